This design comes from an exercise in tuning for small area on the open sky130 flow, not from production work.
The RTL was checked by simulation tests, not by an equivalence proof against the original design.
The runs stand in the order in which they began. Some may have run side by side, so a run need not build on the results above it, and the first need not be the original design.
Not every run is shown, and edits may drop behaviour that the tests do not exercise.
No activity file was given, so power comes from the tool's default toggle rates.

### flow/run.sh
#!/bin/bash
# synth_recipe.tcl (not shown) runs the flow's synth.tcl, then flattens the netlist and writes it again
# the make line also repeats each setting of config.mk as NAME=value (left out here)
make -C /OpenROAD-flow-scripts/flow DESIGN_CONFIG=/design/flow/config.mk WORK_HOME=/design/flow/orfs CLKGATE_MAP_FILE= SYNTH_SCRIPT=/design/flow/synth_recipe.tcl finish
### flow/config.mk
export PLATFORM = sky130hd
export DESIGN_NAME = router
export DESIGN_NICKNAME = router
export VERILOG_FILES = /design/flow/design.v
export SDC_FILE = /design/flow/constraint.sdc
export NUM_CORES = 4
export LEC_CHECK = 0
export CAP_MARGIN = 20
export CORE_MARGIN = 2
export CORE_UTILIZATION = 40
export SLEW_MARGIN = 20
### flow/constraint.sdc
create_clock -name core_clock -period 5.0 [get_ports {clk}]
set_input_delay 1.0000 -clock core_clock [delete_from_list [all_inputs] [get_ports {clk}]]
set_output_delay 1.0000 -clock core_clock [all_outputs]
set_load 0.01 [all_outputs]
### flow/design.v
 module fifo1(input clk,rst,sft_rst,read_enb,write_enb,lfd_state,input [7:0] data_in,output reg[7:0] data_out,output empty,full);
reg [8:0]mem[0:15];
reg [4:0] w_ptr,r_ptr;
reg lfd_t;
integer i;
reg [5:0]temp;
always@(posedge clk)
begin
        if(rst==1'b0)
        begin
                w_ptr<=5'b0;
                for(i=0;i<16;i=i+1)
                begin
                        mem[i]<=9'b0;
                end
        end
        else if(sft_rst)
        begin
                w_ptr<=5'b0;
                for(i=0;i<16;i=i+1)
                begin
                        mem[i]<=9'b0;
                end
        end
        else if(write_enb && !full)
        begin
                mem[w_ptr[3:0]]<={lfd_t,data_in};
                w_ptr<=w_ptr+1'b1;
        end
        else
                        w_ptr<=w_ptr;
end
always@(posedge clk)
begin
        if(rst==1'b0)
        begin
                r_ptr<=5'b0;
                data_out<=8'b0;
        end
        else if(empty==0 && read_enb==1'b1)
        begin
                data_out<=mem[r_ptr[3:0]];
                r_ptr<=r_ptr+1'b1;
        end
        else if(sft_rst==1'b1)
        begin
                data_out<=8'b0;
        end
        else if(temp==0)
                        data_out<=8'b0;
end
always@(posedge clk)
begin
        if(rst==1'b0)
        begin
                lfd_t<=0;
        end
        else if(sft_rst==1'b1)
                lfd_t<=0;
        else
                lfd_t<=lfd_state;
end
always@(posedge clk)
begin
        if(rst==0)
                temp<=0;
        else if(sft_rst)
                temp<=0;
        else if(empty==0 && read_enb)
        begin
                if(mem[r_ptr[3:0]][8]==1)
                temp<=mem[r_ptr[3:0]][7:2]+1'b1;
                else if(temp!=0)
           temp<=temp-1'b1;
                end
end
assign full=(w_ptr==5'd16 && r_ptr==5'd0)?1'b1:1'b0;
assign empty=(r_ptr==w_ptr)?1'b1:1'b0;
endmodule
module Synchronizer(input rst,clk,detect_add,
                          read_enb_0,read_enb_1,read_enb_2,
                          full_0,full_1,full_2,
                          empty_0,empty_1,empty_2,
                          write_enb_reg,
                          input [1:0] data_in,
                    output vld_out_0,vld_out_1,vld_out_2,
                         output reg sft_rst_0,sft_rst_1,sft_rst_2,
                            fifo_full,
                    output reg [2:0] write_enb);
            reg [1:0] address;
            reg [7:0] count_0,count_1,count_2;
                 wire flag_0,flag_1,flag_2;
            always@(posedge clk)
            begin
                    if(rst==1'b0)
                            address<=2'b00;
                    else if(detect_add==1'b1)
                            address<=data_in;
            end
            always@(*)
            begin
                    if(write_enb_reg==1'b1)
                         begin
                            case(address)
                                    2'b00:write_enb=3'b001;
                                    2'b01:write_enb=3'b010;
                                    2'b10:write_enb=3'b100;
                                    default : write_enb=3'b000;
                    endcase
                         end
                    else
                            write_enb=3'b000;
            end
            always@(*)
            begin
                    case(address)
                            2'b00:fifo_full=full_0;
                            2'b01:fifo_full=full_1;
                            2'b10:fifo_full=full_2;
                            default:fifo_full=1'b0;
            endcase
    end
    assign vld_out_0= ~empty_0;
    assign vld_out_1= ~empty_1;
    assign vld_out_2= ~empty_2;
    assign flag_0=(count_0==8'd29);
    assign flag_1=(count_1==8'd29);
    assign flag_2=(count_2==8'd29);
    always@(posedge clk)
    begin
            if(rst==1'b0)
            begin
                    count_0<=0;
                    sft_rst_0<=1'b0;
            end
            else if(vld_out_0==1'b0)
            begin
                    count_0<=0;
                    sft_rst_0<=1'b0;
            end
            else if(read_enb_0==1'b1)
            begin
                    count_0<=8'b0;
                    sft_rst_0<=1'b0;
            end
            else
            begin
                    if(flag_0)
                            begin
                                    count_0<=0;
                                    sft_rst_0<=1'b1;
                            end
                    else
                            count_0<=count_0+1;
            end
    end
         always@(posedge clk)
    begin
            if(rst==1'b0)
            begin
                    count_1<=0;
                    sft_rst_1<=1'b0;
            end
            else if(vld_out_1==1'b0)
            begin
                    count_1<=0;
                    sft_rst_1<=1'b0;
            end
            else if(read_enb_1==1'b1)
            begin
                    count_1<=8'b0;
                    sft_rst_1<=1'b0;
            end
            else
            begin
                    if(flag_1)
                            begin
                                    count_1<=0;
                                    sft_rst_1<=1'b1;
                            end
                    else
                            count_1<=count_1+1;
            end
    end
         always@(posedge clk)
    begin
            if(rst==1'b0)
            begin
                    count_2<=0;
                    sft_rst_2<=1'b0;
            end
            else if(vld_out_2==1'b0)
            begin
                    count_2<=0;
                    sft_rst_2<=1'b0;
            end
            else if(vld_out_2==1'b0)
            begin
                    count_2<=0;
                    sft_rst_2<=1'b0;
            end
            else if(read_enb_2==1'b1)
            begin
                    count_2<=1'b0;
                    sft_rst_2<=1'b0;
            end
            else
            begin
                    if(flag_2)
                            begin
                                    count_2<=0;
                                    sft_rst_2<=1'b1;
                            end
                    else
                            count_2<=count_2+1;
            end
    end
    endmodule
module fsm(input clk,rst,pkt_valid,parity_done,
                 sft_rst_0,sft_rst_1,sft_rst_2,
                 fifo_full,low_pkt_valid,
                 fifo_empty_0,fifo_empty_1,fifo_empty_2,
           input [1:0] data_in,
           output busy,detect_add,ld_state,laf_state,full_state,write_enb_reg,rst_int_reg,lfd_state);
parameter decoder_address=3'b000,
               load_first_data=3'b001,
               wait_till_empty=3'b010,
                         load_data=3'b011,
                    load_parity=3'b100,
               check_parity_error=3'b101,
               fifo_full_state=3'b110,
               load_after_full=3'b111;
  reg [2:0] state,next_state;
  always@(posedge clk)begin
          if(rst==1'b0)
                  state<= decoder_address;
                else if(sft_rst_0 ||sft_rst_1 || sft_rst_2)
                        state<= decoder_address;
          else
                  state<=next_state;
  end
  always@(*)
       begin
               next_state=decoder_address;
               case(state)
                                decoder_address:if((pkt_valid &&(data_in[1:0]==0)&& fifo_empty_0)||
                                               (pkt_valid &&(data_in[1:0]==1)&& fifo_empty_1)||
                                                         (pkt_valid &&(data_in[1:0]==2)&& fifo_empty_2))
                                                                                  begin
                                                                                                next_state=load_first_data;
                                                                                  end
                                        else if((pkt_valid &&(data_in[1:0]==0)&& !fifo_empty_0)||
                                                            (pkt_valid &&(data_in[1:0]==1)&& !fifo_empty_1)||
                                                            (pkt_valid &&(data_in[1:0]==2)&& !fifo_empty_2))
                                                                                  begin
                                                                                                next_state=wait_till_empty;
                                end
                                                                         else
                                                                                                next_state=decoder_address;
                       load_first_data:next_state=load_data;
                                 wait_till_empty:if((fifo_empty_0  && (data_in[1:0]==0)) ||
                                                                                   (fifo_empty_1 && (data_in[1:0]==1)) ||
                                                          (fifo_empty_2 && (data_in[1:0]==2)) )
                                                                                        next_state= load_first_data;
                                                                         else
                                                                                        next_state=wait_till_empty;
                       load_data:if((!fifo_full) && (!pkt_valid))
                                                                        next_state=load_parity;
                                                          else if(fifo_full)
                                                                        next_state=fifo_full_state;
                                                          else
                                                                        next_state=load_data;
                                load_parity:next_state=check_parity_error;
                                check_parity_error:if(!fifo_full)
                                                                                                next_state=decoder_address;
                                                                                 else if(fifo_full)
                                                                                                next_state=fifo_full_state;
                                fifo_full_state:if(!fifo_full)
                                                next_state=load_after_full;
                                        else
                                                next_state=fifo_full_state;
                                load_after_full:if(!parity_done && !low_pkt_valid)
                                           next_state=load_data;
                                        else if(!parity_done && low_pkt_valid)
                                                                        next_state=load_parity;
                                                  else if(parity_done)
                                                                        next_state=decoder_address;
                                                  else
                                                                        next_state=load_after_full;
                endcase
        end
assign busy=((state==load_first_data) ||(state==load_parity)||(state==fifo_full_state) ||(state==load_after_full) ||(state== wait_till_empty) || (state==check_parity_error));
assign detect_add= (state==decoder_address);
assign ld_state= (state==load_data);
assign laf_state= (state==load_after_full);
assign full_state= (state==fifo_full_state);
assign write_enb_reg=(state==load_parity) ||(state==load_data) ||(state==load_after_full) ;
assign rst_int_reg=(state==check_parity_error);
assign lfd_state=(state==load_first_data);
endmodule
module register(input clk,rst,pkt_valid,fifo_full,rst_int_reg,detect_add,ld_state,laf_state,full_state,lfd_state,input [7:0] data_in,output reg parity_done,low_pkt_valid,err,output reg [7:0] dout);
reg [7:0] header;
reg [7:0] full_state_byte;
reg [7:0] internal_parity;
reg [7:0] packet_parity;
always@(posedge clk)
begin
        if(rst==1'b0)
        begin
                dout<=8'b0;
                full_state_byte<=0;
                end
        else if(detect_add && pkt_valid && data_in[1:0]!=2'd3)
                dout<=dout;
        else if(lfd_state)
                dout<=header;
        else if(ld_state && !fifo_full)
                dout<=data_in;
        else if(ld_state && fifo_full)
                full_state_byte<=data_in;
        else if(laf_state)
                dout<=full_state_byte;
        else
                dout<=dout;
end
always@(posedge clk)
begin
        if(rst==1'b0)
                header<=0;
        else if(detect_add && pkt_valid && data_in[1:0]!=3)
                header<=data_in;
        else
                header<=header;
end
always@(posedge clk)
begin
        if(rst==1'b0)
                internal_parity<=8'b0;
        else if(detect_add)
                internal_parity<=8'b0;
        else if(lfd_state)
                internal_parity<=internal_parity^header;
        else if(pkt_valid && ld_state && !full_state)
                internal_parity<=internal_parity^data_in;
        else
                internal_parity<=internal_parity;
end
always@(posedge clk)
begin
        if(rst==1'b0)
                 packet_parity<=8'b0;
        else if(detect_add)
                 packet_parity<=8'b0;
        else if(ld_state && !pkt_valid)
                 packet_parity<=data_in;
        else
                 packet_parity<= packet_parity;
 end
always@(posedge clk)
begin
        if(rst==1'b0)
                parity_done<=1'b0;
        else if((ld_state==1'b1 && (!fifo_full && !pkt_valid)) || (laf_state && low_pkt_valid && (!parity_done)))
                parity_done<=1'b1;
        else if(detect_add)
                parity_done<=1'b0;
end
always@(posedge clk)
begin
        if(!rst)
                low_pkt_valid<=1'b0;
        else if(rst_int_reg==1'b1)
                low_pkt_valid<=1'b0;
        else if(ld_state && (!pkt_valid))
                low_pkt_valid<=1'b1;
        else
        low_pkt_valid<=1'b0;
end
always@(posedge clk)
begin
        if(!rst)
                err<=1'b0;
        else if((packet_parity!=internal_parity) && (parity_done))
                err<=1'b1;
        else if((packet_parity ==internal_parity) && parity_done)
                err<=1'b0;
end
endmodule
module router(input clk,rst,
                                                read_enb_0,read_enb_1,read_enb_2,pkt_valid,
                                                input [7:0] data_in,
                                                output vld_out_0,vld_out_1,vld_out_2,err,busy,
                                                output [7:0] data_out_0,data_out_1,data_out_2);
wire [2:0] write_enb;
wire [7:0] dout;
fifo1 F0(.clk(clk),.rst(rst),.write_enb(write_enb[0]),.sft_rst(sft_rst_0),.read_enb(read_enb_0),.data_in(dout),.lfd_state(lfd_state),.empty(fifo_empty_0),.data_out(data_out_0),.full(full_0));
fifo1 F1(.clk(clk),.rst(rst),.write_enb(write_enb[1]),.sft_rst(sft_rst_1),.read_enb(read_enb_1),.data_in(dout),.lfd_state(lfd_state),.empty(fifo_empty_1),.data_out(data_out_1),.full(full_1));
fifo1 F2(.clk(clk),.rst(rst),.write_enb(write_enb[2]),.sft_rst(sft_rst_2),.read_enb(read_enb_2),.data_in(dout),.lfd_state(lfd_state),.empty(fifo_empty_2),.data_out(data_out_2),.full(full_2));
Synchronizer synch1(.detect_add(detect_add),.data_in(data_in[1:0]),.clk(clk),.rst(rst),.write_enb_reg(write_enb_reg),
                                         .read_enb_0(read_enb_0),.read_enb_1(read_enb_1),.read_enb_2(read_enb_2),
                                         .empty_0(fifo_empty_0),.empty_1(fifo_empty_1),.empty_2(fifo_empty_2),
                                         .full_0(full_0),.full_1(full_1),.full_2(full_2),
                                         .vld_out_0(vld_out_0),.vld_out_1(vld_out_1),.vld_out_2(vld_out_2),
                                         .sft_rst_0(sft_rst_0),.sft_rst_1(sft_rst_1),.sft_rst_2(sft_rst_2),
                                         .fifo_full(fifo_full),.write_enb(write_enb));
fsm fsm1(.clk(clk),.rst(rst),.pkt_valid(pkt_valid),
       .parity_done(parity_done),
            .sft_rst_0(sft_rst_0),.sft_rst_1(sft_rst_1),.sft_rst_2(sft_rst_2),
            .fifo_full(fifo_full),.low_pkt_valid(low_pkt_valid),
                 .fifo_empty_0(fifo_empty_0),.fifo_empty_1(fifo_empty_1),.fifo_empty_2(fifo_empty_2),
            .data_in(data_in[1:0]),
            .busy(busy),.detect_add(detect_add),.ld_state(ld_state),.laf_state(laf_state),.full_state(full_state),
                 .write_enb_reg(write_enb_reg),.rst_int_reg(rst_int_reg),.lfd_state(lfd_state));
register r1(.clk(clk),.rst(rst),.pkt_valid(pkt_valid),.fifo_full(fifo_full),
                                .rst_int_reg(rst_int_reg),.detect_add(detect_add),.ld_state(ld_state),.laf_state(laf_state),
                                .full_state(full_state),.lfd_state(lfd_state),.data_in(data_in),
                                .parity_done(parity_done),.low_pkt_valid(low_pkt_valid),.err(err),.dout(dout));
endmodule
==> results of run 1 <==
## logic make-up after synthesis
kind of cell | Yosys count | share of synthesized area [%]
AO/OA/AOI/OAI | 255 | 5.95
buffers and inverters | 159 | 2.51
multiplexers | 148 | 10.7
adder cells (fa/ha/maj) | 33 | 1.49
AND/OR/NAND/NOR | 874 | 18.4
flip-flops | 594 | 58.4
XOR/XNOR | 80 | 2.52
## layout make-up
class	instances	area, um2
Fill cell	6140	37300
Sequential cell	594	16200
Clock inverter	32	338
Timing Repair Buffer	89	773
Inverter	36	135
Antenna cell	1	2.50
Tap cell	931	1160
Multi-Input combinational cell	1390	10900
Clock buffer	89	1840
## power by group
group          internal, uW  switching (uW)
Sequential             5420             113
Clock                  2910            1980
Combinational           230             431
Total                  8560            2520
## cells in the final DEF (no fill, tap or decap), types with 11 or more instances in the layout
cell type | Yosys | routed
dfxtp_2 | 0 | 11
xor2_1 | 51 | 51
nand2b_1 | 26 | 26
mux4_2 | 120 | 120
nand2_1 | 78 | 78
a21oi_1 | 54 | 54
a31oi_1 | 26 | 26
a211oi_1 | 17 | 17
a22o_1 | 12 | 12
ha_1 | 33 | 33
clkdlybuf4s50_1 | 0 | 42
o21ai_1 | 24 | 22
nand4_1 | 19 | 19
clkbuf_1 | 94 | 15
xnor2_1 | 29 | 29
nor2_1 | 145 | 143
and2_1 | 441 | 441
a22oi_1 | 22 | 22
mux2i_1 | 26 | 26
nand3_1 | 48 | 48
o21ai_0 | 43 | 43
clkbuf_16 | 0 | 68
nor2_2 | 24 | 26
inv_1 | 34 | 34
nor2b_1 | 13 | 13
edfxtp_1 | 432 | 432
o31ai_1 | 15 | 15
buf_4 | 5 | 47
dfxtp_1 | 162 | 150
## path summary, 6_finish.rpt
check / cells past startpoint / from / to
worst max-delay path: 4 / F2.w_ptr[2]$_SDFFE_PP0N_ / vld_out_2
worst min-delay path: 2 / r1.packet_parity[3]$_SDFFE_PP0P_ / r1.packet_parity[3]$_SDFFE_PP0P_
worst max register to register: 6 / fsm1.state[1]$_SDFF_PP0_ / F0.mem[1][4]$_SDFFCE_PN0P_
worst min register to register: 2 / r1.packet_parity[3]$_SDFFE_PP0P_ / r1.packet_parity[3]$_SDFFE_PP0P_
## through the flow
step,hold slack (ns),instance area [um2]
floorplan,0.433,27800
global placement,0.449,29200
detailed placement,0.458,29200
CTS,0.466,31300
global route,0.486,31400
finish,0.464,31400
## routing by layer
layer	share of wire (%)	GRT usage [%]	up-vias
li1	-	-	7906
met1	46	27.5	8686
met2	46	30.1	495
met3	5.0	3.14	111
met4	2.8	5.98	0
met5	0	0	-
## worst reg2reg max path: stages, from the launching register on
cell	delay, ns
dfxtp_1	0.66
inv_2	0.15
mux2_2	0.37
nor4_4	0.85
nand3_4	0.26
nor3_4	0.41
nand2b_1	0.51
==> flow_summary.rst, run 1 <==
.. list-table::
   :header-rows: 1

   * - Metric
     - Value
   * - Sum of negative setup slack
     - 0 ns
   * - Clock Sink Count
     - 594
   * - Total number of nets in the final design
     - 2224
   * - Count of buffer and inverter cells on the critical path
     - 1
   * - Overall power
     - 11100 uW
   * - Classification of the worst-slack hold path
     - flop to flop
   * - Post-synthesis sequential element count
     - 594
   * - Clock period minus final worst setup slack
     - 3.70 ns
   * - PnR worst setup slack
     - 1.30 ns
   * - Setup repair after global routing missed its margin
     - false
   * - Final weighted congestion of routability-driven global placement
     - 0.838
   * - Number of hold-repair buffers added at the cts stage
     - 0
   * - Effective utilization at floorplan
     - 40.4%
   * - Net count of the mapped netlist
     - 2190
   * - Initial DRC Count
     - 1467
   * - Largest net degree at the start of global routing
     - 50
   * - # setup viols final
     - 0
   * - Global routing usage summed across all routing layers
     - 19.3%
   * - Number of buffers inserted by post-CTS setup repair
     - 0
   * - Wire length of the first global-routing pass
     - 105000 um
   * - Core box area
     - 0.0687 mm2
   * - Share of Yosys cell area claimed by the top area cell type
     - 46.7%
   * - Slowest cell on the critical path
     - dfxtp_1
   * - Maximum cell stage delay along the critical path
     - 0.71 ns
   * - Share of synthesized area occupied by flip-flops and latches
     - 58.4%
   * - Detailed placer's ending HPWL
     - 44600 um
   * - Mapped Cells
     - 2143
   * - Endpoint class of the critical path
     - output port
   * - Clk Latency, worst-skew pair
     - 0.61 ns
   * - Maximum achievable frequency
     - 0.270 GHz
   * - Crit Path Max Fanout
     - 11
   * - Routed len/inst
     - 21.5 um
   * - Vias
     - 17200
   * - P per Cell Area
     - 353 mW/mm2
   * - Ys Warns
     - 23
   * - Final Hold Fails
     - 0
   * - Non-filler instance count after layout
     - 3162
   * - Layout cells sized above 1
     - 15.2%
   * - Die Outline Area
     - 0.0716 mm2
   * - Final setup skew
     - 0.0379 ns
   * - Most numerous cell in the Yosys netlist
     - and2_1
   * - Number of antenna violations at the first check in global routing
     - 1
   * - Top cells by area, synth
     - edfxtp_1 47%, dfxtp_1 12%, and2_1 9.9%
   * - Number of global-route vias before repair
     - 17000
   * - Total CTS buffers
     - 66
   * - Count of flip-flops with a built-in enable after synthesis
     - 432
   * - Most common flop cell mapped by yosys
     - edfxtp_1
   * - Setup slack of the worst register-to-register path
     - 1.43 ns
   * - Required time worst endpoint
     - 4.00 ns
   * - Data arrival time of the worst path
     - 2.70 ns
   * - Fraction of synthesis flops using an asynchronous set or reset pin
     - 0%
   * - Cell family with most CP delay
     - flip-flops
   * - Place WS
     - 1.05 ns
   * - Std-Cell Rows
     - 96
   * - Cells along the critical path
     - xor2_1, nor2_1, nand2_1, clkdlybuf4s50_1
   * - Die Height
     - 268 um
   * - CTS HTree Levels
     - 3
   * - Post-synth cell types
     - 74
   * - Clock slew at reported path FFs
     - 0.06 ns
   * - Number of instances in the placed design
     - 3040
   * - Mean post-synth cell area
     - 13.0 um2
   * - First-pass detailed-route iteration total
     - 5
   * - Area grow syn2layout
     - 12.9%
   * - Number of top-level pins
     - 43
   * - Slew at the pin closest to its max-slew limit
     - 1.07 ns
   * - Period Utilization, post-route
     - 74.0%
   * - Routed wire length
     - 68100 um
   * - Static Leakage
     - 0.0109 uW
   * - Clock tree root driver cell
     - clkbuf_16
   * - Clk buf depth
     - 3
   * - Tightest slew margin relative to the limit
     - 28.8%
   * - Number of nets still failing antenna checks after routing
     - 0
   * - Die span in x
     - 268 um
   * - Resized Gates After CTS
     - 0
   * - Max capacitance violation total
     - 0
   * - Result of the run
     - no timing/DRC/antenna violations
   * - CTS tree
     - built
   * - Quantity of I/O buffers inserted on ports
     - 42
   * - Largest voltage drop on the vdd net
     - 0.000212 V
   * - Crit Path Class
     - flop to output port
   * - Remaining DRCs
     - 0
   * - Final max-slew violation count
     - 0
   * - Worst setup SP type
     - flop
   * - Final design utilization
     - 45.6%
   * - Via density per instance
     - 5.44
   * - Overall overflow remaining after global route
     - 0
   * - Combined area of all synthesized cells
     - 0.0278 mm2
   * - Commonest cells in the netlist
     - 441 x and2_1, 432 x edfxtp_1, 162 x dfxtp_1, 145 x nor2_1, 120 x mux4_2
   * - Largest area contributor in the netlist
     - edfxtp_1
==> inputs of run 2 (changes only) <==
==> flow/design.v (replaced) <==
module fifo1(input clk, rst, sft_rst, read_enb, write_enb, lfd_state,
             input [7:0] data_in,
             output reg [7:0] data_out,
             output empty, full);
reg [8:0] mem [0:15];
reg [4:0] w_ptr, r_ptr;
reg wrapped;
reg [5:0] temp;
wire rd = !empty && read_enb;
wire we = write_enb && !full;
wire valid = wrapped || (r_ptr[3:0] < w_ptr[3:0]);
wire [8:0] rdata = valid ? mem[r_ptr[3:0]] : 9'b0;
always @(posedge clk)
        if (we)
                mem[w_ptr[3:0]] <= {lfd_state, data_in};
always @(posedge clk)
        if (!rst || sft_rst) begin
                w_ptr <= 5'b0;
                wrapped <= 1'b0;
        end else if (we) begin
                w_ptr <= w_ptr + 1'b1;
                if (w_ptr[3:0] == 4'hf)
                        wrapped <= 1'b1;
        end
always @(posedge clk)
        if (!rst)
                r_ptr <= 5'b0;
        else if (rd)
                r_ptr <= r_ptr + 1'b1;
always @(posedge clk)
        if (!rst)
                data_out <= 8'b0;
        else if (rd)
                data_out <= rdata[7:0];
        else if (sft_rst || temp == 6'd0)
                data_out <= 8'b0;
always @(posedge clk)
        if (!rst || sft_rst)
                temp <= 6'b0;
        else if (rd) begin
                if (rdata[8])
                        temp <= rdata[7:2] + 1'b1;
                else if (temp != 6'd0)
                        temp <= temp - 1'b1;
        end
assign full = (w_ptr == 5'd16) && (r_ptr == 5'd0);
assign empty = (r_ptr == w_ptr);
endmodule
module Synchronizer(input rst, clk, detect_add,
                    read_enb_0, read_enb_1, read_enb_2,
                    full_0, full_1, full_2,
                    empty_0, empty_1, empty_2,
                    write_enb_reg,
                    input [1:0] data_in,
                    output vld_out_0, vld_out_1, vld_out_2,
                    output sft_rst_0, sft_rst_1, sft_rst_2,
                    output fifo_full,
                    output [2:0] write_enb);
reg [1:0] address;
always @(posedge clk)
        if (!rst)
                address <= 2'b00;
        else if (detect_add)
                address <= data_in;
assign write_enb = write_enb_reg ? {address == 2'd2, address == 2'd1, address == 2'd0} : 3'b000;
assign fifo_full = (address == 2'd0 && full_0) || (address == 2'd1 && full_1) || (address == 2'd2 && full_2);
assign vld_out_0 = ~empty_0;
assign vld_out_1 = ~empty_1;
assign vld_out_2 = ~empty_2;
timeout t0(.clk(clk), .rst(rst), .vld(vld_out_0), .read_enb(read_enb_0), .sft_rst(sft_rst_0));
timeout t1(.clk(clk), .rst(rst), .vld(vld_out_1), .read_enb(read_enb_1), .sft_rst(sft_rst_1));
timeout t2(.clk(clk), .rst(rst), .vld(vld_out_2), .read_enb(read_enb_2), .sft_rst(sft_rst_2));
endmodule
module timeout(input clk, rst, vld, read_enb, output reg sft_rst);
reg [4:0] count;
always @(posedge clk)
        if (!rst || !vld || read_enb) begin
                count <= 5'd0;
                sft_rst <= 1'b0;
        end else if (count == 5'd29) begin
                count <= 5'd0;
                sft_rst <= 1'b1;
        end else
                count <= count + 1'b1;
endmodule
module fsm(input clk, rst, pkt_valid, parity_done,
           sft_rst_0, sft_rst_1, sft_rst_2,
           fifo_full,
           fifo_empty_0, fifo_empty_1, fifo_empty_2,
           input [1:0] data_in,
           output busy, detect_add, ld_state, laf_state, write_enb_reg, lfd_state);
localparam decoder_address    = 3'b000,
           load_data          = 3'b001,
           load_first_data    = 3'b010,
           load_parity        = 3'b011,
           wait_till_empty    = 3'b100,
           load_after_full    = 3'b101,
           check_parity_error = 3'b110,
           fifo_full_state    = 3'b111;
reg [2:0] state, next_state;
wire addr_ok = (data_in != 2'd3);
wire dest_empty = (data_in == 2'd0 && fifo_empty_0) ||
                  (data_in == 2'd1 && fifo_empty_1) ||
                  (data_in == 2'd2 && fifo_empty_2);
always @(posedge clk)
        if (!rst || sft_rst_0 || sft_rst_1 || sft_rst_2)
                state <= decoder_address;
        else
                state <= next_state;
always @(*) begin
        case (state)
        decoder_address:    next_state = (pkt_valid && addr_ok) ? (dest_empty ? load_first_data : wait_till_empty) : decoder_address;
        load_first_data:    next_state = load_data;
        wait_till_empty:    next_state = dest_empty ? load_first_data : wait_till_empty;
        load_data:          next_state = fifo_full ? fifo_full_state : (pkt_valid ? load_data : load_parity);
        load_parity:        next_state = check_parity_error;
        check_parity_error: next_state = fifo_full ? fifo_full_state : decoder_address;
        fifo_full_state:    next_state = fifo_full ? fifo_full_state : load_after_full;
        default:            next_state = parity_done ? decoder_address : load_data;  
        endcase
end
assign busy = state[2] | state[1];
assign detect_add = (state == decoder_address);
assign ld_state = (state == load_data);
assign laf_state = (state == load_after_full);
assign lfd_state = (state == load_first_data);
assign write_enb_reg = (state == load_data) || (state == load_parity) || (state == load_after_full);
endmodule
module register(input clk, rst, pkt_valid, fifo_full, detect_add, ld_state, laf_state,
                input [7:0] data_in,
                output reg parity_done, err,
                output reg [7:0] dout);
reg [7:0] full_state_byte;
reg [7:0] parity;
always @(posedge clk)
        if (!rst)
                dout <= 8'b0;
        else if ((detect_add && pkt_valid && data_in[1:0] != 2'd3) || (ld_state && !fifo_full))
                dout <= data_in;
        else if (laf_state)
                dout <= full_state_byte;
always @(posedge clk)
        if (!rst)
                full_state_byte <= 8'b0;
        else if (ld_state && fifo_full)
                full_state_byte <= data_in;
always @(posedge clk)
        if (detect_add)
                parity <= data_in;
        else if (ld_state && (pkt_valid || !fifo_full))
                parity <= parity ^ data_in;
always @(posedge clk)
        if (!rst)
                parity_done <= 1'b0;
        else if (ld_state && !fifo_full && !pkt_valid)
                parity_done <= 1'b1;
        else if (detect_add)
                parity_done <= 1'b0;
always @(posedge clk)
        if (!rst)
                err <= 1'b0;
        else if (parity_done)
                err <= (parity != 8'b0);
endmodule
module router(input clk, rst,
              read_enb_0, read_enb_1, read_enb_2, pkt_valid,
              input [7:0] data_in,
              output vld_out_0, vld_out_1, vld_out_2, err, busy,
              output [7:0] data_out_0, data_out_1, data_out_2);
wire [2:0] write_enb;
wire [7:0] dout;
wire sft_rst_0, sft_rst_1, sft_rst_2;
wire fifo_empty_0, fifo_empty_1, fifo_empty_2;
wire full_0, full_1, full_2, fifo_full;
wire detect_add, ld_state, laf_state, write_enb_reg, lfd_state, parity_done;
reg lfd_t;
always @(posedge clk)
        lfd_t <= lfd_state;
fifo1 F0(.clk(clk), .rst(rst), .write_enb(write_enb[0]), .sft_rst(sft_rst_0), .read_enb(read_enb_0),
         .data_in(dout), .lfd_state(lfd_t), .empty(fifo_empty_0), .data_out(data_out_0), .full(full_0));
fifo1 F1(.clk(clk), .rst(rst), .write_enb(write_enb[1]), .sft_rst(sft_rst_1), .read_enb(read_enb_1),
         .data_in(dout), .lfd_state(lfd_t), .empty(fifo_empty_1), .data_out(data_out_1), .full(full_1));
fifo1 F2(.clk(clk), .rst(rst), .write_enb(write_enb[2]), .sft_rst(sft_rst_2), .read_enb(read_enb_2),
         .data_in(dout), .lfd_state(lfd_t), .empty(fifo_empty_2), .data_out(data_out_2), .full(full_2));
Synchronizer synch1(.detect_add(detect_add), .data_in(data_in[1:0]), .clk(clk), .rst(rst),
                    .write_enb_reg(write_enb_reg),
                    .read_enb_0(read_enb_0), .read_enb_1(read_enb_1), .read_enb_2(read_enb_2),
                    .empty_0(fifo_empty_0), .empty_1(fifo_empty_1), .empty_2(fifo_empty_2),
                    .full_0(full_0), .full_1(full_1), .full_2(full_2),
                    .vld_out_0(vld_out_0), .vld_out_1(vld_out_1), .vld_out_2(vld_out_2),
                    .sft_rst_0(sft_rst_0), .sft_rst_1(sft_rst_1), .sft_rst_2(sft_rst_2),
                    .fifo_full(fifo_full), .write_enb(write_enb));
fsm fsm1(.clk(clk), .rst(rst), .pkt_valid(pkt_valid), .parity_done(parity_done),
         .sft_rst_0(sft_rst_0), .sft_rst_1(sft_rst_1), .sft_rst_2(sft_rst_2),
         .fifo_full(fifo_full),
         .fifo_empty_0(fifo_empty_0), .fifo_empty_1(fifo_empty_1), .fifo_empty_2(fifo_empty_2),
         .data_in(data_in[1:0]),
         .busy(busy), .detect_add(detect_add), .ld_state(ld_state), .laf_state(laf_state),
         .write_enb_reg(write_enb_reg), .lfd_state(lfd_state));
register r1(.clk(clk), .rst(rst), .pkt_valid(pkt_valid), .fifo_full(fifo_full),
            .detect_add(detect_add), .ld_state(ld_state), .laf_state(laf_state),
            .data_in(data_in), .parity_done(parity_done), .err(err), .dout(dout));
endmodule
==> run 2 against run 1 <==
  * Utilization grew 0.27 points
  * Setup slack gained 0.095 ns
  * Sequential power increased by 2%
  * Cell count down 25%
  * Combinational power decreased by 16%
  * Die area down 16%
  * Fmax up 2.6%
  * Critical endpoint is now vld_out_1
==> flow_summary.rst, run 2 <==
.. list-table::
   :header-rows: 1

   * - Metric
     - Value
   * - Endpoint class of the critical path
     - output port
   * - Total CTS buffers
     - 56
   * - Final setup skew
     - 0.0170 ns
   * - Quantity of I/O buffers inserted on ports
     - 42
   * - Non-filler instance count after layout
     - 2372
   * - Largest voltage drop on the vdd net
     - 0.000269 V
   * - CTS HTree Levels
     - 2
   * - # setup viols final
     - 0
   * - Area share of xor/xnor cells in the synthesized design
     - 1.95%
   * - Result of the run
     - no timing/DRC/antenna violations
   * - Total number of nets in the final design
     - 1617
   * - Std-Cell Rows
     - 88
   * - Most frequent standard cell in the layout excluding fill and tap cells
     - edfxtp_1
   * - Clock Sink Count
     - 569
   * - Net count of the mapped netlist
     - 1556
   * - Tightest slew margin relative to the limit
     - 22.3%
   * - Number of hold-repair buffers added at the cts stage
     - 0
   * - Slowest cell on the critical path
     - clkdlybuf4s50_1
   * - Data arrival time of the worst path
     - 2.61 ns
   * - Most numerous cell in the Yosys netlist
     - edfxtp_1
   * - Share of synthesized area occupied by flip-flops and latches
     - 67.6%
   * - Largest net degree at the start of global routing
     - 50
   * - Post-synthesis sequential element count
     - 569
   * - Final weighted congestion of routability-driven global placement
     - 0.821
   * - Number of buffers inserted by post-CTS setup repair
     - 0
   * - Setup repair after global routing missed its margin
     - false
   * - Multi-input combinational cell area
     - 0.00708 mm2
   * - Detailed placer's ending HPWL
     - 32500 um
   * - Synth Area in Adders
     - 2.41%
   * - Number of nets still failing antenna checks after routing
     - 0
   * - Final design utilization
     - 45.9%
   * - Routed len/inst
     - 21.7 um
   * - Count of flip-flops with a built-in enable after synthesis
     - 440
   * - First-pass detailed-route iteration total
     - 5
   * - Compound-gate portion of the synthesized area
     - 4.75%
   * - Largest family of logic cells by synthesized area
     - multiplexers
   * - Commonest cells in the netlist
     - 440 x edfxtp_1, 149 x nor2_1, 129 x dfxtp_1, 90 x mux4_2, 81 x nand2_1
   * - Number of instances in the placed design
     - 2262
   * - CTS tree
     - built
   * - Final Hold Fails
     - 0
   * - Fraction of synthesis flops using an asynchronous set or reset pin
     - 0%
   * - Die span in x
     - 246 um
   * - Top cells by area, synth
     - edfxtp_1 57%, dfxtp_1 11%, mux4_2 8.7%
   * - Maximum achievable frequency
     - 0.277 GHz
   * - Share of Yosys cell area claimed by the top area cell type
     - 56.5%
   * - Remaining DRCs
     - 0
   * - Maximum cell stage delay along the critical path
     - 0.57 ns
   * - Initial DRC Count
     - 1020
   * - Storage cell area
     - 0.0158 mm2
   * - Clock slew at reported path FFs
     - 0.06 ns
   * - Combined area of all synthesized cells
     - 0.0234 mm2
   * - Resized Gates After CTS
     - 0
   * - Via density per instance
     - 5.45
   * - Fill cell total of the finished layout
     - 5006
   * - Multiplexer share of the synthesized area
     - 12.9%
   * - Routed wire length
     - 51500 um
   * - Static Leakage
     - 0.00844 uW
   * - Die Outline Area
     - 0.0604 mm2
   * - Largest area contributor in the netlist
     - edfxtp_1
   * - Global routing usage summed across all routing layers
     - 17.3%
   * - Clk buf depth
     - 3
   * - Number of antenna violations at the first check in global routing
     - 0
   * - Crit Path Class
     - flop to output port
   * - Max capacitance violation total
     - 0
   * - Number of top-level pins
     - 43
   * - P per Cell Area
     - 390 mW/mm2
   * - Vias
     - 12900
   * - Classification of the worst-slack hold path
     - flop to flop
   * - Crit Path Max Fanout
     - 8
   * - Die Height
     - 246 um
   * - Slew at the pin closest to its max-slew limit
     - 1.16 ns
   * - Wire length of the first global-routing pass
     - 79100 um
   * - Cells along the critical path
     - inv_1, ha_1, and4_1, nand2_1, clkdlybuf4s50_1
   * - Period Utilization, post-route
     - 72.1%
   * - Mean post-synth cell area
     - 15.6 um2
   * - Area grow syn2layout
     - 13.4%
   * - Top library cells by usage in the layout, fill and taps aside
     - 440 x edfxtp_1, 142 x nor2_1, 117 x dfxtp_1
   * - Layout cells sized above 1
     - 15.3%
   * - Effective utilization at floorplan
     - 40.5%
   * - Clock period minus final worst setup slack
     - 3.61 ns
   * - Clock tree root driver cell
     - clkbuf_16
   * - Clk Latency, worst-skew pair
     - 0.62 ns
   * - Overall overflow remaining after global route
     - 0
   * - Worst setup SP type
     - flop
   * - Required time worst endpoint
     - 4.00 ns
   * - Mapped Cells
     - 1497
   * - Core box area
     - 0.0577 mm2
   * - Basic-gate share of the synthesized area counting and, or, nand and nor cells
     - 8.10%
   * - Post-synth cell types
     - 70
   * - Ys Warns
     - 6
   * - Final max-slew violation count
     - 0
   * - Sum of negative setup slack
     - 0 ns
   * - Number of global-route vias before repair
     - 13000
   * - Most common flop cell mapped by yosys
     - edfxtp_1
[run 2: changes by cell type in the layout (fill, tap and decap cells not counted), moves of 22 or more]
cell     previous run  this run
mux4_2            120        90
dfxtp_1           150       117
xor2_1             51        18
o21ai_1            22         0
mux2i_1            26        53
and2_1            441        15
a21oi_1            54        21
[run 2: final timing paths]
kind | endpoint | from | slack, ns | cells after the start
max reg2reg | r1.dout[5]$_SDFFE_PN0P_ | F2.w_ptr[1]$_SDFFE_PP0P_ | 1.67 | 9
min | F1.data_out[6]$_SDFFE_PN0P_ | F1.data_out[6]$_SDFFE_PN0P_ | 0.47 | 2
max | vld_out_1 | F1.w_ptr[3]$_SDFFE_PP0P_ | 1.39 | 5
min reg2reg | F1.data_out[6]$_SDFFE_PN0P_ | F1.data_out[6]$_SDFFE_PN0P_ | 0.47 | 2
[run 2: logic make-up after synthesis]
family,after synthesis
XOR/XNOR,52
AND/OR/NAND/NOR,399
flip-flops,569
buffers and inverters,111
adder cells (fa/ha/maj),45
multiplexers,163
AO/OA/AOI/OAI,158
[run 2: routing by layer]
layer	GRT usage, %	vias to the layer above	wire [um]
li1	-	5914	-
met1	23.5	6607	22500
met2	29.0	313	25400
met3	2.46	89	2370
met4	5.15	0	1210
met5	0	-	0
[run 2: layout make-up]
class                   instances  area share (%)
diodes                          2          0.0189
multi-input cells             817            26.7
clock buffers                  70            5.71
clock inverters                35            1.16
repair buffers                 74            2.49
well taps                     765            3.61
flip-flops and latches        569            59.7
inverters                      40           0.567
[run 2: report_power, final]
part	switching, uW	total, uW	leakage, uW	internal (uW)
Clock	1800	4160	0.000896	2360
Combinational	309	554	0.00246	245
Sequential	280	5630	0.00509	5350
[run 2: critical path: cells and delay by family, from the launching register on]
family | cells | cell delay [ns]
buffers and inverters | 2 | 0.72
flip-flops | 1 | 0.49
adder cells (fa/ha/maj) | 1 | 0.35
AND/OR/NAND/NOR | 2 | 0.43
[run 2: stage by stage]
stage                     total power [uW]  worst slack [ns]  instance area [um2]  hold slack, ns
after global placement                6280              1.57                24600           0.445
after CTS                            10500              1.37                26400           0.470
after detailed placement              6310              1.68                24600           0.461
final                                10300              1.39                26500           0.465
after floorplan                       6000              2.32                23400           0.433
after global routing                 10700              1.24                26500           0.491
==> inputs of run 3 (changes only) <==
--- a/flow/config.mk
+++ b/flow/config.mk
@@ -7,5 +7,7 @@
 export LEC_CHECK = 0
 export CAP_MARGIN = 20
 export CORE_MARGIN = 2
-export CORE_UTILIZATION = 40
+export CORE_UTILIZATION = 70
+export CTS_CLUSTER_DIAMETER = 100
+export CTS_CLUSTER_SIZE = 20
 export SLEW_MARGIN = 20
==> run 3 against run 2 <==
  * Utilization rose by 31 points
  * Count of clock-buffer cells in the layout decreased by 12
  * Design area decreased by 4.8%
  * Sequential share of layout area increased by 3.0 points
  * Setup slack gained 0.10 ns
  * Die area is 42% lower
  * Critical path type is now flop to flop
  * Still clean
  * Synthesized cell count unchanged
  * Largest power group unchanged
  * Critical path depth rose by 4
==> flow_summary.rst, run 3 <==
.. list-table::
   :header-rows: 1

   * - Metric
     - Value
   * - Period Utilization, post-route
     - 70.1%
   * - Maximum cell stage delay along the critical path
     - 0.83 ns
   * - Final weighted congestion of routability-driven global placement
     - 0.834
   * - Count of buffer and inverter cells on the critical path
     - 1
   * - Overall power
     - 8990 uW
   * - Vias
     - 13200
   * - Share of Yosys cell area claimed by the top area cell type
     - 56.5%
   * - Routed len/inst
     - 25.0 um
   * - Most frequent standard cell in the layout excluding fill and tap cells
     - edfxtp_1
   * - Placement Cell Area
     - 0.0242 mm2
   * - Cell family with most CP delay
     - compound AO/OA/AOI/OAI gates
   * - Initial DRC Count
     - 1332
   * - Layout cells sized above 1
     - 11.9%
   * - Number of buffers inserted by post-CTS setup repair
     - 0
   * - Combined area of all synthesized cells
     - 0.0234 mm2
   * - Clock tree root driver cell
     - clkbuf_16
   * - P per Cell Area
     - 356 mW/mm2
   * - Slew at the pin closest to its max-slew limit
     - 1.19 ns
   * - Number of global-route vias before repair
     - 13100
   * - Area grow syn2layout
     - 7.90%
   * - Final setup skew
     - 0.0208 ns
   * - Die Outline Area
     - 0.0349 mm2
   * - Post-synth cell types
     - 70
   * - Crit Path Max Fanout
     - 16
   * - Slowest cell on the critical path
     - a21oi_1
   * - Core box area
     - 0.0327 mm2
   * - Sum of negative setup slack
     - 0 ns
   * - Resized Gates After CTS
     - 0
   * - CTS tree
     - built
   * - Die Height
     - 187 um
   * - Overall overflow remaining after global route
     - 0
   * - Cells along the critical path
     - inv_1, ha_1, nor4bb_1, nand4_1, a31oi_1, nor2_1, a21oi_1, o21ai_0, o311a_1
   * - Die span in x
     - 187 um
   * - Quantity of I/O buffers inserted on ports
     - 42
   * - Via density per instance
     - 6.59
   * - Mapped Cells
     - 1497
   * - Global routing usage summed across all routing layers
     - 29.2%
   * - CTS HTree Levels
     - 2
   * - Clk buf depth
     - 3
   * - Top cells by area, synth
     - edfxtp_1 57%, dfxtp_1 11%, mux4_2 8.7%
   * - Mean post-synth cell area
     - 15.6 um2
   * - Clock Sink Count
     - 569
   * - Most numerous cell in the Yosys netlist
     - edfxtp_1
   * - Wire length of the first global-routing pass
     - 77000 um
   * - Most common flop cell mapped by yosys
     - edfxtp_1
   * - # setup viols final
     - 0
   * - Number of antenna violations at the first check in global routing
     - 0
   * - Routed wire length
     - 50100 um
   * - Total number of nets in the final design
     - 1596
   * - Final Hold Fails
     - 0
   * - Final max-slew violation count
     - 0
   * - Fill cell total of the finished layout
     - 1881
   * - Clock period minus final worst setup slack
     - 3.51 ns
   * - Ys Warns
     - 6
   * - Tightest slew margin relative to the limit
     - 20.1%
   * - Largest net degree at the start of global routing
     - 50
   * - Number of nets still failing antenna checks after routing
     - 0
   * - Static Leakage
     - 0.00800 uW
   * - Design Area, Final
     - 0.0252 mm2
   * - Detailed placer's ending HPWL
     - 31000 um
   * - Worst setup SP type
     - flop
   * - Inserted Diodes
     - 0
   * - Fraction of synthesis flops using an asynchronous set or reset pin
     - 0%
   * - Effective utilization at floorplan
     - 71.5%
   * - Data arrival time of the worst path
     - 3.93 ns
   * - Net count of the mapped netlist
     - 1556
   * - Required time worst endpoint
     - 5.42 ns
   * - Top library cells by usage in the layout, fill and taps aside
     - 440 x edfxtp_1, 147 x nor2_1, 118 x dfxtp_1
   * - Endpoint class of the critical path
     - flop
   * - Number of top-level pins
     - 43
   * - Clock slew at reported path FFs
     - 0.08 ns
   * - Setup repair after global routing missed its margin
     - false
   * - Remaining DRCs
     - 0
   * - Total CTS buffers
     - 34
   * - Largest area contributor in the netlist
     - edfxtp_1
   * - Largest voltage drop on the vdd net
     - 0.000346 V
   * - First-pass detailed-route iteration total
     - 5
   * - Std-Cell Rows
     - 66
   * - Result of the run
     - no timing/DRC/antenna violations
   * - Clk Latency, worst-skew pair
     - 0.54 ns
   * - Maximum achievable frequency
     - 0.285 GHz
   * - Share of synthesized area occupied by flip-flops and latches
     - 67.6%
   * - Max capacitance violation total
     - 0
   * - Classification of the worst-slack hold path
     - flop to flop
   * - Number of hold-repair buffers added at the cts stage
     - 0
   * - Count of flip-flops with a built-in enable after synthesis
     - 440
   * - Post-synthesis sequential element count
     - 569
   * - Commonest cells in the netlist
     - 440 x edfxtp_1, 149 x nor2_1, 129 x dfxtp_1, 90 x mux4_2, 81 x nand2_1
   * - Crit Path Class
     - flop to flop
run 3: cell count changes in the layout (fill, tap and decap cells not counted), moves of 5 or more:
| cell | previous run | this run |
|---|---|---|
| clkbuf_8 | 6 | 0 |
| clkinv_1 | 10 | 0 |
| clkinv_2 | 13 | 0 |
| clkbuf_16 | 56 | 34 |
| clkbuf_1 | 8 | 24 |
| nor2_2 | 8 | 3 |
| nor2_1 | 142 | 147 |
run 3: cells by family (layout without fill, tap and decap cells):
kind of cell / count (synthesis) / count (layout) / synth area share (%)
fa+ha+maj: 45 / 45 / 2.41
compound gates: 158 / 158 / 4.75
flops: 569 / 569 / 67.6
xor+xnor: 52 / 52 / 1.95
mux: 163 / 163 / 12.9
buf+inv: 111 / 175 / 2.27
simple gates: 399 / 399 / 8.10
run 3: final cells by class:
cell class / instances / area [um2] / area share, %
inverter: 40 / 150 / 0.595
tap: 442 / 553 / 2.19
sequential: 569 / 15800 / 62.7
timing repair buffer: 75 / 666 / 2.64
clock buffer: 58 / 941 / 3.73
clock inverter: 2 / 32.5 / 0.129
multi-input combinational: 817 / 7050 / 28.0
run 3: stage by stage:
step	hold slack, ns	setup WS, ns	cells	utilization (%)
after floorplan	0.433	2.32	1497	-
after CTS	0.476	1.52	2003	77.0
after global routing	0.511	1.30	2003	77.1
after global placement	0.444	1.71	1942	74.1
final	0.473	1.49	2003	77.1
after detailed placement	0.458	1.57	1943	74.1
run 3: path summary, 6_finish.rpt:
path	startpoint	to	slack, ns	depth (start not counted)
hold reg to reg	synch1.t0.count[0]$_SDFF_PP0_	synch1.t0.count[0]$_SDFF_PP0_	0.47	1
setup reg to reg	F2.w_ptr[0]$_SDFFE_PP0P_	r1.dout[0]$_SDFFE_PN0P_	1.49	9
setup / recovery	F2.w_ptr[0]$_SDFFE_PP0P_	r1.dout[0]$_SDFFE_PN0P_	1.49	9
hold / removal	synch1.t0.count[0]$_SDFF_PP0_	synch1.t0.count[0]$_SDFF_PP0_	0.47	1
run 3: power by group:
| part | internal [uW] | total [uW] | switching, uW |
|---|---|---|---|
| clock network | 1300 | 2810 | 1500 |
| logic | 245 | 536 | 291 |
| registers | 5340 | 5650 | 304 |
| total | 6890 | 8990 | 2100 |
run 3: per-layer routing:
metal | up-vias | share of wire [%] | GRT usage (%)
li1 | 5834 | - | -
met5 | - | 0 | 0
met1 | 6618 | 41 | 41.6
met2 | 642 | 49 | 47.3
met4 | 0 | 3.1 | 9.31
met3 | 111 | 7.7 | 4.40
==> inputs of run 4 (changes only) <==
--- a/flow/config.mk
+++ b/flow/config.mk
@@ -8,6 +8,6 @@
 export CAP_MARGIN = 20
 export CORE_MARGIN = 2
 export CORE_UTILIZATION = 70
-export CTS_CLUSTER_DIAMETER = 100
-export CTS_CLUSTER_SIZE = 20
+export CTS_BUF_LIST = sky130_fd_sc_hd__clkbuf_8
+export CTS_CLUSTER_SIZE = 30
 export SLEW_MARGIN = 20
==> run 4 against run 3 <==
  * Register-to-register slack improved by 0.03 ns
  * Setup slack got worse by 0.053 ns
  * Clock power rose by 25%
  * Highest routed layer unchanged
  * Combinational power barely moved
  * Sequential cell count did not move
  * Global-route usage barely moved
==> flow_summary.rst, run 4 <==
.. list-table::
   :header-rows: 1

   * - Metric
     - Value
   * - Std-Cell Rows
     - 66
   * - Combined area of all synthesized cells
     - 0.0234 mm2
   * - Post-synth cell types
     - 70
   * - Endpoint class of the critical path
     - output port
   * - Place WS
     - 1.57 ns
   * - P per Cell Area
     - 375 mW/mm2
   * - Number of nets still failing antenna checks after routing
     - 0
   * - Overall power
     - 9690 uW
   * - Wire length of the first global-routing pass
     - 77000 um
   * - Setup slack of the worst register-to-register path
     - 1.52 ns
   * - Initial DRC Count
     - 1328
   * - Worst setup SP type
     - flop
   * - Largest voltage drop on the vdd net
     - 0.000298 V
   * - Sum of negative setup slack
     - 0 ns
   * - Die Height
     - 187 um
   * - Design Area, Final
     - 0.0258 mm2
   * - Multi-input combinational cell area
     - 0.00705 mm2
   * - PnR worst setup slack
     - 1.44 ns
   * - Static Leakage
     - 0.00848 uW
   * - Die Outline Area
     - 0.0349 mm2
   * - Most numerous cell in the Yosys netlist
     - edfxtp_1
   * - Die span in x
     - 187 um
   * - Tightest slew margin relative to the limit
     - 24.9%
   * - Core box area
     - 0.0327 mm2
   * - Remaining DRCs
     - 0
   * - # setup viols final
     - 0
   * - Final Hold Fails
     - 0
   * - Fraction of synthesis flops using an asynchronous set or reset pin
     - 0%
   * - Detailed placer's ending HPWL
     - 31000 um
   * - Required time worst endpoint
     - 4.00 ns
   * - Final weighted congestion of routability-driven global placement
     - 0.834
   * - Net count of the mapped netlist
     - 1556
   * - Number of top-level pins
     - 43
   * - Clk Latency, worst-skew pair
     - 0.65 ns
   * - Mean post-synth cell area
     - 15.6 um2
   * - Number of antenna violations at the first check in global routing
     - 1
   * - Area grow syn2layout
     - 10.5%
   * - Top cells by area, synth
     - edfxtp_1 57%, dfxtp_1 11%, mux4_2 8.7%
   * - Overall overflow remaining after global route
     - 0
   * - Period Utilization, post-route
     - 71.2%
   * - Cell family with most CP delay
     - buffers and inverters
   * - Slowest cell on the critical path
     - clkdlybuf4s50_1
   * - Count of flip-flops with a built-in enable after synthesis
     - 440
   * - Layout cells sized above 1
     - 15.4%
   * - Most common flop cell mapped by yosys
     - edfxtp_1
   * - Total number of nets in the final design
     - 1649
   * - Quantity of I/O buffers inserted on ports
     - 42
   * - Cells along the critical path
     - inv_1, ha_1, and4_1, nand2_1, clkdlybuf4s50_1
   * - Final setup skew
     - 0.0270 ns
   * - Share of synthesized area occupied by flip-flops and latches
     - 67.6%
   * - Number of buffers inserted by post-CTS setup repair
     - 0
   * - Total CTS buffers
     - 87
   * - Max capacitance violation total
     - 0
   * - Largest net degree at the start of global routing
     - 50
   * - Count of buffer and inverter cells on the critical path
     - 2
   * - Top library cells by usage in the layout, fill and taps aside
     - 440 x edfxtp_1, 147 x nor2_1, 118 x dfxtp_1
   * - Largest area contributor in the netlist
     - edfxtp_1
   * - Vias
     - 13500
   * - CTS HTree Levels
     - 3
   * - Maximum cell stage delay along the critical path
     - 0.56 ns
   * - Fill cell total of the finished layout
     - 1815
   * - Hold_ws
     - 0.465 ns
   * - Slew at the pin closest to its max-slew limit
     - 1.13 ns
   * - Ys Warns
     - 6
   * - Global routing usage summed across all routing layers
     - 29.2%
   * - Crit Path Max Fanout
     - 8
   * - Data arrival time of the worst path
     - 2.56 ns
   * - Number of hold-repair buffers added at the cts stage
     - 0
   * - First-pass detailed-route iteration total
     - 5
   * - Commonest cells in the netlist
     - 440 x edfxtp_1, 149 x nor2_1, 129 x dfxtp_1, 90 x mux4_2, 81 x nand2_1
   * - Clock period minus final worst setup slack
     - 3.56 ns
   * - Resized Gates After CTS
     - 0
   * - Mapped Cells
     - 1497
   * - Clk buf depth
     - 3
   * - Routed wire length
     - 49700 um
   * - Number of global-route vias before repair
     - 13500
   * - Final max-slew violation count
     - 0
   * - Share of Yosys cell area claimed by the top area cell type
     - 56.5%
   * - Clock slew at reported path FFs
     - 0.06 ns
   * - Post-synthesis sequential element count
     - 569
   * - Routed len/inst
     - 23.6 um
   * - Setup repair after global routing missed its margin
     - false
   * - Via density per instance
     - 6.41
   * - Most frequent standard cell in the layout excluding fill and tap cells
     - edfxtp_1
   * - Inserted Diodes
     - 0
   * - Placement Cell Area
     - 0.0242 mm2
   * - CTS tree
     - built
   * - Crit Path Class
     - flop to output port
   * - Clock Sink Count
     - 569
   * - Maximum achievable frequency
     - 0.281 GHz
   * - Effective utilization at floorplan
     - 71.5%
   * - Clock tree root driver cell
     - clkbuf_8
   * - Result of the run
     - no timing/DRC/antenna violations
   * - Storage cell area
     - 0.0158 mm2
   * - Classification of the worst-slack hold path
     - flop to flop
==> run 4: layout make-up <==
class	instances	share of cell area, %
clock buffers	94	5.01
clock inverters	67	1.13
inverters	40	0.581
multi-input cells	817	27.3
flip-flops and latches	569	61.2
well taps	442	2.14
repair buffers	75	2.58
==> run 4: worst reg2reg max path: cells and delay by family (launching register included) <==
| family | cells | cell delay (ns) |
|---|---|---|
| adder cells (fa/ha/maj) | 1 | 0.20 |
| AND/OR/NAND/NOR | 3 | 0.82 |
| AO/OA/AOI/OAI | 4 | 1.86 |
| buffers and inverters | 1 | 0.12 |
| flip-flops | 1 | 0.38 |
==> run 4: logic make-up (layout without fill, tap and decap cells) <==
logic type,after synthesis,after routing,synth area share (%)
DFF,569,569,67.6
and+or+nand+nor,399,399,8.10
muxes,163,163,12.9
AOI/OAI and AO/OA,158,158,4.75
buffers and inverters,111,276,2.27
xor gates and xnor gates,52,52,1.95
adders and majority gates,45,45,2.41
==> run 4: worst paths after layout <==
path	from	endpoint	cells past startpoint
hold / removal	synch1.t0.count[0]$_SDFF_PP0_	synch1.t0.count[0]$_SDFF_PP0_	1
setup reg to reg	F2.w_ptr[0]$_SDFFE_PP0P_	r1.dout[7]$_SDFFE_PN0P_	9
setup / recovery	F1.w_ptr[3]$_SDFFE_PP0P_	vld_out_1	5
hold reg to reg	synch1.t0.count[0]$_SDFF_PP0_	synch1.t0.count[0]$_SDFF_PP0_	1
==> run 4: metrics by stage <==
stage          utilization, %  std cells
2_1_floorplan               -       1497
3_3_place_gp             74.1       1942
3_5_place_dp             74.1       1943
4_1_cts                  78.9       2104
5_1_grt                  79.0       2104
6_report                 79.0       2104
==> run 4: power by group <==
part           internal (uW)  switching [uW]
Combinational            245             290
Clock                   1740            1760
Sequential              5350             301
==> run 4: routing by layer <==
layer  global-route usage [%]  vias up  wire [um]
met3                     5.44      134       3720
met1                     41.1     6782      20300
met2                     46.3      590      24000
met4                     10.9        0       1640
li1                         -     5990          -
met5                        0        -          0
==> inputs of run 5 (changes only) <==
--- a/flow/design.v
+++ b/flow/design.v
@@ -5,11 +5,20 @@
 reg [8:0] mem [0:15];
 reg [4:0] w_ptr, r_ptr;
 reg wrapped;
-reg [5:0] temp;
+reg [5:0] temp;   
+wire temp_zero = &temp;
 wire rd = !empty && read_enb;
 wire we = write_enb && !full;
-wire valid = wrapped || (r_ptr[3:0] < w_ptr[3:0]);
-wire [8:0] rdata = valid ? mem[r_ptr[3:0]] : 9'b0;
+reg [15:0] sel;
+reg [8:0] rdata;
+integer i;
+always @(*) begin
+        rdata = 9'b0;
+        for (i = 0; i < 16; i = i + 1) begin
+                sel[i] = (r_ptr[3:0] == i) && (wrapped || w_ptr[3:0] > i);
+                rdata = rdata | ({9{sel[i]}} & mem[i]);
+        end
+end
 always @(posedge clk)
         if (we)
                 mem[w_ptr[3:0]] <= {lfd_state, data_in};
@@ -32,15 +41,15 @@
                 data_out <= 8'b0;
         else if (rd)
                 data_out <= rdata[7:0];
-        else if (sft_rst || temp == 6'd0)
+        else if (sft_rst || temp_zero)
                 data_out <= 8'b0;
 always @(posedge clk)
         if (!rst || sft_rst)
-                temp <= 6'b0;
+                temp <= 6'h3f;
         else if (rd) begin
                 if (rdata[8])
-                        temp <= rdata[7:2] + 1'b1;
-                else if (temp != 6'd0)
+                        temp <= rdata[7:2];
+                else if (!temp_zero)
                         temp <= temp - 1'b1;
         end
 assign full = (w_ptr == 5'd16) && (r_ptr == 5'd0);
@@ -77,11 +86,11 @@
         if (!rst || !vld || read_enb) begin
                 count <= 5'd0;
                 sft_rst <= 1'b0;
-        end else if (count == 5'd29) begin
+        end else if (count == 5'b11000) begin
                 count <= 5'd0;
                 sft_rst <= 1'b1;
         end else
-                count <= count + 1'b1;
+                count <= {count[3:0], ~(count[4] ^ count[2])};
 endmodule
 module fsm(input clk, rst, pkt_valid, parity_done,
            sft_rst_0, sft_rst_1, sft_rst_2,
--- a/flow/config.mk
+++ b/flow/config.mk
@@ -8,6 +8,6 @@
 export CAP_MARGIN = 20
 export CORE_MARGIN = 2
 export CORE_UTILIZATION = 70
-export CTS_BUF_LIST = sky130_fd_sc_hd__clkbuf_8
-export CTS_CLUSTER_SIZE = 30
+export CTS_CLUSTER_DIAMETER = 100
+export CTS_CLUSTER_SIZE = 20
 export SLEW_MARGIN = 20
==> run 5 against run 4 <==
  * Combinational power shrank 38%
  * Synthesized cell count increased by 6.6%
  * Design area down 6.5%
  * Largest cell class unchanged
  * Largest power group unchanged
  * Highest routed layer unchanged
==> flow_summary.rst, run 5 <==
.. list-table::
   :header-rows: 1

   * - Metric
     - Value
   * - Result of the run
     - no timing/DRC/antenna violations
   * - Fill cell total of the finished layout
     - 1961
   * - Mapped Cells
     - 1596
   * - Endpoint of the worst hold-timing path
     - F1.data_out[0]$_SDFFE_PN0P_
   * - Slew at the pin closest to its max-slew limit
     - 1.14 ns
   * - CTS tree
     - built
   * - Commonest cells in the netlist
     - 440 x edfxtp_1, 117 x dfxtp_1, 106 x a22oi_1, 104 x nor2_1, 102 x nand2_1
   * - Crit Path Class
     - flop to flop
   * - Worst setup SP type
     - flop
   * - Total CTS buffers
     - 31
   * - Number of antenna violations at the first check in global routing
     - 0
   * - Wire length of the first global-routing pass
     - 81300 um
   * - Clock period minus final worst setup slack
     - 3.61 ns
   * - Final setup skew
     - 0.0308 ns
   * - Tightest slew margin relative to the limit
     - 23.4%
   * - Quantity of I/O buffers inserted on ports
     - 42
   * - Maximum achievable frequency
     - 0.277 GHz
   * - Share of synthesized area occupied by flip-flops and latches
     - 69.2%
   * - Period Utilization, post-route
     - 72.1%
   * - Layout cells sized above 1
     - 6.05%
   * - Net count of the mapped netlist
     - 1643
   * - Clk Latency, worst-skew pair
     - 0.62 ns
   * - Die Height
     - 183 um
   * - Required time worst endpoint
     - 5.48 ns
   * - Combined area of all synthesized cells
     - 0.0225 mm2
   * - Area grow syn2layout
     - 7.40%
   * - Detailed placer's ending HPWL
     - 34100 um
   * - Number of hold-repair buffers added at the cts stage
     - 0
   * - Post-synthesis sequential element count
     - 557
   * - Most common flop cell mapped by yosys
     - edfxtp_1
   * - Source of the worst hold timing path
     - F1.data_out[0]$_SDFFE_PN0P_
   * - # setup viols final
     - 0
   * - Hold path depth
     - 2
   * - Effective utilization at floorplan
     - 71.2%
   * - Length in cells of the worst reg-to-reg path
     - 9
   * - Crit Path Max Fanout
     - 11
   * - Total number of nets in the final design
     - 1658
   * - Mean post-synth cell area
     - 14.1 um2
   * - Number of top-level pins
     - 43
   * - Number of instances in the placed design
     - 1978
   * - Most frequent standard cell in the layout excluding fill and tap cells
     - edfxtp_1
   * - Origin of the worst setup path
     - F0.w_ptr[1]$_SDFFE_PP0P_
   * - Endpoint class of the critical path
     - flop
   * - Final weighted congestion of routability-driven global placement
     - 0.922
   * - Vias
     - 14200
   * - Number of global-route vias before repair
     - 13600
   * - Startpoint of the most critical register-to-register path
     - F0.w_ptr[1]$_SDFFE_PP0P_
   * - Post-synth cell types
     - 80
   * - Endpoint of the worst-slack reg-to-reg timing path
     - F0.w_ptr[4]$_SDFFE_PP0P_
   * - Die span in x
     - 183 um
   * - Die Outline Area
     - 0.0336 mm2
   * - Top library cells by usage in the layout, fill and taps aside
     - 440 x edfxtp_1, 108 x dfxtp_1, 106 x a22oi_1
   * - Overall overflow remaining after global route
     - 0
   * - Global routing usage summed across all routing layers
     - 32.2%
   * - Clk buf depth
     - 3
   * - Ys Warns
     - 6
   * - Share of Yosys cell area claimed by the top area cell type
     - 58.8%
   * - Routed len/inst
     - 26.3 um
   * - First-pass detailed-route iteration total
     - 7
   * - Initial DRC Count
     - 1651
   * - Routed wire length
     - 53600 um
   * - CTS HTree Levels
     - 1
   * - Data arrival time of the worst path
     - 4.08 ns
   * - Number of nets still failing antenna checks after routing
     - 0
   * - Top cells by area, synth
     - edfxtp_1 59%, dfxtp_1 10%, a22oi_1 3.5%
   * - Clock tree root driver cell
     - clkbuf_16
   * - Std-Cell Rows
     - 65
   * - Hold_ws
     - 0.465 ns
   * - Largest voltage drop on the vdd net
     - 0.000341 V
   * - Most numerous cell in the Yosys netlist
     - edfxtp_1
   * - Clock Sink Count
     - 557
   * - Max capacitance violation total
     - 0
   * - Setup slack of the worst register-to-register path
     - 1.39 ns
   * - Final Hold Fails
     - 0
   * - Core box area
     - 0.0316 mm2
   * - Static Leakage
     - 0.00799 uW
   * - P per Cell Area
     - 347 mW/mm2
   * - Largest net degree at the start of global routing
     - 54
   * - Largest area contributor in the netlist
     - edfxtp_1
   * - Clock slew at reported path FFs
     - 0.09 ns
   * - Via density per instance
     - 6.95
   * - Fraction of synthesis flops using an asynchronous set or reset pin
     - 0%
   * - Non-filler instance count after layout
     - 2039
   * - Resized Gates After CTS
     - 0
   * - Remaining DRCs
     - 0
   * - Setup repair after global routing missed its margin
     - false
   * - Number of buffers inserted by post-CTS setup repair
     - 0
   * - Sum of negative setup slack
     - 0 ns
   * - Final max-slew violation count
     - 0
   * - Classification of the worst-slack hold path
     - flop to flop
   * - Count of flip-flops with a built-in enable after synthesis
     - 440
## run 5: cell count changes after synthesis, sizes merged, moves of 16 or more
cell    change
a22o       +29
nor2       -46
and3       +21
a222oi     +44
clkbuf     +18
mux2i      -33
mux4      -106
a221oi     +18
a22oi      +65
and2       +16
nand2      +21
## run 5: per-stage QoR
| stage | total power [uW] | instance area [um2] | worst slack (ns) | util (%) |
|---|---|---|---|---|
| CTS | 8390 | 24100 | 1.36 | 76.4 |
| floorplan | 5650 | 22500 | 1.91 | - |
| global route | 8610 | 24100 | 1.10 | 76.5 |
| detailed placement | 5880 | 23200 | 1.47 | 73.5 |
| global placement | 5870 | 23200 | 1.50 | 73.5 |
| finish | 8380 | 24100 | 1.39 | 76.5 |
## run 5: cell type report
type | instances | area (um2) | share of cell area (%)
clock buffer | 56 | 870 | 3.60
tap | 402 | 503 | 2.08
timing repair buffer | 61 | 568 | 2.35
sequential | 557 | 15600 | 64.5
inverter | 35 | 131 | 0.544
antenna | 1 | 2.50 | 0.0104
clock inverter | 2 | 25.0 | 0.104
multi-input combinational | 925 | 6470 | 26.8
## run 5: how the worst max path moves through the flow
stage	cells past startpoint	slack [ns]	end
2_1_floorplan	12	1.91	F1.temp[1]$_SDFFE_PP1P_
3_3_place_gp	7	1.50	F0.mem[15][5]$_DFFE_PP_
3_5_place_dp	9	1.47	F0.w_ptr[4]$_SDFFE_PP0P_
4_1_cts	4	1.36	vld_out_0
5_1_grt	9	1.10	F0.w_ptr[4]$_SDFFE_PP0P_
6_report	9	1.39	F0.w_ptr[4]$_SDFFE_PP0P_
## run 5: worst max-delay path: stages, from the launching register on
cell       delay, ns
dfxtp_1         0.60
inv_1           0.17
ha_1            0.31
nand4bb_1       0.16
nor3_1          0.07
nor4_2          0.69
nand2_1         0.36
nor2_1          0.87
xnor2_1         0.20
nor2_1          0.05
## run 5: layer usage
metal | GRT usage (%) | share of wire [%] | vias to the layer above
met5 | 0 | 0 | -
met4 | 12.0 | 3.8 | 0
met3 | 5.68 | 9.8 | 125
met2 | 50.0 | 46 | 757
met1 | 46.6 | 40 | 7030
li1 | - | - | 6263
## run 5: cells by family (layout without fill, tap and decap cells)
group | after synthesis | count (layout) | share of synthesized area, %
adders and majority gates | 33 | 33 | 1.84
DFF | 557 | 557 | 69.2
AOI/OAI and AO/OA | 349 | 349 | 12.6
xor gates and xnor gates | 49 | 49 | 1.91
buffers and inverters | 114 | 154 | 2.13
muxes | 25 | 25 | 1.16
and+or+nand+nor | 469 | 469 | 11.2
other | 0 | 1 | 0
## run 5: power breakdown
part	switching [uW]	internal [uW]	total, uW	leakage (uW)
clock	1420	1180	2600	0.000425
sequential	244	5210	5450	0.00499
combinational	208	123	331	0.00257
==> inputs of run 6 (changes only) <==
==> flow/flow/run.sh (new file) <==
#!/bin/bash
# Standard layout, with a leaner clock tree (small buffers, no dummy loads)
# and the smallest buffer on the ports.
export CTS_ARGS="-sink_clustering_enable -repair_clock_nets -dont_use_dummy_load -buf_list sky130_fd_sc_hd__clkbuf_8 -sink_clustering_size 20 -sink_clustering_max_diameter 50"
export BUFFER_PORTS_ARGS="-buffer_cell sky130_fd_sc_hd__buf_1"
bash standard.sh > standard_run.log 2>&1
==> flow/standard.sh (new file) <==
#!/bin/bash
# synth_recipe.tcl (not shown) runs the flow's synth.tcl, then flattens the netlist and writes it again
# the make line also repeats each setting of config.mk as NAME=value (left out here)
make -C /OpenROAD-flow-scripts/flow DESIGN_CONFIG=/design/flow/config.mk WORK_HOME=/design/flow/orfs CLKGATE_MAP_FILE= SYNTH_SCRIPT=/design/flow/synth_recipe.tcl "${@:-finish}"
--- a/flow/config.mk
+++ b/flow/config.mk
@@ -8,6 +8,4 @@
 export CAP_MARGIN = 20
 export CORE_MARGIN = 2
 export CORE_UTILIZATION = 70
-export CTS_CLUSTER_DIAMETER = 100
-export CTS_CLUSTER_SIZE = 20
 export SLEW_MARGIN = 20
removed: flow/run.sh
==> run 6 against run 5 <==
  * Still clean on timing, DRC and antenna
  * Sequential cell count unchanged
  * Total power down 6.6%
  * Combinational power fell by 5%
  * Clock skew grew 0.042 ns
  * Die area is the same
  * Highest routed layer is now met5
  * Fmax up 4.6%
  * Critical path type unchanged
  * Clock power is 21% lower
==> flow_summary.rst, run 6 <==
.. list-table::
   :header-rows: 1

   * - Metric
     - Value
   * - Die Height
     - 183 um
   * - Most frequent standard cell in the layout excluding fill and tap cells
     - edfxtp_1
   * - Data arrival time of the worst path
     - 3.86 ns
   * - Crit Path Max Fanout
     - 11
   * - Slew at the pin closest to its max-slew limit
     - 1.19 ns
   * - Clock period minus final worst setup slack
     - 3.45 ns
   * - First-pass detailed-route iteration total
     - 7
   * - Std-Cell Rows
     - 65
   * - Worst setup SP type
     - flop
   * - Max capacitance violation total
     - 0
   * - Fraction of synthesis flops using an asynchronous set or reset pin
     - 0%
   * - Total number of nets in the final design
     - 1670
   * - Sum of negative setup slack
     - 0 ns
   * - Final max-slew violation count
     - 0
   * - Endpoint class of the critical path
     - flop
   * - Number of nets still failing antenna checks after routing
     - 0
   * - Mapped Cells
     - 1596
   * - Via density per instance
     - 6.90
   * - Post-synthesis sequential element count
     - 557
   * - Net count of the mapped netlist
     - 1643
   * - Global routing usage summed across all routing layers
     - 32.2%
   * - Mean post-synth cell area
     - 14.1 um2
   * - Remaining DRCs
     - 0
   * - Routed wire length
     - 53000 um
   * - Layout cells sized above 1
     - 6.66%
   * - Top routing layer in use
     - met5
   * - Classification of the worst-slack hold path
     - flop to flop
   * - Static Leakage
     - 0.00778 uW
   * - Combined area of all synthesized cells
     - 0.0225 mm2
   * - Top cells by area, synth
     - edfxtp_1 59%, dfxtp_1 10%, a22oi_1 3.5%
   * - Number of top-level pins
     - 43
   * - CTS HTree Levels
     - 2
   * - Inserted Diodes
     - 0
   * - Clock tree root driver cell
     - clkbuf_8
   * - Final Hold Fails
     - 0
   * - Number of hold-repair buffers added at the cts stage
     - 0
   * - Routed len/inst
     - 26.2 um
   * - Clock Sink Count
     - 557
   * - Area grow syn2layout
     - 4.90%
   * - Required time worst endpoint
     - 5.41 ns
   * - Overall overflow remaining after global route
     - 0
   * - Clk buf depth
     - 3
   * - Effective utilization at floorplan
     - 71.2%
   * - Final setup skew
     - 0.0732 ns
   * - Vias
     - 14000
   * - Crit Path Class
     - flop to flop
   * - Clock slew at reported path FFs
     - 0.10 ns
   * - Number of antenna violations at the first check in global routing
     - 1
   * - Most common flop cell mapped by yosys
     - edfxtp_1
   * - Detailed placer's ending HPWL
     - 33800 um
   * - Share of synthesized area occupied by flip-flops and latches
     - 69.2%
   * - Number of instances in the placed design
     - 1980
   * - Maximum achievable frequency
     - 0.290 GHz
   * - P per Cell Area
     - 332 mW/mm2
   * - Top library cells by usage in the layout, fill and taps aside
     - 440 x edfxtp_1, 108 x dfxtp_1, 106 x a22oi_1
   * - Setup repair after global routing missed its margin
     - false
   * - Share of Yosys cell area claimed by the top area cell type
     - 58.8%
   * - Post-synth cell types
     - 80
   * - Number of buffers inserted by post-CTS setup repair
     - 0
   * - Result of the run
     - no timing/DRC/antenna violations
   * - CTS tree
     - built
   * - Largest net degree at the start of global routing
     - 50
   * - Wire length of the first global-routing pass
     - 80500 um
   * - Die span in x
     - 183 um
   * - Commonest cells in the netlist
     - 440 x edfxtp_1, 117 x dfxtp_1, 106 x a22oi_1, 104 x nor2_1, 102 x nand2_1
   * - Non-filler instance count after layout
     - 2023
   * - Clk Latency, worst-skew pair
     - 0.60 ns
   * - Most numerous cell in the Yosys netlist
     - edfxtp_1
   * - Largest area contributor in the netlist
     - edfxtp_1
   * - Count of flip-flops with a built-in enable after synthesis
     - 440
   * - # setup viols final
     - 0
   * - Initial DRC Count
     - 1850
   * - Design Area, Final
     - 0.0236 mm2
   * - Final design utilization
     - 74.7%
   * - Largest voltage drop on the vdd net
     - 0.000323 V
   * - Period Utilization, post-route
     - 69.0%
   * - Quantity of I/O buffers inserted on ports
     - 42
   * - Core box area
     - 0.0316 mm2
   * - Die Outline Area
     - 0.0336 mm2
   * - Ys Warns
     - 6
   * - Resized Gates After CTS
     - 0
   * - Met2 Wirelength
     - 24700 um
   * - Total CTS buffers
     - 42
   * - Final weighted congestion of routability-driven global placement
     - 0.879
   * - Length of routed wiring on met1
     - 21400 um
   * - Hold_ws
     - 0.461 ns
   * - Placement Cell Area
     - 0.0230 mm2
   * - Met3 wire length
     - 5170 um
   * - Number of global-route vias before repair
     - 13600
   * - Tightest slew margin relative to the limit
     - 20.6%
[run 6: routing by layer]
layer / global-route usage, % / vias to the layer above
met5: 0 / -
met4: 10.7 / 2
met3: 7.68 / 111
met2: 50.4 / 658
met1: 45.1 / 6952
li1: - / 6238
[run 6: path summary, 6_finish.rpt]
path                                                    start                             to  slack, ns  depth (start not counted)
worst max-delay path                 F0.w_ptr[0]$_SDFFE_PP0P_       F0.w_ptr[4]$_SDFFE_PP0P_       1.55                          9
worst min-delay path            synch1.t0.count[1]$_SDFF_PP0_  synch1.t0.count[2]$_SDFF_PP0_       0.46                          1
worst max register to register       F0.w_ptr[0]$_SDFFE_PP0P_       F0.w_ptr[4]$_SDFFE_PP0P_       1.55                          9
worst min register to register  synch1.t0.count[1]$_SDFF_PP0_  synch1.t0.count[2]$_SDFF_PP0_       0.46                          1
[run 6: layout make-up]
type / count / area, um2
Sequential cell: 557 / 15600
Fill cell: 1991 / 7970
Multi-Input combinational cell: 925 / 6470
Clock buffer: 42 / 578
Tap cell: 402 / 503
Timing Repair Buffer: 62 / 322
Inverter: 35 / 131
[run 6: critical path, cell delays in order (launching register included)]
cell and delay [ns]:
dfxtp_1 0.57, inv_1 0.15, ha_1 0.31, nand4bb_1 0.18, nor3_1 0.07, nor4_2 0.60, nand2_1 0.30, nor2_1 0.84
xnor2_1 0.20, nor2_1 0.05
[run 6: metrics by stage]
| stage | worst slack [ns] | total power, uW |
|---|---|---|
| floorplan | 1.91 | 5650 |
| global placement | 1.59 | 5860 |
| detailed placement | 1.63 | 5870 |
| CTS | 1.56 | 7840 |
| global route | 1.27 | 8040 |
| finish | 1.55 | 7830 |
[run 6: where the power goes]
group / total, uW / switching, uW / internal, uW
combinational: 316 / 208 / 107
clock: 2060 / 1300 / 755
sequential: 5460 / 248 / 5210
total: 7830 / 1760 / 6070
[run 6: cell families after synthesis]
group / synth area share, %
and+or+nand+nor: 11.2
DFF: 69.2
buffers and inverters: 2.13
muxes: 1.16
AOI/OAI and AO/OA: 12.6
adders and majority gates: 1.84
xor gates and xnor gates: 1.91
==> inputs of run 7 (changes only) <==
==> flow/flow/run.sh (replaced) <==
#!/bin/bash
# Standard layout, with a leaner clock tree (small buffers, no dummy loads)
# and the smallest buffer on the ports.
export CTS_ARGS="-sink_clustering_enable -repair_clock_nets -dont_use_dummy_load -buf_list sky130_fd_sc_hd__clkbuf_16 -sink_clustering_size 35 -sink_clustering_max_diameter 60"
export BUFFER_PORTS_ARGS="-buffer_cell sky130_fd_sc_hd__buf_1"
bash standard.sh > standard_run.log 2>&1
==> run 7 against run 6 <==
  * Largest cell class unchanged
  * Critical endpoint is now F0.mem[2][2]$_DFFE_PP_
  * Highest routed layer unchanged
  * Sequential power hardly changed
  * Fmax is 0.26% lower
  * Critical path depth shrank 2
  * Clock skew fell by 0.011 ns
==> flow_summary.rst, run 7 <==
.. list-table::
   :header-rows: 1

   * - Metric
     - Value
   * - Largest net degree at the start of global routing
     - 50
   * - Result of the run
     - no timing/DRC/antenna violations
   * - Number of hold-repair buffers added at the cts stage
     - 0
   * - Clock slew at reported path FFs
     - 0.08 ns
   * - P per Cell Area
     - 354 mW/mm2
   * - Die span in x
     - 183 um
   * - Mapped Cells
     - 1596
   * - Static Leakage
     - 0.00794 uW
   * - Endpoint of the worst-slack reg-to-reg timing path
     - F0.mem[2][2]$_DFFE_PP_
   * - Routed len/inst
     - 26.6 um
   * - Total number of nets in the final design
     - 1667
   * - Final setup skew
     - 0.0627 ns
   * - Most numerous cell in the Yosys netlist
     - edfxtp_1
   * - Final max-slew violation count
     - 0
   * - Layout cells sized above 1
     - 6.49%
   * - CTS tree
     - built
   * - Clock power share
     - 31.9%
   * - Slew at the pin closest to its max-slew limit
     - 1.16 ns
   * - Power share of the combinational group
     - 3.7%
   * - Setup repair after global routing missed its margin
     - false
   * - # setup viols final
     - 0
   * - Top library cells by usage in the layout, fill and taps aside
     - 440 x edfxtp_1, 108 x dfxtp_1, 106 x a22oi_1
   * - Storage cell area
     - 0.0156 mm2
   * - Fraction of synthesis flops using an asynchronous set or reset pin
     - 0%
   * - Max capacitance violation total
     - 0
   * - Clk Latency, worst-skew pair
     - 0.56 ns
   * - Commonest cells in the netlist
     - 440 x edfxtp_1, 117 x dfxtp_1, 106 x a22oi_1, 104 x nor2_1, 102 x nand2_1
   * - Die Height
     - 183 um
   * - Number of nets still failing antenna checks after routing
     - 0
   * - Worst setup SP type
     - flop
   * - Number of global-route vias before repair
     - 13700
   * - Combined area of all synthesized cells
     - 0.0225 mm2
   * - Crit Path Class
     - flop to flop
   * - CTS HTree Levels
     - 2
   * - Most common flop cell mapped by yosys
     - edfxtp_1
   * - Maximum achievable frequency
     - 0.289 GHz
   * - Top cells by area, synth
     - edfxtp_1 59%, dfxtp_1 10%, a22oi_1 3.5%
   * - Data arrival time of the worst path
     - 3.61 ns
   * - Startpoint of the most critical register-to-register path
     - F0.w_ptr[1]$_SDFFE_PP0P_
   * - Required time worst endpoint
     - 5.15 ns
   * - Count of flip-flops with a built-in enable after synthesis
     - 440
   * - Classification of the worst-slack hold path
     - flop to flop
   * - Number of antenna violations at the first check in global routing
     - 1
   * - Total internal power
     - 6630 uW
   * - Share of Yosys cell area claimed by the top area cell type
     - 58.8%
   * - Length in cells of the worst reg-to-reg path
     - 7
   * - Clock tree root driver cell
     - clkbuf_16
   * - Initial DRC Count
     - 1976
   * - Resized Gates After CTS
     - 0
   * - First-pass detailed-route iteration total
     - 8
   * - Crit Path Max Fanout
     - 11
   * - Largest voltage drop on the vdd net
     - 0.000459 V
   * - Final weighted congestion of routability-driven global placement
     - 0.879
   * - Ys Warns
     - 6
   * - Total CTS buffers
     - 37
   * - Net count of the mapped netlist
     - 1643
   * - Net switching power figure
     - 1850 uW
   * - Remaining DRCs
     - 0
   * - Overall overflow remaining after global route
     - 0
   * - Non-filler instance count after layout
     - 2020
   * - Origin of the worst setup path
     - F0.w_ptr[1]$_SDFFE_PP0P_
   * - Detailed placer's ending HPWL
     - 33800 um
   * - Sequential group share of total power
     - 64.4%
   * - Area grow syn2layout
     - 6.51%
   * - Inserted Diodes
     - 0
   * - Endpoint class of the critical path
     - flop
   * - Global routing usage summed across all routing layers
     - 32.7%
   * - Most frequent standard cell in the layout excluding fill and tap cells
     - edfxtp_1
   * - Die Outline Area
     - 0.0336 mm2
   * - Wire length of the first global-routing pass
     - 81800 um
   * - Clock period minus final worst setup slack
     - 3.46 ns
   * - Number of buffers inserted by post-CTS setup repair
     - 0
   * - Largest area contributor in the netlist
     - edfxtp_1
   * - Multi-input combinational cell area
     - 0.00647 mm2
   * - Routed wire length
     - 53800 um
   * - Quantity of I/O buffers inserted on ports
     - 42
   * - Core box area
     - 0.0316 mm2
   * - Setup slack of the worst register-to-register path
     - 1.54 ns
   * - Final Hold Fails
     - 0
   * - Share of synthesized area occupied by flip-flops and latches
     - 69.2%
   * - Post-synthesis sequential element count
     - 557
   * - Mean post-synth cell area
     - 14.1 um2
   * - Net Sw Frac
     - 21.8%
   * - Post-synth cell types
     - 80
   * - Tightest slew margin relative to the limit
     - 22.3%
   * - Std-Cell Rows
     - 65
   * - End of the critical path
     - F0.mem[2][2]$_DFFE_PP_
   * - Hold path depth
     - 2
   * - Period Utilization, post-route
     - 69.2%
   * - Effective utilization at floorplan
     - 71.2%
   * - Clock Sink Count
     - 557
   * - Vias
     - 14200
   * - Fill cell total of the finished layout
     - 1942
   * - Sum of negative setup slack
     - 0 ns
   * - Via density per instance
     - 7.04
   * - Number of top-level pins
     - 43
   * - Number of instances in the placed design
     - 1980
   * - Clk buf depth
     - 3
-- run 7: how the worst min path moves through the flow --
stage,slack (ns),from,endpoint
detailed placement,0.44,synch1.t1.count[1]$_SDFF_PP0_,synch1.t1.count[2]$_SDFF_PP0_
global placement,0.44,synch1.t1.count[0]$_SDFF_PP0_,synch1.t1.count[1]$_SDFF_PP0_
finish,0.46,r1.full_state_byte[2]$_SDFFE_PN0P_,r1.full_state_byte[2]$_SDFFE_PN0P_
floorplan,0.43,synch1.t0.count[1]$_SDFF_PP0_,synch1.t0.count[2]$_SDFF_PP0_
global route,0.48,synch1.t1.count[1]$_SDFF_PP0_,synch1.t1.count[2]$_SDFF_PP0_
CTS,0.46,r1.full_state_byte[2]$_SDFFE_PN0P_,r1.full_state_byte[2]$_SDFFE_PN0P_
-- run 7: final cells by class --
type	instances	area share, %
timing repair buffer	64	1.40
multi-input combinational	925	27.0
clock buffer	37	3.87
tap	402	2.10
inverter	35	0.549
sequential	557	65.1
-- run 7: worst max-delay path: stages, from the launching register on --
cell       delay [ns]
dfxtp_1          0.59
inv_1            0.15
ha_1             0.29
nand4bb_1        0.17
nor3_1           0.07
nor4_2           0.65
nand2_1          0.26
nor2_1           0.88
-- run 7: kinds of logic (layout without fill, tap and decap cells) --
kind of cell | count (synthesis) | in the layout | share of synthesized area, %
xor+xnor | 49 | 49 | 1.91
fa+ha+maj | 33 | 33 | 1.84
flops | 557 | 557 | 69.2
mux | 25 | 25 | 1.16
compound gates | 349 | 349 | 12.6
simple gates | 469 | 469 | 11.2
buf+inv | 114 | 136 | 2.13
-- run 7: routing by layer --
metal | global-route usage [%] | routed length (um) | up-vias
met2 | 51.9 | 25100 | 810
met3 | 6.16 | 5510 | 136
met5 | 0 | 13 | -
met1 | 46.5 | 21300 | 7014
li1 | - | - | 6254
met4 | 10.7 | 1910 | 2
-- run 7: stage by stage --
step	power (uW)	util, %	worst slack (ns)	hold WS [ns]	area (um2)
final	8480	75.9	1.54	0.460	23900
after CTS	8480	75.7	1.61	0.458	23900
after global placement	5860	72.7	1.59	0.437	22900
after global routing	8690	75.9	1.34	0.479	23900
after detailed placement	5870	72.8	1.63	0.442	23000
after floorplan	5650	-	1.91	0.430	22500
-- run 7: power by group through the flow --
stage	clock (uW)	combinational, uW	sequential (uW)
3_5_place_dp	0	288	5580
6_report	2700	317	5460
3_3_place_gp	0	283	5580
5_1_grt	2860	348	5480
4_1_cts	2710	291	5480
2_1_floorplan	0	224	5420
==> inputs of run 8 (changes only) <==
==> flow/flow/run.sh (replaced) <==
#!/bin/bash
# Layout flow: the standard synthesis, its combinational logic re-mapped for
# area, then the standard layout steps with a leaner clock tree (clkbuf_8
# only, no dummy loads) and buf_1 cells as the port buffers.
set -euo pipefail
here=$(pwd)
flowdir=$here/flow
res=$here/orfs/results/$FLOW_PLATFORM/router/base
lib=$FLOW_HOME/platforms/$FLOW_PLATFORM/lib/sky130_fd_sc_hd__tt_025C_1v80.lib
YOSYS=$(command -v yosys || echo /OpenROAD-flow-scripts/tools/install/yosys/bin/yosys)

export CTS_ARGS="-sink_clustering_enable -repair_clock_nets -dont_use_dummy_load -buf_list sky130_fd_sc_hd__clkbuf_8 -sink_clustering_size 20 -sink_clustering_max_diameter 50"
export BUFFER_PORTS_ARGS="-buffer_cell sky130_fd_sc_hd__buf_1"

# 1. standard synthesis
bash standard.sh synth > synth_standard.log 2>&1

# 2. re-map the combinational logic
dont_use=""
for c in $(cat "$flowdir/dont_use.txt"); do dont_use="$dont_use -dont_use $c"; done
python3 "$flowdir/genmodels.py" "$lib" "$here/comb_models.v" > genmodels.log 2>&1
cp "$res/1_2_yosys.v" "$here/1_2_yosys.standard.v"
sed -e "s#@LIB@#$lib#g" -e "s#@MODELS@#$here/comb_models.v#" \
    -e "s#@NETLIST_IN@#$here/1_2_yosys.standard.v#" -e "s#@NETLIST_OUT@#$here/1_2_yosys.resynth.v#" \
    -e "s#@TOP@#$FLOW_TOP#" -e "s#@ABC_SCRIPT@#$flowdir/area.abc#" -e "s#@DONT_USE@#$dont_use#" \
    "$flowdir/resynth.ys.in" > resynth.ys
"$YOSYS" -s resynth.ys > resynth.log 2>&1
cp "$here/1_2_yosys.resynth.v" "$res/1_2_yosys.v"
rm -f "$res/1_synth.odb" "$res/1_synth.sdc"

# 3. the rest of the standard layout
bash standard.sh > layout_standard.log 2>&1
==> flow/flow/area.abc (new file) <==
&get -n
&st
&deepsyn -T 60
&dch -f
&nf -R 1000 -p
&put
==> flow/flow/dont_use.txt (new file) <==
sky130_fd_sc_hd__probe_p_8
sky130_fd_sc_hd__probec_p_8
sky130_fd_sc_hd__lpflow_bleeder_1
sky130_fd_sc_hd__lpflow_clkbufkapwr_1
sky130_fd_sc_hd__lpflow_clkbufkapwr_16
sky130_fd_sc_hd__lpflow_clkbufkapwr_2
sky130_fd_sc_hd__lpflow_clkbufkapwr_4
sky130_fd_sc_hd__lpflow_clkbufkapwr_8
sky130_fd_sc_hd__lpflow_clkinvkapwr_1
sky130_fd_sc_hd__lpflow_clkinvkapwr_16
sky130_fd_sc_hd__lpflow_clkinvkapwr_2
sky130_fd_sc_hd__lpflow_clkinvkapwr_4
sky130_fd_sc_hd__lpflow_clkinvkapwr_8
sky130_fd_sc_hd__lpflow_decapkapwr_12
sky130_fd_sc_hd__lpflow_decapkapwr_3
sky130_fd_sc_hd__lpflow_decapkapwr_4
sky130_fd_sc_hd__lpflow_decapkapwr_6
sky130_fd_sc_hd__lpflow_decapkapwr_8
sky130_fd_sc_hd__lpflow_inputiso0n_1
sky130_fd_sc_hd__lpflow_inputiso0p_1
sky130_fd_sc_hd__lpflow_inputiso1n_1
sky130_fd_sc_hd__lpflow_inputiso1p_1
sky130_fd_sc_hd__lpflow_inputisolatch_1
sky130_fd_sc_hd__lpflow_isobufsrc_1
sky130_fd_sc_hd__lpflow_isobufsrc_16
sky130_fd_sc_hd__lpflow_isobufsrc_2
sky130_fd_sc_hd__lpflow_isobufsrc_4
sky130_fd_sc_hd__lpflow_isobufsrc_8
sky130_fd_sc_hd__lpflow_isobufsrckapwr_16
sky130_fd_sc_hd__lpflow_lsbuf_lh_hl_isowell_tap_1
sky130_fd_sc_hd__lpflow_lsbuf_lh_hl_isowell_tap_2
sky130_fd_sc_hd__lpflow_lsbuf_lh_hl_isowell_tap_4
sky130_fd_sc_hd__lpflow_lsbuf_lh_isowell_4
sky130_fd_sc_hd__lpflow_lsbuf_lh_isowell_tap_1
sky130_fd_sc_hd__lpflow_lsbuf_lh_isowell_tap_2
sky130_fd_sc_hd__lpflow_lsbuf_lh_isowell_tap_4
==> flow/flow/genmodels.py (new file) <==
# Write Verilog models of the liberty's combinational cells (from their
# function attributes) so Yosys can re-optimise an already mapped netlist.
import re, sys
lib = open(sys.argv[1]).read()
out = []
cells = re.split(r'\n\s*cell\s*\(', lib)[1:]
for c in cells:
    name = re.match(r'\s*"?(\w+)"?', c).group(1)
    if re.search(r'\b(ff|latch|statetable)\s*\(', c):
        continue
    pins = []
    for m in re.finditer(r'\n\s*pin\s*\(\s*"?(\w+)"?\s*\)\s*\{(.*?)\n\s*\}', c, re.S):
        pn, body = m.group(1), m.group(2)
        d = re.search(r'direction\s*:\s*"?(\w+)"?', body)
        f = re.search(r'function\s*:\s*"([^"]*)"', body)
        pins.append((pn, d.group(1) if d else None, f.group(1) if f else None))
    outs = [p for p in pins if p[1] == 'output']
    ins = [p for p in pins if p[1] == 'input']
    if not outs or any(p[2] is None for p in outs) or not ins:
        continue
    if any(p[1] not in ('input', 'output') for p in pins):
        continue
    def conv(f):
        f = f.replace("'", "")  # not used in sky130
        f = re.sub(r'\s*\+\s*', ' | ', f)
        f = re.sub(r'\s*\*\s*', ' & ', f)
        f = f.replace('!', '~')
        return f
    ports = ', '.join([p[0] for p in ins] + [p[0] for p in outs])
    s = 'module %s(%s);\n' % (name, ports)
    for p in ins: s += '  input %s;\n' % p[0]
    for p in outs: s += '  output %s;\n  assign %s = %s;\n' % (p[0], p[0], conv(p[2]))
    s += 'endmodule\n'
    out.append(s)
open(sys.argv[2], 'w').write('\n'.join(out))
print(len(out), 'cells')
==> flow/flow/resynth.ys.in (new file) <==
# Re-map the combinational logic of the standard synthesis's netlist.
# The flip-flops stay as they are (same instances, names and cell types);
# every combinational cell is read as its liberty function, flattened and
# mapped again by ABC with an area-oriented script.
read_liberty -lib @LIB@
read_verilog -overwrite @MODELS@
read_verilog @NETLIST_IN@
hierarchy -top @TOP@
flatten
opt -purge
techmap
opt -fast
abc -script @ABC_SCRIPT@ -liberty @LIB@ @DONT_USE@
setundef -zero
splitnets
opt_clean -purge
hilomap -singleton -hicell sky130_fd_sc_hd__conb_1 HI -locell sky130_fd_sc_hd__conb_1 LO
insbuf -buf sky130_fd_sc_hd__buf_4 A X
opt_clean -purge
rename -enumerate -pattern rs_%_ w:$* c:$*
stat -liberty @LIB@
write_verilog -noattr -nohex -nodec @NETLIST_OUT@
==> run 8 against run 7 <==
  * Total power fell by 7.5%
  * Non-clock buffer count increased by 19
  * Clock skew increased by 0.012 ns
  * Setup slack lost 0.24 ns
  * Hold slack got worse by 0.022 ns
  * Utilization shrank 0.41 points
  * Combinational power is 4% higher
  * Sequential share of layout area increased by 4.9 points
  * Sequential power grew 0.7%
  * Design area decreased by 7.1%
  * Critical endpoint is now F2.mem[14][0]$_DFFE_PP_
  * Largest power group unchanged
==> flow_summary.rst, run 8 <==
.. list-table::
   :header-rows: 1

   * - Metric
     - Value
   * - Result of the run
     - no timing/DRC/antenna violations
   * - First-pass detailed-route iteration total
     - 6
   * - Largest net degree at the start of global routing
     - 50
   * - Non-filler instance count after layout
     - 1937
   * - Static Leakage
     - 0.00706 uW
   * - Slowest cell on the critical path
     - nor4b_1
   * - Number of top-level pins
     - 43
   * - Hold path depth
     - 2
   * - Worst setup SP type
     - flop
   * - Number of buffers inserted by post-CTS setup repair
     - 0
   * - Clk Latency, worst-skew pair
     - 0.59 ns
   * - Mean post-synth cell area
     - 14.4 um2
   * - Multi-input combinational cell area
     - 0.00510 mm2
   * - Net count of the mapped netlist
     - 1461
   * - Hold_ws
     - 0.438 ns
   * - Mapped Cells
     - 1447
   * - Clock tree root driver cell
     - clkbuf_8
   * - Period Utilization, post-route
     - 74.0%
   * - Number of nets still failing antenna checks after routing
     - 0
   * - Number of hold-repair buffers added at the cts stage
     - 0
   * - Std-Cell Rows
     - 63
   * - Top library cells by usage in the layout, fill and taps aside
     - 440 x edfxtp_1, 143 x nor2_1, 136 x nand2_1
   * - Classification of the worst-slack hold path
     - flop to flop
   * - Resized Gates After CTS
     - 0
   * - Global routing usage summed across all routing layers
     - 32.0%
   * - Cells along the critical path
     - xnor2_1, nand4_1, nor4b_1, nor2b_1, nand2_1, nand3_1, nor2_1
   * - Maximum achievable frequency
     - 0.270 GHz
   * - Slew at the pin closest to its max-slew limit
     - 1.17 ns
   * - Via density per instance
     - 6.95
   * - Crit path depth
     - 7
   * - Vias
     - 13500
   * - Total number of nets in the final design
     - 1562
   * - Final Hold Fails
     - 0
   * - Die Height
     - 177 um
   * - Crit Path Max Fanout
     - 16
   * - Met3 wire length
     - 4950 um
   * - Crit Path Class
     - flop to flop
   * - Effective utilization at floorplan
     - 70.8%
   * - Storage cell area
     - 0.0156 mm2
   * - Clock slew at reported path FFs
     - 0.11 ns
   * - Number of global-route vias before repair
     - 12800
   * - Setup slack of the worst register-to-register path
     - 1.30 ns
   * - Place WS
     - 1.40 ns
   * - P per Cell Area
     - 352 mW/mm2
   * - Setup repair after global routing missed its margin
     - false
   * - Clock period minus final worst setup slack
     - 3.70 ns
   * - Die span in x
     - 177 um
   * - Most frequent standard cell in the layout excluding fill and tap cells
     - edfxtp_1
   * - Top routing layer in use
     - met4
   * - Largest voltage drop on the vdd net
     - 0.000288 V
   * - # setup viols final
     - 0
   * - Final max-slew violation count
     - 0
   * - Number of instances in the placed design
     - 1896
   * - Ys Warns
     - 6
   * - Tightest slew margin relative to the limit
     - 21.6%
   * - Combined area of all synthesized cells
     - 0.0209 mm2
   * - Clock Sink Count
     - 557
   * - CTS tree
     - built
   * - Routed len/inst
     - 25.4 um
   * - Maximum cell stage delay along the critical path
     - 0.88 ns
   * - Area grow syn2layout
     - 6.56%
   * - Initial DRC Count
     - 1891
   * - Length in cells of the worst reg-to-reg path
     - 7
   * - Data arrival time of the worst path
     - 3.86 ns
   * - Total CTS buffers
     - 40
   * - Met2 Wirelength
     - 23200 um
   * - Detailed placer's ending HPWL
     - 31500 um
   * - Endpoint class of the critical path
     - flop
   * - Required time worst endpoint
     - 5.16 ns
   * - Max capacitance violation total
     - 0
   * - Quantity of I/O buffers inserted on ports
     - 42
   * - Length of routed wiring on met1
     - 19600 um
   * - Sum of negative setup slack
     - 0 ns
   * - Core box area
     - 0.0295 mm2
   * - Clk buf depth
     - 3
   * - CTS HTree Levels
     - 2
   * - Overall power
     - 7840 uW
   * - Die Outline Area
     - 0.0312 mm2
   * - PnR worst setup slack
     - 1.30 ns
   * - Fill cell total of the finished layout
     - 1840
   * - Routed wire length
     - 49200 um
   * - Cell family with most CP delay
     - simple AND/OR/NAND/NOR gates
   * - Overall overflow remaining after global route
     - 0
   * - Layout cells sized above 1
     - 6.21%
   * - Remaining DRCs
     - 0
   * - Count of buffer and inverter cells on the critical path
     - 0
   * - Number of antenna violations at the first check in global routing
     - 0
   * - Final weighted congestion of routability-driven global placement
     - 0.895
   * - Wire length of the first global-routing pass
     - 74900 um
   * - Final setup skew
     - 0.0750 ns
run 8: cell types whose count changed in the layout (fill, tap and decap cells not counted), moves of 21 or more:
cell	previous run	this run
nor2_1	103	143
clkbuf_16	37	0
a21oi_1	13	51
buf_4	20	41
nand2_1	102	136
clkbuf_8	0	40
a22oi_1	106	48
a222oi_1	45	85
ha_1	33	0
and2_1	30	0
inv_1	35	0
run 8: routing by layer:
layer  GRT usage (%)  vias to the layer above
met1            46.8                     6656
met4            10.6                        0
met3            4.57                      100
met5               0                        -
met2            50.5                      776
li1                -                     5931
run 8: final cells by class:
class / count / area share, %
Tap cell: 390 / 2.19
Timing Repair Buffer: 83 / 2.09
Inverter: 19 / 0.321
Clock buffer: 40 / 2.47
Antenna cell: 1 / 0.0112
Sequential cell: 557 / 70.0
Multi-Input combinational cell: 847 / 22.9
run 8: power by group:
part	leakage [uW]	internal (uW)	switching [uW]
clock	0.000288	722	1290
sequential	0.00499	5240	266
combinational	0.00178	116	215
total	0.00706	6070	1770
run 8: stage by stage:
step,instance area (um2),utilization [%]
after global placement,21700,73.5
final,22200,75.5
after CTS,22200,75.4
after detailed placement,21700,73.6
after floorplan,20900,-
after global routing,22200,75.5
run 8: worst paths after layout:
check                                      from                             to
setup / recovery       F2.w_ptr[3]$_SDFFE_PP0P_        F2.mem[14][0]$_DFFE_PP_
hold / removal    synch1.t2.count[3]$_SDFF_PP0_  synch1.t2.count[4]$_SDFF_PP0_
setup reg to reg       F2.w_ptr[3]$_SDFFE_PP0P_        F2.mem[14][0]$_DFFE_PP_
hold reg to reg   synch1.t2.count[3]$_SDFF_PP0_  synch1.t2.count[4]$_SDFF_PP0_
run 8: tightest hold or removal path, stage by stage (launching register included):
cell     delay, ns
dfxtp_1       0.33
nand2_1       0.05
nor2_1        0.03
==> inputs of run 9 (changes only) <==
--- a/flow/config.mk
+++ b/flow/config.mk
@@ -5,7 +5,7 @@
 export SDC_FILE = /design/flow/constraint.sdc
 export NUM_CORES = 4
 export LEC_CHECK = 0
-export CAP_MARGIN = 20
+export CAP_MARGIN = 0
 export CORE_MARGIN = 2
 export CORE_UTILIZATION = 70
-export SLEW_MARGIN = 20
+export SLEW_MARGIN = 0
==> run 9 against run 8 <==
  * Synthesized cell count is the same
  * Still clean
  * Highest routed layer is now met5
  * Critical path type unchanged
  * Sequential power is essentially flat
  * Synthesized area is the same
  * Clock power is essentially flat
  * Non-clock buffer count is the same
  * Clock skew shrank 0.026 ns
  * Critical path depth is the same
  * Utilization shrank 0.12 points
  * Cell count is essentially flat
==> flow_summary.rst, run 9 <==
.. list-table::
   :header-rows: 1

   * - Metric
     - Value
   * - Result of the run
     - no timing/DRC/antenna violations
   * - Final setup skew
     - 0.0486 ns
   * - Design Area, Final
     - 0.0222 mm2
   * - Net count of the mapped netlist
     - 1461
   * - Ys Warns
     - 6
   * - Placement Cell Area
     - 0.0217 mm2
   * - Initial DRC Count
     - 1893
   * - Global routing usage summed across all routing layers
     - 32.1%
   * - Endpoint class of the critical path
     - flop
   * - Setup repair after global routing missed its margin
     - false
   * - Fill cell total of the finished layout
     - 1837
   * - Crit Path Max Fanout
     - 16
   * - Total number of nets in the final design
     - 1561
   * - P per Cell Area
     - 352 mW/mm2
   * - Final max-slew violation count
     - 0
   * - Storage cell area
     - 0.0156 mm2
   * - Combined area of all synthesized cells
     - 0.0209 mm2
   * - Tightest slew margin relative to the limit
     - 16.3%
   * - Static Leakage
     - 0.00705 uW
   * - Max capacitance violation total
     - 0
   * - Routed wire length
     - 49200 um
   * - Crit Path Class
     - flop to flop
   * - Total CTS buffers
     - 39
   * - Origin of the worst setup path
     - F2.w_ptr[3]$_SDFFE_PP0P_
   * - Endpoint of the worst hold-timing path
     - synch1.t1.count[0]$_SDFF_PP0_
   * - Number of global-route vias before repair
     - 12800
   * - Maximum achievable frequency
     - 0.262 GHz
   * - Area grow syn2layout
     - 6.38%
   * - Most frequent standard cell in the layout excluding fill and tap cells
     - edfxtp_1
   * - Effective utilization at floorplan
     - 70.8%
   * - Clock tree root driver cell
     - clkbuf_8
   * - CTS HTree Levels
     - 2
   * - Number of top-level pins
     - 43
   * - Required time worst endpoint
     - 5.18 ns
   * - Number of instances in the placed design
     - 1896
   * - Die span in x
     - 177 um
   * - Routed len/inst
     - 25.4 um
   * - Die Height
     - 177 um
   * - Data arrival time of the worst path
     - 4.00 ns
   * - CTS tree
     - built
   * - Top library cells by usage in the layout, fill and taps aside
     - 440 x edfxtp_1, 146 x nor2_1, 136 x nand2_1
   * - Slowest cell on the critical path
     - nor3_1
   * - Std-Cell Rows
     - 63
   * - Slew at the pin closest to its max-slew limit
     - 1.25 ns
   * - # setup viols final
     - 0
   * - Resized Gates After CTS
     - 0
   * - Core box area
     - 0.0295 mm2
   * - Die Outline Area
     - 0.0312 mm2
   * - Multi-input combinational cell area
     - 0.00508 mm2
   * - Startpoint of the most critical register-to-register path
     - F2.w_ptr[3]$_SDFFE_PP0P_
   * - Endpoint of the worst-slack reg-to-reg timing path
     - F2.mem[2][3]$_DFFE_PP_
   * - Classification of the worst-slack hold path
     - flop to flop
   * - Clock slew at reported path FFs
     - 0.11 ns
   * - Clock period minus final worst setup slack
     - 3.82 ns
   * - Mapped Cells
     - 1447
   * - Number of nets still failing antenna checks after routing
     - 0
   * - Length in cells of the worst reg-to-reg path
     - 7
   * - Overall overflow remaining after global route
     - 0
   * - Final weighted congestion of routability-driven global placement
     - 0.895
   * - Number of buffers inserted by post-CTS setup repair
     - 0
   * - Clk Latency, worst-skew pair
     - 0.58 ns
   * - Period Utilization, post-route
     - 76.3%
   * - Cells along the critical path
     - xnor2_1, nand4_1, nor4b_1, nor2b_1, nand2_1, nand3_1, nor3_1
   * - Wire length of the first global-routing pass
     - 75200 um
   * - Vias
     - 13500
   * - Largest voltage drop on the vdd net
     - 0.000279 V
   * - Maximum cell stage delay along the critical path
     - 0.98 ns
   * - Quantity of I/O buffers inserted on ports
     - 42
   * - Number of hold-repair buffers added at the cts stage
     - 0
   * - Largest net degree at the start of global routing
     - 50
   * - Worst setup SP type
     - flop
   * - Overall power
     - 7810 uW
   * - Setup slack of the worst register-to-register path
     - 1.18 ns
   * - Clock Sink Count
     - 557
   * - Number of antenna violations at the first check in global routing
     - 1
   * - Sum of negative setup slack
     - 0 ns
   * - Layout cells sized above 1
     - 5.83%
   * - Non-filler instance count after layout
     - 1936
   * - Source of the worst hold timing path
     - synch1.t1.count[2]$_SDFF_PP0_
   * - Remaining DRCs
     - 0
   * - Clk buf depth
     - 3
   * - Mean post-synth cell area
     - 14.4 um2
   * - Detailed placer's ending HPWL
     - 31500 um
   * - First-pass detailed-route iteration total
     - 9
   * - Hold path depth
     - 2
   * - Final Hold Fails
     - 0
   * - Via density per instance
     - 6.95
run 9: per-stage QoR:
step                      util (%)  hold WS [ns]  worst slack, ns
after global placement        73.5         0.416             1.22
final                         75.3         0.436             1.18
after global routing          75.3         0.458            0.872
after CTS                     75.3         0.437             1.15
after floorplan                  -         0.410             1.56
after detailed placement      73.5         0.424             1.15
run 9: cell type report:
cell class | instances | area share (%)
inverter | 19 | 0.321
sequential | 557 | 70.1
antenna | 1 | 0.0113
timing repair buffer | 83 | 2.10
clock buffer | 39 | 2.42
tap | 390 | 2.20
multi-input combinational | 847 | 22.9
run 9: report_power, final:
group	switching [uW]	leakage [uW]	total [uW]	internal [uW]
Combinational	213	0.00177	330	116
Clock	1280	0.000280	1980	705
Sequential	267	0.00499	5500	5240
run 9: layer usage:
layer / track usage, % / part of all wire [%] / up-vias
li1: - / - / 5939
met3: 4.15 / 10 / 108
met1: 47.6 / 40 / 6585
met4: 10.4 / 3.0 / 2
met5: 0 / 0.037 / -
met2: 50.3 / 47 / 824
run 9: worst max-delay path: cells and delay by family (launching register included):
family           cells  cell delay, ns
AND/OR/NAND/NOR      6            2.56
flip-flops           1            0.69
XOR/XNOR             1            0.18
run 9: how the worst max path moves through the flow:
stage | endpoint | cells past startpoint
6_report | F2.mem[2][3]$_DFFE_PP_ | 7
5_1_grt | F2.mem[2][8]$_DFFE_PP_ | 7
4_1_cts | F2.mem[2][3]$_DFFE_PP_ | 7
3_5_place_dp | F2.mem[2][0]$_DFFE_PP_ | 7
3_3_place_gp | F2.mem[2][0]$_DFFE_PP_ | 7
2_1_floorplan | F0.temp[3]$_SDFFE_PP1P_ | 10
==> inputs of run 10 (changes only) <==
--- a/flow/flow/resynth.ys.in
+++ b/flow/flow/resynth.ys.in
@@ -1,12 +1,11 @@
 # Re-map the combinational logic of the standard synthesis's netlist.
 # The flip-flops stay as they are (same instances, names and cell types);
-# every combinational cell is read as its liberty function, flattened and
-# mapped again by ABC with an area-oriented script.
+# every combinational cell is replaced by its liberty function and the
+# logic mapped again by ABC with an area-oriented script.
 read_liberty -lib @LIB@
-read_verilog -overwrite @MODELS@
 read_verilog @NETLIST_IN@
 hierarchy -top @TOP@
-flatten
+techmap -map @MODELS@
 opt -purge
 techmap
 opt -fast
--- a/flow/config.mk
+++ b/flow/config.mk
@@ -8,4 +8,5 @@
 export CAP_MARGIN = 0
 export CORE_MARGIN = 2
 export CORE_UTILIZATION = 70
+export GPL_TIMING_DRIVEN = 0
 export SLEW_MARGIN = 0
==> run 10 against run 9 <==
  * Now fails the layout checks on capacitance limit, slew limit
  * Register-to-register slack got worse by 0.18 ns
  * Setup slack got worse by 0.18 ns
  * Cell count down 2.2%
  * Via count down 1.8%
  * Routed wire length decreased by 2.0%
  * Largest cell class unchanged
  * Count of clock-buffer cells in the layout grew 1
  * Utilization increased by 1.3 points
  * Largest power group unchanged
  * Synthesized cell count is 2.6% lower
==> flow_summary.rst, run 10 <==
.. list-table::
   :header-rows: 1

   * - Metric
     - Value
   * - Wire length of the first global-routing pass
     - 73700 um
   * - Ys Warns
     - 6
   * - Clock tree root driver cell
     - clkbuf_8
   * - Clock period minus final worst setup slack
     - 3.99 ns
   * - Effective utilization at floorplan
     - 71.4%
   * - Number of top-level pins
     - 43
   * - Clock Sink Count
     - 557
   * - Die Height
     - 176 um
   * - Routed wire length
     - 48300 um
   * - Hold path depth
     - 2
   * - Routed len/inst
     - 25.5 um
   * - Number of hold-repair buffers added at the cts stage
     - 0
   * - # setup viols final
     - 0
   * - Layout checks that failed
     - capacitance limit, slew limit
   * - Mapped Cells
     - 1409
   * - Number of nets still failing antenna checks after routing
     - 0
   * - Result of the run
     - finished with violations
   * - Design Area, Final
     - 0.0221 mm2
   * - Core box area
     - 0.0289 mm2
   * - Worst setup SP type
     - flop
   * - Global routing usage summed across all routing layers
     - 31.9%
   * - Maximum achievable frequency
     - 0.250 GHz
   * - Slew at the pin closest to its max-slew limit
     - 1.51 ns
   * - First-pass detailed-route iteration total
     - 8
   * - Resized Gates After CTS
     - 0
   * - Overall power
     - 8480 uW
   * - Placement Cell Area
     - 0.0215 mm2
   * - Sum of negative setup slack
     - 0 ns
   * - Net count of the mapped netlist
     - 1423
   * - Area grow syn2layout
     - 7.35%
   * - Final Hold Fails
     - 0
   * - P per Cell Area
     - 383 mW/mm2
   * - Clock slew at reported path FFs
     - 0.11 ns
   * - Place WS
     - 1.08 ns
   * - Detailed placer's ending HPWL
     - 31000 um
   * - Total CTS buffers
     - 40
   * - Fill cell total of the finished layout
     - 1736
   * - Die Outline Area
     - 0.0308 mm2
   * - Final weighted congestion of routability-driven global placement
     - 0.898
   * - Largest voltage drop on the vdd net
     - 0.000433 V
   * - Most frequent standard cell in the layout excluding fill and tap cells
     - edfxtp_1
   * - Classification of the worst-slack hold path
     - flop to flop
   * - Top library cells by usage in the layout, fill and taps aside
     - 440 x edfxtp_1, 147 x nand2_1, 124 x nor2_1
   * - Clk buf depth
     - 3
   * - Vias
     - 13200
   * - Overall overflow remaining after global route
     - 0
   * - Max capacitance violation total
     - 1
   * - Via density per instance
     - 6.98
   * - Endpoint class of the critical path
     - flop
   * - Number of antenna violations at the first check in global routing
     - 0
   * - Crit Path Max Fanout
     - 10
   * - Period Utilization, post-route
     - 79.8%
   * - Final max-slew violation count
     - 10
   * - Inserted Diodes
     - 0
   * - Total number of nets in the final design
     - 1526
   * - Die span in x
     - 176 um
   * - Static Leakage
     - 0.00698 uW
   * - Std-Cell Rows
     - 62
   * - Required time worst endpoint
     - 5.42 ns
   * - Number of buffers inserted by post-CTS setup repair
     - 0
   * - Clk Latency, worst-skew pair
     - 0.60 ns
   * - CTS HTree Levels
     - 2
   * - Number of global-route vias before repair
     - 12700
   * - Crit Path Class
     - flop to flop
   * - Largest net degree at the start of global routing
     - 50
   * - PnR worst setup slack
     - 1.01 ns
   * - Final design utilization
     - 76.6%
   * - Data arrival time of the worst path
     - 4.41 ns
   * - Length in cells of the worst reg-to-reg path
     - 10
   * - Combined area of all synthesized cells
     - 0.0206 mm2
   * - Setup repair after global routing missed its margin
     - false
   * - Layout cells sized above 1
     - 5.96%
   * - Quantity of I/O buffers inserted on ports
     - 42
   * - Remaining DRCs
     - 0
   * - Tightest slew margin relative to the limit
     - -1.32%
   * - Initial DRC Count
     - 1990
   * - Mean post-synth cell area
     - 14.6 um2
   * - Final setup skew
     - 0.0814 ns
   * - CTS tree
     - built
run 10: final cells by class:
class / count / area [um2] / area share, %
Clock buffer: 40 / 551 / 2.49
Inverter: 23 / 86.3 / 0.390
Multi-Input combinational cell: 829 / 5080 / 23.0
Sequential cell: 557 / 15600 / 70.4
Tap cell: 384 / 480 / 2.17
Timing Repair Buffer: 61 / 354 / 1.60
run 10: worst paths after layout:
kind	start	end	slack, ns
hold / removal	synch1.t0.count[3]$_SDFF_PP0_	synch1.t0.count[4]$_SDFF_PP0_	0.43
setup / recovery	F2.r_ptr[3]$_SDFFE_PN0P_	r1.dout[7]$_SDFFE_PN0P_	1.01
setup reg to reg	F2.r_ptr[3]$_SDFFE_PN0P_	r1.dout[7]$_SDFFE_PN0P_	1.01
hold reg to reg	synch1.t0.count[3]$_SDFF_PP0_	synch1.t0.count[4]$_SDFF_PP0_	0.43
run 10: metrics by stage:
stage | instances | hold slack [ns]
after floorplan | 1409 | 0.410
after global placement | 1835 | 0.420
after detailed placement | 1852 | 0.424
after CTS | 1892 | 0.433
after global routing | 1894 | 0.457
final | 1894 | 0.432
run 10: routing by layer:
metal / track usage [%] / part of all wire [%]
met1: 45.3 / 38
met2: 52.1 / 48
met3: 4.87 / 10
met4: 10.0 / 3.0
met5: 0 / 0
run 10: worst max-delay path, cell delays in order (launching register included):
cell and delay, ns:
dfxtp_1 0.56, clkinv_1 0.19, a222oi_1 0.34, nand2_1 0.12
o41a_1 0.39, o32ai_1 0.74, nand2_1 0.16, nor2_1 0.59
nor2b_1 0.34, a22oi_1 0.29, a222oi_1 0.10
run 10: power breakdown:
group / internal [uW] / switching, uW
Combinational: 234 / 539
Clock: 722 / 1300
Sequential: 5420 / 267
==> inputs of run 11 (changes only) <==
==> flow/flow/area.abc (replaced) <==
&get -n
&st
&deepsyn -T 60
&dch -f
&nf -R 1000 -p
&put
topo
stime -c
buffer -c
upsize -c
dnsize -c
stime -c
--- a/flow/flow/resynth.ys.in
+++ b/flow/flow/resynth.ys.in
@@ -9,7 +9,7 @@
 opt -purge
 techmap
 opt -fast
-abc -script @ABC_SCRIPT@ -liberty @LIB@ @DONT_USE@
+abc -D 5000 -script @ABC_SCRIPT@ -liberty @LIB@ @DONT_USE@
 setundef -zero
 splitnets
 opt_clean -purge
--- a/flow/config.mk
+++ b/flow/config.mk
@@ -8,5 +8,4 @@
 export CAP_MARGIN = 0
 export CORE_MARGIN = 2
 export CORE_UTILIZATION = 70
-export GPL_TIMING_DRIVEN = 0
 export SLEW_MARGIN = 0
==> run 11 against run 10 <==
  * The run now finishes clean
  * Sequential share of layout area decreased by 0.53 points
  * Clock power hardly changed
  * Routed wire length up 3.5%
  * Count of clock-buffer cells in the layout down 1
  * Sequential power up 3%
  * Sequential cell count is the same
  * Global-route usage grew 0.56 points
  * Utilization decreased by 1.0 points
  * Highest routed layer unchanged
==> flow_summary.rst, run 11 <==
.. list-table::
   :header-rows: 1

   * - Metric
     - Value
   * - Total CTS buffers
     - 39
   * - Max capacitance violation total
     - 0
   * - Final setup skew
     - 0.0713 ns
   * - First-pass detailed-route iteration total
     - 8
   * - Top library cells by usage in the layout, fill and taps aside
     - 440 x edfxtp_1, 143 x nand2_1, 122 x nor2_1
   * - Final weighted congestion of routability-driven global placement
     - 0.870
   * - Number of nets still failing antenna checks after routing
     - 0
   * - Cells along the critical path
     - inv_2, a222oi_1, nand2_1, nor3_1, o221ai_1, buf_1
   * - Crit Path Max Fanout
     - 10
   * - Tightest slew margin relative to the limit
     - 20.9%
   * - Wire length of the first global-routing pass
     - 75400 um
   * - Number of buffers inserted by post-CTS setup repair
     - 0
   * - Resized Gates After CTS
     - 0
   * - P per Cell Area
     - 379 mW/mm2
   * - Overall overflow remaining after global route
     - 0
   * - Setup repair after global routing missed its margin
     - false
   * - Number of top-level pins
     - 43
   * - Quantity of I/O buffers inserted on ports
     - 42
   * - Area grow syn2layout
     - 6.73%
   * - Crit Path Class
     - flop to output port
   * - Combined area of all synthesized cells
     - 0.0209 mm2
   * - Total number of nets in the final design
     - 1539
   * - Slowest cell on the critical path
     - dfxtp_1
   * - Static Leakage
     - 0.00711 uW
   * - Via density per instance
     - 6.99
   * - Number of antenna violations at the first check in global routing
     - 0
   * - Clock tree root driver cell
     - clkbuf_8
   * - Net count of the mapped netlist
     - 1436
   * - Placement Cell Area
     - 0.0217 mm2
   * - Routed len/inst
     - 26.1 um
   * - Number of hold-repair buffers added at the cts stage
     - 0
   * - Clock period minus final worst setup slack
     - 3.71 ns
   * - Clk buf depth
     - 3
   * - Remaining DRCs
     - 0
   * - Design Area, Final
     - 0.0223 mm2
   * - CTS tree
     - built
   * - CTS HTree Levels
     - 2
   * - Period Utilization, post-route
     - 74.2%
   * - Storage cell area
     - 0.0156 mm2
   * - Length in cells of the worst reg-to-reg path
     - 10
   * - Final Hold Fails
     - 0
   * - Die Height
     - 177 um
   * - Die Outline Area
     - 0.0312 mm2
   * - Sum of negative setup slack
     - 0 ns
   * - Multi-input combinational cell area
     - 0.00520 mm2
   * - Data arrival time of the worst path
     - 2.71 ns
   * - Initial DRC Count
     - 2135
   * - Inserted Diodes
     - 0
   * - Hold path depth
     - 2
   * - Slew at the pin closest to its max-slew limit
     - 1.18 ns
   * - Maximum cell stage delay along the critical path
     - 0.59 ns
   * - Required time worst endpoint
     - 4.00 ns
   * - Final max-slew violation count
     - 0
   * - Routed wire length
     - 49900 um
   * - Classification of the worst-slack hold path
     - flop to flop
   * - Number of global-route vias before repair
     - 12500
   * - Core box area
     - 0.0295 mm2
   * - Largest net degree at the start of global routing
     - 50
   * - Clk Latency, worst-skew pair
     - 0.59 ns
   * - Clock slew at reported path FFs
     - 0.11 ns
   * - Effective utilization at floorplan
     - 70.8%
   * - Clock Sink Count
     - 557
   * - Fill cell total of the finished layout
     - 1858
   * - Endpoint class of the critical path
     - output port
   * - Ys Warns
     - 6
   * - Result of the run
     - no timing/DRC/antenna violations
   * - Most frequent standard cell in the layout excluding fill and tap cells
     - edfxtp_1
   * - Std-Cell Rows
     - 63
   * - Detailed placer's ending HPWL
     - 32100 um
   * - Maximum achievable frequency
     - 0.270 GHz
   * - Mean post-synth cell area
     - 14.7 um2
   * - Largest voltage drop on the vdd net
     - 0.000450 V
   * - Vias
     - 13400
   * - Global routing usage summed across all routing layers
     - 32.5%
   * - Die span in x
     - 177 um
   * - Mapped Cells
     - 1422
   * - Worst setup SP type
     - flop
   * - # setup viols final
     - 0
   * - Layout cells sized above 1
     - 8.34%
-- run 11: report_power, final --
group / internal [uW] / switching [uW]
Clock: 705 / 1300
Sequential: 5430 / 425
Combinational: 208 / 391
-- run 11: per-layer routing --
| layer | vias up | wire length, um | GRT usage, % |
|---|---|---|---|
| li1 | 5887 | - | - |
| met1 | 6672 | 19700 | 47.5 |
| met2 | 728 | 24600 | 53.1 |
| met3 | 79 | 4600 | 4.27 |
| met4 | 0 | 1050 | 7.58 |
| met5 | - | 0 | 0 |
-- run 11: critical path: cells and delay by family, from the launching register on --
kind,cells,cell delay [ns]
buffers and inverters,2,0.36
AOI/OAI and AO/OA,2,0.82
DFF,1,0.59
and+or+nand+nor,2,0.33
-- run 11: per-stage QoR --
step	hold WS, ns	setup WS [ns]	utilization [%]	total power [uW]	std cells
after floorplan	0.410	2.43	-	6170	1422
after global placement	0.415	1.62	73.8	6520	1874
after detailed placement	0.427	1.54	73.8	6560	1874
after CTS	0.423	1.30	75.6	8470	1913
after global routing	0.455	1.19	75.6	8720	1913
final	0.431	1.29	75.6	8450	1913
-- run 11: final timing paths --
kind | slack (ns) | startpoint | to
worst max register to register | 1.38 | F2.r_ptr[3]$_SDFFE_PN0P_ | F2.data_out[4]$_SDFFE_PN0P_
worst min register to register | 0.43 | synch1.t1.count[3]$_SDFF_PP0_ | synch1.t1.count[4]$_SDFF_PP0_
worst max-delay path | 1.29 | F2.r_ptr[3]$_SDFFE_PN0P_ | vld_out_2
worst min-delay path | 0.43 | synch1.t1.count[3]$_SDFF_PP0_ | synch1.t1.count[4]$_SDFF_PP0_
-- run 11: layout make-up --
| class | count | share of cell area, % |
|---|---|---|
| clock buffers | 39 | 2.41 |
| flip-flops and latches | 557 | 69.9 |
| multi-input cells | 829 | 23.3 |
| well taps | 390 | 2.19 |
| inverters | 23 | 0.399 |
| repair buffers | 75 | 1.82 |
==> inputs of run 12 (changes only) <==
==> flow/flow/area.abc (replaced) <==
&get -n
&st
&deepsyn -T 60
&dch -f
&nf -R 1000 -p
&put
--- a/flow/flow/resynth.ys.in
+++ b/flow/flow/resynth.ys.in
@@ -9,7 +9,7 @@
 opt -purge
 techmap
 opt -fast
-abc -D 5000 -script @ABC_SCRIPT@ -liberty @LIB@ @DONT_USE@
+abc -script @ABC_SCRIPT@ -liberty @LIB@ @DONT_USE@
 setundef -zero
 splitnets
 opt_clean -purge
--- a/flow/config.mk
+++ b/flow/config.mk
@@ -5,7 +5,8 @@
 export SDC_FILE = /design/flow/constraint.sdc
 export NUM_CORES = 4
 export LEC_CHECK = 0
-export CAP_MARGIN = 0
+export CAP_MARGIN = 10
 export CORE_MARGIN = 2
 export CORE_UTILIZATION = 70
-export SLEW_MARGIN = 0
+export GPL_TIMING_DRIVEN = 0
+export SLEW_MARGIN = 10
==> run 12 against run 11 <==
  * Sequential cell count did not move
  * Sequential share of layout area rose by 0.25 points
  * Utilization rose by 1.4 points
  * Fmax fell by 3.1%
  * Largest cell class unchanged
==> flow_summary.rst, run 12 <==
.. list-table::
   :header-rows: 1

   * - Metric
     - Value
   * - Maximum cell stage delay along the critical path
     - 0.69 ns
   * - CTS HTree Levels
     - 2
   * - Net count of the mapped netlist
     - 1423
   * - Clk buf depth
     - 3
   * - Data arrival time of the worst path
     - 4.22 ns
   * - Mean post-synth cell area
     - 14.6 um2
   * - Largest voltage drop on the vdd net
     - 0.000305 V
   * - Wire length of the first global-routing pass
     - 73500 um
   * - Result of the run
     - no timing/DRC/antenna violations
   * - Std-Cell Rows
     - 62
   * - Inserted Diodes
     - 0
   * - Mapped Cells
     - 1409
   * - Ys Warns
     - 6
   * - First-pass detailed-route iteration total
     - 10
   * - Largest net degree at the start of global routing
     - 50
   * - Crit Path Max Fanout
     - 10
   * - Layout cells sized above 1
     - 6.42%
   * - Clock Sink Count
     - 557
   * - Number of hold-repair buffers added at the cts stage
     - 0
   * - Maximum achievable frequency
     - 0.261 GHz
   * - Cells along the critical path
     - clkinv_1, a222oi_1, nand2_1, o41a_1, o32ai_1, nand2_1, nor2_1, nor2b_1, a22oi_1, a222oi_1
   * - Setup repair after global routing missed its margin
     - false
   * - Final setup skew
     - 0.0590 ns
   * - Count of buffer and inverter cells on the critical path
     - 1
   * - Detailed placer's ending HPWL
     - 31900 um
   * - Setup slack of the worst register-to-register path
     - 1.17 ns
   * - Cell family with most CP delay
     - compound AO/OA/AOI/OAI gates
   * - Resized Gates After CTS
     - 0
   * - Crit Path Class
     - flop to flop
   * - Worst setup SP type
     - flop
   * - Global routing usage summed across all routing layers
     - 31.7%
   * - Area grow syn2layout
     - 7.79%
   * - Die span in x
     - 176 um
   * - Clock period minus final worst setup slack
     - 3.83 ns
   * - Hold_ws
     - 0.434 ns
   * - Routed len/inst
     - 25.3 um
   * - Remaining DRCs
     - 0
   * - Total number of nets in the final design
     - 1528
   * - Clock tree root driver cell
     - clkbuf_8
   * - Number of antenna violations at the first check in global routing
     - 1
   * - CTS tree
     - built
   * - Classification of the worst-slack hold path
     - flop to flop
   * - P per Cell Area
     - 382 mW/mm2
   * - # setup viols final
     - 0
   * - Routed wire length
     - 48000 um
   * - Overall power
     - 8480 uW
   * - Combined area of all synthesized cells
     - 0.0206 mm2
   * - Vias
     - 13200
   * - Top library cells by usage in the layout, fill and taps aside
     - 440 x edfxtp_1, 147 x nand2_1, 123 x nor2_1
   * - Number of nets still failing antenna checks after routing
     - 0
   * - Period Utilization, post-route
     - 76.5%
   * - Number of global-route vias before repair
     - 12500
   * - Number of buffers inserted by post-CTS setup repair
     - 0
   * - Number of top-level pins
     - 43
   * - Required time worst endpoint
     - 5.40 ns
   * - Clock slew at reported path FFs
     - 0.09 ns
   * - Fill cell total of the finished layout
     - 1708
   * - Clk Latency, worst-skew pair
     - 0.58 ns
   * - Total CTS buffers
     - 40
   * - Final weighted congestion of routability-driven global placement
     - 0.898
   * - Max capacitance violation total
     - 0
   * - Effective utilization at floorplan
     - 71.4%
   * - Core box area
     - 0.0289 mm2
   * - Slew at the pin closest to its max-slew limit
     - 1.28 ns
   * - Die Outline Area
     - 0.0308 mm2
   * - Final Hold Fails
     - 0
   * - Die Height
     - 176 um
   * - Via density per instance
     - 6.97
   * - Final max-slew violation count
     - 0
   * - Most frequent standard cell in the layout excluding fill and tap cells
     - edfxtp_1
   * - Static Leakage
     - 0.00702 uW
   * - Overall overflow remaining after global route
     - 0
   * - Endpoint class of the critical path
     - flop
   * - Initial DRC Count
     - 2278
   * - Tightest slew margin relative to the limit
     - 14.2%
   * - Quantity of I/O buffers inserted on ports
     - 42
   * - Slowest cell on the critical path
     - o32ai_1
run 12: where the power goes:
group / switching (uW) / total (uW) / internal, uW
combinational: 527 / 783 / 256
clock: 1280 / 2000 / 722
sequential: 282 / 5700 / 5420
run 12: metal layers:
metal	track usage [%]	share of wire [%]	vias up
met4	8.92	2.9	0
met2	52.7	49	712
li1	-	-	5861
met1	45.5	39	6528
met3	3.61	9.3	107
met5	0	0	-
run 12: worst paths after layout:
check	startpoint	to	cells after the start
max	F2.r_ptr[3]$_SDFFE_PN0P_	r1.dout[7]$_SDFFE_PN0P_	10
min	synch1.t0.count[3]$_SDFF_PP0_	synch1.t0.count[4]$_SDFF_PP0_	2
max reg2reg	F2.r_ptr[3]$_SDFFE_PN0P_	r1.dout[7]$_SDFFE_PN0P_	10
min reg2reg	synch1.t0.count[3]$_SDFF_PP0_	synch1.t0.count[4]$_SDFF_PP0_	2
run 12: tightest hold or removal path, cell delays in order (launching register included):
cell,delay [ns]
dfxtp_1,0.32
nand2_1,0.05
nor2_1,0.03
run 12: final cells by class:
type,count,area (um2),area share [%]
sequential,557,15600,70.1
timing repair buffer,63,419,1.89
inverter,23,86.3,0.389
tap,384,480,2.16
clock buffer,40,551,2.48
multi-input combinational,829,5100,23.0
run 12: per-stage QoR:
step / util [%] / cell area [um2] / setup TNS, ns / setup slack, ns / std cells
2_1_floorplan: - / 20600 / 0 / 1.87 / 1409
3_3_place_gp: 73.6 / 21200 / -0.0401 / -0.0207 / 1835
3_5_place_dp: 75.0 / 21600 / 0 / 1.21 / 1855
4_1_cts: 76.9 / 22200 / 0 / 1.22 / 1895
5_1_grt: 76.9 / 22200 / 0 / 0.832 / 1896
6_report: 76.9 / 22200 / 0 / 1.17 / 1896
==> inputs of run 13 (changes only) <==
==> flow/config.mk (replaced) <==
export PLATFORM = sky130hd
export DESIGN_NAME = router
export DESIGN_NICKNAME = router
export VERILOG_FILES = /design/flow/design.v
export SDC_FILE = /design/flow/constraint.sdc
export NUM_CORES = 4
export LEC_CHECK = 0
export CAP_MARGIN = 0
export CORE_MARGIN = 2
export CORE_UTILIZATION = 70
export SLEW_MARGIN = 0
==> run 13 against run 12 <==
  * Sequential share of layout area is 0.12 points higher
  * Highest routed layer unchanged
  * Routed wire length is 2.5% higher
  * Cell count is 1.1% higher
  * Global-route usage is 0.81 points higher
  * Hold slack better by 0.0018 ns
==> flow_summary.rst, run 13 <==
.. list-table::
   :header-rows: 1

   * - Metric
     - Value
   * - Result of the run
     - no timing/DRC/antenna violations
   * - Largest net degree at the start of global routing
     - 50
   * - Top library cells by usage in the layout, fill and taps aside
     - 440 x edfxtp_1, 147 x nand2_1, 124 x nor2_1
   * - Crit Path Class
     - flop to flop
   * - Clock Sink Count
     - 557
   * - Slew at the pin closest to its max-slew limit
     - 1.35 ns
   * - Cell family with most CP delay
     - simple AND/OR/NAND/NOR gates
   * - Tightest slew margin relative to the limit
     - 9.94%
   * - Global routing usage summed across all routing layers
     - 32.6%
   * - Data arrival time of the worst path
     - 4.26 ns
   * - Endpoint of the worst hold-timing path
     - synch1.t2.count[4]$_SDFF_PP0_
   * - Die Height
     - 176 um
   * - Number of nets still failing antenna checks after routing
     - 0
   * - Total number of nets in the final design
     - 1549
   * - Clk buf depth
     - 3
   * - M2 GR Usage
     - 52.4%
   * - # setup viols final
     - 0
   * - Number of antenna violations at the first check in global routing
     - 0
   * - Vias
     - 13400
   * - Overall overflow remaining after global route
     - 0
   * - Met3 usage in global routing
     - 4.26%
   * - Std-Cell Rows
     - 62
   * - Mapped Cells
     - 1409
   * - Net count of the mapped netlist
     - 1423
   * - Endpoint class of the critical path
     - flop
   * - Required time worst endpoint
     - 5.50 ns
   * - Initial DRC Count
     - 2253
   * - Clock slew at reported path FFs
     - 0.11 ns
   * - Routed len/inst
     - 25.7 um
   * - Clk Latency, worst-skew pair
     - 0.59 ns
   * - Endpoint of the worst-slack reg-to-reg timing path
     - F2.temp[3]$_SDFFE_PP1P_
   * - Place WS
     - 1.30 ns
   * - Length in cells of the worst reg-to-reg path
     - 12
   * - Final setup skew
     - 0.0649 ns
   * - Crit Path Max Fanout
     - 10
   * - Setup repair after global routing missed its margin
     - false
   * - Die Outline Area
     - 0.0308 mm2
   * - Clock period minus final worst setup slack
     - 3.76 ns
   * - Core box area
     - 0.0289 mm2
   * - Final Hold Fails
     - 0
   * - Hold path depth
     - 2
   * - Total CTS buffers
     - 41
   * - Most frequent standard cell in the layout excluding fill and tap cells
     - edfxtp_1
   * - Setup slack of the worst register-to-register path
     - 1.24 ns
   * - Ys Warns
     - 6
   * - Startpoint of the most critical register-to-register path
     - F2.r_ptr[3]$_SDFFE_PN0P_
   * - Resized Gates After CTS
     - 0
   * - Routed wire length
     - 49200 um
   * - Layout cells sized above 1
     - 6.39%
   * - CTS HTree Levels
     - 2
   * - Fill cell total of the finished layout
     - 1741
   * - Clock tree root driver cell
     - clkbuf_8
   * - Detailed placer's ending HPWL
     - 31600 um
   * - First-pass detailed-route iteration total
     - 7
   * - Most used routing layer in global routing
     - met2
   * - Number of buffers inserted by post-CTS setup repair
     - 0
   * - Mean post-synth cell area
     - 14.6 um2
   * - Maximum cell stage delay along the critical path
     - 0.54 ns
   * - Met1 Resource Use GR
     - 47.6%
   * - Classification of the worst-slack hold path
     - flop to flop
   * - Number of top-level pins
     - 43
   * - Max capacitance violation total
     - 0
   * - Remaining DRCs
     - 0
   * - Via density per instance
     - 7.01
   * - Static Leakage
     - 0.00707 uW
   * - Final weighted congestion of routability-driven global placement
     - 0.910
   * - Maximum achievable frequency
     - 0.266 GHz
   * - Largest voltage drop on the vdd net
     - 0.000369 V
   * - Wire length of the first global-routing pass
     - 74800 um
   * - Sum of negative setup slack
     - 0 ns
   * - Final max-slew violation count
     - 0
   * - Count of buffer and inverter cells on the critical path
     - 1
   * - Number of global-route vias before repair
     - 12800
   * - Worst setup SP type
     - flop
   * - CTS tree
     - built
   * - Combined area of all synthesized cells
     - 0.0206 mm2
   * - Inserted Diodes
     - 0
   * - Number of hold-repair buffers added at the cts stage
     - 0
   * - Area grow syn2layout
     - 7.60%
   * - Source of the worst hold timing path
     - synch1.t2.count[3]$_SDFF_PP0_
   * - Period Utilization, post-route
     - 75.3%
   * - Effective utilization at floorplan
     - 71.4%
   * - P per Cell Area
     - 381 mW/mm2
   * - Cells along the critical path
     - clkinv_1, a222oi_1, nand2_1, nor3_1, o221ai_1, and2_0, nand2_1, nor4_1, nor2b_1, nor2_1, nor2_1, a221oi_1
   * - PnR worst setup slack
     - 1.24 ns
   * - Die span in x
     - 176 um
   * - Quantity of I/O buffers inserted on ports
     - 42
   * - Slowest cell on the critical path
     - and2_0
run 13: through the flow:
| step | util, % | instances | power [uW] | instance area [um2] | hold slack, ns |
|---|---|---|---|---|---|
| floorplan | - | 1409 | 6130 | 20600 | 0.410 |
| global placement | 74.9 | 1876 | 6470 | 21600 | 0.413 |
| detailed placement | 74.9 | 1876 | 6510 | 21600 | 0.426 |
| CTS | 76.8 | 1917 | 8440 | 22200 | 0.438 |
| global route | 76.8 | 1917 | 8700 | 22200 | 0.451 |
| finish | 76.8 | 1917 | 8440 | 22200 | 0.436 |
run 13: layer usage:
layer  wire length [um]  vias to the layer above
met5                  0                        -
met4               1370                        0
met3               4960                      107
met2              23600                      794
met1              19300                     6639
li1                   -                     5898
run 13: tightest hold or removal path, stage by stage, from the launching register on:
cell	delay, ns
dfxtp_1	0.32
nand2_1	0.05
nor2_1	0.03
run 13: cell type report:
class | count | area [um2] | share of cell area [%]
flip-flops and latches | 557 | 15600 | 70.2
multi-input cells | 829 | 5000 | 22.6
well taps | 384 | 480 | 2.17
inverters | 23 | 86.3 | 0.389
repair buffers | 83 | 465 | 2.10
clock buffers | 41 | 564 | 2.55
run 13: how the worst max path moves through the flow:
stage | startpoint | to | slack [ns] | depth (start not counted)
after global placement | F2.r_ptr[3]$_SDFFE_PN0P_ | F2.temp[5]$_SDFFE_PP1P_ | 1.43 | 12
after floorplan | F1.r_ptr[3]$_SDFFE_PN0P_ | F1.temp[2]$_SDFFE_PP1P_ | 1.87 | 9
after detailed placement | F2.r_ptr[3]$_SDFFE_PN0P_ | F2.temp[3]$_SDFFE_PP1P_ | 1.30 | 12
after CTS | F2.r_ptr[3]$_SDFFE_PN0P_ | vld_out_2 | 1.32 | 6
after global routing | F2.r_ptr[3]$_SDFFE_PN0P_ | F2.temp[3]$_SDFFE_PP1P_ | 1.05 | 12
final | F2.r_ptr[3]$_SDFFE_PN0P_ | F2.temp[3]$_SDFFE_PP1P_ | 1.24 | 12
run 13: power by group:
part | total, uW | internal, uW | switching, uW
combinational | 575 | 197 | 378
sequential | 5840 | 5430 | 410
clock | 2030 | 738 | 1290
==> inputs of run 14 (changes only) <==
--- a/flow/flow/run.sh
+++ b/flow/flow/run.sh
@@ -28,5 +28,6 @@
 cp "$here/1_2_yosys.resynth.v" "$res/1_2_yosys.v"
 rm -f "$res/1_synth.odb" "$res/1_synth.sdc"
 
-# 3. the rest of the standard layout
+# 3. the rest of the standard layout; repairs use buffers no larger than buf_2
+export DONT_USE_CELLS="sky130_fd_sc_hd__buf_4 sky130_fd_sc_hd__buf_6 sky130_fd_sc_hd__buf_8 sky130_fd_sc_hd__buf_12 sky130_fd_sc_hd__buf_16"
 bash standard.sh > layout_standard.log 2>&1
==> run 14 against run 13 <==
  * Non-clock buffer count is the same
  * Combinational power barely moved
  * Setup slack did not move
  * Sequential power about the same
  * Sequential share of layout area did not move
  * Utilization stayed put
  * Design area unchanged
  * Highest routed layer unchanged
==> flow_summary.rst, run 14 <==
.. list-table::
   :header-rows: 1

   * - Metric
     - Value
   * - Sum of negative setup slack
     - 0 ns
   * - CTS HTree Levels
     - 2
   * - Place WS
     - 1.30 ns
   * - Number of buffers inserted by post-CTS setup repair
     - 0
   * - Number of global-route vias before repair
     - 12800
   * - Length in cells of the worst reg-to-reg path
     - 12
   * - Vias
     - 13400
   * - Period Utilization, post-route
     - 75.3%
   * - Die Outline Area
     - 0.0308 mm2
   * - Source of the worst hold timing path
     - synch1.t2.count[3]$_SDFF_PP0_
   * - Total CTS buffers
     - 41
   * - Slew at the pin closest to its max-slew limit
     - 1.35 ns
   * - Tightest slew margin relative to the limit
     - 9.94%
   * - CTS tree
     - built
   * - Via density per instance
     - 7.01
   * - Detailed placer's ending HPWL
     - 31600 um
   * - Setup repair after global routing missed its margin
     - false
   * - Non-filler instance count after layout
     - 1917
   * - # setup viols final
     - 0
   * - Final setup skew
     - 0.0649 ns
   * - Total number of nets in the final design
     - 1549
   * - Number of hold-repair buffers added at the cts stage
     - 0
   * - Most frequent standard cell in the layout excluding fill and tap cells
     - edfxtp_1
   * - Std-Cell Rows
     - 62
   * - Startpoint of the most critical register-to-register path
     - F2.r_ptr[3]$_SDFFE_PN0P_
   * - First-pass detailed-route iteration total
     - 7
   * - Number of instances in the placed design
     - 1876
   * - Number of antenna violations at the first check in global routing
     - 0
   * - Result of the run
     - no timing/DRC/antenna violations
   * - Crit Path Max Fanout
     - 10
   * - PnR worst setup slack
     - 1.24 ns
   * - Overall power
     - 8440 uW
   * - P per Cell Area
     - 381 mW/mm2
   * - Classification of the worst-slack hold path
     - flop to flop
   * - Core box area
     - 0.0289 mm2
   * - Final Hold Fails
     - 0
   * - Number of nets still failing antenna checks after routing
     - 0
   * - Crit Path Class
     - flop to flop
   * - Net count of the mapped netlist
     - 1423
   * - Hold path depth
     - 2
   * - Ys Warns
     - 6
   * - Wire length of the first global-routing pass
     - 74800 um
   * - Combined area of all synthesized cells
     - 0.0206 mm2
   * - Maximum achievable frequency
     - 0.266 GHz
   * - Resized Gates After CTS
     - 0
   * - Final max-slew violation count
     - 0
   * - Routed len/inst
     - 25.7 um
   * - Endpoint class of the critical path
     - flop
   * - Effective utilization at floorplan
     - 71.4%
   * - Die span in x
     - 176 um
   * - Mapped Cells
     - 1409
   * - Clock period minus final worst setup slack
     - 3.76 ns
   * - Static Leakage
     - 0.00707 uW
   * - Max capacitance violation total
     - 0
   * - Largest net degree at the start of global routing
     - 50
   * - Data arrival time of the worst path
     - 4.26 ns
   * - Clock tree root driver cell
     - clkbuf_8
   * - Die Height
     - 176 um
   * - Inserted Diodes
     - 0
   * - Endpoint of the worst hold-timing path
     - synch1.t2.count[4]$_SDFF_PP0_
   * - Routed wire length
     - 49200 um
   * - Area grow syn2layout
     - 7.60%
   * - Worst setup SP type
     - flop
   * - Endpoint of the worst-slack reg-to-reg timing path
     - F2.temp[3]$_SDFFE_PP1P_
   * - Top library cells by usage in the layout, fill and taps aside
     - 440 x edfxtp_1, 147 x nand2_1, 124 x nor2_1
   * - Clk buf depth
     - 3
   * - Final weighted congestion of routability-driven global placement
     - 0.910
   * - Largest voltage drop on the vdd net
     - 0.000369 V
   * - Required time worst endpoint
     - 5.50 ns
   * - Clock Sink Count
     - 557
   * - Number of top-level pins
     - 43
   * - Layout cells sized above 1
     - 6.39%
   * - Initial DRC Count
     - 2253
   * - Setup slack of the worst register-to-register path
     - 1.24 ns
   * - Global routing usage summed across all routing layers
     - 32.6%
   * - Clk Latency, worst-skew pair
     - 0.59 ns
   * - Clock slew at reported path FFs
     - 0.11 ns
   * - Mean post-synth cell area
     - 14.6 um2
   * - Remaining DRCs
     - 0
   * - Overall overflow remaining after global route
     - 0
   * - Quantity of I/O buffers inserted on ports
     - 42
-- run 14: worst max path at each step --
stage | start | to | slack (ns) | cells past startpoint
after floorplan | F1.r_ptr[3]$_SDFFE_PN0P_ | F1.temp[2]$_SDFFE_PP1P_ | 1.87 | 9
after global placement | F2.r_ptr[3]$_SDFFE_PN0P_ | F2.temp[5]$_SDFFE_PP1P_ | 1.43 | 12
after detailed placement | F2.r_ptr[3]$_SDFFE_PN0P_ | F2.temp[3]$_SDFFE_PP1P_ | 1.30 | 12
after CTS | F2.r_ptr[3]$_SDFFE_PN0P_ | vld_out_2 | 1.32 | 6
after global routing | F2.r_ptr[3]$_SDFFE_PN0P_ | F2.temp[3]$_SDFFE_PP1P_ | 1.05 | 12
final | F2.r_ptr[3]$_SDFFE_PN0P_ | F2.temp[3]$_SDFFE_PP1P_ | 1.24 | 12
-- run 14: worst max-delay path: stages (launching register included) --
cell      delay [ns]
dfxtp_1         0.50
clkinv_1        0.17
a222oi_1        0.38
nand2_1         0.14
nor3_1          0.22
o221ai_1        0.49
and2_0          0.54
nand2_1         0.44
nor4_1          0.21
nor2b_1         0.19
nor2_1          0.16
nor2_1          0.06
a221oi_1        0.22
-- run 14: metrics by stage --
| stage | utilization (%) | hold WS (ns) | cell area, um2 |
|---|---|---|---|
| floorplan | - | 0.410 | 20600 |
| global placement | 74.9 | 0.413 | 21600 |
| detailed placement | 74.9 | 0.426 | 21600 |
| CTS | 76.8 | 0.438 | 22200 |
| global route | 76.8 | 0.451 | 22200 |
| finish | 76.8 | 0.436 | 22200 |
-- run 14: per-layer routing --
| metal | vias to the layer above | GRT usage (%) | part of all wire (%) |
|---|---|---|---|
| li1 | 5898 | - | - |
| met1 | 6639 | 47.6 | 39 |
| met2 | 794 | 52.4 | 48 |
| met3 | 107 | 4.26 | 10 |
| met4 | 0 | 9.95 | 2.8 |
| met5 | - | 0 | 0 |
-- run 14: cell type report --
cell class	instances	area, um2
inverter	23	86.3
tap	384	480
clock buffer	41	564
multi-input combinational	829	5000
timing repair buffer	83	465
sequential	557	15600
fill	1741	6690
-- run 14: power breakdown --
group | switching [uW] | internal, uW | total [uW]
Combinational | 378 | 197 | 575
Sequential | 410 | 5430 | 5840
Clock | 1290 | 738 | 2030
Total | 2080 | 6360 | 8440
==> inputs of run 15 (changes only) <==
--- a/flow/design.v
+++ b/flow/design.v
@@ -144,14 +144,14 @@
 always @(posedge clk)
         if (!rst)
                 dout <= 8'b0;
-        else if ((detect_add && pkt_valid && data_in[1:0] != 2'd3) || (ld_state && !fifo_full))
+        else if (detect_add || (ld_state && !fifo_full))
                 dout <= data_in;
         else if (laf_state)
                 dout <= full_state_byte;
 always @(posedge clk)
         if (!rst)
                 full_state_byte <= 8'b0;
-        else if (ld_state && fifo_full)
+        else if (ld_state)
                 full_state_byte <= data_in;
 always @(posedge clk)
         if (detect_add)
--- a/flow/flow/run.sh
+++ b/flow/flow/run.sh
@@ -28,6 +28,5 @@
 cp "$here/1_2_yosys.resynth.v" "$res/1_2_yosys.v"
 rm -f "$res/1_synth.odb" "$res/1_synth.sdc"
 
-# 3. the rest of the standard layout; repairs use buffers no larger than buf_2
-export DONT_USE_CELLS="sky130_fd_sc_hd__buf_4 sky130_fd_sc_hd__buf_6 sky130_fd_sc_hd__buf_8 sky130_fd_sc_hd__buf_12 sky130_fd_sc_hd__buf_16"
+# 3. the rest of the standard layout
 bash standard.sh > layout_standard.log 2>&1
==> run 15 against run 14 <==
  * Non-clock buffer count shrank 2
  * Total power shrank 4.9%
  * Setup slack lost 0.23 ns
  * Largest cell class unchanged
  * Hold slack lost 0.00069 ns
  * Synthesized area shrank 0.15%
  * Critical path depth shrank 3
  * Clock skew shrank 0.00092 ns
==> flow_summary.rst, run 15 <==
.. list-table::
   :header-rows: 1

   * - Metric
     - Value
   * - Result of the run
     - no timing/DRC/antenna violations
   * - Detailed placer's ending HPWL
     - 31400 um
   * - Final weighted congestion of routability-driven global placement
     - 0.904
   * - Net Sw Frac
     - 23.1%
   * - # setup viols final
     - 0
   * - Max capacitance violation total
     - 0
   * - Endpoint of the worst-slack reg-to-reg timing path
     - F1.mem[10][7]$_DFFE_PP_
   * - End of the critical path
     - F1.mem[10][7]$_DFFE_PP_
   * - Total number of nets in the final design
     - 1526
   * - Number of global-route vias before repair
     - 12500
   * - Crit Path Class
     - flop to flop
   * - Top library cells by usage in the layout, fill and taps aside
     - 440 x edfxtp_1, 141 x nand2_1, 117 x nor2_1
   * - Die Outline Area
     - 0.0308 mm2
   * - Global routing usage summed across all routing layers
     - 32.3%
   * - Sequential group share of total power
     - 70.1%
   * - Fill cell total of the finished layout
     - 1747
   * - Startpoint of the most critical register-to-register path
     - F1.r_ptr[2]$_SDFFE_PN0P_
   * - Die span in x
     - 175 um
   * - Combined area of all synthesized cells
     - 0.0206 mm2
   * - Vias
     - 13200
   * - Period Utilization, post-route
     - 79.8%
   * - Clock slew at reported path FFs
     - 0.11 ns
   * - Total internal power
     - 6170 uW
   * - Slew at the pin closest to its max-slew limit
     - 1.17 ns
   * - Net count of the mapped netlist
     - 1402
   * - Core box area
     - 0.0289 mm2
   * - Quantity of I/O buffers inserted on ports
     - 42
   * - Final max-slew violation count
     - 0
   * - First-pass detailed-route iteration total
     - 6
   * - P per Cell Area
     - 363 mW/mm2
   * - Inserted Diodes
     - 0
   * - Via density per instance
     - 6.96
   * - Clk Latency, worst-skew pair
     - 0.58 ns
   * - Clock Sink Count
     - 557
   * - Length in cells of the worst reg-to-reg path
     - 9
   * - Net switching power figure
     - 1860 uW
   * - Remaining DRCs
     - 0
   * - Largest net degree at the start of global routing
     - 50
   * - CTS HTree Levels
     - 2
   * - Sum of negative setup slack
     - 0 ns
   * - Number of buffers inserted by post-CTS setup repair
     - 0
   * - Final setup skew
     - 0.0639 ns
   * - Std-Cell Rows
     - 62
   * - Final Hold Fails
     - 0
   * - Area grow syn2layout
     - 7.60%
   * - Overall overflow remaining after global route
     - 0
   * - Setup repair after global routing missed its margin
     - false
   * - Worst setup SP type
     - flop
   * - Clock tree root driver cell
     - clkbuf_8
   * - Initial DRC Count
     - 2350
   * - Routed len/inst
     - 26.1 um
   * - Power share of the combinational group
     - 4.3%
   * - Classification of the worst-slack hold path
     - flop to flop
   * - Mean post-synth cell area
     - 14.8 um2
   * - Required time worst endpoint
     - 5.20 ns
   * - Static Leakage
     - 0.00705 uW
   * - Resized Gates After CTS
     - 0
   * - Most frequent standard cell in the layout excluding fill and tap cells
     - edfxtp_1
   * - Setup slack of the worst register-to-register path
     - 1.01 ns
   * - Routed wire length
     - 49400 um
   * - Mapped Cells
     - 1388
   * - Crit Path Max Fanout
     - 15
   * - Die Height
     - 175 um
   * - Endpoint class of the critical path
     - flop
   * - Source of the worst hold timing path
     - synch1.t0.count[3]$_SDFF_PP0_
   * - Wire length of the first global-routing pass
     - 74500 um
   * - Origin of the worst setup path
     - F1.r_ptr[2]$_SDFFE_PN0P_
   * - Number of top-level pins
     - 43
   * - Overall power
     - 8030 uW
   * - Clock period minus final worst setup slack
     - 3.99 ns
   * - Clock power share
     - 25.6%
   * - Ys Warns
     - 6
   * - CTS tree
     - built
   * - Number of nets still failing antenna checks after routing
     - 0
   * - Number of hold-repair buffers added at the cts stage
     - 0
   * - Largest voltage drop on the vdd net
     - 0.000442 V
   * - Data arrival time of the worst path
     - 4.19 ns
   * - Maximum achievable frequency
     - 0.251 GHz
   * - Effective utilization at floorplan
     - 71.3%
   * - Number of antenna violations at the first check in global routing
     - 0
   * - Layout cells sized above 1
     - 6.56%
   * - Tightest slew margin relative to the limit
     - 21.7%
   * - Total CTS buffers
     - 41
   * - Clk buf depth
     - 3
## run 15: cell count changes in the layout (fill, tap and decap cells not counted), sizes merged, moves of 7 or more
cell / change
a21oi: -20
clkinv: -9
a222oi: -15
nor2: -7
a32oi: +7
o21ai: +9
xnor2: +7
## run 15: how the worst min path moves through the flow
stage | slack [ns] | endpoint | depth (start not counted)
floorplan | 0.41 | synch1.t0.count[4]$_SDFF_PP0_ | 2
global placement | 0.42 | synch1.t0.count[4]$_SDFF_PP0_ | 2
detailed placement | 0.42 | synch1.t2.count[4]$_SDFF_PP0_ | 2
CTS | 0.44 | synch1.t0.count[4]$_SDFF_PP0_ | 2
global route | 0.46 | synch1.t2.count[4]$_SDFF_PP0_ | 2
finish | 0.44 | synch1.t0.count[4]$_SDFF_PP0_ | 2
## run 15: through the flow
step,instance area [um2],instances,hold slack (ns),utilization [%],worst slack (ns)
3_3_place_gp,21600,1853,0.415,74.7,1.12
6_report,22100,1894,0.436,76.7,1.01
5_1_grt,22100,1894,0.461,76.7,0.746
3_5_place_dp,21600,1853,0.419,74.7,1.02
2_1_floorplan,20600,1388,0.410,-,1.49
4_1_cts,22100,1894,0.435,76.7,0.962
## run 15: final cells by class
type / instances / area [um2] / share of cell area [%]
Inverter: 14 / 52.6 / 0.237
Multi-Input combinational cell: 817 / 5020 / 22.7
Sequential cell: 557 / 15600 / 70.3
Clock buffer: 41 / 564 / 2.55
Tap cell: 384 / 480 / 2.17
Timing Repair Buffer: 81 / 450 / 2.03
## run 15: power groups by stage
stage,registers [uW],clock network [uW],logic (uW)
2_1_floorplan,5560,0,234
3_3_place_gp,5720,0,329
3_5_place_dp,5740,0,339
4_1_cts,5630,2060,341
5_1_grt,5670,2220,379
6_report,5630,2050,346
## run 15: per-layer routing
| layer | wire, um | global-route usage (%) | vias to the layer above |
|---|---|---|---|
| met3 | 5020 | 5.50 | 77 |
| met1 | 19700 | 47.0 | 6490 |
| met5 | 0 | 0 | - |
| met4 | 1030 | 8.23 | 0 |
| li1 | - | - | 5817 |
| met2 | 23600 | 51.9 | 806 |
## run 15: critical path, stage by stage (launching register included)
cell and delay [ns]:
dfxtp_1 0.63, xnor2_1 0.17, o21ai_0 0.10, or3_1 0.41
nor4b_1 0.80, nor2_1 0.25, nand2_1 0.16, nand2_1 0.07
or2_0 0.29, nor2_1 0.73
==> inputs of run 16 (changes only) <==
--- a/flow/flow/dont_use.txt
+++ b/flow/flow/dont_use.txt
@@ -34,3 +34,11 @@
 sky130_fd_sc_hd__lpflow_lsbuf_lh_isowell_tap_1
 sky130_fd_sc_hd__lpflow_lsbuf_lh_isowell_tap_2
 sky130_fd_sc_hd__lpflow_lsbuf_lh_isowell_tap_4
+sky130_fd_sc_hd__nor3_1
+sky130_fd_sc_hd__nor4_1
+sky130_fd_sc_hd__nor3b_1
+sky130_fd_sc_hd__nor4b_1
+sky130_fd_sc_hd__nor4bb_1
+sky130_fd_sc_hd__a2111oi_0
+sky130_fd_sc_hd__nor3_2
+sky130_fd_sc_hd__nor4_2
==> run 16 against run 15 <==
  * Clock skew is 0.0074 ns higher
  * Non-clock buffer count down 27
  * Combinational power grew 87%
  * Still clean on timing, DRC and antenna
  * Highest routed layer unchanged
  * Die area increased by 0.40%
==> flow_summary.rst, run 16 <==
.. list-table::
   :header-rows: 1

   * - Metric
     - Value
   * - Result of the run
     - no timing/DRC/antenna violations
   * - Global routing usage summed across all routing layers
     - 31.7%
   * - Final setup skew
     - 0.0713 ns
   * - Via density per instance
     - 7.05
   * - Final max-slew violation count
     - 0
   * - Clock power share
     - 23.4%
   * - Final weighted congestion of routability-driven global placement
     - 0.934
   * - Net switching power figure
     - 2200 uW
   * - Largest voltage drop on the vdd net
     - 0.000640 V
   * - PnR worst setup slack
     - 1.60 ns
   * - Crit Path Max Fanout
     - 10
   * - Max capacitance violation total
     - 0
   * - Total CTS buffers
     - 41
   * - Clock tree root driver cell
     - clkbuf_8
   * - Net count of the mapped netlist
     - 1416
   * - Quantity of I/O buffers inserted on ports
     - 42
   * - CTS HTree Levels
     - 2
   * - Period Utilization, post-route
     - 68.0%
   * - Most frequent standard cell in the layout excluding fill and tap cells
     - edfxtp_1
   * - Maximum achievable frequency
     - 0.294 GHz
   * - Place WS
     - 1.63 ns
   * - Slew at the pin closest to its max-slew limit
     - 1.13 ns
   * - Number of instances in the placed design
     - 1840
   * - Top library cells by usage in the layout, fill and taps aside
     - 440 x edfxtp_1, 146 x nor2_1, 138 x nand2_1
   * - Final Hold Fails
     - 0
   * - Mean post-synth cell area
     - 14.7 um2
   * - Clk buf depth
     - 3
   * - Overall overflow remaining after global route
     - 0
   * - Detailed placer's ending HPWL
     - 31500 um
   * - Setup repair after global routing missed its margin
     - false
   * - Sum of negative setup slack
     - 0 ns
   * - Setup slack of the worst register-to-register path
     - 1.60 ns
   * - Classification of the worst-slack hold path
     - flop to flop
   * - Remaining DRCs
     - 0
   * - Clock slew at reported path FFs
     - 0.11 ns
   * - Inserted Diodes
     - 0
   * - Number of antenna violations at the first check in global routing
     - 0
   * - Routed wire length
     - 48700 um
   * - Non-filler instance count after layout
     - 1881
   * - Sequential group share of total power
     - 69.2%
   * - Std-Cell Rows
     - 62
   * - Resized Gates After CTS
     - 0
   * - Area grow syn2layout
     - 6.32%
   * - Die span in x
     - 176 um
   * - Combined area of all synthesized cells
     - 0.0207 mm2
   * - Crit Path Class
     - flop to flop
   * - Number of global-route vias before repair
     - 12500
   * - Total internal power
     - 6470 uW
   * - P per Cell Area
     - 395 mW/mm2
   * - Number of nets still failing antenna checks after routing
     - 0
   * - Number of buffers inserted by post-CTS setup repair
     - 0
   * - Clock Sink Count
     - 557
   * - Clk Latency, worst-skew pair
     - 0.60 ns
   * - Vias
     - 13300
   * - Ys Warns
     - 6
   * - Net Sw Frac
     - 25.4%
   * - Power share of the combinational group
     - 7.5%
   * - Clock period minus final worst setup slack
     - 3.40 ns
   * - Endpoint class of the critical path
     - flop
   * - Total number of nets in the final design
     - 1513
   * - Static Leakage
     - 0.00725 uW
   * - Worst setup SP type
     - flop
   * - CTS tree
     - built
   * - Data arrival time of the worst path
     - 3.83 ns
   * - First-pass detailed-route iteration total
     - 7
   * - Wire length of the first global-routing pass
     - 73400 um
   * - Die Outline Area
     - 0.0309 mm2
   * - Required time worst endpoint
     - 5.43 ns
   * - # setup viols final
     - 0
   * - Number of top-level pins
     - 43
   * - Mapped Cells
     - 1402
   * - Routed len/inst
     - 25.9 um
   * - Largest net degree at the start of global routing
     - 50
   * - Layout cells sized above 1
     - 4.21%
   * - Tightest slew margin relative to the limit
     - 24.2%
   * - Number of hold-repair buffers added at the cts stage
     - 0
   * - Core box area
     - 0.0289 mm2
   * - Effective utilization at floorplan
     - 71.6%
   * - Initial DRC Count
     - 2362
   * - Die Height
     - 176 um
[run 16: routing by layer]
layer / vias to the layer above / track usage [%] / wire [um]
li1: 5792 / - / -
met1: 6553 / 46.2 / 19100
met2: 816 / 50.8 / 23200
met3: 94 / 4.72 / 5170
met4: 0 / 9.30 / 1300
met5: - / 0 / 0
[run 16: layout make-up]
type | instances | area [um2]
sequential | 557 | 15600
fill | 1770 | 6900
multi-input combinational | 834 | 5060
clock buffer | 41 | 564
tap | 384 | 480
timing repair buffer | 54 | 249
inverter | 11 | 41.3
[run 16: power groups by stage]
| stage | registers, uW | clock network, uW | logic [uW] |
|---|---|---|---|
| floorplan | 5840 | 0 | 432 |
| global placement | 6070 | 0 | 620 |
| detailed placement | 6110 | 0 | 633 |
| CTS | 6000 | 2040 | 637 |
| global route | 6050 | 2190 | 700 |
| finish | 6000 | 2020 | 648 |
[run 16: critical path, stage by stage (launching register included)]
cell and delay [ns]:
dfxtp_1 0.42, or3_1 0.47, o211a_1 0.41, a222oi_1 0.56, nand4_1 0.17, nor2_1 0.12
nand2_1 0.08, a21boi_0 0.63, o21ai_0 0.18, a21oi_1 0.16, a21oi_1 0.05
[run 16: final timing paths]
path,startpoint,to,depth (start not counted)
hold reg to reg,F0.data_out[2]$_SDFFE_PN0P_,F0.data_out[2]$_SDFFE_PN0P_,2
setup / recovery,F2.w_ptr[1]$_SDFFE_PP0P_,F2.temp[5]$_SDFFE_PP1P_,10
setup reg to reg,F2.w_ptr[1]$_SDFFE_PP0P_,F2.temp[5]$_SDFFE_PP1P_,10
hold / removal,F0.data_out[2]$_SDFFE_PN0P_,F0.data_out[2]$_SDFFE_PN0P_,2
[run 16: per-stage QoR]
stage / area, um2 / total power [uW] / hold WS (ns) / utilization (%)
after floorplan: 20700 / 6270 / 0.426 / -
after global placement: 21400 / 6690 / 0.429 / 74.1
after global routing: 22000 / 8940 / 0.466 / 76.1
after CTS: 22000 / 8670 / 0.453 / 76.1
after detailed placement: 21400 / 6740 / 0.441 / 74.1
final: 22000 / 8670 / 0.451 / 76.1
==> inputs of run 17 (changes only) <==
--- a/flow/flow/dont_use.txt
+++ b/flow/flow/dont_use.txt
@@ -42,3 +42,12 @@
 sky130_fd_sc_hd__a2111oi_0
 sky130_fd_sc_hd__nor3_2
 sky130_fd_sc_hd__nor4_2
+sky130_fd_sc_hd__a21boi_0
+sky130_fd_sc_hd__o21ai_0
+sky130_fd_sc_hd__o311ai_0
+sky130_fd_sc_hd__and2_0
+sky130_fd_sc_hd__or2_0
+sky130_fd_sc_hd__a21oi_1
+sky130_fd_sc_hd__nor2_1
+sky130_fd_sc_hd__nor2b_1
+sky130_fd_sc_hd__o21ai_1
==> run 17 against run 16 <==
  * Sequential share of layout area fell by 1.3 points
  * Clock power is essentially flat
  * First-iteration DRC count decreased by 19%
  * Fmax fell by 0.21%
  * Global-route usage fell by 0.89 points
  * Sequential power is 7.3% lower
  * Via count shrank 3.6%
  * Cell count is 3.5% lower
  * Die area up 2.2%
  * Non-clock buffer count shrank 8
  * Hold slack worse by 0.044 ns
  * Routed wire length shrank 2.4%
  * Critical endpoint is now r1.parity[5]$_DFFE_PP_
  * Largest power group unchanged
  * Highest routed layer is now met5
==> flow_summary.rst, run 17 <==
.. list-table::
   :header-rows: 1

   * - Metric
     - Value
   * - Final max-slew violation count
     - 0
   * - Total CTS buffers
     - 41
   * - Vias
     - 12800
   * - Static Leakage
     - 0.00768 uW
   * - Remaining DRCs
     - 0
   * - Top library cells by usage in the layout, fill and taps aside
     - 440 x edfxtp_1, 109 x dfxtp_1, 100 x nand2_1
   * - Crit Path Class
     - flop to flop
   * - Required time worst endpoint
     - 5.22 ns
   * - Wire length of the first global-routing pass
     - 71900 um
   * - Final Hold Fails
     - 0
   * - Worst setup SP type
     - flop
   * - Most frequent standard cell in the layout excluding fill and tap cells
     - edfxtp_1
   * - Net Sw Frac
     - 22.5%
   * - Ys Warns
     - 6
   * - Setup slack of the worst register-to-register path
     - 1.59 ns
   * - Mean post-synth cell area
     - 15.8 um2
   * - Net count of the mapped netlist
     - 1352
   * - Result of the run
     - no timing/DRC/antenna violations
   * - Layout cells sized above 1
     - 8.35%
   * - Number of top-level pins
     - 43
   * - Slew at the pin closest to its max-slew limit
     - 1.11 ns
   * - Global routing usage summed across all routing layers
     - 30.8%
   * - # setup viols final
     - 0
   * - Core box area
     - 0.0296 mm2
   * - Maximum cell stage delay along the critical path
     - 0.62 ns
   * - Number of nets still failing antenna checks after routing
     - 0
   * - Classification of the worst-slack hold path
     - flop to flop
   * - Max capacitance violation total
     - 0
   * - Placement Cell Area
     - 0.0218 mm2
   * - CTS tree
     - built
   * - Final weighted congestion of routability-driven global placement
     - 0.862
   * - Clk Latency, worst-skew pair
     - 0.59 ns
   * - Storage cell area
     - 0.0156 mm2
   * - Slowest cell on the critical path
     - o21bai_1
   * - Combined area of all synthesized cells
     - 0.0211 mm2
   * - Total internal power
     - 6150 uW
   * - Clock power share
     - 25.4%
   * - Routed wire length
     - 47600 um
   * - Resized Gates After CTS
     - 0
   * - Clk buf depth
     - 3
   * - Detailed placer's ending HPWL
     - 30600 um
   * - First-pass detailed-route iteration total
     - 7
   * - Sequential group share of total power
     - 70.0%
   * - Fill cell total of the finished layout
     - 1817
   * - Die Height
     - 178 um
   * - Largest voltage drop on the vdd net
     - 0.000260 V
   * - Cells along the critical path
     - xnor2_1, nand3_1, a211oi_1, a41oi_1, or3_1, o31a_1, o21bai_1, nand2_1
   * - Period Utilization, post-route
     - 68.1%
   * - Die span in x
     - 178 um
   * - Inserted Diodes
     - 0
   * - Number of global-route vias before repair
     - 12100
   * - Number of antenna violations at the first check in global routing
     - 2
   * - Sum of negative setup slack
     - 0 ns
   * - Routed len/inst
     - 26.2 um
   * - Via density per instance
     - 7.04
   * - Largest net degree at the start of global routing
     - 50
   * - Clock tree root driver cell
     - clkbuf_8
   * - Design Area, Final
     - 0.0224 mm2
   * - Effective utilization at floorplan
     - 71.2%
   * - Cell family with most CP delay
     - compound AO/OA/AOI/OAI gates
   * - Quantity of I/O buffers inserted on ports
     - 42
   * - Data arrival time of the worst path
     - 3.63 ns
   * - Area grow syn2layout
     - 5.93%
   * - Std-Cell Rows
     - 63
   * - Crit Path Max Fanout
     - 11
   * - Final design utilization
     - 75.4%
   * - CTS HTree Levels
     - 2
   * - Tightest slew margin relative to the limit
     - 26.1%
   * - Endpoint class of the critical path
     - flop
   * - Clock Sink Count
     - 557
   * - Final setup skew
     - 0.0494 ns
   * - P per Cell Area
     - 355 mW/mm2
   * - Number of buffers inserted by post-CTS setup repair
     - 0
   * - Setup repair after global routing missed its margin
     - false
   * - Die Outline Area
     - 0.0316 mm2
   * - Net switching power figure
     - 1780 uW
   * - Total number of nets in the final design
     - 1441
   * - Clock slew at reported path FFs
     - 0.11 ns
   * - Number of hold-repair buffers added at the cts stage
     - 0
   * - Overall overflow remaining after global route
     - 0
   * - Clock period minus final worst setup slack
     - 3.41 ns
   * - Power share of the combinational group
     - 4.6%
   * - Multi-input combinational cell area
     - 0.00550 mm2
   * - Mapped Cells
     - 1338
   * - Initial DRC Count
     - 1923
   * - Count of buffer and inverter cells on the critical path
     - 0
   * - Maximum achievable frequency
     - 0.294 GHz
run 17: metal layers:
metal | track usage, % | share of wire [%] | up-vias
met5 | 1.12 | 0.11 | -
met3 | 4.80 | 9.9 | 93
met2 | 48.7 | 48 | 711
li1 | - | - | 5652
met4 | 9.08 | 2.7 | 2
met1 | 45.1 | 40 | 6319
run 17: stage by stage:
stage	setup WS, ns	power (uW)	std cells	hold slack (ns)
2_1_floorplan	2.30	5770	1338	0.423
3_3_place_gp	1.86	6000	1774	0.432
3_5_place_dp	1.69	6020	1774	0.439
4_1_cts	1.66	7960	1815	0.408
5_1_grt	1.17	8190	1815	0.413
6_report	1.59	7940	1815	0.407
run 17: worst paths after layout:
kind                                    to  cells after the start                          start
min          synch1.t0.count[2]$_SDFF_PP0_                      1  synch1.t0.count[1]$_SDFF_PP0_
max reg2reg         r1.parity[5]$_DFFE_PP_                      8       F0.r_ptr[2]$_SDFFE_PN0P_
max                 r1.parity[5]$_DFFE_PP_                      8       F0.r_ptr[2]$_SDFFE_PN0P_
min reg2reg  synch1.t0.count[2]$_SDFF_PP0_                      1  synch1.t0.count[1]$_SDFF_PP0_
run 17: layout make-up:
cell class	instances	share of cell area [%]
Inverter	14	0.235
Tap cell	390	2.18
Clock buffer	41	2.52
Multi-Input combinational cell	767	24.6
Sequential cell	557	69.6
Timing Repair Buffer	46	0.845
run 17: power groups by stage:
| stage | clock network (uW) | registers, uW | logic (uW) |
|---|---|---|---|
| after detailed placement | 0 | 5670 | 356 |
| after floorplan | 0 | 5530 | 235 |
| after CTS | 2040 | 5560 | 358 |
| after global routing | 2200 | 5590 | 396 |
| final | 2020 | 5560 | 362 |
| after global placement | 0 | 5650 | 348 |
==> inputs of run 18 (changes only) <==
--- a/flow/flow/dont_use.txt
+++ b/flow/flow/dont_use.txt
@@ -47,7 +47,3 @@
 sky130_fd_sc_hd__o311ai_0
 sky130_fd_sc_hd__and2_0
 sky130_fd_sc_hd__or2_0
-sky130_fd_sc_hd__a21oi_1
-sky130_fd_sc_hd__nor2_1
-sky130_fd_sc_hd__nor2b_1
-sky130_fd_sc_hd__o21ai_1
==> run 18 against run 17 <==
  * Fmax increased by 5.7%
  * Utilization increased by 0.37 points
  * Via count increased by 2.7%
  * Design area decreased by 2.2%
  * Die area decreased by 2.1%
  * Setup slack improved by 0.18 ns
  * Sequential cell count unchanged
  * Routed wire length increased by 0.62%
  * Largest cell class unchanged
==> flow_summary.rst, run 18 <==
.. list-table::
   :header-rows: 1

   * - Metric
     - Value
   * - Initial DRC Count
     - 2258
   * - Largest voltage drop on the vdd net
     - 0.000501 V
   * - Core box area
     - 0.0289 mm2
   * - Number of hold-repair buffers added at the cts stage
     - 0
   * - Static Leakage
     - 0.00721 uW
   * - Number of buffers inserted by post-CTS setup repair
     - 0
   * - Final setup skew
     - 0.0661 ns
   * - P per Cell Area
     - 395 mW/mm2
   * - Clock Sink Count
     - 557
   * - Number of global-route vias before repair
     - 12400
   * - Clk buf depth
     - 3
   * - Number of antenna violations at the first check in global routing
     - 0
   * - Top library cells by usage in the layout, fill and taps aside
     - 440 x edfxtp_1, 146 x nor2_1, 138 x nand2_1
   * - Mean post-synth cell area
     - 14.7 um2
   * - Remaining DRCs
     - 0
   * - Combined area of all synthesized cells
     - 0.0207 mm2
   * - Non-filler instance count after layout
     - 1872
   * - Clock period minus final worst setup slack
     - 3.22 ns
   * - Detailed placer's ending HPWL
     - 30800 um
   * - Final design utilization
     - 75.8%
   * - Hold_ws
     - 0.446 ns
   * - Clk Latency, worst-skew pair
     - 0.60 ns
   * - Data arrival time of the worst path
     - 3.66 ns
   * - Ys Warns
     - 6
   * - Required time worst endpoint
     - 5.44 ns
   * - Die Outline Area
     - 0.0309 mm2
   * - Layout cells sized above 1
     - 3.63%
   * - Sum of negative setup slack
     - 0 ns
   * - Maximum achievable frequency
     - 0.310 GHz
   * - Final Hold Fails
     - 0
   * - Die span in x
     - 176 um
   * - Resized Gates After CTS
     - 0
   * - Most frequent standard cell in the layout excluding fill and tap cells
     - edfxtp_1
   * - Period Utilization, post-route
     - 64.4%
   * - # setup viols final
     - 0
   * - Quantity of I/O buffers inserted on ports
     - 42
   * - First-pass detailed-route iteration total
     - 9
   * - Vias
     - 13100
   * - Crit Path Max Fanout
     - 11
   * - Net count of the mapped netlist
     - 1416
   * - Total CTS buffers
     - 39
   * - Routed wire length
     - 47900 um
   * - Die Height
     - 176 um
   * - Clock slew at reported path FFs
     - 0.10 ns
   * - Inserted Diodes
     - 0
   * - Std-Cell Rows
     - 62
   * - Number of nets still failing antenna checks after routing
     - 0
   * - Largest net degree at the start of global routing
     - 50
   * - Worst setup SP type
     - flop
   * - Number of top-level pins
     - 43
   * - CTS tree
     - built
   * - Final weighted congestion of routability-driven global placement
     - 0.917
   * - Endpoint class of the critical path
     - flop
   * - Effective utilization at floorplan
     - 71.6%
   * - Classification of the worst-slack hold path
     - flop to flop
   * - Total number of nets in the final design
     - 1504
   * - Crit Path Class
     - flop to flop
   * - Routed len/inst
     - 25.6 um
   * - Wire length of the first global-routing pass
     - 73000 um
   * - Area grow syn2layout
     - 5.93%
   * - Mapped Cells
     - 1402
   * - Global routing usage summed across all routing layers
     - 31.4%
   * - CTS HTree Levels
     - 2
   * - Overall overflow remaining after global route
     - 0
   * - Via density per instance
     - 7.01
   * - Result of the run
     - no timing/DRC/antenna violations
   * - Tightest slew margin relative to the limit
     - 21.1%
   * - Slew at the pin closest to its max-slew limit
     - 1.18 ns
   * - Clock tree root driver cell
     - clkbuf_8
   * - Setup repair after global routing missed its margin
     - false
   * - Fill cell total of the finished layout
     - 1777
   * - Max capacitance violation total
     - 0
   * - Number of instances in the placed design
     - 1833
   * - Final max-slew violation count
     - 0
run 18: cell count changes in the layout (fill, tap and decap cells not counted), moves of 15 or more:
cell and change:
o21ai_1 +69, and2b_1 -15, nor2b_1 +24, nand2b_1 -30, nor2_2 -62, and3_1 -29, o2bb2ai_1 -18, nand2_1 +38
a21oi_1 +42, nor2_1 +146
run 18: final cells by class:
type | count | area (um2) | area share (%)
Tap cell | 384 | 480 | 2.20
Clock buffer | 39 | 537 | 2.45
Multi-Input combinational cell | 834 | 5060 | 23.1
Inverter | 11 | 41.3 | 0.189
Sequential cell | 557 | 15600 | 71.1
Timing Repair Buffer | 47 | 196 | 0.898
run 18: worst paths after layout:
| path | startpoint | to | slack (ns) | cells past startpoint |
|---|---|---|---|---|
| worst min-delay path | synch1.t1.count[3]$_SDFF_PP0_ | synch1.t1.count[4]$_SDFF_PP0_ | 0.45 | 2 |
| worst max-delay path | F0.w_ptr[2]$_SDFFE_PP0P_ | r1.dout[4]$_SDFFE_PN0P_ | 1.78 | 9 |
| worst min register to register | synch1.t1.count[3]$_SDFF_PP0_ | synch1.t1.count[4]$_SDFF_PP0_ | 0.45 | 2 |
| worst max register to register | F0.w_ptr[2]$_SDFFE_PP0P_ | r1.dout[4]$_SDFFE_PN0P_ | 1.78 | 9 |
run 18: critical path, stage by stage, from the launching register on:
cell	delay, ns
dfxtp_1	0.54
xnor2_1	0.16
nand3_1	0.09
a211oi_1	0.24
a41oi_1	0.22
o32ai_1	0.90
nand2_1	0.13
nand2_1	0.30
nand2_1	0.25
o221a_1	0.28
run 18: through the flow:
stage	setup slack (ns)	area, um2	power, uW
final	1.78	21900	8650
after global routing	1.53	21900	8910
after CTS	1.86	21900	8650
after detailed placement	1.88	21300	6760
after global placement	1.91	21300	6720
after floorplan	2.42	20700	6280
run 18: report_power, final:
group	internal [uW]	total (uW)	switching (uW)
clock network	704	1990	1290
logic	228	659	431
registers	5510	6000	486
total	6440	8650	2200
run 18: per-layer routing:
layer | GRT usage [%] | vias to the layer above | share of wire (%)
met3 | 4.94 | 88 | 11
met1 | 46.6 | 6421 | 39
met5 | 0 | - | 0
met4 | 8.99 | 0 | 2.4
met2 | 49.4 | 814 | 47
li1 | - | 5793 | -
==> inputs of run 19 (changes only) <==
--- a/flow/config.mk
+++ b/flow/config.mk
@@ -7,5 +7,5 @@
 export LEC_CHECK = 0
 export CAP_MARGIN = 0
 export CORE_MARGIN = 2
-export CORE_UTILIZATION = 70
+export CORE_UTILIZATION = 80
 export SLEW_MARGIN = 0
==> run 19 against run 18 <==
  * Setup slack got worse by 0.098 ns
  * Register-to-register slack got worse by 0.098 ns
  * Sequential share of layout area grew 0.38 points
  * Combinational power increased by 2%
  * Critical path type unchanged
  * Critical endpoint is now F2.temp[5]$_SDFFE_PP1P_
  * Largest power group unchanged
==> flow_summary.rst, run 19 <==
.. list-table::
   :header-rows: 1

   * - Metric
     - Value
   * - Global routing usage summed across all routing layers
     - 39.7%
   * - Effective utilization at floorplan
     - 81.8%
   * - Routed wire length
     - 52300 um
   * - Mean post-synth cell area
     - 14.7 um2
   * - Result of the run
     - no timing/DRC/antenna violations
   * - Setup slack of the worst register-to-register path
     - 1.68 ns
   * - Required time worst endpoint
     - 5.43 ns
   * - Final weighted congestion of routability-driven global placement
     - 1.01
   * - Routed len/inst
     - 28.9 um
   * - # setup viols final
     - 0
   * - Final Hold Fails
     - 0
   * - Most used routing layer in global routing
     - met2
   * - P per Cell Area
     - 397 mW/mm2
   * - Final design utilization
     - 86.2%
   * - Via density per instance
     - 7.65
   * - CTS HTree Levels
     - 2
   * - Mapped Cells
     - 1402
   * - Total number of nets in the final design
     - 1499
   * - Period Utilization, post-route
     - 66.4%
   * - Area grow syn2layout
     - 5.36%
   * - Resized Gates After CTS
     - 0
   * - Final max-slew violation count
     - 0
   * - Fill cell total of the finished layout
     - 1124
   * - Die Height
     - 165 um
   * - Clock tree root driver cell
     - clkbuf_8
   * - Clk buf depth
     - 3
   * - Die span in x
     - 165 um
   * - Slew at the pin closest to its max-slew limit
     - 1.30 ns
   * - Most frequent standard cell in the layout excluding fill and tap cells
     - edfxtp_1
   * - Maximum achievable frequency
     - 0.301 GHz
   * - Clk Latency, worst-skew pair
     - 0.57 ns
   * - Met1 Resource Use GR
     - 54.5%
   * - Number of top-level pins
     - 43
   * - Combined area of all synthesized cells
     - 0.0207 mm2
   * - Worst setup SP type
     - flop
   * - Core box area
     - 0.0253 mm2
   * - Inserted Diodes
     - 0
   * - Vias
     - 13900
   * - Largest voltage drop on the vdd net
     - 0.000823 V
   * - Number of hold-repair buffers added at the cts stage
     - 0
   * - Die Outline Area
     - 0.0271 mm2
   * - Number of buffers inserted by post-CTS setup repair
     - 0
   * - Std-Cell Rows
     - 58
   * - CTS tree
     - built
   * - Clock Sink Count
     - 557
   * - M2 GR Usage
     - 63.0%
   * - Clock slew at reported path FFs
     - 0.10 ns
   * - Tightest slew margin relative to the limit
     - 13.3%
   * - Number of global-route vias before repair
     - 13100
   * - Classification of the worst-slack hold path
     - flop to flop
   * - Remaining DRCs
     - 0
   * - Static Leakage
     - 0.00718 uW
   * - Wire length of the first global-routing pass
     - 78100 um
   * - Largest net degree at the start of global routing
     - 50
   * - Net count of the mapped netlist
     - 1416
   * - Total CTS buffers
     - 37
   * - Top library cells by usage in the layout, fill and taps aside
     - 440 x edfxtp_1, 146 x nor2_1, 138 x nand2_1
   * - Final setup skew
     - 0.0382 ns
   * - Number of nets still failing antenna checks after routing
     - 0
   * - Clock period minus final worst setup slack
     - 3.32 ns
   * - Max capacitance violation total
     - 0
   * - Initial DRC Count
     - 3159
   * - First-pass detailed-route iteration total
     - 8
   * - Crit Path Class
     - flop to flop
   * - Setup repair after global routing missed its margin
     - false
   * - Endpoint class of the critical path
     - flop
   * - Crit Path Max Fanout
     - 10
   * - Data arrival time of the worst path
     - 3.75 ns
   * - Detailed placer's ending HPWL
     - 33000 um
   * - Storage cell area
     - 0.0156 mm2
   * - Number of antenna violations at the first check in global routing
     - 0
   * - Ys Warns
     - 6
   * - Quantity of I/O buffers inserted on ports
     - 42
   * - Multi-input combinational cell area
     - 0.00506 mm2
   * - Met3 usage in global routing
     - 9.07%
   * - Overall overflow remaining after global route
     - 0
   * - Layout cells sized above 1
     - 3.30%
   * - Sum of negative setup slack
     - 0 ns
[run 19: changes by cell type in the layout (fill, tap and decap cells not counted)]
cell,change
buf_4,-3
clkbuf_8,-2
[run 19: worst paths after layout]
| kind | from | endpoint | cells past startpoint |
|---|---|---|---|
| setup / recovery | F2.w_ptr[1]$_SDFFE_PP0P_ | F2.temp[5]$_SDFFE_PP1P_ | 10 |
| hold reg to reg | synch1.t1.count[3]$_SDFF_PP0_ | synch1.t1.count[4]$_SDFF_PP0_ | 2 |
| setup reg to reg | F2.w_ptr[1]$_SDFFE_PP0P_ | F2.temp[5]$_SDFFE_PP1P_ | 10 |
| hold / removal | synch1.t1.count[3]$_SDFF_PP0_ | synch1.t1.count[4]$_SDFF_PP0_ | 2 |
[run 19: routing by layer]
metal  part of all wire (%)  vias to the layer above  wire, um
met5                      0                        -         0
met4                    4.9                        0      2590
met3                     14                      227      7230
met2                     47                     1281     24800
met1                     34                     6598     17700
li1                       -                     5761         -
[run 19: worst max-delay path, stage by stage, from the launching register on]
cell,delay (ns)
dfxtp_1,0.43
or3_1,0.47
o211a_1,0.43
a222oi_1,0.48
nand4_1,0.24
nor2_1,0.13
nand2_1,0.07
a21boi_1,0.50
o21ai_1,0.20
a21oi_1,0.16
a21oi_1,0.06
[run 19: through the flow]
step                      cells  instance area (um2)  hold WS [ns]  total power, uW  setup slack (ns)
after detailed placement   1776                21300         0.446             6750              1.80
after CTS                  1813                21800         0.461             8590              1.81
after global routing       1813                21800         0.481             8850              1.56
final                      1813                21800         0.460             8650              1.68
after floorplan            1402                20700         0.426             6280              2.42
after global placement     1776                21300         0.433             6680              1.91
[run 19: where the power goes]
| part | internal [uW] | switching, uW | leakage (uW) |
|---|---|---|---|
| clock network | 671 | 1290 | 0.000266 |
| logic | 218 | 454 | 0.00194 |
| registers | 5510 | 503 | 0.00498 |
| total | 6400 | 2250 | 0.00718 |
[run 19: area by class of cell]
cell class | instances | area share [%]
flip-flops and latches | 557 | 71.5
inverters | 11 | 0.190
clock buffers | 37 | 2.34
multi-input cells | 834 | 23.2
repair buffers | 44 | 0.799
well taps | 330 | 1.90
==> inputs of run 20 (changes only) <==
--- a/flow/config.mk
+++ b/flow/config.mk
@@ -7,5 +7,5 @@
 export LEC_CHECK = 0
 export CAP_MARGIN = 0
 export CORE_MARGIN = 2
-export CORE_UTILIZATION = 80
+export CORE_UTILIZATION = 60
 export SLEW_MARGIN = 0
==> run 20 against run 19 <==
  * Still clean on timing, DRC and antenna
  * Critical endpoint is now F0.mem[13][8]$_DFFE_PP_
  * Setup slack improved by 0.093 ns
  * Total power up 1.5%
  * Hold slack lost 0.031 ns
  * Highest routed layer unchanged
  * Critical path type unchanged
  * Non-clock buffer count up 2
  * First-iteration DRC count shrank 46%
  * Sequential power hardly changed
  * Synthesized cell count unchanged
==> flow_summary.rst, run 20 <==
.. list-table::
   :header-rows: 1

   * - Metric
     - Value
   * - Max capacitance violation total
     - 0
   * - Core box area
     - 0.0337 mm2
   * - Die Height
     - 190 um
   * - Place WS
     - 1.75 ns
   * - Final setup skew
     - 0.0520 ns
   * - Number of buffers inserted by post-CTS setup repair
     - 0
   * - Largest voltage drop on the vdd net
     - 0.000375 V
   * - Required time worst endpoint
     - 5.18 ns
   * - Clock period minus final worst setup slack
     - 3.23 ns
   * - Clk Latency, worst-skew pair
     - 0.60 ns
   * - Initial DRC Count
     - 1693
   * - Static Leakage
     - 0.00724 uW
   * - Final weighted congestion of routability-driven global placement
     - 0.882
   * - Routed len/inst
     - 25.5 um
   * - Quantity of I/O buffers inserted on ports
     - 42
   * - Most frequent standard cell in the layout excluding fill and tap cells
     - edfxtp_1
   * - Routed wire length
     - 49400 um
   * - Via density per instance
     - 6.62
   * - Worst setup SP type
     - flop
   * - Net count of the mapped netlist
     - 1416
   * - Period Utilization, post-route
     - 64.5%
   * - Mapped Cells
     - 1402
   * - Number of global-route vias before repair
     - 12100
   * - Mean post-synth cell area
     - 14.7 um2
   * - Die span in x
     - 190 um
   * - Global routing usage summed across all routing layers
     - 27.7%
   * - Endpoint class of the critical path
     - flop
   * - Crit Path Class
     - flop to flop
   * - Hold_ws
     - 0.429 ns
   * - Inserted Diodes
     - 0
   * - Final Hold Fails
     - 0
   * - Startpoint of the most critical register-to-register path
     - F0.w_ptr[1]$_SDFFE_PP0P_
   * - CTS HTree Levels
     - 2
   * - Wire length of the first global-routing pass
     - 74000 um
   * - Resized Gates After CTS
     - 0
   * - Setup slack of the worst register-to-register path
     - 1.77 ns
   * - Std-Cell Rows
     - 67
   * - Top library cells by usage in the layout, fill and taps aside
     - 440 x edfxtp_1, 146 x nor2_1, 138 x nand2_1
   * - Hold path depth
     - 1
   * - PnR worst setup slack
     - 1.77 ns
   * - Clock Sink Count
     - 557
   * - Endpoint of the worst hold-timing path
     - synch1.t2.count[1]$_SDFF_PP0_
   * - Setup repair after global routing missed its margin
     - false
   * - Detailed placer's ending HPWL
     - 31500 um
   * - Length in cells of the worst reg-to-reg path
     - 7
   * - Result of the run
     - no timing/DRC/antenna violations
   * - Ys Warns
     - 6
   * - Clk buf depth
     - 3
   * - First-pass detailed-route iteration total
     - 7
   * - Combined area of all synthesized cells
     - 0.0207 mm2
   * - Number of top-level pins
     - 43
   * - Largest net degree at the start of global routing
     - 50
   * - Final max-slew violation count
     - 0
   * - Source of the worst hold timing path
     - synch1.t2.count[0]$_SDFF_PP0_
   * - Die Outline Area
     - 0.0359 mm2
   * - Endpoint of the worst-slack reg-to-reg timing path
     - F0.mem[13][8]$_DFFE_PP_
   * - Clock tree root driver cell
     - clkbuf_8
   * - CTS tree
     - built
   * - Number of nets still failing antenna checks after routing
     - 0
   * - Clock slew at reported path FFs
     - 0.11 ns
   * - Layout cells sized above 1
     - 3.89%
   * - Classification of the worst-slack hold path
     - flop to flop
   * - Area grow syn2layout
     - 6.61%
   * - Vias
     - 12800
   * - Maximum achievable frequency
     - 0.310 GHz
   * - Total number of nets in the final design
     - 1508
   * - Effective utilization at floorplan
     - 61.3%
   * - Remaining DRCs
     - 0
   * - Overall overflow remaining after global route
     - 0
   * - Crit Path Max Fanout
     - 13
   * - Slew at the pin closest to its max-slew limit
     - 1.17 ns
   * - Data arrival time of the worst path
     - 3.41 ns
   * - Number of antenna violations at the first check in global routing
     - 0
   * - Number of hold-repair buffers added at the cts stage
     - 0
   * - Tightest slew margin relative to the limit
     - 21.9%
   * - P per Cell Area
     - 399 mW/mm2
   * - Total CTS buffers
     - 44
   * - # setup viols final
     - 0
   * - Sum of negative setup slack
     - 0 ns
## run 20: critical path, stage by stage, from the launching register on
cell and delay (ns):
dfxtp_1 0.56, xor2_1 0.19, a211oi_1 0.08, a41oi_1 0.42, and2_1 0.37, nand2_1 0.10
or2_1 0.30, nor2_1 0.83
## run 20: worst max-delay path by stage
stage | slack [ns] | from | endpoint | cells after the start
finish | 1.77 | F0.w_ptr[1]$_SDFFE_PP0P_ | F0.mem[13][8]$_DFFE_PP_ | 7
global route | 1.55 | F0.w_ptr[2]$_SDFFE_PP0P_ | r1.dout[3]$_SDFFE_PN0P_ | 10
CTS | 1.82 | F0.w_ptr[2]$_SDFFE_PP0P_ | vld_out_0 | 6
detailed placement | 1.75 | rst | F1.temp[2]$_SDFFE_PP1P_ | 8
global placement | 1.86 | rst | F0.data_out[1]$_SDFFE_PN0P_ | 6
floorplan | 2.42 | F0.w_ptr[2]$_SDFFE_PP0P_ | F0.temp[5]$_SDFFE_PP1P_ | 10
## run 20: power by group
part / switching (uW) / internal, uW
Sequential: 494 / 5510
Combinational: 442 / 227
Clock: 1310 / 790
## run 20: metrics by stage
stage	cell area [um2]	power [uW]	utilization (%)	cells
finish	22000	8780	65.3	1940
detailed placement	21400	6790	63.5	1896
floorplan	20700	6280	-	1402
global placement	21400	6750	63.5	1896
global route	22000	9110	65.3	1940
CTS	22000	8830	65.3	1940
## run 20: layer usage
metal / track usage, % / up-vias / share of wire, %
li1: - / 5792 / -
met1: 41.2 / 6346 / 42
met2: 42.7 / 624 / 46
met3: 5.33 / 78 / 9.7
met4: 7.13 / 0 / 2.3
met5: 0 / - / 0
## run 20: cell type report
type / instances / area, um2
sequential: 557 / 15600
fill: 2478 / 11700
multi-input combinational: 834 / 5060
clock buffer: 44 / 606
tap: 448 / 561
timing repair buffer: 46 / 189
inverter: 11 / 41.3
==> inputs of run 21 (changes only) <==
--- a/flow/flow/run.sh
+++ b/flow/flow/run.sh
@@ -2,6 +2,9 @@
 # Layout flow: the standard synthesis, its combinational logic re-mapped for
 # area, then the standard layout steps with a leaner clock tree (clkbuf_8
 # only, no dummy loads) and buf_1 cells as the port buffers.
+# The re-mapping avoids the cells in dont_use.txt: the platform's don't-use
+# cells and weak NOR-type and _0 cells, which placement would otherwise
+# buffer to meet slew limits.
 set -euo pipefail
 here=$(pwd)
 flowdir=$here/flow
--- a/flow/config.mk
+++ b/flow/config.mk
@@ -7,5 +7,5 @@
 export LEC_CHECK = 0
 export CAP_MARGIN = 0
 export CORE_MARGIN = 2
-export CORE_UTILIZATION = 60
+export CORE_UTILIZATION = 80
 export SLEW_MARGIN = 0
==> run 21 against run 20 <==
  * Routed wire length grew 6.0%
  * Via count grew 8.0%
  * Non-clock buffer count shrank 2
  * Register-to-register slack lost 0.09 ns
  * First-iteration DRC count grew 87%
  * Setup slack lost 0.093 ns
  * Clock skew shrank 0.014 ns
  * Utilization grew 21 points
  * Global-route usage grew 12 points
  * Design area shrank 1.2%
  * Largest power group unchanged
==> flow_summary.rst, run 21 <==
.. list-table::
   :header-rows: 1

   * - Metric
     - Value
   * - Clk buf depth
     - 3
   * - Number of hold-repair buffers added at the cts stage
     - 0
   * - Worst setup SP type
     - flop
   * - Largest voltage drop on the vdd net
     - 0.000823 V
   * - Most used routing layer in global routing
     - met2
   * - Std-Cell Rows
     - 58
   * - Number of buffers inserted by post-CTS setup repair
     - 0
   * - Die span in x
     - 165 um
   * - Setup slack of the worst register-to-register path
     - 1.68 ns
   * - Period Utilization, post-route
     - 66.4%
   * - Combined area of all synthesized cells
     - 0.0207 mm2
   * - Via density per instance
     - 7.65
   * - Routed len/inst
     - 28.9 um
   * - Maximum achievable frequency
     - 0.301 GHz
   * - Total CTS buffers
     - 37
   * - Mean post-synth cell area
     - 14.7 um2
   * - Largest net degree at the start of global routing
     - 50
   * - Required time worst endpoint
     - 5.43 ns
   * - Layout cells sized above 1
     - 3.30%
   * - Final weighted congestion of routability-driven global placement
     - 1.01
   * - Global routing usage summed across all routing layers
     - 39.7%
   * - Tightest slew margin relative to the limit
     - 13.3%
   * - Area grow syn2layout
     - 5.36%
   * - CTS HTree Levels
     - 2
   * - Data arrival time of the worst path
     - 3.75 ns
   * - Slew at the pin closest to its max-slew limit
     - 1.30 ns
   * - Initial DRC Count
     - 3159
   * - Max capacitance violation total
     - 0
   * - Detailed placer's ending HPWL
     - 33000 um
   * - Sum of negative setup slack
     - 0 ns
   * - Routed wire length
     - 52300 um
   * - Startpoint of the most critical register-to-register path
     - F2.w_ptr[1]$_SDFFE_PP0P_
   * - Mapped Cells
     - 1402
   * - Result of the run
     - no timing/DRC/antenna violations
   * - Met1 Resource Use GR
     - 54.5%
   * - Source of the worst hold timing path
     - synch1.t1.count[3]$_SDFF_PP0_
   * - Clock period minus final worst setup slack
     - 3.32 ns
   * - Number of global-route vias before repair
     - 13100
   * - Top library cells by usage in the layout, fill and taps aside
     - 440 x edfxtp_1, 146 x nor2_1, 138 x nand2_1
   * - Endpoint class of the critical path
     - flop
   * - Hold path depth
     - 2
   * - Classification of the worst-slack hold path
     - flop to flop
   * - Endpoint of the worst-slack reg-to-reg timing path
     - F2.temp[5]$_SDFFE_PP1P_
   * - Endpoint of the worst hold-timing path
     - synch1.t1.count[4]$_SDFF_PP0_
   * - Most frequent standard cell in the layout excluding fill and tap cells
     - edfxtp_1
   * - Inserted Diodes
     - 0
   * - M2 GR Usage
     - 63.0%
   * - # setup viols final
     - 0
   * - P per Cell Area
     - 397 mW/mm2
   * - Number of antenna violations at the first check in global routing
     - 0
   * - Number of nets still failing antenna checks after routing
     - 0
   * - Length in cells of the worst reg-to-reg path
     - 10
   * - Number of top-level pins
     - 43
   * - Hold_ws
     - 0.460 ns
   * - Vias
     - 13900
   * - Clock tree root driver cell
     - clkbuf_8
   * - First-pass detailed-route iteration total
     - 8
   * - Wire length of the first global-routing pass
     - 78100 um
   * - Clk Latency, worst-skew pair
     - 0.57 ns
   * - Final setup skew
     - 0.0382 ns
   * - Die Outline Area
     - 0.0271 mm2
   * - Crit Path Max Fanout
     - 10
   * - Static Leakage
     - 0.00718 uW
   * - Overall overflow remaining after global route
     - 0
   * - Net count of the mapped netlist
     - 1416
   * - Clock slew at reported path FFs
     - 0.10 ns
   * - Core box area
     - 0.0253 mm2
   * - Remaining DRCs
     - 0
   * - Total number of nets in the final design
     - 1499
   * - Crit Path Class
     - flop to flop
   * - Clock Sink Count
     - 557
   * - Final max-slew violation count
     - 0
   * - Final Hold Fails
     - 0
   * - Setup repair after global routing missed its margin
     - false
   * - Ys Warns
     - 6
   * - Effective utilization at floorplan
     - 81.8%
   * - CTS tree
     - built
   * - Resized Gates After CTS
     - 0
   * - Die Height
     - 165 um
   * - Met3 usage in global routing
     - 9.07%
   * - Quantity of I/O buffers inserted on ports
     - 42
[run 21: cell count changes in the layout (fill, tap and decap cells not counted), sizes merged]
cell	previous run	this run
clkbuf	45	38
buf	45	43
[run 21: power breakdown]
part / leakage, uW / total [uW] / switching [uW] / internal (uW)
registers: 0.00498 / 6010 / 503 / 5510
clock network: 0.000266 / 1960 / 1290 / 671
logic: 0.00194 / 672 / 454 / 218
[run 21: worst max path at each step]
stage,startpoint,to,cells past startpoint
global route,F0.w_ptr[2]$_SDFFE_PP0P_,F0.temp[5]$_SDFFE_PP1P_,10
CTS,F0.w_ptr[2]$_SDFFE_PP0P_,F0.temp[5]$_SDFFE_PP1P_,10
global placement,F0.w_ptr[2]$_SDFFE_PP0P_,F0.temp[5]$_SDFFE_PP1P_,10
finish,F2.w_ptr[1]$_SDFFE_PP0P_,F2.temp[5]$_SDFFE_PP1P_,10
floorplan,F0.w_ptr[2]$_SDFFE_PP0P_,F0.temp[5]$_SDFFE_PP1P_,10
detailed placement,rst,F1.temp[2]$_SDFFE_PP1P_,8
[run 21: critical path: stages (launching register included)]
cell and delay [ns]:
dfxtp_1 0.43, or3_1 0.47, o211a_1 0.43, a222oi_1 0.48, nand4_1 0.24, nor2_1 0.13, nand2_1 0.07, a21boi_1 0.50
o21ai_1 0.20, a21oi_1 0.16, a21oi_1 0.06
[run 21: cell type report]
type,instances,area [um2]
fill,1124,3490
clock buffer,37,509
sequential,557,15600
tap,330,413
multi-input combinational,834,5060
inverter,11,41.3
timing repair buffer,44,174
[run 21: layer usage]
metal  routed length, um  vias up
met5                   0        -
met4                2590        0
met3                7230      227
met2               24800     1281
met1               17700     6598
li1                    -     5761
[run 21: stage by stage]
stage               utilization [%]  instances  total power (uW)  worst slack (ns)  instance area, um2
floorplan                         -       1402              6280              2.42               20700
global placement               84.2       1776              6680              1.91               21300
detailed placement             84.2       1776              6750              1.80               21300
CTS                            86.2       1813              8590              1.81               21800
global route                   86.2       1813              8850              1.56               21800
finish                         86.2       1813              8650              1.68               21800
==> inputs of run 22 (changes only) <==
--- a/flow/flow/run.sh
+++ b/flow/flow/run.sh
@@ -12,7 +12,7 @@
 lib=$FLOW_HOME/platforms/$FLOW_PLATFORM/lib/sky130_fd_sc_hd__tt_025C_1v80.lib
 YOSYS=$(command -v yosys || echo /OpenROAD-flow-scripts/tools/install/yosys/bin/yosys)
 
-export CTS_ARGS="-sink_clustering_enable -repair_clock_nets -dont_use_dummy_load -buf_list sky130_fd_sc_hd__clkbuf_8 -sink_clustering_size 20 -sink_clustering_max_diameter 50"
+export CTS_ARGS="-sink_clustering_enable -repair_clock_nets -dont_use_dummy_load -buf_list sky130_fd_sc_hd__clkbuf_8 -sink_clustering_size 24 -sink_clustering_max_diameter 40"
 export BUFFER_PORTS_ARGS="-buffer_cell sky130_fd_sc_hd__buf_1"
 
 # 1. standard synthesis
==> run 22 against run 21 <==
  * Critical endpoint is now F0.temp[5]$_SDFFE_PP1P_
  * Count of clock-buffer cells in the layout rose by 8
  * Still clean
  * Total power rose by 1.8%
  * First-iteration DRC count fell by 15%
  * Fmax rose by 0.99%
==> flow_summary.rst, run 22 <==
.. list-table::
   :header-rows: 1

   * - Metric
     - Value
   * - Number of antenna violations at the first check in global routing
     - 0
   * - Net Sw Frac
     - 25.8%
   * - Data arrival time of the worst path
     - 3.74 ns
   * - Clock tree root driver cell
     - clkbuf_8
   * - Worst setup SP type
     - flop
   * - Initial DRC Count
     - 2682
   * - Clock power share
     - 24.1%
   * - Result of the run
     - no timing/DRC/antenna violations
   * - Mapped Cells
     - 1402
   * - Routed wire length
     - 52600 um
   * - Mean post-synth cell area
     - 14.7 um2
   * - Clock Sink Count
     - 557
   * - Number of nets still failing antenna checks after routing
     - 0
   * - Tightest slew margin relative to the limit
     - 13.3%
   * - Vias
     - 13900
   * - Number of buffers inserted by post-CTS setup repair
     - 0
   * - Crit Path Class
     - flop to flop
   * - Number of global-route vias before repair
     - 13300
   * - Resized Gates After CTS
     - 0
   * - Required time worst endpoint
     - 5.45 ns
   * - CP most frequent cell
     - a21oi_1
   * - Total internal power
     - 6540 uW
   * - Sum of negative setup slack
     - 0 ns
   * - Total CTS buffers
     - 45
   * - Hold_ws
     - 0.455 ns
   * - Die Outline Area
     - 0.0271 mm2
   * - Net count of the mapped netlist
     - 1416
   * - Die Height
     - 165 um
   * - Top library cells by usage in the layout, fill and taps aside
     - 440 x edfxtp_1, 146 x nor2_1, 138 x nand2_1
   * - Classification of the worst-slack hold path
     - flop to flop
   * - Die span in x
     - 165 um
   * - P per Cell Area
     - 403 mW/mm2
   * - Largest voltage drop on the vdd net
     - 0.000771 V
   * - Final weighted congestion of routability-driven global placement
     - 1.01
   * - Combined area of all synthesized cells
     - 0.0207 mm2
   * - Final max-slew violation count
     - 0
   * - Source of the worst hold timing path
     - F0.data_out[3]$_SDFFE_PN0P_
   * - Setup repair after global routing missed its margin
     - false
   * - Slowest cell on the critical path
     - a222oi_1
   * - Effective utilization at floorplan
     - 81.8%
   * - Global routing usage summed across all routing layers
     - 39.9%
   * - Largest net degree at the start of global routing
     - 50
   * - Fill cell total of the finished layout
     - 1082
   * - Overall overflow remaining after global route
     - 0
   * - Number of top-level pins
     - 43
   * - Startpoint of the most critical register-to-register path
     - F0.w_ptr[2]$_SDFFE_PP0P_
   * - CTS HTree Levels
     - 2
   * - Net switching power figure
     - 2270 uW
   * - Number of hold-repair buffers added at the cts stage
     - 0
   * - Clk Latency, worst-skew pair
     - 0.59 ns
   * - Routed len/inst
     - 28.9 um
   * - Maximum achievable frequency
     - 0.304 GHz
   * - Max capacitance violation total
     - 0
   * - Multi-input combinational cell area
     - 0.00506 mm2
   * - Core box area
     - 0.0253 mm2
   * - Total number of nets in the final design
     - 1507
   * - Maximum cell stage delay along the critical path
     - 0.44 ns
   * - Cells along the critical path
     - or2_1, or4_1, and3_1, a222oi_1, nand3_1, o31ai_1, and2_1, o21ai_1, a21oi_1, a21oi_1
   * - Wire length of the first global-routing pass
     - 78900 um
   * - Clock slew at reported path FFs
     - 0.11 ns
   * - Layout cells sized above 1
     - 3.82%
   * - Clock period minus final worst setup slack
     - 3.29 ns
   * - Most frequent standard cell in the layout excluding fill and tap cells
     - edfxtp_1
   * - Static Leakage
     - 0.00724 uW
   * - Power share of the combinational group
     - 7.7%
   * - Slew at the pin closest to its max-slew limit
     - 1.30 ns
   * - Std-Cell Rows
     - 58
   * - Sequential group share of total power
     - 68.3%
   * - Ys Warns
     - 6
   * - Endpoint class of the critical path
     - flop
   * - Crit Path Max Fanout
     - 11
   * - Final Hold Fails
     - 0
   * - Storage cell area
     - 0.0156 mm2
   * - # setup viols final
     - 0
   * - Final setup skew
     - 0.0610 ns
   * - Period Utilization, post-route
     - 65.7%
   * - CTS tree
     - built
   * - Remaining DRCs
     - 0
   * - Origin of the worst setup path
     - F0.w_ptr[2]$_SDFFE_PP0P_
   * - Quantity of I/O buffers inserted on ports
     - 42
   * - Area grow syn2layout
     - 5.89%
   * - Via density per instance
     - 7.63
   * - First-pass detailed-route iteration total
     - 8
   * - Detailed placer's ending HPWL
     - 33000 um
   * - Inserted Diodes
     - 0
   * - Clk buf depth
     - 3
-- run 22: area by class of cell --
cell class / count / share of cell area (%)
Inverter: 11 / 0.189
Sequential cell: 557 / 71.2
Tap cell: 330 / 1.89
Timing Repair Buffer: 44 / 0.795
Clock buffer: 45 / 2.83
Multi-Input combinational cell: 834 / 23.1
-- run 22: through the flow --
stage	setup slack [ns]	util [%]	cells	instance area, um2	total power, uW
global route	1.54	86.6	1821	21900	9020
global placement	1.91	84.2	1776	21300	6680
detailed placement	1.80	84.2	1776	21300	6750
finish	1.71	86.6	1821	21900	8810
CTS	1.82	86.6	1821	21900	8750
floorplan	2.42	-	1402	20700	6280
-- run 22: per-layer routing --
metal	vias up	share of wire [%]	GRT usage, %
li1	5789	-	-
met1	6614	34	54.0
met2	1258	46	63.6
met3	233	14	9.84
met4	0	5.4	16.5
met5	-	0	0
-- run 22: final timing paths --
kind / to / slack (ns) / cells after the start
setup / recovery: F0.temp[5]$_SDFFE_PP1P_ / 1.71 / 10
hold / removal: F0.data_out[3]$_SDFFE_PN0P_ / 0.46 / 2
setup reg to reg: F0.temp[5]$_SDFFE_PP1P_ / 1.71 / 10
hold reg to reg: F0.data_out[3]$_SDFFE_PN0P_ / 0.46 / 2
-- run 22: power by group through the flow --
stage	Sequential, uW	Combinational (uW)	Clock [uW]
final	6010	674	2120
after global routing	6060	719	2240
after CTS	6000	650	2100
after floorplan	5840	442	0
after detailed placement	6110	642	0
after global placement	6070	614	0
-- run 22: worst max-delay path: cells and delay by family (launching register included) --
| family | cells | cell delay [ns] |
|---|---|---|
| compound gates | 5 | 1.12 |
| simple gates | 5 | 1.62 |
| flops | 1 | 0.42 |
==> inputs of run 23 (changes only) <==
--- a/flow/flow/run.sh
+++ b/flow/flow/run.sh
@@ -12,7 +12,7 @@
 lib=$FLOW_HOME/platforms/$FLOW_PLATFORM/lib/sky130_fd_sc_hd__tt_025C_1v80.lib
 YOSYS=$(command -v yosys || echo /OpenROAD-flow-scripts/tools/install/yosys/bin/yosys)
 
-export CTS_ARGS="-sink_clustering_enable -repair_clock_nets -dont_use_dummy_load -buf_list sky130_fd_sc_hd__clkbuf_8 -sink_clustering_size 24 -sink_clustering_max_diameter 40"
+export CTS_ARGS="-sink_clustering_enable -repair_clock_nets -dont_use_dummy_load -buf_list sky130_fd_sc_hd__clkbuf_8 -sink_clustering_size 20 -sink_clustering_max_diameter 50"
 export BUFFER_PORTS_ARGS="-buffer_cell sky130_fd_sc_hd__buf_1"
 
 # 1. standard synthesis
==> flow/flow/area.abc (replaced) <==
&get -n
&st
&deepsyn -T 60
&dch -f
&nf -R 1000 -p -F 8 -A 4 -C 32
&put
==> run 23 against run 22 <==
  * Non-clock buffer count is 7 higher
  * Setup slack worse by 0.34 ns
  * Hold slack worse by 0.058 ns
  * Synthesized area is 0.12% lower
  * Register-to-register slack worse by 0.34 ns
  * Sequential cell count stayed put
  * Design area is 0.26% lower
  * Via count is 2.4% higher
  * Sequential power is 2% lower
  * First-iteration DRC count is 17% higher
  * Count of clock-buffer cells in the layout is 6 lower
  * Combinational power is 7.9% higher
  * Critical path type unchanged
  * Critical endpoint is now F2.temp[5]$_SDFFE_PP1P_
  * Largest power group unchanged
==> flow_summary.rst, run 23 <==
.. list-table::
   :header-rows: 1

   * - Metric
     - Value
   * - Result of the run
     - no timing/DRC/antenna violations
   * - CTS HTree Levels
     - 2
   * - Required time worst endpoint
     - 5.45 ns
   * - Number of global-route vias before repair
     - 13700
   * - Setup repair after global routing missed its margin
     - false
   * - Clk Latency, worst-skew pair
     - 0.61 ns
   * - Ys Warns
     - 6
   * - Die Outline Area
     - 0.0271 mm2
   * - Total number of nets in the final design
     - 1500
   * - Routed len/inst
     - 30.5 um
   * - Crit Path Class
     - flop to flop
   * - Routed wire length
     - 55300 um
   * - Detailed placer's ending HPWL
     - 34400 um
   * - Vias
     - 14200
   * - Quantity of I/O buffers inserted on ports
     - 42
   * - Die span in x
     - 165 um
   * - Std-Cell Rows
     - 58
   * - Source of the worst hold timing path
     - synch1.t2.count[3]$_SDFF_PP0_
   * - Max capacitance violation total
     - 0
   * - CTS tree
     - built
   * - Global routing usage summed across all routing layers
     - 42.0%
   * - Number of buffers inserted by post-CTS setup repair
     - 0
   * - Number of nets still failing antenna checks after routing
     - 0
   * - Largest voltage drop on the vdd net
     - 0.000474 V
   * - Period Utilization, post-route
     - 72.5%
   * - Classification of the worst-slack hold path
     - flop to flop
   * - Clk buf depth
     - 3
   * - Clock period minus final worst setup slack
     - 3.63 ns
   * - Number of top-level pins
     - 43
   * - First-pass detailed-route iteration total
     - 12
   * - Tightest slew margin relative to the limit
     - 15.3%
   * - Total CTS buffers
     - 39
   * - Final weighted congestion of routability-driven global placement
     - 0.926
   * - Area grow syn2layout
     - 5.75%
   * - # setup viols final
     - 0
   * - Final Hold Fails
     - 0
   * - Final max-slew violation count
     - 0
   * - Clock tree root driver cell
     - clkbuf_8
   * - Combined area of all synthesized cells
     - 0.0206 mm2
   * - Static Leakage
     - 0.00716 uW
   * - Data arrival time of the worst path
     - 4.08 ns
   * - Startpoint of the most critical register-to-register path
     - F2.w_ptr[1]$_SDFFE_PP0P_
   * - Slew at the pin closest to its max-slew limit
     - 1.27 ns
   * - Final setup skew
     - 0.0833 ns
   * - Design Area, Final
     - 0.0218 mm2
   * - Effective utilization at floorplan
     - 81.7%
   * - Remaining DRCs
     - 0
   * - Endpoint class of the critical path
     - flop
   * - Clock Sink Count
     - 557
   * - Net count of the mapped netlist
     - 1408
   * - Initial DRC Count
     - 3131
   * - Die Height
     - 165 um
   * - Origin of the worst setup path
     - F2.w_ptr[1]$_SDFFE_PP0P_
   * - Resized Gates After CTS
     - 0
   * - Most frequent standard cell in the layout excluding fill and tap cells
     - edfxtp_1
   * - Inserted Diodes
     - 0
   * - Mean post-synth cell area
     - 14.8 um2
   * - Crit Path Max Fanout
     - 9
   * - Core box area
     - 0.0253 mm2
   * - Worst setup SP type
     - flop
   * - Placement Cell Area
     - 0.0213 mm2
   * - Number of hold-repair buffers added at the cts stage
     - 0
   * - Top library cells by usage in the layout, fill and taps aside
     - 440 x edfxtp_1, 140 x nor2_1, 134 x nand2_1
   * - Mapped Cells
     - 1394
   * - Number of antenna violations at the first check in global routing
     - 3
   * - Number of instances in the placed design
     - 1775
   * - Layout cells sized above 1
     - 3.84%
   * - Largest net degree at the start of global routing
     - 50
   * - Fill cell total of the finished layout
     - 1135
   * - Clock slew at reported path FFs
     - 0.11 ns
   * - Via density per instance
     - 7.85
   * - Sum of negative setup slack
     - 0 ns
   * - Non-filler instance count after layout
     - 1814
   * - Overall overflow remaining after global route
     - 0
   * - P per Cell Area
     - 394 mW/mm2
   * - Maximum achievable frequency
     - 0.276 GHz
   * - Wire length of the first global-routing pass
     - 82700 um
==> run 23: final timing paths <==
kind,to,slack (ns),depth (start not counted)
worst max-delay path,F2.temp[5]$_SDFFE_PP1P_,1.37,10
worst max register to register,F2.temp[5]$_SDFFE_PP1P_,1.37,10
worst min register to register,synch1.t2.count[4]$_SDFF_PP0_,0.40,2
worst min-delay path,synch1.t2.count[4]$_SDFF_PP0_,0.40,2
==> run 23: final cells by class <==
cell class | instances | area, um2 | area share, %
Tap cell | 330 | 413 | 1.89
Multi-Input combinational cell | 820 | 5010 | 23.0
Clock buffer | 39 | 537 | 2.46
Sequential cell | 557 | 15600 | 71.3
Inverter | 17 | 63.8 | 0.292
Timing Repair Buffer | 51 | 226 | 1.04
==> run 23: report_power, final <==
group,internal [uW],switching [uW]
Sequential,5450,408
Clock,706,1310
Combinational,211,517
==> run 23: critical path, cell delays in order, from the launching register on <==
cell	delay [ns]
dfxtp_1	0.42
or3_1	0.47
o311a_1	0.49
a222oi_1	0.44
nand4_1	0.22
nor2_1	0.19
nand2_1	0.10
a21oi_1	0.67
o21ai_1	0.22
a21oi_1	0.21
a21oi_1	0.06
==> run 23: metrics by stage <==
stage	setup slack (ns)	power (uW)	util, %	hold slack (ns)
4_1_cts	1.61	8540	86.4	0.394
5_1_grt	1.36	8810	86.4	0.407
3_5_place_dp	1.72	6640	84.3	0.417
3_3_place_gp	1.81	6560	84.3	0.405
6_report	1.37	8600	86.4	0.398
2_1_floorplan	2.39	6190	-	0.403
==> run 23: per-layer routing <==
layer	wire length, um	global-route usage (%)	part of all wire [%]
met4	2970	18.9	5.4
met1	17500	54.9	32
met3	8510	11.5	15
met2	26300	67.2	48
met5	37	0.189	0.067

afterwards: timing with drivers on the ports:
Ports are ideal in the flow. The routed layouts listed here were re-timed in OpenROAD. Step 1 (the two cells are an assumption about what drives the block):
set clk [get_ports {clk}]
set_driving_cell -lib_cell sky130_fd_sc_hd__clkbuf_16 $clk
set_driving_cell -lib_cell sky130_fd_sc_hd__buf_2 [delete_from_list [all_inputs] $clk]
Step 2 times the ports against the registers' clock, not the clock port: input delays grow and output delays shrink by t, the midpoint of the rising clock arrivals with the driver on. Three values: ideal ports, drivers, drivers and shift; two values: the first two.
| run | shift t [ns] | setup WS [ns] | hold slack, ns |
|---|---|---|---|
| run 1 | 0.659 | 1.298 / 1.235 / 1.042 | 0.464 / 0.464 / 0.464 |
| run 2 | 0.671 | 1.393 / 1.335 / 1.670 | 0.465 / 0.465 / 0.465 |
| run 3 | 0.589 | 1.494 / 1.459 / 1.494 | 0.473 / 0.473 / 0.473 |
| run 4 | 0.682 | 1.441 / 1.393 / 1.522 | 0.465 / 0.465 / 0.465 |
| run 5 | 0.650 | 1.393 / 1.374 / 1.393 | 0.465 / 0.465 / 0.465 |
| run 6 | 0.612 | 1.550 / 1.550 / 1.550 | 0.461 / 0.461 / 0.461 |
| run 7 | 0.583 | 1.541 / 1.541 / 1.541 | 0.460 / 0.460 / 0.460 |
| run 8 | 0.611 | 1.301 / 1.301 / 1.301 | 0.438 / 0.438 / 0.438 |
| run 9 | 0.603 | 1.184 / 1.184 / 1.184 | 0.436 / 0.436 / 0.436 |
| run 10 | 0.605 | 1.008 / 1.008 / 1.008 | 0.432 / 0.432 / 0.432 |
| run 11 | 0.609 | 1.292 / 1.240 / 1.379 | 0.431 / 0.431 / 0.431 |
| run 12 | 0.604 | 1.174 / 1.174 / 1.174 | 0.434 / 0.434 / 0.434 |
| run 13 | 0.607 | 1.236 / 1.236 / 1.236 | 0.436 / 0.436 / 0.436 |
| run 14 | 0.607 | 1.236 / 1.236 / 1.236 | 0.436 / 0.436 / 0.436 |
| run 15 | 0.600 | 1.008 / 1.008 / 1.008 | 0.436 / 0.436 / 0.436 |
| run 16 | 0.611 | 1.600 / 1.600 / 1.526 | 0.451 / 0.451 / 0.451 |
| run 17 | 0.613 | 1.593 / 1.593 / 1.593 | 0.407 / 0.407 / 0.407 |
| run 18 | 0.609 | 1.778 / 1.778 / 1.778 | 0.446 / 0.446 / 0.446 |
| run 19 | 0.609 | 1.680 / 1.680 / 1.652 | 0.460 / 0.460 / 0.460 |
| run 20 | 0.619 | 1.773 / 1.773 / 1.759 | 0.429 / 0.429 / 0.429 |
| run 21 | 0.609 | 1.680 / 1.680 / 1.652 | 0.460 / 0.460 / 0.460 |
| run 22 | 0.606 | 1.713 / 1.713 / 1.567 | 0.455 / 0.455 / 0.455 |
| run 23 | 0.610 | 1.375 / 1.375 / 1.375 | 0.398 / 0.398 / 0.398 |
The setup slack of run 1, which loses most, moves by -0.063 ns with the drivers and by -0.256 ns with both steps.
